From an optimization exercise on the open Yosys and OpenROAD flow, aimed at small area; shortcuts taken in it are not production practice.
At most, simulation tests tie the RTL to the original design; equivalence was not proved.
Order is by start time. A run may have started before the one above it ended, and the first run may already hold edits.
Some runs may be left out. An edit can pass the tests and still lose a function that they never use.
Function not checked in runs 2, 3, 10 to 15 and 25: the RTL went through the layout flow alone.
No activity file was given, so power comes from the tool's default toggle rates.

==> flow/design.v <==
`timescale 1ns / 1ps
module check_receive_window#(
		parameter OFFSET = 10,
		parameter WAIT_TABLE = 0,
		parameter CHECK_FLAG = 1,
		parameter CHECK_TIME = 0,
		parameter WAIT_DATA = 1,
		parameter DROP_DATA = 2,
		parameter CHECK_ID_LENGTH = 3
		)
	(
	input clk,
	input rst_n,
	input [63:0] in_tt_data,
	input [7:0] in_tt_ctrl,
	input in_tt_wr,
	input in_buffer_rdy,
	input in_table_wr,
	input [15:0] in_port_number,
	input [15:0] in_buffer_number,
	input [63:0] in_window_start,
	input [63:0] in_window_end,
	input [63:0] in_global_time,
	input [15:0] in_flow_id,
	input in_tt_flag,
	input [15:0] in_tt_length,
	output reg out_tt_flag_clear,
	output reg [63:0] out_buffer_data,
	output reg [7:0] out_buffer_ctrl,
	output reg out_buffer_wr,
	output reg out_tt_rdy,
	output reg [3:0] out_switch_port,
	output reg [3:0] out_switch_buffer,
	output reg out_table_rdy
    );
	reg state1;
	reg [1:0] state2;
	reg [15:0] temp_port_number;
	reg [3:0] temp_buffer_number;
	reg [63:0] temp_window_start;
	reg [63:0] temp_window_end;
	reg [15:0] temp_flow_id;
	reg [15:0] temp_tt_length;
	reg check_header_done;
	 reg [63:0] temp_data [1:0];
	 reg [1:0] in_count;
	 reg [1:0] out_count;
	 reg empty;
	always @(posedge clk or negedge rst_n)begin 
	if(!rst_n)begin
		out_table_rdy <= 0;
		empty <= 1;
		state1 <= WAIT_TABLE;
		temp_port_number <= 0;
		temp_buffer_number <= 0;
		temp_window_start <= 0;
		temp_window_end <= 0;
		temp_flow_id <= 0;
		temp_tt_length <= 0;
		out_tt_flag_clear <= 0;
		end
	else begin
	case(state1)
	WAIT_TABLE:begin
		out_tt_flag_clear <= 0;
		if(in_table_wr == 1)begin
		empty <= 0;
		temp_port_number <= in_port_number;
		temp_buffer_number <= in_buffer_number;
		temp_window_start <= in_window_start;
		temp_window_end <= in_window_end;
		temp_tt_length <= in_tt_length;
		temp_flow_id <= in_flow_id;
		state1 <= CHECK_FLAG;
		out_table_rdy <= 0;
		end
		else begin
		out_table_rdy <= 1;
		end
	end
	CHECK_FLAG:begin
		if(in_global_time >= temp_window_end + OFFSET)begin
			if(in_tt_flag == 0)begin
				state1 <= WAIT_TABLE;
			end
			else begin
				if(check_header_done == 1)begin
					out_tt_flag_clear <= 1;
					state1 <= WAIT_TABLE;
				end
			end
		end
	end
	endcase
	end
	end
	always @(posedge clk or negedge rst_n)begin 
	if(!rst_n)begin
		state2 <= CHECK_TIME;
		in_count <= 0;
		out_count <= 0;
		check_header_done <= 0;
		end
	else
	case(state2)
	CHECK_TIME:begin
	if(empty == 1) ;
	else begin
			if(in_count == 2 )begin
				if(temp_data[0] >= temp_window_start && temp_data[0] <= temp_window_end)begin
				check_header_done <= 1;
				state2 <= CHECK_ID_LENGTH;
				in_count <= 0;
				end
				else begin
				state2 <= DROP_DATA;
				in_count <= 0;
				end
			end
			else if(in_count == 1)begin
				if(in_tt_wr == 1)begin
				temp_data[in_count] <= in_tt_data;
				in_count <= 2;
				out_count <= 0;
				check_header_done <= 0;
				end
			end
			else begin
				if(in_tt_wr == 1)begin
				check_header_done <= 0;
				out_count <= 0;
				temp_data[in_count] <= in_tt_data;
				in_count <= 1;
				end
			end
	end
end
	CHECK_ID_LENGTH: begin
		if(temp_data[1][63:48] == temp_flow_id && temp_data[1][47:32] == temp_tt_length)begin
		out_count <= 0;
		state2 <= WAIT_DATA;
		check_header_done <= 1;
		end
		else begin
		in_count <= 0;
		state2 <= DROP_DATA;
		end
end
	DROP_DATA:begin
		if(in_tt_ctrl == 1) state2 <= CHECK_TIME;
	end
	WAIT_DATA:begin
		if(out_count == 2) out_count <= 3;
		if(out_count == 1) out_count <= 2;
		else if(out_count == 0) out_count <= 1;
		else begin
		if(in_tt_ctrl == 1) begin
				state2 <= CHECK_TIME;
			end
			else ;
		end
	end
	endcase
	end
	always @(*) begin
	case(state2)
	CHECK_TIME:
	begin
		if(in_count == 0) out_tt_rdy = 1;
		else out_tt_rdy = 0;
		out_buffer_data = 0;
		out_buffer_ctrl = 0;
		out_buffer_wr = 0;
		out_switch_port = 0;
		out_switch_buffer = 0;
	end
	CHECK_ID_LENGTH:begin
		out_tt_rdy = 0;
		out_buffer_data = 0;
		out_buffer_ctrl = 0;
		out_buffer_wr = 0;
		out_switch_port = 0;
		out_switch_buffer = 0;
	end
	WAIT_DATA: begin
	if(out_count == 0) begin
		out_tt_rdy = 0;
		out_buffer_data = 0;
		out_buffer_ctrl = 0;
		out_buffer_wr = 0;
	case(temp_port_number)
		1: out_switch_port = 4'b0001;
		2: out_switch_port = 4'b0010;
		3: out_switch_port = 4'b0100;
		4: out_switch_port = 4'b1000;
		default: out_switch_port = 4'b0000;
		endcase
		out_switch_buffer = temp_buffer_number;
	end
	else if(out_count <= 2)begin
	out_tt_rdy = 0;
	out_buffer_data = temp_data[out_count-1];
	out_buffer_ctrl = 0;
	out_buffer_wr = 1;
	case(temp_port_number)
		1: out_switch_port = 4'b0001;
		2: out_switch_port = 4'b0010;
		3: out_switch_port = 4'b0100;
		4: out_switch_port = 4'b1000;
		default: out_switch_port = 4'b0000;
		endcase
		out_switch_buffer = temp_buffer_number;
	end
	else begin
		out_tt_rdy = in_buffer_rdy;
		out_buffer_data = in_tt_data;
		out_buffer_ctrl = in_tt_ctrl;
		out_buffer_wr = in_tt_wr;
		case(temp_port_number)
		1: out_switch_port = 4'b0001;
		2: out_switch_port = 4'b0010;
		3: out_switch_port = 4'b0100;
		4: out_switch_port = 4'b1000;
		default: out_switch_port = 4'b0000;
		endcase
		out_switch_buffer = temp_buffer_number;
		end
	end
	DROP_DATA:begin
		out_tt_rdy = 1;
		out_buffer_data = 0;
		out_buffer_ctrl = 0;
		out_buffer_wr = 0;
		out_switch_port = 0;
		out_switch_buffer = 0;
	end
	default: begin
		out_tt_rdy = 0;
		out_buffer_data = 0;
		out_buffer_ctrl = 0;
		out_buffer_wr = 0;
		out_switch_port = 0;
		out_switch_buffer = 0;
	end
	endcase
	end
endmodule
==> flow/run.sh <==
#!/bin/bash
# synth_recipe.tcl (not shown) runs the flow's synth.tcl, then flattens the netlist and writes it again
# the make line also repeats each setting of config.mk as NAME=value (left out here)
make -C /OpenROAD-flow-scripts/flow DESIGN_CONFIG=/design/flow/config.mk WORK_HOME=/design/flow/orfs CLKGATE_MAP_FILE= SYNTH_SCRIPT=/design/flow/synth_recipe.tcl finish
==> flow/config.mk <==
export PLATFORM = sky130hd
export DESIGN_NAME = check_receive_window
export DESIGN_NICKNAME = check_receive_window
export VERILOG_FILES = /design/flow/design.v
export SDC_FILE = /design/flow/constraint.sdc
export NUM_CORES = 4
export LEC_CHECK = 0
export CAP_MARGIN = 20
export CORE_MARGIN = 2
export CORE_UTILIZATION = 40
export SLEW_MARGIN = 20
==> flow/constraint.sdc <==
create_clock -name core_clock -period 5.0 [get_ports {clk}]
set_input_delay 1.0000 -clock core_clock [delete_from_list [all_inputs] [get_ports {clk}]]
set_output_delay 1.0000 -clock core_clock [all_outputs]
set_load 0.01 [all_outputs]
==> results of run 1 <==
Yosys cell counts (9+ instances only):
master	number	area share, %
xnor2_1	60	2.8
nand4_1	52	1.7
and3_1	9	0.30
clkbuf_1	60	1.2
ha_1	204	14
nor3_1	22	0.59
dfrtp_1	190	26
nor2b_1	9	0.30
o21ai_0	163	4.4
inv_1	146	2.9
nand2_1	196	3.9
nor4_1	19	0.64
xor2_1	33	1.6
a21o_1	19	0.77
a21oi_1	133	3.6
edfxtp_1	128	21
a221oi_1	10	0.47
a211oi_1	11	0.44
mux2_2	54	3.3
mux2i_1	64	3.4
nand3_1	34	0.91
nor2_1	168	3.4
repair_timing:
item,4_1_cts,5_1_grt
hold endpoints to repair,0,0
setup buffers,0,0
endpoints found under the setup margin,0,2
gates resized for setup,0,7
stage by stage:
step | hold WS (ns) | instance area, sq um | total power [mW]
6_report | 0.365 | 24800 | 11.9
3_5_place_dp | 0.492 | 23400 | 8.98
3_3_place_gp | 0.484 | 23400 | 8.79
5_1_grt | 0.371 | 24800 | 12.8
2_1_floorplan | 0.473 | 18600 | 7.34
4_1_cts | 0.354 | 24700 | 12.0
cells in the final DEF, fill, tap and decap left out, drive strengths merged, types with 60 or more instances in the layout:
cell           count
nor2             168
xnor2             60
a21oi            133
edfxtp           128
ha               204
inv              148
mux2i             64
clkdlybuf4s50    404
o21ai            163
dfrtp            190
nand2            197
layout make-up:
cell class | count | area, sq um
fillers | 4166 | 21500
well taps | 607 | 759
repair buffers | 421 | 4230
clock inverters | 17 | 244
flip-flops and latches | 319 | 8630
clock buffers | 53 | 1070
diodes | 8 | 20.0
inverters | 146 | 548
multi-input cells | 1330 | 9280
cells by family (layout without fill, tap and decap cells):
group                      Yosys count  after routing  synth area share [%]
AOI/OAI and AO/OA                  366            366                  10.9
xor gates and xnor gates            93             93                  4.37
adders and majority gates          204            204                  13.7
buffers and inverters              212            637                  4.31
DFF                                319            319                  46.3
muxes                              118            118                  6.70
other                                0              8                     0
and+or+nand+nor                    549            549                  13.7
final timing paths:
kind,from,end,cells past startpoint
setup / recovery,temp_window_end[6],out_tt_flag_clear,17
hold / removal,rst_n,temp_window_end[59],1
setup reg to reg,temp_window_end[6],out_tt_flag_clear,17
hold reg to reg,temp_buffer_number[1],temp_buffer_number[1],1
max in group asynchronous,rst_n,temp_port_number[6],2
min in group core_clock,temp_buffer_number[1],temp_buffer_number[1],1
metal layers:
layer | share of wire (%) | vias to the layer above
li1 | - | 7395
met1 | 43 | 7331
met2 | 47 | 399
met3 | 6.5 | 110
met4 | 3.1 | 16
met5 | 0.17 | -
sequential cells by signal, indices dropped and copies added, names as in the netlist, 4 cells and up:
name	count
temp_window_end	64
temp_port_number	16
temp_window_start	64
temp_flow_id	16
temp_tt_length	16
temp_buffer_number	4
temp_data	128
power breakdown:
group | total (mW) | internal (mW) | switching (mW)
clock network | 2.92 | 1.77 | 1.15
registers | 4.17 | 3.61 | 0.561
logic | 4.79 | 2.09 | 2.70
==> results.yml, run 1 <==
global_routing:
  overflow: 0
  grtUsageMet2_pct: 40.0
  antenna_found_initial: 18
  grt_pass1_vias: 15311
  top_usage_layer: "met2"
  grt_use_total_pct: 24.6
  grt_pass1_wl_mm: 88.8
  gr-usage-met1_pct: 31.8
  grt_max_degree: 158
  grt_use_met3_pct: 5.89
clock_network:
  clock-sinks: 319
  path_clk_slew_ns: 0.06
  cts_buffer_depth: 3
  root_buffer: "clkbuf_16"
  cts_buffers: 38
  cts_tree: "built"
  clock_latency_ns: 0.56
  hold_buffers: 0
  htreeDepth: 2
run:
  maxCapViolations: 0
setup_path:
  endpoint_kind: "flop"
  crit_chain: "nand4_2, nor4_4, nand3_2, nor3_4, nand2_1, nor4_2, nand3_1, xnor2_1, ha_1, a2111oi_1, o21ai_0, a31o_2, a221oi_1, o21ai_0, a211oi_1, o21ai_0, a22o_1"
  critPathMaxStageDelay_ns: 0.46
  worst-path-buf-inv: 0
  required_ns: 5.43
  critPathKind: "reg -> reg"
  worst_setup_path_start_kind: "flop"
  crit_top_cell: "o21ai_0"
  cp_max_fo: 6
  critPathSlowestCell: "a2111oi_1"
  rrSetupSlack_ns: 0.44
  arrival_ns: 5.00
  path_delay_family: "compound AO/OA/AOI/OAI gates"
floorplan:
  start_util_pct: 40.3
  pin_count: 418
  row_count: 79
  die_area_sq_mm: 0.0483
  die_w_microns: 220
  coreArea_sq_mm: 0.0463
  fp.dieH_microns: 220
logic_synthesis:
  syn-cell-area_sq_mm: 0.0186
  yosys_warnings: 2
  ys_types: 55
  synthCells: 1861
  synth_seq_cells: 319
  synth_ff_type: "dfrtp_1"
  async_reset_ff_share_pct: 59.9
  seq_area_frac_synth_pct: 46.3
  synth-edff-count: 128
  syn_nets: 2399
  avgSynthCellArea_sq_um: 10.0
placement:
  place.gp.congestion: 0.851
  dp_slack_ns: 0.281
  dp.cells: 2823
  port_buffers: 405
  hpwl_mm: 45.9
route:
  wire_per_inst_microns: 20.7
  route.final.wire_length_mm: 60.2
  drc: 0
  via_per_inst: 5.26
  vias: 15251
  ant_nets: 0
  dr.pass1.iters: 5
  drtIter0Drc: 873
sta:
  skew_ns: 0.0191
  worst_slack_ns: 0.438
  rsz0062_at_grt: "no"
  max-slew-margin-rel_pct: 34.2
  setup_violations: 0
  tns_ns: 0
  slew_viol_final: 0
  min_period_ns: 4.56
  post-route-period-util_pct: 91.2
  fmax_mhz: 219
  hold_violations: 0
  tightest_slew_ns: 0.987
power_and_ir_drop:
  ir_worst_vdd_mv: 0.271
  leakagePower_nw: 10.0
  powerDensity_mw_per_mm2: 479
run_status:
  outcome: "finished clean"
final_layout:
  final_nets: 2794
  fin_util_pct: 53.6
  final_cells: 2901
  syn_to_final_growth_pct: 33.0
  drive_gt1_share_pct: 6.78
hold_path:
  hp-class: "in -> async"
==> inputs of run 2 (changes only) <==
==> flow/design.v (replaced) <==
`timescale 1ns / 1ps
module check_receive_window (
	input clk,
	input rst_n,
	input [63:0] in_tt_data,
	input [7:0] in_tt_ctrl,
	input in_tt_wr,
	input in_buffer_rdy,
	input in_table_wr,
	input [15:0] in_port_number,
	input [15:0] in_buffer_number,
	input [63:0] in_window_start,
	input [63:0] in_window_end,
	input [63:0] in_global_time,
	input [15:0] in_flow_id,
	input in_tt_flag,
	input [15:0] in_tt_length,
	output reg out_tt_flag_clear,
	output [63:0] out_buffer_data,
	output [7:0] out_buffer_ctrl,
	output out_buffer_wr,
	output out_tt_rdy,
	output [3:0] out_switch_port,
	output [3:0] out_switch_buffer,
	output reg out_table_rdy
);
	localparam CHECK_TIME = 2'd0, WAIT_DATA = 2'd1, DROP_DATA = 2'd2, CHECK_ID = 2'd3;
	reg entry_active;           
	reg armed;                  
	reg [3:0] port_onehot;
	reg [3:0] buffer_number;
	reg [63:0] window_start;
	reg [63:0] window_end;
	reg [15:0] flow_id;
	reg [15:0] tt_length;
	reg [1:0] state2;
	reg [1:0] count;            
	reg header_ok;
	reg [63:0] word_a;          
	reg [63:0] word_b;          
	wire [63:0] end_plus;
	wire [64:0] inc_carry;
	assign end_plus[0] = window_end[0];
	assign end_plus[1] = ~window_end[1];
	assign end_plus[2] = window_end[2] ^ window_end[1];
	assign end_plus[3] = ~(window_end[3] ^ (window_end[2] & window_end[1]));
	assign inc_carry[4] = window_end[3] | (window_end[2] & window_end[1]);
	genvar gi;
	generate
		for (gi = 4; gi < 64; gi = gi + 1) begin : inc
			assign end_plus[gi] = window_end[gi] ^ inc_carry[gi];
			assign inc_carry[gi + 1] = window_end[gi] & inc_carry[gi];
		end
	endgenerate
	wire expired, start_ok, end_ok;
	ge64 ge_exp (.a(in_global_time), .b(end_plus), .y(expired));
	ge64 ge_start (.a(word_a), .b(window_start), .y(start_ok));
	ge64 ge_end (.a(window_end), .b(word_a), .y(end_ok));
	wire time_ok = start_ok && end_ok;
	wire id_ok = word_b[63:32] == {flow_id, tt_length};
	wire ctrl_end = in_tt_ctrl == 8'h01;
	wire in_check = state2 == CHECK_TIME;
	wire in_wait = state2 == WAIT_DATA;
	wire take0 = in_check && armed && count == 2'd0 && in_tt_wr;
	wire take1 = in_check && count == 2'd1 && in_tt_wr;
	wire fwd_hdr = in_wait && (count == 2'd1 || count == 2'd2);
	wire pass = in_wait && count == 2'd3;
	always @(posedge clk or negedge rst_n) begin
		if (!rst_n) begin
			entry_active <= 1'b0;
			armed <= 1'b0;
			out_table_rdy <= 1'b0;
			out_tt_flag_clear <= 1'b0;
		end else begin
			out_table_rdy <= !entry_active && !in_table_wr;
			out_tt_flag_clear <= entry_active && expired && in_tt_flag && header_ok;
			if (!entry_active) begin
				if (in_table_wr) begin
					entry_active <= 1'b1;
					armed <= 1'b1;
				end
			end else if (expired && (!in_tt_flag || header_ok)) begin
				entry_active <= 1'b0;
			end
		end
	end
	always @(posedge clk) begin
		if (!entry_active && in_table_wr) begin
			port_onehot <= {in_port_number == 16'd4, in_port_number == 16'd3,
			                in_port_number == 16'd2, in_port_number == 16'd1};
			buffer_number <= in_buffer_number[3:0];
			window_start <= in_window_start;
			window_end <= in_window_end;
			flow_id <= in_flow_id;
			tt_length <= in_tt_length;
		end
	end
	always @(posedge clk or negedge rst_n) begin
		if (!rst_n) begin
			state2 <= CHECK_TIME;
			count <= 2'd0;
			header_ok <= 1'b0;
		end else begin
			case (state2)
			CHECK_TIME: begin
				if (count == 2'd2) begin
					count <= 2'd0;
					if (time_ok) begin
						header_ok <= 1'b1;
						state2 <= CHECK_ID;
					end else begin
						state2 <= DROP_DATA;
					end
				end else if (take0 || take1) begin
					count <= count + 2'd1;
					header_ok <= 1'b0;
				end
			end
			CHECK_ID: state2 <= id_ok ? WAIT_DATA : DROP_DATA;
			DROP_DATA: if (ctrl_end) state2 <= CHECK_TIME;
			WAIT_DATA: begin
				if (count >= 2'd2 && ctrl_end) begin
					state2 <= CHECK_TIME;
					count <= 2'd0;
				end else if (count != 2'd3) begin
					count <= count + 2'd1;
				end
			end
			endcase
		end
	end
	always @(posedge clk) begin
		if (take0 || take1) word_b <= in_tt_data;
		if (take1 || (in_wait && count == 2'd1)) word_a <= word_b;
	end
	assign out_tt_rdy = (in_check && count == 2'd0) || state2 == DROP_DATA || (pass && in_buffer_rdy);
	assign out_buffer_wr = fwd_hdr || (pass && in_tt_wr);
	assign out_buffer_data = fwd_hdr ? word_a : in_tt_data;
	assign out_buffer_ctrl = fwd_hdr ? 8'd0 : in_tt_ctrl;
	assign out_switch_port = port_onehot;
	assign out_switch_buffer = buffer_number;
endmodule
module ge64 (
	input [63:0] a,
	input [63:0] b,
	output y
);
	wire [63:0] g0 = a & ~b;
	wire [63:0] t0 = a | ~b;
	wire [31:0] g1, t1;
	wire [15:0] g2, t2;
	wire [7:0] g3, t3;
	wire [3:0] g4, t4;
	wire [1:0] g5, t5;
	genvar i;
	generate
		for (i = 0; i < 32; i = i + 1) begin : l1
			assign g1[i] = g0[2*i+1] | (t0[2*i+1] & g0[2*i]);
			assign t1[i] = t0[2*i+1] & t0[2*i];
		end
		for (i = 0; i < 16; i = i + 1) begin : l2
			assign g2[i] = g1[2*i+1] | (t1[2*i+1] & g1[2*i]);
			assign t2[i] = t1[2*i+1] & t1[2*i];
		end
		for (i = 0; i < 8; i = i + 1) begin : l3
			assign g3[i] = g2[2*i+1] | (t2[2*i+1] & g2[2*i]);
			assign t3[i] = t2[2*i+1] & t2[2*i];
		end
		for (i = 0; i < 4; i = i + 1) begin : l4
			assign g4[i] = g3[2*i+1] | (t3[2*i+1] & g3[2*i]);
			assign t4[i] = t3[2*i+1] & t3[2*i];
		end
		for (i = 0; i < 2; i = i + 1) begin : l5
			assign g5[i] = g4[2*i+1] | (t4[2*i+1] & g4[2*i]);
			assign t5[i] = t4[2*i+1] & t4[2*i];
		end
	endgenerate
	assign y = g5[1] | (t5[1] & (g5[0] | t5[0]));
endmodule
==> run 2 against run 1 <==
The layout now fails its checks (negative setup slack). Power is 21% lower. Synthesized cell count is 37% lower. Fmax is 60% lower. Global-route usage is 0.17 points lower. Clock skew is 0.0049 ns lower. Worst setup slack worse by 6.9 ns. Combinational power is 37% lower. Routed wire length is 21% lower. Non-clock buffer count is 46 higher. Critical path type unchanged.
==> results.yml, run 2 <==
final_layout:
  syn_to_final_growth_pct: 47.7
  drive_gt1_share_pct: 13.2
  final_cell_mix: "clkdlybuf4s50_1, edfxtp_1, inv_1"
  fin_util_pct: 60.0
  final_cells: 2165
  finish.instance_area_sq_mm: 0.0220
  fillers: 2976
  final_nets: 2066
  layout_commonest_cell: "clkdlybuf4s50_1"
sta:
  worst_slack_ns: -6.44
  post-route-period-util_pct: 229
  hold_violations: 0
  setup_violations: 2
  holdWs_ns: 0.418
  max-slew-margin-rel_pct: 30.0
  rsz0062_at_grt: "yes"
  slew_viol_final: 0
  tightest_slew_ns: 1.05
  min_period_ns: 11.44
  skew_ns: 0.0141
  tns_ns: -12.88
  fmax_mhz: 87.4
logic_synthesis:
  yosys_warnings: 1
  yosys.area.top_type: "edfxtp_1"
  syn-cell-area_sq_mm: 0.0149
  synth_seq_cells: 305
  synth_most_common_cell: "edfxtp_1"
  synthCells: 1167
  syn_nets: 1572
  async_reset_ff_share_pct: 2.95
  avgSynthCellArea_sq_um: 12.7
  synthTopCellsByArea: "edfxtp_1, ha_1, inv_1"
  synth_ff_type: "edfxtp_1"
  ys_types: 62
  synth_commonest_cells: "edfxtp_1, inv_1, ha_1, nand2_1, o21ai_0"
  synth-edff-count: 296
  seq_area_frac_synth_pct: 61.3
  synth_top_area_share_pct: 59.8
power_and_ir_drop:
  combinationalPowerShare_pct: 32.3
  leakagePower_nw: 7.98
  pwr-share-clk_pct: 27.1
  intPower_mw: 6.43
  powerDensity_mw_per_mm2: 430
  seqPwrFrac_pct: 40.7
  switchingPower_mw: 3.01
  ir_worst_vdd_mv: 0.335
  switching_share_pct: 31.9
clock_network:
  htreeDepth: 2
  clock_latency_ns: 0.53
  root_buffer: "clkbuf_16"
  cts_buffer_depth: 3
  hold_buffers: 0
  path_clk_slew_ns: 0.06
  clock-sinks: 305
  cts_buffers: 37
  cts_tree: "built"
placement:
  hpwl_mm: 37.3
  port_buffers: 405
  dp.cells: 2088
  place_area_sq_mm: 0.0207
  place.gp.congestion: 0.900
route:
  via_per_inst: 5.24
  drc: 0
  wire_per_inst_microns: 22.0
  drtIter0Drc: 717
  dr.pass1.iters: 5
  ant_nets: 0
  route.final.wire_length_mm: 47.7
  vias: 11349
setup_path:
  worst_setup_path_start_kind: "flop"
  crit_top_cell: "ha_4"
  endpoint_kind: "flop"
  critPathMaxStageDelay_ns: 0.40
  arrival_ns: 11.91
  critPathKind: "reg -> reg"
  required_ns: 5.47
  critPathSlowestCell: "edfxtp_1"
  cp_max_fo: 2
global_routing:
  grt_pass1_vias: 11588
  grt_max_degree: 65
  grt_pass1_wl_mm: 69.4
  antenna_found_initial: 14
  grt_use_total_pct: 24.4
  overflow: 0
floorplan:
  die_w_microns: 197
  pin_count: 418
  coreArea_sq_mm: 0.0366
  fp.dieH_microns: 197
  die_area_sq_mm: 0.0387
  row_count: 70
  start_util_pct: 40.6
run_status:
  outcome: "complete, but fails checks"
  failed_checks: "negative setup slack"
run:
  maxCapViolations: 0
hold_path:
  hp-class: "reg -> reg"
[run 2: changes by cell type after synthesis, sizes merged, moves of 52 or more]
| cell | before | now |
|---|---|---|
| a21oi | 133 | 28 |
| dfrtp | 190 | 9 |
| edfxtp | 128 | 296 |
| ha | 204 | 71 |
| mux2i | 64 | 0 |
| nand2 | 197 | 68 |
| nand2b | 6 | 58 |
| nor2 | 168 | 33 |
| o21ai | 163 | 69 |
[run 2: per-layer routing]
layer / global-route usage (%) / part of all wire, % / vias up
met5: 0 / 0.12 / -
met4: 7.44 / 2.1 / 8
met3: 7.03 / 8.6 / 57
li1: - / - / 5393
met1: 31.2 / 41 / 5460
met2: 40.2 / 48 / 431
[run 2: layout make-up]
type / instances / area (sq um) / share of cell area (%)
well taps: 468 / 586 / 2.67
clock buffers: 47 / 1010 / 4.58
flip-flops and latches: 305 / 9110 / 41.5
clock inverters: 18 / 146 / 0.667
inverters: 147 / 557 / 2.54
multi-input cells: 703 / 5990 / 27.3
diodes: 10 / 25.0 / 0.114
repair buffers: 467 / 4530 / 20.6
[run 2: stage by stage]
step | worst slack [ns] | power [mW]
finish | -6.44 | 9.43
global route | -6.76 | 9.95
CTS | -6.49 | 9.53
detailed placement | -6.58 | 6.93
global placement | -6.46 | 6.89
floorplan | -6.14 | 5.42
[run 2: what timing repair did]
item / 4_1_cts / 5_1_grt
gates resized for setup: 9 / 1
buffers inserted: 1 / 1
endpoints found under the setup margin: 2 / 2
pin swaps: 8 / 1
[run 2: final timing paths]
kind	depth (start not counted)	end	from	slack (ns)
worst max-delay path	70	entry_active	window_end[1]	-6.44
worst min-delay path	0	word_a[13]	word_b[13]	0.42
worst max register to register	70	entry_active	window_end[1]	-6.44
worst min register to register	0	word_a[13]	word_b[13]	0.42
max in group asynchronous	1	state2[1]	rst_n	3.88
min in group asynchronous	1	entry_active	rst_n	0.80
[run 2: power groups by stage]
stage,Sequential (mW),Clock (mW),Combinational [mW]
after floorplan,3.85,0,1.56
after global placement,3.87,0,3.02
after detailed placement,3.89,0,3.04
after CTS,3.84,2.62,3.08
after global routing,3.90,2.73,3.33
final,3.84,2.55,3.04
[run 2: kinds of logic (layout without fill, tap and decap cells)]
| logic type | after synthesis | after routing | share of synthesized area, % |
|---|---|---|---|
| flops | 305 | 305 | 61.3 |
| simple gates | 288 | 288 | 10.5 |
| compound gates | 246 | 246 | 11.6 |
| buf+inv | 159 | 679 | 4.02 |
| fa+ha+maj | 116 | 116 | 9.05 |
| xor+xnor | 33 | 33 | 1.94 |
| mux | 20 | 20 | 1.52 |
| other cells | 0 | 10 | 0 |
[run 2: critical path, delay by kind of cell (launching register included)]
kind / cells / cell delay (ns)
and+or+nand+nor: 2 / 0.20
buffers and inverters: 3 / 0.23
DFF: 1 / 0.40
adders and majority gates: 62 / 9.70
AOI/OAI and AO/OA: 3 / 0.74
==> inputs of run 3 (changes only) <==
==> flow/flow/run.sh (new file) <==
#!/bin/bash
# Standard ORFS layout with smaller port buffers and a leaner clock tree.
set -euo pipefail
export BUFFER_PORTS_ARGS="-buffer_cell sky130_fd_sc_hd__buf_1"
export CTS_ARGS="-sink_clustering_enable -repair_clock_nets -dont_use_dummy_load"
bash standard.sh > flow_make.log 2>&1
==> flow/standard.sh (new file) <==
#!/bin/bash
# synth_recipe.tcl (not shown) runs the flow's synth.tcl, then flattens the netlist and writes it again
# the make line also repeats each setting of config.mk as NAME=value (left out here)
make -C /OpenROAD-flow-scripts/flow DESIGN_CONFIG=/design/flow/config.mk WORK_HOME=/design/flow/orfs CLKGATE_MAP_FILE= SYNTH_SCRIPT=/design/flow/synth_recipe.tcl "${@:-finish}"
removed: flow/run.sh
==> run 3 against run 2 <==
Still fails the layout checks on negative setup slack. Power fell by 8.5%. Clock power fell by 13%. Critical path depth rose by 2. Largest power group unchanged. Highest routed layer unchanged.
==> results.yml, run 3 <==
sta:
  max-slew-margin-rel_pct: 24.7
  post-route-period-util_pct: 230
  hold_violations: 0
  min_period_ns: 11.49
  skew_ns: 0.0218
  worst_slack_ns: -6.49
  setup_violations: 2
  rsz0062_at_grt: "yes"
  tightest_slew_ns: 1.13
  fmax_mhz: 87.1
  slew_viol_final: 0
logic_synthesis:
  yosys_warnings: 1
  synthCells: 1167
  ys_types: 62
  synth_most_common_cell: "edfxtp_1"
  synthAdderAreaFrac_pct: 9.05
  seq_area_frac_synth_pct: 61.3
  async_reset_ff_share_pct: 2.95
  syn_nets: 1572
  synth_top_area_share_pct: 59.8
  synthXorXnorAreaFrac_pct: 1.94
  yosys.area.top_type: "edfxtp_1"
  yosys.area_share.simple_pct: 10.5
  synthTopCellsByArea: "edfxtp_1, ha_1, inv_1"
  synth_ff_type: "edfxtp_1"
  syn-cell-area_sq_mm: 0.0149
  synth_top_family_by_area: "compound AO/OA/AOI/OAI gates"
  synth_compound_area_share_pct: 11.6
  avgSynthCellArea_sq_um: 12.7
  synthMuxAreaShare_pct: 1.52
  synth-edff-count: 296
  synth_seq_cells: 305
  synth_commonest_cells: "edfxtp_1, inv_1, ha_1, nand2_1, o21ai_0"
clock_network:
  cts_buffer_depth: 3
  cts_tree: "built"
  path_clk_slew_ns: 0.06
  clock-sinks: 305
  clock_latency_ns: 0.54
  root_buffer: "clkbuf_16"
  hold_buffers: 0
  htreeDepth: 2
  cts_buffers: 36
setup_path:
  timing.rr.start: "window_end[1]"
  endpoint_kind: "flop"
  critPathSlowestCell: "edfxtp_1"
  critPathKind: "reg -> reg"
  arrival_ns: 11.91
  cp_max_fo: 2
  worst_setup_path_start_kind: "flop"
  rr_worst_depth: 72
  critPathMaxStageDelay_ns: 0.39
  crit_top_cell: "ha_4"
  crit_start: "window_end[1]"
  required_ns: 5.42
floorplan:
  die_w_microns: 197
  coreArea_sq_mm: 0.0366
  fp.dieH_microns: 197
  die_area_sq_mm: 0.0387
  row_count: 70
  pin_count: 418
  start_util_pct: 40.6
final_layout:
  final_cells: 2128
  layout_commonest_cell: "buf_1"
  drive_gt1_share_pct: 12.5
  final_nets: 2064
  final_cell_mix: "buf_1, edfxtp_1, inv_1"
  syn_to_final_growth_pct: 28.8
route:
  via_per_inst: 5.32
  ant_nets: 0
  dr.pass1.iters: 5
  drtIter0Drc: 672
  route.final.wire_length_mm: 45.6
  drc: 0
  wire_per_inst_microns: 21.4
  vias: 11324
global_routing:
  grt_use_total_pct: 22.9
  grt_pass1_wl_mm: 65.7
  antenna_found_initial: 7
  grt_pass1_vias: 11310
  grt_max_degree: 92
  overflow: 0
power_and_ir_drop:
  intPower_mw: 5.72
  seqPwrFrac_pct: 44.5
  combinationalPowerShare_pct: 29.9
  switching_share_pct: 33.7
  ir_worst_vdd_mv: 0.281
  switchingPower_mw: 2.91
  pwr-share-clk_pct: 25.6
  powerDensity_mw_per_mm2: 451
  power_mw: 8.63
  leakagePower_nw: 6.75
hold_path:
  hp-class: "reg -> reg"
  whs_path_depth: 0
  hp-start: "word_b[14]"
run:
  maxCapViolations: 0
placement:
  place.gp.congestion: 0.845
  hpwl_mm: 35.8
  dp.cells: 2087
  port_buffers: 405
run_status:
  outcome: "complete, but fails checks"
  failed_checks: "negative setup slack"
run 3: cell families after synthesis:
| logic type | after synthesis |
|---|---|
| XOR/XNOR | 33 |
| AND/OR/NAND/NOR | 288 |
| buffers and inverters | 159 |
| AO/OA/AOI/OAI | 246 |
| multiplexers | 20 |
| flip-flops | 305 |
| adder cells (fa/ha/maj) | 116 |
run 3: final cells by class:
| type | instances | area (sq um) |
|---|---|---|
| Inverter | 147 | 557 |
| Tap cell | 468 | 586 |
| Multi-Input combinational cell | 703 | 5980 |
| Clock buffer | 36 | 901 |
| Antenna cell | 3 | 7.51 |
| Sequential cell | 305 | 9110 |
| Timing Repair Buffer | 466 | 1990 |
| Fill cell | 3259 | 17500 |
run 3: what timing repair did:
action | CTS | global route
pin swaps | 9 | 3
setup endpoints to repair | 2 | 2
setup buffers | 0 | 2
gates resized for setup | 7 | 3
gates cloned | 0 | 0
run 3: final timing paths:
check | end | slack [ns]
setup / recovery | entry_active | -6.49
hold / removal | word_a[14] | 0.41
setup reg to reg | entry_active | -6.49
hold reg to reg | word_a[14] | 0.41
max in group asynchronous | count[1] | 4.16
min in group asynchronous | out_table_rdy | 0.44
run 3: per-stage QoR:
stage | worst slack [ns] | TNS (ns) | area, sq um | hold slack [ns] | utilization (%)
global route | -6.79 | -13.58 | 19100 | 0.424 | 52.3
global placement | -6.54 | -13.07 | 18200 | 0.400 | 49.6
detailed placement | -6.65 | -13.31 | 18200 | 0.405 | 49.6
floorplan | -6.14 | -12.27 | 15600 | 0.400 | -
finish | -6.49 | -12.96 | 19100 | 0.408 | 52.3
CTS | -6.52 | -13.03 | 19100 | 0.410 | 52.2
run 3: critical path: cells and delay by family (launching register included):
family                     cells  cell delay (ns)
AOI/OAI and AO/OA              4             0.86
and+or+nand+nor                4             0.43
buffers and inverters          3             0.24
DFF                            1             0.39
adders and majority gates     61             9.39
run 3: routing by layer:
| metal | vias up | share of wire, % | track usage, % |
|---|---|---|---|
| met2 | 448 | 47 | 37.8 |
| li1 | 5352 | - | - |
| met1 | 5442 | 41 | 29.3 |
| met4 | 6 | 2.8 | 7.91 |
| met3 | 76 | 8.7 | 6.13 |
| met5 | - | 0.092 | 0 |
run 3: power groups by stage:
stage / Combinational (mW) / Sequential, mW / Clock, mW
2_1_floorplan: 1.56 / 3.85 / 0
3_3_place_gp: 2.55 / 3.87 / 0
3_5_place_dp: 2.58 / 3.88 / 0
4_1_cts: 2.61 / 3.84 / 2.27
5_1_grt: 2.84 / 3.89 / 2.35
6_report: 2.58 / 3.84 / 2.21
==> inputs of run 4 (changes only) <==
--- a/flow/design.v
+++ b/flow/design.v
@@ -39,16 +39,28 @@
 	reg [63:0] word_a;          
 	reg [63:0] word_b;          
+	wire carry4 = window_end[3] | (window_end[2] & window_end[1]);
 	wire [63:0] end_plus;
-	wire [64:0] inc_carry;
+	wire [63:4] run;            
+	wire [15:0] blk;            
+	wire [15:0] blk_pre;        
 	assign end_plus[0] = window_end[0];
 	assign end_plus[1] = ~window_end[1];
 	assign end_plus[2] = window_end[2] ^ window_end[1];
 	assign end_plus[3] = ~(window_end[3] ^ (window_end[2] & window_end[1]));
-	assign inc_carry[4] = window_end[3] | (window_end[2] & window_end[1]);
+	assign blk_pre[1] = 1'b1;
 	genvar gi;
 	generate
+		for (gi = 1; gi < 16; gi = gi + 1) begin : blocks
+			assign blk[gi] = &window_end[4*gi+3:4*gi];
+			if (gi > 1) begin : pre
+				assign blk_pre[gi] = blk_pre[gi-1] & blk[gi-1];
+			end
+			assign run[4*gi] = blk_pre[gi];
+			assign run[4*gi+1] = blk_pre[gi] & window_end[4*gi];
+			assign run[4*gi+2] = blk_pre[gi] & (&window_end[4*gi+1:4*gi]);
+			assign run[4*gi+3] = blk_pre[gi] & (&window_end[4*gi+2:4*gi]);
+		end
 		for (gi = 4; gi < 64; gi = gi + 1) begin : inc
-			assign end_plus[gi] = window_end[gi] ^ inc_carry[gi];
-			assign inc_carry[gi + 1] = window_end[gi] & inc_carry[gi];
+			assign end_plus[gi] = window_end[gi] ^ (carry4 & run[gi]);
 		end
 	endgenerate
==> run 4 against run 3 <==
Now clean on timing, DRC and antenna. Sequential share of layout area is 0.77 points higher. Clock power hardly changed. Count of clock-buffer cells in the layout stayed put. First-iteration DRC count is 53% higher. Sequential power is 1% higher. Worst hold slack worse by 0.0013 ns. Combinational power is 2% higher. Critical path type unchanged.
==> results.yml, run 4 <==
logic_synthesis:
  async_reset_ff_share_pct: 2.95
  seq_area_frac_synth_pct: 57.7
  synth_commonest_cells: "edfxtp_1, nand2_1, inv_1, o21ai_0, nor2_1"
  ys_types: 84
  yosys.area.top_type: "edfxtp_1"
  synthCells: 1389
  synthTopCellsByArea: "edfxtp_1, o21ai_0, maj3_1"
  synth_ff_type: "edfxtp_1"
  synth_seq_cells: 305
  syn_nets: 1736
  synth-edff-count: 296
  synth_most_common_cell: "edfxtp_1"
  synth_top_area_share_pct: 56.3
  yosys_warnings: 1
  syn-cell-area_sq_mm: 0.0158
  avgSynthCellArea_sq_um: 11.4
clock_network:
  clock_latency_ns: 0.55
  clock-sinks: 305
  hold_buffers: 0
  cts_tree: "built"
  cts_setup_buffers: 0
  cts_buffer_depth: 3
  cts_resized: 0
  htreeDepth: 2
  cts_buffers: 36
  root_buffer: "clkbuf_16"
  path_clk_slew_ns: 0.06
global_routing:
  grt_pass1_vias: 12298
  grt_max_degree: 104
  overflow: 0
  grt_use_total_pct: 23.5
  antenna_found_initial: 7
  grt_pass1_wl_mm: 72.5
floorplan:
  pin_count: 418
  die_w_microns: 203
  start_util_pct: 40.6
  fp.dieH_microns: 203
  die_area_sq_mm: 0.0411
  row_count: 72
  coreArea_sq_mm: 0.0388
placement:
  place.gp.congestion: 0.900
  port_buffers: 405
  hpwl_mm: 38.0
  dp_slack_ns: 0.485
  dp.cells: 2281
  place_area_sq_mm: 0.0179
sta:
  post-route-period-util_pct: 91.7
  tightest_slew_ns: 1.02
  max-slew-margin-rel_pct: 31.7
  setup_violations: 0
  slew_viol_final: 0
  rsz0062_at_grt: "no"
  worst_slack_ns: 0.416
  hold_violations: 0
  skew_ns: 0.0501
  fmax_mhz: 218
  tns_ns: 0
  min_period_ns: 4.58
setup_path:
  critPathKind: "reg -> reg"
  arrival_ns: 4.97
  endpoint_kind: "flop"
  worst_setup_path_start_kind: "flop"
  cp_max_fo: 14
  rr_worst_depth: 16
  required_ns: 5.38
final_layout:
  final_cell_mix: "buf_1, edfxtp_1, nand2_1"
  syn_to_final_growth_pct: 19.3
  final_cells: 2323
  layout_commonest_cell: "buf_1"
  final_nets: 2148
  finish.instance_area_sq_mm: 0.0188
  drive_gt1_share_pct: 4.56
power_and_ir_drop:
  intPower_mw: 5.65
  switchingPower_mw: 3.08
  powerDensity_mw_per_mm2: 463
  seqPwrFrac_pct: 44.5
  pwr-share-clk_pct: 25.4
  switching_share_pct: 35.3
  ir_worst_vdd_mv: 0.294
  leakagePower_nw: 6.35
  combinationalPowerShare_pct: 30.2
hold_path:
  whs_path_depth: 0
  hp-class: "reg -> reg"
route:
  wire_per_inst_microns: 21.3
  drc: 0
  route.final.wire_length_mm: 49.5
  dr.pass1.iters: 5
  drtIter0Drc: 1031
  vias: 12883
  via_per_inst: 5.55
  ant_nets: 0
run:
  maxCapViolations: 0
run_status:
  outcome: "finished clean"
==> run 4: changes by cell type after synthesis, moves of 29 or more <==
cell and delta:
nand2b_1 -29, o21ai_0 +42, nor2_1 +34, a21oi_1 +32, nor2b_1 -31, ha_1 -58, nand2_1 +55
==> run 4: cell families (layout without fill, tap and decap cells) <==
logic type	after synthesis	count (layout)	synth area share [%]
compound gates	373	373	15.8
mux	9	9	0.603
flops	305	305	57.7
simple gates	407	407	13.8
other cells	0	6	0
fa+ha+maj	63	63	4.20
buf+inv	164	574	4.08
xor+xnor	68	68	3.77
==> run 4: power groups by stage <==
stage | clock network [mW] | registers [mW] | logic [mW]
final | 2.21 | 3.88 | 2.63
after global routing | 2.35 | 3.94 | 2.92
after CTS | 2.27 | 3.88 | 2.66
after detailed placement | 0 | 3.92 | 2.64
after global placement | 0 | 3.91 | 2.61
after floorplan | 0 | 3.80 | 1.73
==> run 4: final cells by class <==
cell class / instances / area (sq um)
Antenna cell: 6 / 15.0
Clock buffer: 36 / 901
Fill cell: 3589 / 20000
Inverter: 119 / 447
Multi-Input combinational cell: 920 / 6060
Sequential cell: 305 / 9110
Tap cell: 518 / 648
Timing Repair Buffer: 419 / 1650
==> run 4: worst paths after layout <==
check                                   start  slack (ns)            end
worst max-delay path            window_end[1]        0.42   entry_active
worst min-delay path               word_b[16]        0.41     word_a[16]
worst max register to register  window_end[1]        0.42   entry_active
worst min register to register     word_b[16]        0.41     word_a[16]
max in group asynchronous               rst_n        4.02  out_table_rdy
min in group asynchronous               rst_n        0.49          armed
==> run 4: worst max-delay path, stage by stage (launching register included) <==
cell and delay, ns:
edfxtp_1 0.41, ha_1 0.16, inv_1 0.04, ha_1 0.27, nand4b_2 0.30, or4_4 0.71, buf_4 0.22, nor4_2 0.57
nand3_1 0.29, xor2_1 0.22, o221a_2 0.25, and4_1 0.24, nand2_1 0.11, a211oi_1 0.20, buf_4 0.17, o2111a_1 0.21
nor3_2 0.05
==> run 4: through the flow <==
step	hold WS, ns	utilization (%)	power (mW)
2_1_floorplan	0.400	-	5.53
3_3_place_gp	0.401	46.1	6.51
3_5_place_dp	0.405	46.1	6.56
4_1_cts	0.412	48.5	8.80
5_1_grt	0.424	48.5	9.21
6_report	0.407	48.5	8.72
==> run 4: per-layer routing <==
layer  part of all wire [%]  vias to the layer above  routed length, microns  GRT usage [%]
li1                       -                     6131                       -              -
met1                     43                     6139                   21000           31.6
met2                     47                      523                   23000           37.9
met3                    8.1                       84                    4010           4.99
met4                    2.7                        6                    1340           7.69
met5                  0.077                        -                      38              0
==> inputs of run 5 (changes only) <==
==> flow/flow/run.sh (replaced) <==
#!/bin/bash
# Standard ORFS layout with smaller port buffers and a leaner clock tree.
set -euo pipefail
export BUFFER_PORTS_ARGS="-buffer_cell sky130_fd_sc_hd__buf_1"
export CTS_ARGS="-sink_clustering_enable -repair_clock_nets -dont_use_dummy_load -buf_list sky130_fd_sc_hd__clkbuf_16 -sink_clustering_size 24 -sink_clustering_max_diameter 60"
bash standard.sh > flow_make.log 2>&1
==> run 5 against run 4 <==
Synthesized cell count unchanged. Worst setup slack worse by 0.030 ns. Combinational power about the same. Routed wire length down 0.66%. Still clean. Clock power down 11%. Highest routed layer unchanged.
==> results.yml, run 5 <==
route:
  route.final.wire_length_mm: 49.1
  via_per_inst: 5.52
  drc: 0
  drtIter0Drc: 995
  ant_nets: 0
  dr.pass1.iters: 6
  vias: 12795
  wire_per_inst_microns: 21.2
sta:
  tightest_slew_ns: 1.00
  skew_ns: 0.0515
  setup_violations: 0
  post-route-period-util_pct: 92.3
  hold_violations: 0
  rsz0062_at_grt: "no"
  tns_ns: 0
  worst_slack_ns: 0.387
  min_period_ns: 4.61
  fmax_mhz: 217
  slew_viol_final: 0
  max-slew-margin-rel_pct: 33.3
final_layout:
  syn_to_final_growth_pct: 18.5
  layout_commonest_cell: "buf_1"
  final_cells: 2318
  drive_gt1_share_pct: 4.29
  fillers: 3612
  final_cell_mix: "buf_1, edfxtp_1, nand2_1"
  final_nets: 2143
  finish.instance_area_sq_mm: 0.0187
global_routing:
  grt_pass1_vias: 12203
  gr-usage-met1_pct: 31.5
  top_usage_layer: "met2"
  overflow: 0
  grtUsageMet2_pct: 38.1
  antenna_found_initial: 7
  grt_pass1_wl_mm: 72.1
  grt_use_met3_pct: 4.96
  grt_max_degree: 104
  grt_use_total_pct: 23.2
setup_path:
  rr_worst_depth: 16
  worst_setup_path_start_kind: "flop"
  rrSetupSlack_ns: 0.39
  cp_max_fo: 14
  arrival_ns: 5.04
  timing.rr.start: "window_end[1]"
  crit_start: "window_end[1]"
  required_ns: 5.43
  endpoint_kind: "flop"
  rr_endpoint: "entry_active"
  critPathKind: "reg -> reg"
  endpoint: "entry_active"
placement:
  dp.cells: 2281
  place_area_sq_mm: 0.0179
  hpwl_mm: 38.0
  dp_slack_ns: 0.485
  place.gp.congestion: 0.900
  port_buffers: 405
clock_network:
  hold_buffers: 0
  htreeDepth: 1
  clock_latency_ns: 0.58
  cts_resized: 0
  cts_buffer_depth: 3
  clock-sinks: 305
  cts_tree: "built"
  root_buffer: "clkbuf_16"
  cts_buffers: 31
  cts_setup_buffers: 0
  path_clk_slew_ns: 0.07
run_status:
  outcome: "finished clean"
hold_path:
  hp-class: "reg -> reg"
  whs_path_depth: 0
power_and_ir_drop:
  powerDensity_mw_per_mm2: 453
  intPower_mw: 5.46
  switching_share_pct: 35.7
  power_mw: 8.48
  switchingPower_mw: 3.02
  combinationalPowerShare_pct: 31.0
  leakagePower_nw: 6.29
  seqPwrFrac_pct: 45.7
  pwr-share-clk_pct: 23.3
  ir_worst_vdd_mv: 0.290
logic_synthesis:
  synth_ff_type: "edfxtp_1"
  syn-cell-area_sq_mm: 0.0158
  yosys.area.top_type: "edfxtp_1"
  synth_top_area_share_pct: 56.3
  yosys_warnings: 1
  synth_commonest_cells: "edfxtp_1, nand2_1, inv_1, o21ai_0, nor2_1"
  synthTopCellsByArea: "edfxtp_1, o21ai_0, maj3_1"
  seq_area_frac_synth_pct: 57.7
  ys_types: 84
  avgSynthCellArea_sq_um: 11.4
  synth-edff-count: 296
  synthCells: 1389
  synth_seq_cells: 305
  syn_nets: 1736
  synth_most_common_cell: "edfxtp_1"
  async_reset_ff_share_pct: 2.95
floorplan:
  pin_count: 418
  row_count: 72
  coreArea_sq_mm: 0.0388
  die_w_microns: 203
  fp.dieH_microns: 203
  start_util_pct: 40.6
  die_area_sq_mm: 0.0411
run:
  maxCapViolations: 0
==> run 5: per-stage QoR <==
stage,hold WS (ns),util (%)
floorplan,0.400,-
global placement,0.401,46.1
detailed placement,0.405,46.1
CTS,0.410,48.1
global route,0.419,48.2
finish,0.407,48.2
==> run 5: final cells by class <==
| type | instances | area [sq um] | area share, % |
|---|---|---|---|
| Antenna cell | 6 | 15.0 | 0.0803 |
| Clock buffer | 31 | 776 | 4.15 |
| Inverter | 119 | 447 | 2.39 |
| Multi-Input combinational cell | 920 | 6060 | 32.4 |
| Sequential cell | 305 | 9110 | 48.7 |
| Tap cell | 518 | 648 | 3.46 |
| Timing Repair Buffer | 419 | 1650 | 8.82 |
==> run 5: kinds of logic after synthesis <==
kind of cell,share of synthesized area (%)
AND/OR/NAND/NOR,13.8
AO/OA/AOI/OAI,15.8
flip-flops,57.7
buffers and inverters,4.08
XOR/XNOR,3.77
adder cells (fa/ha/maj),4.20
multiplexers,0.603
==> run 5: worst max-delay path: stages (launching register included) <==
cell	delay, ns
edfxtp_1	0.40
ha_1	0.16
inv_1	0.04
ha_1	0.27
nand4b_2	0.30
or4_4	0.71
buf_4	0.22
nor4_2	0.58
nand3_1	0.29
xor2_1	0.23
o221a_2	0.25
and4_1	0.24
nand2_1	0.12
a211oi_1	0.20
buf_4	0.17
o2111a_1	0.21
nor3_2	0.05
==> run 5: worst min-delay path by stage <==
stage                     startpoint         end  slack, ns
after global routing      word_b[21]  word_a[21]       0.42
after CTS                 word_b[16]  word_a[16]       0.41
after global placement     word_b[4]   word_a[4]       0.40
after floorplan            word_b[0]   word_a[0]       0.40
after detailed placement  word_b[28]  word_a[28]       0.40
final                     word_b[16]  word_a[16]       0.41
==> run 5: layer usage <==
metal  part of all wire [%]  vias to the layer above
met5                  0.077                        -
met4                    2.4                        6
met3                    7.8                       64
met2                     47                      516
met1                     43                     6091
li1                       -                     6118
==> run 5: power groups by stage <==
stage | sequential, mW | combinational (mW) | clock [mW]
detailed placement | 3.92 | 2.64 | 0
global route | 3.94 | 2.92 | 2.12
global placement | 3.91 | 2.61 | 0
finish | 3.88 | 2.63 | 1.97
CTS | 3.87 | 2.66 | 2.03
floorplan | 3.80 | 1.73 | 0
==> inputs of run 6 (changes only) <==
==> flow/flow/run.sh (replaced) <==
#!/bin/bash
# ORFS layout with an area-oriented ABC mapping, smaller port buffers and a
# leaner clock tree. Everything else is the standard flow (standard.sh).
set -euo pipefail
here=$(pwd)
# copy of the ORFS scripts with only the ABC script replaced
rm -rf "$here/orfs_scripts"
cp -r "$FLOW_HOME/scripts" "$here/orfs_scripts"
cp "$here/flow/abc.script" "$here/orfs_scripts/abc_speed.script"
export SCRIPTS_DIR="$here/orfs_scripts"
export BUFFER_PORTS_ARGS="-buffer_cell sky130_fd_sc_hd__buf_1"
export CTS_ARGS="-sink_clustering_enable -repair_clock_nets -dont_use_dummy_load"
bash standard.sh > flow_make.log 2>&1
==> flow/flow/abc.script (new file) <==
strash
&get -n
&fraig -x
&put
scorr
dc2
strash
&get -n
&dch -f
&nf
&put
topo
stime -c
buffer -c
upsize -c
dnsize -c
==> run 6 against run 5 <==
The layout now fails its checks (negative setup slack). Combinational power shrank 17%. Synthesized cell count shrank 15%. Area after synthesis shrank 8.6%. Cell count shrank 7.6%. Worst setup slack lost 2.2 ns. Critical endpoint is now out_tt_flag_clear.
==> results.yml, run 6 <==
setup_path:
  critPathSlowestCell: "edfxtp_1"
  critPathMaxStageDelay_ns: 0.40
  endpoint_kind: "flop"
  cp_max_fo: 2
  timing.rr.start: "window_end[1]"
  worst_setup_path_start_kind: "flop"
  required_ns: 5.40
  crit_top_cell: "o21ai_1"
  critPathKind: "reg -> reg"
  crit_start: "window_end[1]"
  arrival_ns: 7.23
logic_synthesis:
  synthCells: 1180
  syn-cell-area_sq_mm: 0.0144
  synthTopCellsByArea: "edfxtp_1, nand2_1, inv_1"
  avgSynthCellArea_sq_um: 12.2
  seq_area_frac_synth_pct: 63.2
  synth_commonest_cells: "edfxtp_1, nand2_1, inv_1, o21ai_0, o22ai_1"
  async_reset_ff_share_pct: 2.95
  yosys.area.top_type: "edfxtp_1"
  synth_top_area_share_pct: 61.6
  synth-edff-count: 296
  synth_seq_cells: 305
  syn_nets: 1527
  yosys_warnings: 1
  synth_most_common_cell: "edfxtp_1"
  synth_ff_type: "edfxtp_1"
  ys_types: 66
floorplan:
  pin_count: 418
  fp.dieH_microns: 194
  die_w_microns: 194
  start_util_pct: 40.5
  coreArea_sq_mm: 0.0356
  row_count: 69
  die_area_sq_mm: 0.0376
clock_network:
  cts_buffers: 36
  cts_buffer_depth: 3
  htreeDepth: 2
  clock-sinks: 305
  hold_buffers: 0
  root_buffer: "clkbuf_16"
  path_clk_slew_ns: 0.05
  clock_latency_ns: 0.51
  cts_tree: "built"
final_layout:
  drive_gt1_share_pct: 10.3
  layout_commonest_cell: "buf_1"
  final_cell_mix: "buf_1, edfxtp_1, nand2_1"
  fillers: 3251
  fin_util_pct: 50.8
  final_nets: 2026
  syn_to_final_growth_pct: 25.4
  finish.instance_area_sq_mm: 0.0181
global_routing:
  grt_max_degree: 86
  grt_pass1_wl_mm: 62.1
  overflow: 0
  grt_use_total_pct: 21.4
  grt_pass1_vias: 11033
  antenna_found_initial: 3
power_and_ir_drop:
  ir_worst_vdd_mv: 0.332
  power_mw: 8.14
  powerDensity_mw_per_mm2: 450
  leakagePower_nw: 6.49
route:
  dr.pass1.iters: 6
  ant_nets: 0
  route.final.wire_length_mm: 41.8
  drtIter0Drc: 790
  drc: 0
  vias: 11285
  via_per_inst: 5.27
  wire_per_inst_microns: 19.5
sta:
  setup_violations: 2
  min_period_ns: 6.83
  skew_ns: 0.0214
  fmax_mhz: 146
  tns_ns: -3.59
  tightest_slew_ns: 0.964
  rsz0062_at_grt: "yes"
  worst_slack_ns: -1.83
  slew_viol_final: 0
  holdWs_ns: 0.395
  hold_violations: 0
  post-route-period-util_pct: 137
  max-slew-margin-rel_pct: 35.7
placement:
  hpwl_mm: 32.2
  port_buffers: 405
  place.gp.congestion: 0.858
  place_area_sq_mm: 0.0171
hold_path:
  hp-class: "reg -> reg"
  hp-start: "word_b[17]"
run:
  maxCapViolations: 0
run_status:
  outcome: "complete, but fails checks"
  failed_checks: "negative setup slack"
run 6: power by group:
| group | switching [mW] | internal, mW |
|---|---|---|
| clock | 0.939 | 1.26 |
| combinational | 1.41 | 0.775 |
| sequential | 0.297 | 3.46 |
| total | 2.65 | 5.50 |
run 6: final cells by class:
| cell class | count | area [sq um] | area share, % |
|---|---|---|---|
| Multi-Input combinational cell | 718 | 4860 | 26.9 |
| Clock buffer | 36 | 901 | 4.98 |
| Inverter | 141 | 532 | 2.94 |
| Sequential cell | 305 | 9110 | 50.4 |
| Antenna cell | 3 | 7.51 | 0.0415 |
| Tap cell | 461 | 577 | 3.19 |
| Timing Repair Buffer | 477 | 2090 | 11.5 |
run 6: cell families (layout without fill, tap and decap cells):
family | count (synthesis) | after routing | synth area share, %
AND/OR/NAND/NOR | 309 | 309 | 11.7
adder cells (fa/ha/maj) | 19 | 19 | 1.54
other | 0 | 3 | 0
buffers and inverters | 157 | 654 | 4.11
AO/OA/AOI/OAI | 327 | 327 | 15.4
multiplexers | 10 | 10 | 0.781
flip-flops | 305 | 305 | 63.2
XOR/XNOR | 53 | 53 | 3.27
run 6: metrics by stage:
| stage | cells | setup slack, ns |
|---|---|---|
| global placement | 2099 | -2.31 |
| detailed placement | 2099 | -2.24 |
| finish | 2141 | -1.83 |
| global route | 2140 | -2.33 |
| CTS | 2138 | -1.80 |
| floorplan | 1180 | -0.979 |
run 6: critical path: cells and delay by family, from the launching register on:
kind | cells | cell delay, ns
AO/OA/AOI/OAI | 29 | 5.05
adder cells (fa/ha/maj) | 3 | 0.58
buffers and inverters | 5 | 0.48
flip-flops | 1 | 0.40
AND/OR/NAND/NOR | 1 | 0.19
run 6: timing repair:
| item | 4_1_cts | 5_1_grt |
|---|---|---|
| hold endpoints to repair | 0 | 0 |
| pin swaps | 33 | 14 |
| gates cloned | 0 | 0 |
| resized for setup | 11 | 11 |
| buffers inserted | 3 | 0 |
| endpoints found under the setup margin | 3 | 4 |
run 6: final timing paths:
kind / to / slack (ns) / cells past startpoint
max: out_tt_flag_clear / -1.83 / 38
max reg2reg: out_tt_flag_clear / -1.83 / 38
max in group asynchronous: armed / 4.04 / 1
min in group asynchronous: out_table_rdy / 0.51 / 1
min: word_a[17] / 0.39 / 0
min reg2reg: word_a[17] / 0.39 / 0
run 6: metal layers:
layer	track usage [%]	wire, microns	vias to the layer above	part of all wire (%)
li1	-	-	5439	-
met1	29.2	18300	5355	44
met2	35.5	20000	428	48
met3	3.62	2560	63	6.1
met4	5.95	955	0	2.3
met5	0	0	-	0
==> inputs of run 7 (changes only) <==
==> flow/flow/abc.script (replaced) <==
strash
dch
map -D 3000
strash
dch
map -D 3000
topo
stime -c
buffer -c
upsize -c
dnsize -c
==> run 7 against run 6 <==
Fmax grew 52%. Die area is 3.8% higher. Now clean on timing, DRC and antenna. Utilization fell by 1.9 points. Largest cell class unchanged. Combinational power decreased by 5%. Synthesized cell count grew 25%. Clock skew grew 0.016 ns. Design area shrank 0.37%.
==> results.yml, run 7 <==
hold_path:
  hp-class: "reg -> reg"
floorplan:
  start_util_pct: 40.7
  fp.dieH_microns: 198
  die_w_microns: 198
  coreArea_sq_mm: 0.0368
  die_area_sq_mm: 0.0390
  row_count: 70
  pin_count: 418
clock_network:
  path_clk_slew_ns: 0.06
  cts_resized: 0
  cts_tree: "built"
  cts_buffer_depth: 3
  clock_latency_ns: 0.54
  cts_setup_buffers: 0
  cts_buffers: 35
  root_buffer: "clkbuf_16"
  hold_buffers: 0
  htreeDepth: 2
  clock-sinks: 305
final_layout:
  seq_area_sq_mm: 0.00911
  syn_to_final_growth_pct: 20.2
  drive_gt1_share_pct: 5.26
  final_nets: 2251
  layout_commonest_cell: "buf_1"
  final_cells: 2371
  final_cell_mix: "buf_1, edfxtp_1, inv_1"
  multi_input_area_sq_mm: 0.00489
  fillers: 3439
logic_synthesis:
  async_reset_ff_share_pct: 2.95
  synth-edff-count: 296
  yosys.area.top_type: "edfxtp_1"
  ys_types: 65
  synthTopCellsByArea: "edfxtp_1, inv_1, nand2_1"
  syn-cell-area_sq_mm: 0.0150
  synth_ff_type: "edfxtp_1"
  syn_nets: 1817
  avgSynthCellArea_sq_um: 10.2
  synth_seq_cells: 305
  yosys_warnings: 1
  synth_top_area_share_pct: 59.3
  seq_area_frac_synth_pct: 60.8
  synth_commonest_cells: "edfxtp_1, inv_1, nand2_1, nor2_1, o21ai_0"
  synthCells: 1470
  synth_most_common_cell: "edfxtp_1"
setup_path:
  critPathKind: "reg -> reg"
  arrival_ns: 4.90
  worst_setup_path_start_kind: "flop"
  cp_max_fo: 5
  required_ns: 5.42
  endpoint_kind: "flop"
route:
  wire_per_inst_microns: 19.4
  vias: 12572
  drtIter0Drc: 878
  ant_nets: 0
  drc: 0
  dr.pass1.iters: 7
  route.final.wire_length_mm: 46.1
  via_per_inst: 5.30
sta:
  tightest_slew_ns: 1.04
  setup_violations: 0
  hold_violations: 0
  tns_ns: 0
  holdWs_ns: 0.413
  min_period_ns: 4.49
  fmax_mhz: 223
  skew_ns: 0.0369
  max-slew-margin-rel_pct: 28.7
  post-route-period-util_pct: 89.7
  slew_viol_final: 0
  rsz0062_at_grt: "no"
placement:
  hpwl_mm: 36.0
  port_buffers: 405
  dp.cells: 2335
  place.gp.congestion: 0.874
power_and_ir_drop:
  ir_worst_vdd_mv: 0.260
  powerDensity_mw_per_mm2: 441
  leakagePower_nw: 6.86
  power_mw: 7.94
global_routing:
  grt_use_total_pct: 23.2
  grt_pass1_wl_mm: 68.0
  grt_pass1_vias: 11980
  antenna_found_initial: 5
  grt_max_degree: 106
  overflow: 0
run_status:
  outcome: "finished clean"
run:
  maxCapViolations: 0
[run 7: cell count changes in the layout (fill, tap and decap cells not counted), sizes merged, moves of 12 or more]
| cell | change |
|---|---|
| nand3 | +12 |
| nand2 | +95 |
| o21ai | +21 |
| o2bb2ai | -13 |
| xnor2 | -34 |
| nor3 | +35 |
| a222oi | -16 |
| inv | +112 |
| a21oi | +14 |
| nor2b | -12 |
| buf | -65 |
| nor2 | +102 |
[run 7: logic make-up after synthesis]
kind of cell | synth area share [%]
flip-flops | 60.8
adder cells (fa/ha/maj) | 1.09
AND/OR/NAND/NOR | 15.7
AO/OA/AOI/OAI | 14.4
buffers and inverters | 6.77
XOR/XNOR | 1.23
[run 7: layout make-up]
cell class	instances	area share (%)
Multi-Input combinational cell	895	27.2
Timing Repair Buffer	412	8.80
Sequential cell	305	50.6
Tap cell	468	3.25
Antenna cell	1	0.0139
Clock buffer	35	4.86
Inverter	255	5.31
[run 7: per-layer routing]
| metal | vias up | track usage, % | part of all wire, % |
|---|---|---|---|
| li1 | 6044 | - | - |
| met1 | 5942 | 31.3 | 43 |
| met2 | 510 | 38.5 | 47 |
| met3 | 68 | 4.15 | 7.5 |
| met4 | 8 | 6.54 | 2.0 |
| met5 | - | 0 | 0.13 |
[run 7: where the power goes]
| part | total [mW] | leakage (nW) | switching (mW) | internal (mW) |
|---|---|---|---|---|
| clock network | 2.16 | 0.431 | 0.933 | 1.23 |
| logic | 2.07 | 3.58 | 1.43 | 0.638 |
| registers | 3.71 | 2.85 | 0.268 | 3.44 |
| total | 7.94 | 6.86 | 2.63 | 5.31 |
[run 7: worst paths after layout]
kind                       slack, ns           endpoint  cells after the start     startpoint
hold reg to reg                 0.41         word_a[13]                      0     word_b[13]
min in group asynchronous       0.45              armed                      1          rst_n
setup / recovery                0.51  out_tt_flag_clear                     23  window_end[1]
setup reg to reg                0.51  out_tt_flag_clear                     23  window_end[1]
max in group asynchronous       4.15          state2[1]                      1          rst_n
hold / removal                  0.41         word_a[13]                      0     word_b[13]
[run 7: through the flow]
step	util (%)	setup slack [ns]	area (sq um)
floorplan	-	0.888	15000
global placement	46.6	0.633	17100
detailed placement	46.6	0.559	17100
CTS	49.0	0.516	18000
global route	49.0	0.0179	18000
finish	49.0	0.514	18000
[run 7: critical path: stages (launching register included)]
cell and delay (ns):
edfxtp_1 0.42, ha_1 0.17, inv_1 0.04, ha_1 0.29, nor2_2 0.18, inv_2 0.05
nor2_2 0.11, inv_2 0.07, nor4_4 0.24, nand4_2 0.23, nor3_2 0.29, nand3_1 0.20
nor4_2 0.27, xor2_1 0.13, or2_2 0.30, nand2_1 0.09, a221oi_2 0.05, o21ai_1 0.13
a21oi_1 0.07, o41ai_1 0.58, a31oi_1 0.16, buf_4 0.19, nand2_1 0.05, nor2_1 0.04
==> inputs of run 8 (changes only) <==
--- a/flow/flow/run.sh
+++ b/flow/flow/run.sh
@@ -10,4 +10,4 @@
 export SCRIPTS_DIR="$here/orfs_scripts"
 export BUFFER_PORTS_ARGS="-buffer_cell sky130_fd_sc_hd__buf_1"
-export CTS_ARGS="-sink_clustering_enable -repair_clock_nets -dont_use_dummy_load"
+export CTS_ARGS="-sink_clustering_enable -repair_clock_nets -dont_use_dummy_load -buf_list sky130_fd_sc_hd__clkbuf_16 -sink_clustering_size 30 -sink_clustering_max_diameter 100"
 bash standard.sh > flow_make.log 2>&1
==> run 8 against run 7 <==
Still clean. Non-clock buffer count did not move. Global-route usage is 0.67 points lower. Area after synthesis unchanged. Critical path type unchanged. Largest cell class unchanged. Largest power group unchanged. Highest routed layer unchanged.
==> results.yml, run 8 <==
setup_path:
  path_delay_family: "simple AND/OR/NAND/NOR gates"
  cp.depth: 23
  critPathMaxStageDelay_ns: 0.57
  cp_max_fo: 5
  critPathSlowestCell: "o41ai_1"
  arrival_ns: 4.92
  worst-path-buf-inv: 4
  critPathKind: "reg -> reg"
  endpoint_kind: "flop"
  rr_worst_depth: 23
  crit_chain: "ha_1, inv_1, ha_1, nor2_2, inv_2, nor2_2, inv_2, nor4_4, nand4_2, nor3_2, nand3_1, nor4_2, xor2_1, or2_2, nand2_1, a221oi_2, o21ai_1, a21oi_1, o41ai_1, a31oi_1, buf_4, nand2_1, nor2_1"
  required_ns: 5.42
  worst_setup_path_start_kind: "flop"
hold_path:
  whs_path_depth: 0
  hp-class: "reg -> reg"
floorplan:
  start_util_pct: 40.7
  fp.dieH_microns: 198
  pin_count: 418
  die_w_microns: 198
  row_count: 70
  die_area_sq_mm: 0.0390
  coreArea_sq_mm: 0.0368
sta:
  setup_violations: 0
  tns_ns: 0
  holdWs_ns: 0.417
  rsz0062_at_grt: "no"
  tightest_slew_ns: 1.00
  slew_viol_final: 0
  min_period_ns: 4.51
  hold_violations: 0
  max-slew-margin-rel_pct: 31.5
  skew_ns: 0.0629
  post-route-period-util_pct: 90.1
  fmax_mhz: 222
route:
  via_per_inst: 5.29
  dr.pass1.iters: 5
  drc: 0
  ant_nets: 0
  drtIter0Drc: 911
  route.final.wire_length_mm: 45.3
  vias: 12437
  wire_per_inst_microns: 19.3
final_layout:
  fillers: 3502
  layout_commonest_cell: "buf_1"
  drive_gt1_share_pct: 4.30
  syn_to_final_growth_pct: 17.0
  finish.instance_area_sq_mm: 0.0175
  final_cell_mix: "buf_1, edfxtp_1, inv_1"
  final_nets: 2231
logic_synthesis:
  synth_ff_type: "edfxtp_1"
  synth_most_common_cell: "edfxtp_1"
  ys_types: 65
  synth_commonest_cells: "edfxtp_1, inv_1, nand2_1, nor2_1, o21ai_0"
  avgSynthCellArea_sq_um: 10.2
  synth_seq_cells: 305
  seq_area_frac_synth_pct: 60.8
  async_reset_ff_share_pct: 2.95
  synthCells: 1470
  syn_nets: 1817
  synth-edff-count: 296
  yosys_warnings: 1
  synthTopCellsByArea: "edfxtp_1, inv_1, nand2_1"
  synth_top_area_share_pct: 59.3
  syn-cell-area_sq_mm: 0.0150
  yosys.area.top_type: "edfxtp_1"
power_and_ir_drop:
  switchingPower_mw: 2.47
  leakagePower_nw: 6.62
  switching_share_pct: 34.9
  powerDensity_mw_per_mm2: 404
  intPower_mw: 4.61
  combinationalPowerShare_pct: 29.1
  pwr-share-clk_pct: 18.6
  seqPwrFrac_pct: 52.2
  ir_worst_vdd_mv: 0.299
clock_network:
  clock_latency_ns: 0.53
  clock-sinks: 305
  htreeDepth: 1
  root_buffer: "clkbuf_16"
  cts_buffer_depth: 3
  cts_tree: "built"
  cts_setup_buffers: 0
  cts_buffers: 15
  path_clk_slew_ns: 0.11
global_routing:
  grt_max_degree: 106
  antenna_found_initial: 7
  grt_pass1_wl_mm: 66.7
  overflow: 0
  grt_use_total_pct: 22.6
  grt_pass1_vias: 11749
placement:
  port_buffers: 405
  place_area_sq_mm: 0.0171
  place.gp.congestion: 0.874
  hpwl_mm: 36.0
run_status:
  outcome: "finished clean"
run:
  maxCapViolations: 0
==> run 8: repair_timing <==
action / in CTS / in global routing
endpoints found under the setup margin: 0 / 1
hold buffers: 0 / 0
gates resized for setup: 0 / 1
==> run 8: path summary, 6_finish.rpt <==
path,to,slack (ns),start
worst min-delay path,word_a[16],0.42,word_b[16]
worst max register to register,out_tt_flag_clear,0.49,window_end[1]
worst max-delay path,out_tt_flag_clear,0.49,window_end[1]
worst min register to register,word_a[16],0.42,word_b[16]
min in group asynchronous,armed,0.43,rst_n
max in group asynchronous,state2[1],4.17,rst_n
==> run 8: worst register-to-register path: cells and delay by family (launching register included) <==
family | cells | cell delay [ns]
AOI/OAI and AO/OA | 5 | 0.98
xor gates and xnor gates | 1 | 0.13
adders and majority gates | 2 | 0.46
buffers and inverters | 4 | 0.35
DFF | 1 | 0.43
and+or+nand+nor | 11 | 2.05
==> run 8: cell families after synthesis <==
| logic type | Yosys count | synth area share [%] |
|---|---|---|
| flops | 305 | 60.8 |
| xor+xnor | 21 | 1.23 |
| fa+ha+maj | 13 | 1.09 |
| simple gates | 524 | 15.7 |
| buf+inv | 270 | 6.77 |
| compound gates | 337 | 14.4 |
==> run 8: area by class of cell <==
cell class / instances / area [sq um] / share of cell area, %
inverters: 255 / 957 / 5.46
repair buffers: 412 / 1590 / 9.05
flip-flops and latches: 305 / 9110 / 52.0
well taps: 468 / 586 / 3.34
multi-input cells: 895 / 4890 / 27.9
diodes: 3 / 7.51 / 0.0429
clock buffers: 15 / 375 / 2.14
==> run 8: through the flow <==
step	std cells	power [mW]	utilization, %	setup WS (ns)
after global placement	2335	5.78	46.6	0.633
after detailed placement	2335	5.82	46.6	0.559
after floorplan	1470	5.03	-	0.888
final	2353	7.09	47.6	0.493
after CTS	2350	7.14	47.6	0.469
after global routing	2352	7.51	47.6	0.0572
==> run 8: power by group through the flow <==
stage | Sequential [mW] | Combinational, mW | Clock (mW)
6_report | 3.70 | 2.06 | 1.32
5_1_grt | 3.75 | 2.31 | 1.45
2_1_floorplan | 3.70 | 1.33 | 0
3_3_place_gp | 3.75 | 2.03 | 0
3_5_place_dp | 3.76 | 2.06 | 0
4_1_cts | 3.70 | 2.07 | 1.36
==> run 8: layer usage <==
metal / part of all wire (%) / GRT usage (%) / wire length, microns / vias up
li1: - / - / - / 6006
met1: 44 / 31.3 / 19900 / 5906
met2: 47 / 37.8 / 21400 / 470
met3: 6.7 / 3.07 / 3060 / 47
met4: 1.9 / 4.76 / 872 / 8
met5: 0.14 / 0 / 64 / -
==> inputs of run 9 (changes only) <==
--- a/flow/flow/run.sh
+++ b/flow/flow/run.sh
@@ -10,4 +10,4 @@
 export SCRIPTS_DIR="$here/orfs_scripts"
 export BUFFER_PORTS_ARGS="-buffer_cell sky130_fd_sc_hd__buf_1"
-export CTS_ARGS="-sink_clustering_enable -repair_clock_nets -dont_use_dummy_load -buf_list sky130_fd_sc_hd__clkbuf_16 -sink_clustering_size 30 -sink_clustering_max_diameter 100"
+export CTS_ARGS="-sink_clustering_enable -repair_clock_nets -dont_use_dummy_load -buf_list sky130_fd_sc_hd__clkbuf_8 -sink_clustering_size 16 -sink_clustering_max_diameter 80"
 bash standard.sh > flow_make.log 2>&1
==> run 9 against run 8 <==
Routed wire length increased by 1.1%. Critical path depth unchanged. Non-clock buffer count unchanged. Synthesized cell count unchanged. Combinational power about the same. First-iteration DRC count decreased by 2.1%. Worst hold slack got worse by 0.047 ns. Via count increased by 1.2%. Critical path type unchanged. Largest power group unchanged.
==> results.yml, run 9 <==
run_status:
  outcome: "finished clean"
setup_path:
  arrival_ns: 4.99
  cp.depth: 23
  timing.rr.start: "window_end[1]"
  crit_chain: "ha_1, inv_1, ha_1, nor2_2, inv_2, nor2_2, inv_2, nor4_4, nand4_2, nor3_2, nand3_1, nor4_2, xor2_1, or2_2, nand2_1, a221oi_2, o21ai_1, a21oi_1, o41ai_1, a31oi_1, buf_4, nand2_1, nor2_1"
  path_delay_family: "simple AND/OR/NAND/NOR gates"
  cp_max_fo: 5
  rrSetupSlack_ns: 0.51
  critPathMaxStageDelay_ns: 0.61
  worst_setup_path_start_kind: "flop"
  required_ns: 5.50
  rr_endpoint: "out_tt_flag_clear"
  rr_worst_depth: 23
  critPathKind: "reg -> reg"
  crit_start: "window_end[1]"
  worst-path-buf-inv: 4
  endpoint: "out_tt_flag_clear"
  endpoint_kind: "flop"
  critPathSlowestCell: "o41ai_1"
global_routing:
  grt_max_degree: 106
  overflow: 0
  grt_pass1_wl_mm: 67.3
  grt_pass1_vias: 11927
  grt_use_total_pct: 22.7
  antenna_found_initial: 5
power_and_ir_drop:
  ir_worst_vdd_mv: 0.275
  powerDensity_mw_per_mm2: 402
  leakagePower_nw: 6.61
final_layout:
  final_nets: 2241
  drive_gt1_share_pct: 4.76
  layout_commonest_cell: "buf_1"
  final_cell_mix: "buf_1, edfxtp_1, inv_1"
  seq_area_sq_mm: 0.00911
  final_cells: 2362
  fillers: 3512
  multi_input_area_sq_mm: 0.00489
  syn_to_final_growth_pct: 16.7
logic_synthesis:
  synth_ff_type: "edfxtp_1"
  synth_commonest_cells: "edfxtp_1, inv_1, nand2_1, nor2_1, o21ai_0"
  seq_area_frac_synth_pct: 60.8
  syn_nets: 1817
  syn-cell-area_sq_mm: 0.0150
  avgSynthCellArea_sq_um: 10.2
  yosys_warnings: 1
  synthCells: 1470
  synth_seq_cells: 305
  synthTopCellsByArea: "edfxtp_1, inv_1, nand2_1"
  synth-edff-count: 296
  yosys.area.top_type: "edfxtp_1"
  synth_most_common_cell: "edfxtp_1"
  async_reset_ff_share_pct: 2.95
  synth_top_area_share_pct: 59.3
  ys_types: 65
sta:
  min_period_ns: 4.49
  setup_violations: 0
  post-route-period-util_pct: 89.9
  skew_ns: 0.0491
  hold_violations: 0
  tightest_slew_ns: 1.03
  rsz0062_at_grt: "no"
  slew_viol_final: 0
  fmax_mhz: 223
  max-slew-margin-rel_pct: 29.5
  tns_ns: 0
floorplan:
  fp.dieH_microns: 198
  start_util_pct: 40.7
  die_w_microns: 198
  die_area_sq_mm: 0.0390
  coreArea_sq_mm: 0.0368
  pin_count: 418
  row_count: 70
clock_network:
  cts_resized: 0
  hold_buffers: 0
  htreeDepth: 1
  clock_latency_ns: 0.60
  cts_buffer_depth: 3
  cts_buffers: 25
  cts_setup_buffers: 0
  path_clk_slew_ns: 0.11
  root_buffer: "clkbuf_8"
  clock-sinks: 305
  cts_tree: "built"
route:
  vias: 12584
  ant_nets: 0
  drtIter0Drc: 892
  drc: 0
  dr.pass1.iters: 5
  route.final.wire_length_mm: 45.8
  wire_per_inst_microns: 19.4
  via_per_inst: 5.33
hold_path:
  hp-class: "in -> async"
placement:
  place.gp.congestion: 0.874
  dp.cells: 2335
  port_buffers: 405
  hpwl_mm: 36.0
run:
  maxCapViolations: 0
## run 9: cell counts after synthesis
Identical to the previous run, type by type.
## run 9: layer usage
layer | routed length (microns) | vias to the layer above | track usage, %
li1 | - | 6012 | -
met4 | 977 | 6 | 5.15
met3 | 3000 | 57 | 3.06
met5 | 46 | - | 0
met2 | 21600 | 496 | 38.0
met1 | 20300 | 6013 | 31.6
## run 9: where the power goes
group | leakage, nW | internal (mW) | switching, mW
Sequential | 2.85 | 3.43 | 0.269
Clock | 0.180 | 0.446 | 0.802
Combinational | 3.58 | 0.638 | 1.43
Total | 6.61 | 4.52 | 2.50
## run 9: final cells by class
type / count / share of cell area (%)
Sequential cell: 305 / 52.1
Multi-Input combinational cell: 895 / 28.0
Timing Repair Buffer: 412 / 9.07
Inverter: 255 / 5.48
Tap cell: 468 / 3.35
Clock buffer: 25 / 1.97
Antenna cell: 2 / 0.0286
## run 9: cell families after synthesis
group                    Yosys count  synth area share (%)
adder cells (fa/ha/maj)           13                  1.09
buffers and inverters            270                  6.77
AND/OR/NAND/NOR                  524                  15.7
AO/OA/AOI/OAI                    337                  14.4
XOR/XNOR                          21                  1.23
flip-flops                       305                  60.8
## run 9: through the flow
stage          hold WS [ns]  util [%]  cell area, sq um  setup slack (ns)  power, mW
2_1_floorplan         0.400         -             15000             0.888       5.03
5_1_grt               0.373      47.5             17500            0.0204       7.44
3_5_place_dp          0.405      46.6             17100             0.559       5.82
6_report              0.370      47.5             17500             0.506       7.02
4_1_cts               0.330      47.5             17500             0.522       7.08
3_3_place_gp          0.401      46.6             17100             0.633       5.78
## run 9: worst min-delay path by stage
stage                         to  slack (ns)
2_1_floorplan          word_a[0]        0.40
6_report       out_tt_flag_clear        0.37
3_3_place_gp           word_a[6]        0.40
3_5_place_dp          word_a[12]        0.40
5_1_grt        out_tt_flag_clear        0.37
4_1_cts        out_tt_flag_clear        0.33
==> inputs of run 10 (changes only) <==
--- a/flow/design.v
+++ b/flow/design.v
@@ -41,28 +41,100 @@
 	wire carry4 = window_end[3] | (window_end[2] & window_end[1]);
 	wire [63:0] end_plus;
-	wire [63:4] run;            
-	wire [15:0] blk;            
-	wire [15:0] blk_pre;        
 	assign end_plus[0] = window_end[0];
 	assign end_plus[1] = ~window_end[1];
 	assign end_plus[2] = window_end[2] ^ window_end[1];
 	assign end_plus[3] = ~(window_end[3] ^ (window_end[2] & window_end[1]));
-	assign blk_pre[1] = 1'b1;
-	genvar gi;
-	generate
-		for (gi = 1; gi < 16; gi = gi + 1) begin : blocks
-			assign blk[gi] = &window_end[4*gi+3:4*gi];
-			if (gi > 1) begin : pre
-				assign blk_pre[gi] = blk_pre[gi-1] & blk[gi-1];
-			end
-			assign run[4*gi] = blk_pre[gi];
-			assign run[4*gi+1] = blk_pre[gi] & window_end[4*gi];
-			assign run[4*gi+2] = blk_pre[gi] & (&window_end[4*gi+1:4*gi]);
-			assign run[4*gi+3] = blk_pre[gi] & (&window_end[4*gi+2:4*gi]);
-		end
-		for (gi = 4; gi < 64; gi = gi + 1) begin : inc
-			assign end_plus[gi] = window_end[gi] ^ (carry4 & run[gi]);
-		end
-	endgenerate
+	wire [30:0] bp;
+	assign bp[0] = carry4;
+	assign bp[1] = bp[0] & (&window_end[5:4]);
+	assign end_plus[4] = window_end[4] ^ bp[0];
+	assign end_plus[5] = window_end[5] ^ (bp[0] & (&window_end[4:4]));
+	assign bp[2] = bp[1] & (&window_end[7:6]);
+	assign end_plus[6] = window_end[6] ^ bp[1];
+	assign end_plus[7] = window_end[7] ^ (bp[1] & (&window_end[6:6]));
+	assign bp[3] = bp[2] & (&window_end[9:8]);
+	assign end_plus[8] = window_end[8] ^ bp[2];
+	assign end_plus[9] = window_end[9] ^ (bp[2] & (&window_end[8:8]));
+	assign bp[4] = bp[3] & (&window_end[11:10]);
+	assign end_plus[10] = window_end[10] ^ bp[3];
+	assign end_plus[11] = window_end[11] ^ (bp[3] & (&window_end[10:10]));
+	assign bp[5] = bp[4] & (&window_end[13:12]);
+	assign end_plus[12] = window_end[12] ^ bp[4];
+	assign end_plus[13] = window_end[13] ^ (bp[4] & (&window_end[12:12]));
+	assign bp[6] = bp[5] & (&window_end[15:14]);
+	assign end_plus[14] = window_end[14] ^ bp[5];
+	assign end_plus[15] = window_end[15] ^ (bp[5] & (&window_end[14:14]));
+	assign bp[7] = bp[6] & (&window_end[17:16]);
+	assign end_plus[16] = window_end[16] ^ bp[6];
+	assign end_plus[17] = window_end[17] ^ (bp[6] & (&window_end[16:16]));
+	assign bp[8] = bp[7] & (&window_end[19:18]);
+	assign end_plus[18] = window_end[18] ^ bp[7];
+	assign end_plus[19] = window_end[19] ^ (bp[7] & (&window_end[18:18]));
+	assign bp[9] = bp[8] & (&window_end[21:20]);
+	assign end_plus[20] = window_end[20] ^ bp[8];
+	assign end_plus[21] = window_end[21] ^ (bp[8] & (&window_end[20:20]));
+	assign bp[10] = bp[9] & (&window_end[23:22]);
+	assign end_plus[22] = window_end[22] ^ bp[9];
+	assign end_plus[23] = window_end[23] ^ (bp[9] & (&window_end[22:22]));
+	assign bp[11] = bp[10] & (&window_end[25:24]);
+	assign end_plus[24] = window_end[24] ^ bp[10];
+	assign end_plus[25] = window_end[25] ^ (bp[10] & (&window_end[24:24]));
+	assign bp[12] = bp[11] & (&window_end[27:26]);
+	assign end_plus[26] = window_end[26] ^ bp[11];
+	assign end_plus[27] = window_end[27] ^ (bp[11] & (&window_end[26:26]));
+	assign bp[13] = bp[12] & (&window_end[29:28]);
+	assign end_plus[28] = window_end[28] ^ bp[12];
+	assign end_plus[29] = window_end[29] ^ (bp[12] & (&window_end[28:28]));
+	assign bp[14] = bp[13] & (&window_end[31:30]);
+	assign end_plus[30] = window_end[30] ^ bp[13];
+	assign end_plus[31] = window_end[31] ^ (bp[13] & (&window_end[30:30]));
+	assign bp[15] = bp[14] & (&window_end[33:32]);
+	assign end_plus[32] = window_end[32] ^ bp[14];
+	assign end_plus[33] = window_end[33] ^ (bp[14] & (&window_end[32:32]));
+	assign bp[16] = bp[15] & (&window_end[35:34]);
+	assign end_plus[34] = window_end[34] ^ bp[15];
+	assign end_plus[35] = window_end[35] ^ (bp[15] & (&window_end[34:34]));
+	assign bp[17] = bp[16] & (&window_end[37:36]);
+	assign end_plus[36] = window_end[36] ^ bp[16];
+	assign end_plus[37] = window_end[37] ^ (bp[16] & (&window_end[36:36]));
+	assign bp[18] = bp[17] & (&window_end[39:38]);
+	assign end_plus[38] = window_end[38] ^ bp[17];
+	assign end_plus[39] = window_end[39] ^ (bp[17] & (&window_end[38:38]));
+	assign bp[19] = bp[18] & (&window_end[41:40]);
+	assign end_plus[40] = window_end[40] ^ bp[18];
+	assign end_plus[41] = window_end[41] ^ (bp[18] & (&window_end[40:40]));
+	assign bp[20] = bp[19] & (&window_end[43:42]);
+	assign end_plus[42] = window_end[42] ^ bp[19];
+	assign end_plus[43] = window_end[43] ^ (bp[19] & (&window_end[42:42]));
+	assign bp[21] = bp[20] & (&window_end[45:44]);
+	assign end_plus[44] = window_end[44] ^ bp[20];
+	assign end_plus[45] = window_end[45] ^ (bp[20] & (&window_end[44:44]));
+	assign bp[22] = bp[21] & (&window_end[47:46]);
+	assign end_plus[46] = window_end[46] ^ bp[21];
+	assign end_plus[47] = window_end[47] ^ (bp[21] & (&window_end[46:46]));
+	assign bp[23] = bp[22] & (&window_end[49:48]);
+	assign end_plus[48] = window_end[48] ^ bp[22];
+	assign end_plus[49] = window_end[49] ^ (bp[22] & (&window_end[48:48]));
+	assign bp[24] = bp[23] & (&window_end[51:50]);
+	assign end_plus[50] = window_end[50] ^ bp[23];
+	assign end_plus[51] = window_end[51] ^ (bp[23] & (&window_end[50:50]));
+	assign bp[25] = bp[24] & (&window_end[53:52]);
+	assign end_plus[52] = window_end[52] ^ bp[24];
+	assign end_plus[53] = window_end[53] ^ (bp[24] & (&window_end[52:52]));
+	assign bp[26] = bp[25] & (&window_end[55:54]);
+	assign end_plus[54] = window_end[54] ^ bp[25];
+	assign end_plus[55] = window_end[55] ^ (bp[25] & (&window_end[54:54]));
+	assign bp[27] = bp[26] & (&window_end[57:56]);
+	assign end_plus[56] = window_end[56] ^ bp[26];
+	assign end_plus[57] = window_end[57] ^ (bp[26] & (&window_end[56:56]));
+	assign bp[28] = bp[27] & (&window_end[59:58]);
+	assign end_plus[58] = window_end[58] ^ bp[27];
+	assign end_plus[59] = window_end[59] ^ (bp[27] & (&window_end[58:58]));
+	assign bp[29] = bp[28] & (&window_end[61:60]);
+	assign end_plus[60] = window_end[60] ^ bp[28];
+	assign end_plus[61] = window_end[61] ^ (bp[28] & (&window_end[60:60]));
+	assign bp[30] = bp[29] & (&window_end[63:62]);
+	assign end_plus[62] = window_end[62] ^ bp[29];
+	assign end_plus[63] = window_end[63] ^ (bp[29] & (&window_end[62:62]));
 	wire expired, start_ok, end_ok;
 	ge64 ge_exp (.a(in_global_time), .b(end_plus), .y(expired));
==> run 10 against run 9 <==
The layout now fails its checks (negative setup slack). Combinational power rose by 21%. Sequential power grew 1%. Flip-flop and latch count is the same. Non-clock buffer count is 50 higher. Cell count shrank 4.9%. Worst hold slack got worse by 0.0076 ns. Worst setup slack got worse by 1.7 ns. Global-route usage is 1.1 points lower. Routed wire length is 9.0% lower. Synthesized cell count down 11%. Critical endpoint unchanged.
==> results.yml, run 10 <==
final_layout:
  syn_to_final_growth_pct: 20.4
  final_nets: 2153
  final_cells: 2246
  layout_commonest_cell: "buf_1"
  final_cell_mix: "buf_1, edfxtp_1, inv_1"
  drive_gt1_share_pct: 7.27
setup_path:
  critPathKind: "reg -> reg"
  endpoint_kind: "flop"
  worst_setup_path_start_kind: "flop"
  cp_max_fo: 3
  arrival_ns: 6.64
  crit_top_cell: "and3_4"
  required_ns: 5.49
  critPathSlowestCell: "edfxtp_1"
  critPathMaxStageDelay_ns: 0.39
floorplan:
  start_util_pct: 40.3
  pin_count: 418
  fp.dieH_microns: 195
  coreArea_sq_mm: 0.0363
  die_w_microns: 195
  die_area_sq_mm: 0.0381
  row_count: 70
clock_network:
  cts_tree: "built"
  root_buffer: "clkbuf_8"
  cts_buffer_depth: 3
  clock-sinks: 305
  cts_buffers: 25
  hold_buffers: 0
  htreeDepth: 1
  clock_latency_ns: 0.57
  path_clk_slew_ns: 0.10
placement:
  port_buffers: 405
  dp.cells: 2209
  place.gp.congestion: 0.884
  hpwl_mm: 32.9
sta:
  worst_slack_ns: -1.15
  skew_ns: 0.0468
  post-route-period-util_pct: 123
  fmax_mhz: 163
  max-slew-margin-rel_pct: 31.5
  setup_violations: 2
  rsz0062_at_grt: "yes"
  hold_violations: 0
  slew_viol_final: 0
  tns_ns: -2.29
  tightest_slew_ns: 1.02
  min_period_ns: 6.15
power_and_ir_drop:
  power_mw: 7.47
  switching_share_pct: 37.0
  switchingPower_mw: 2.77
  intPower_mw: 4.71
  powerDensity_mw_per_mm2: 425
  pwr-share-clk_pct: 16.3
  seqPwrFrac_pct: 50.2
  combinationalPowerShare_pct: 33.6
  ir_worst_vdd_mv: 0.252
  leakagePower_nw: 6.62
logic_synthesis:
  synth_seq_cells: 305
  synthCells: 1302
  syn_nets: 1678
  synthTopCellsByArea: "edfxtp_1, inv_1, nand2_1"
  synth-edff-count: 296
  synth_ff_type: "edfxtp_1"
  yosys_warnings: 1
  avgSynthCellArea_sq_um: 11.2
  ys_types: 56
  synth_top_area_share_pct: 60.8
  seq_area_frac_synth_pct: 62.3
  syn-cell-area_sq_mm: 0.0146
  synth_commonest_cells: "edfxtp_1, inv_1, nand2_1, o21ai_0, nor2_1"
  yosys.area.top_type: "edfxtp_1"
  synth_most_common_cell: "edfxtp_1"
  async_reset_ff_share_pct: 2.95
route:
  ant_nets: 0
  wire_per_inst_microns: 18.6
  dr.pass1.iters: 5
  via_per_inst: 5.15
  vias: 11565
  drc: 0
  drtIter0Drc: 708
  route.final.wire_length_mm: 41.7
run_status:
  outcome: "complete, but fails checks"
  failed_checks: "negative setup slack"
hold_path:
  hp-class: "in -> async"
global_routing:
  grt_use_total_pct: 21.6
  overflow: 0
  grt_max_degree: 81
  grt_pass1_vias: 11326
  grt_pass1_wl_mm: 63.4
  antenna_found_initial: 6
run:
  maxCapViolations: 0
[run 10: changes by cell type in the layout (fill, tap and decap cells not counted), sizes merged, moves of 10 or more]
| cell | before | now |
|---|---|---|
| ha | 13 | 42 |
| nand3 | 38 | 25 |
| buf | 412 | 462 |
| a22oi | 33 | 43 |
| inv | 253 | 196 |
| a21oi | 50 | 38 |
| nor2 | 155 | 112 |
| nand2 | 245 | 166 |
| xnor2 | 9 | 37 |
[run 10: kinds of logic after synthesis]
logic type               synth area share, %
AND/OR/NAND/NOR                         12.2
AO/OA/AOI/OAI                           14.0
flip-flops                              62.3
buffers and inverters                   5.42
adder cells (fa/ha/maj)                 3.59
XOR/XNOR                                2.40
[run 10: worst paths after layout]
path | start | endpoint | slack [ns] | depth (start not counted)
min | rst_n | out_table_rdy | 0.36 | 1
max reg2reg | window_end[1] | out_tt_flag_clear | -1.15 | 40
min in group core_clock | word_b[31] | word_a[31] | 0.39 | 0
min reg2reg | word_b[31] | word_a[31] | 0.39 | 0
max | window_end[1] | out_tt_flag_clear | -1.15 | 40
max in group asynchronous | rst_n | state2[0] | 4.26 | 1
[run 10: per-stage QoR]
stage,setup WS (ns),area [sq um],hold WS [ns],util [%]
after floorplan,-0.639,14700,0.400,-
after global placement,-1.29,17100,0.401,47.1
after detailed placement,-1.41,17100,0.405,47.1
after CTS,-1.19,17600,0.331,48.4
after global routing,-1.62,17600,0.362,48.5
final,-1.15,17600,0.363,48.5
[run 10: layout make-up]
class	instances	area, sq um
diodes	3	7.51
clock buffers	25	344
flip-flops and latches	305	9110
fillers	3458	18700
inverters	197	742
multi-input cells	786	4850
well taps	468	586
repair buffers	462	1950
[run 10: per-layer routing]
metal	routed length, microns	vias to the layer above	global-route usage, %
met4	834	6	4.92
met5	38	-	0
met2	20500	378	37.6
met1	17900	5468	28.5
li1	-	5657	-
met3	2500	56	3.49
[run 10: what timing repair did]
item | CTS | global route
setup buffers | 9 | 0
gates cloned | 0 | 0
endpoints found under the setup margin | 2 | 2
pin swaps | 2 | 0
hold endpoints to repair | 0 | 0
gates resized for setup | 13 | 4
[run 10: worst max-delay path: cells and delay by family (launching register included)]
family / cells / cell delay [ns]
buf+inv: 3 / 0.26
xor+xnor: 1 / 0.12
fa+ha+maj: 3 / 0.57
flops: 1 / 0.39
simple gates: 29 / 3.79
compound gates: 4 / 0.90
[run 10: power by group through the flow]
stage	clock network [mW]	registers, mW	logic (mW)
global route	1.36	3.81	2.83
floorplan	0	3.77	1.54
CTS	1.28	3.75	2.55
finish	1.22	3.75	2.51
detailed placement	0	3.81	2.53
global placement	0	3.79	2.48
==> inputs of run 11 (changes only) <==
==> flow/design.v (replaced) <==
`timescale 1ns / 1ps
module check_receive_window (
	input clk,
	input rst_n,
	input [63:0] in_tt_data,
	input [7:0] in_tt_ctrl,
	input in_tt_wr,
	input in_buffer_rdy,
	input in_table_wr,
	input [15:0] in_port_number,
	input [15:0] in_buffer_number,
	input [63:0] in_window_start,
	input [63:0] in_window_end,
	input [63:0] in_global_time,
	input [15:0] in_flow_id,
	input in_tt_flag,
	input [15:0] in_tt_length,
	output reg out_tt_flag_clear,
	output [63:0] out_buffer_data,
	output [7:0] out_buffer_ctrl,
	output out_buffer_wr,
	output out_tt_rdy,
	output [3:0] out_switch_port,
	output [3:0] out_switch_buffer,
	output reg out_table_rdy
);
	localparam CHECK_TIME = 2'd0, WAIT_DATA = 2'd1, DROP_DATA = 2'd2, CHECK_ID = 2'd3;
	reg entry_active;           
	reg armed;                  
	reg [3:0] port_onehot;
	reg [3:0] buffer_number;
	reg [63:0] window_start;
	reg [63:0] window_end;
	reg [15:0] flow_id;
	reg [15:0] tt_length;
	reg [1:0] state2;
	reg [1:0] count;            
	reg header_ok;
	reg [63:0] word_a;          
	reg [63:0] word_b;          
	wire carry4 = window_end[3] | (window_end[2] & window_end[1]);
	wire [63:0] end_plus;
	assign end_plus[0] = window_end[0];
	assign end_plus[1] = ~window_end[1];
	assign end_plus[2] = window_end[2] ^ window_end[1];
	assign end_plus[3] = ~(window_end[3] ^ (window_end[2] & window_end[1]));
	wire [10:0] bp;
	assign bp[0] = carry4;
	assign bp[1] = bp[0] & (&window_end[9:4]);
	assign end_plus[4] = window_end[4] ^ bp[0];
	assign end_plus[5] = window_end[5] ^ (bp[0] & (&window_end[4:4]));
	assign end_plus[6] = window_end[6] ^ (bp[0] & (&window_end[5:4]));
	assign end_plus[7] = window_end[7] ^ (bp[0] & (&window_end[6:4]));
	assign end_plus[8] = window_end[8] ^ (bp[0] & (&window_end[7:4]));
	assign end_plus[9] = window_end[9] ^ (bp[0] & (&window_end[8:4]));
	assign bp[2] = bp[1] & (&window_end[15:10]);
	assign end_plus[10] = window_end[10] ^ bp[1];
	assign end_plus[11] = window_end[11] ^ (bp[1] & (&window_end[10:10]));
	assign end_plus[12] = window_end[12] ^ (bp[1] & (&window_end[11:10]));
	assign end_plus[13] = window_end[13] ^ (bp[1] & (&window_end[12:10]));
	assign end_plus[14] = window_end[14] ^ (bp[1] & (&window_end[13:10]));
	assign end_plus[15] = window_end[15] ^ (bp[1] & (&window_end[14:10]));
	assign bp[3] = bp[2] & (&window_end[21:16]);
	assign end_plus[16] = window_end[16] ^ bp[2];
	assign end_plus[17] = window_end[17] ^ (bp[2] & (&window_end[16:16]));
	assign end_plus[18] = window_end[18] ^ (bp[2] & (&window_end[17:16]));
	assign end_plus[19] = window_end[19] ^ (bp[2] & (&window_end[18:16]));
	assign end_plus[20] = window_end[20] ^ (bp[2] & (&window_end[19:16]));
	assign end_plus[21] = window_end[21] ^ (bp[2] & (&window_end[20:16]));
	assign bp[4] = bp[3] & (&window_end[27:22]);
	assign end_plus[22] = window_end[22] ^ bp[3];
	assign end_plus[23] = window_end[23] ^ (bp[3] & (&window_end[22:22]));
	assign end_plus[24] = window_end[24] ^ (bp[3] & (&window_end[23:22]));
	assign end_plus[25] = window_end[25] ^ (bp[3] & (&window_end[24:22]));
	assign end_plus[26] = window_end[26] ^ (bp[3] & (&window_end[25:22]));
	assign end_plus[27] = window_end[27] ^ (bp[3] & (&window_end[26:22]));
	assign bp[5] = bp[4] & (&window_end[33:28]);
	assign end_plus[28] = window_end[28] ^ bp[4];
	assign end_plus[29] = window_end[29] ^ (bp[4] & (&window_end[28:28]));
	assign end_plus[30] = window_end[30] ^ (bp[4] & (&window_end[29:28]));
	assign end_plus[31] = window_end[31] ^ (bp[4] & (&window_end[30:28]));
	assign end_plus[32] = window_end[32] ^ (bp[4] & (&window_end[31:28]));
	assign end_plus[33] = window_end[33] ^ (bp[4] & (&window_end[32:28]));
	assign bp[6] = bp[5] & (&window_end[39:34]);
	assign end_plus[34] = window_end[34] ^ bp[5];
	assign end_plus[35] = window_end[35] ^ (bp[5] & (&window_end[34:34]));
	assign end_plus[36] = window_end[36] ^ (bp[5] & (&window_end[35:34]));
	assign end_plus[37] = window_end[37] ^ (bp[5] & (&window_end[36:34]));
	assign end_plus[38] = window_end[38] ^ (bp[5] & (&window_end[37:34]));
	assign end_plus[39] = window_end[39] ^ (bp[5] & (&window_end[38:34]));
	assign bp[7] = bp[6] & (&window_end[45:40]);
	assign end_plus[40] = window_end[40] ^ bp[6];
	assign end_plus[41] = window_end[41] ^ (bp[6] & (&window_end[40:40]));
	assign end_plus[42] = window_end[42] ^ (bp[6] & (&window_end[41:40]));
	assign end_plus[43] = window_end[43] ^ (bp[6] & (&window_end[42:40]));
	assign end_plus[44] = window_end[44] ^ (bp[6] & (&window_end[43:40]));
	assign end_plus[45] = window_end[45] ^ (bp[6] & (&window_end[44:40]));
	assign bp[8] = bp[7] & (&window_end[51:46]);
	assign end_plus[46] = window_end[46] ^ bp[7];
	assign end_plus[47] = window_end[47] ^ (bp[7] & (&window_end[46:46]));
	assign end_plus[48] = window_end[48] ^ (bp[7] & (&window_end[47:46]));
	assign end_plus[49] = window_end[49] ^ (bp[7] & (&window_end[48:46]));
	assign end_plus[50] = window_end[50] ^ (bp[7] & (&window_end[49:46]));
	assign end_plus[51] = window_end[51] ^ (bp[7] & (&window_end[50:46]));
	assign bp[9] = bp[8] & (&window_end[57:52]);
	assign end_plus[52] = window_end[52] ^ bp[8];
	assign end_plus[53] = window_end[53] ^ (bp[8] & (&window_end[52:52]));
	assign end_plus[54] = window_end[54] ^ (bp[8] & (&window_end[53:52]));
	assign end_plus[55] = window_end[55] ^ (bp[8] & (&window_end[54:52]));
	assign end_plus[56] = window_end[56] ^ (bp[8] & (&window_end[55:52]));
	assign end_plus[57] = window_end[57] ^ (bp[8] & (&window_end[56:52]));
	assign bp[10] = bp[9] & (&window_end[63:58]);
	assign end_plus[58] = window_end[58] ^ bp[9];
	assign end_plus[59] = window_end[59] ^ (bp[9] & (&window_end[58:58]));
	assign end_plus[60] = window_end[60] ^ (bp[9] & (&window_end[59:58]));
	assign end_plus[61] = window_end[61] ^ (bp[9] & (&window_end[60:58]));
	assign end_plus[62] = window_end[62] ^ (bp[9] & (&window_end[61:58]));
	assign end_plus[63] = window_end[63] ^ (bp[9] & (&window_end[62:58]));
	wire expired, start_ok, end_ok;
	ge64 ge_exp (.a(in_global_time), .b(end_plus), .y(expired));
	ge64 ge_start (.a(word_a), .b(window_start), .y(start_ok));
	ge64 ge_end (.a(window_end), .b(word_a), .y(end_ok));
	wire time_ok = start_ok && end_ok;
	wire id_ok = word_b[63:32] == {flow_id, tt_length};
	wire ctrl_end = in_tt_ctrl == 8'h01;
	wire in_check = state2 == CHECK_TIME;
	wire in_wait = state2 == WAIT_DATA;
	wire take0 = in_check && armed && count == 2'd0 && in_tt_wr;
	wire take1 = in_check && count == 2'd1 && in_tt_wr;
	wire fwd_hdr = in_wait && (count == 2'd1 || count == 2'd2);
	wire pass = in_wait && count == 2'd3;
	always @(posedge clk or negedge rst_n) begin
		if (!rst_n) begin
			entry_active <= 1'b0;
			armed <= 1'b0;
			out_table_rdy <= 1'b0;
			out_tt_flag_clear <= 1'b0;
		end else begin
			out_table_rdy <= !entry_active && !in_table_wr;
			out_tt_flag_clear <= entry_active && expired && in_tt_flag && header_ok;
			if (!entry_active) begin
				if (in_table_wr) begin
					entry_active <= 1'b1;
					armed <= 1'b1;
				end
			end else if (expired && (!in_tt_flag || header_ok)) begin
				entry_active <= 1'b0;
			end
		end
	end
	always @(posedge clk) begin
		if (!entry_active && in_table_wr) begin
			port_onehot <= {in_port_number == 16'd4, in_port_number == 16'd3,
			                in_port_number == 16'd2, in_port_number == 16'd1};
			buffer_number <= in_buffer_number[3:0];
			window_start <= in_window_start;
			window_end <= in_window_end;
			flow_id <= in_flow_id;
			tt_length <= in_tt_length;
		end
	end
	always @(posedge clk or negedge rst_n) begin
		if (!rst_n) begin
			state2 <= CHECK_TIME;
			count <= 2'd0;
			header_ok <= 1'b0;
		end else begin
			case (state2)
			CHECK_TIME: begin
				if (count == 2'd2) begin
					count <= 2'd0;
					if (time_ok) begin
						header_ok <= 1'b1;
						state2 <= CHECK_ID;
					end else begin
						state2 <= DROP_DATA;
					end
				end else if (take0 || take1) begin
					count <= count + 2'd1;
					header_ok <= 1'b0;
				end
			end
			CHECK_ID: state2 <= id_ok ? WAIT_DATA : DROP_DATA;
			DROP_DATA: if (ctrl_end) state2 <= CHECK_TIME;
			WAIT_DATA: begin
				if (count >= 2'd2 && ctrl_end) begin
					state2 <= CHECK_TIME;
					count <= 2'd0;
				end else if (count != 2'd3) begin
					count <= count + 2'd1;
				end
			end
			endcase
		end
	end
	always @(posedge clk) begin
		if (take0 || take1) word_b <= in_tt_data;
		if (take1 || (in_wait && count == 2'd1)) word_a <= word_b;
	end
	assign out_tt_rdy = (in_check && count == 2'd0) || state2 == DROP_DATA || (pass && in_buffer_rdy);
	assign out_buffer_wr = fwd_hdr || (pass && in_tt_wr);
	assign out_buffer_data = fwd_hdr ? word_a : in_tt_data;
	assign out_buffer_ctrl = fwd_hdr ? 8'd0 : in_tt_ctrl;
	assign out_switch_port = port_onehot;
	assign out_switch_buffer = buffer_number;
endmodule
module ge64 (
	input [63:0] a,
	input [63:0] b,
	output y
);
	wire [63:0] g0 = a & ~b;
	wire [63:0] t0 = a | ~b;
	wire [31:0] g1, t1;
	wire [15:0] g2, t2;
	wire [7:0] g3, t3;
	wire [3:0] g4, t4;
	wire [1:0] g5, t5;
	genvar i;
	generate
		for (i = 0; i < 32; i = i + 1) begin : l1
			assign g1[i] = g0[2*i+1] | (t0[2*i+1] & g0[2*i]);
			assign t1[i] = t0[2*i+1] & t0[2*i];
		end
		for (i = 0; i < 16; i = i + 1) begin : l2
			assign g2[i] = g1[2*i+1] | (t1[2*i+1] & g1[2*i]);
			assign t2[i] = t1[2*i+1] & t1[2*i];
		end
		for (i = 0; i < 8; i = i + 1) begin : l3
			assign g3[i] = g2[2*i+1] | (t2[2*i+1] & g2[2*i]);
			assign t3[i] = t2[2*i+1] & t2[2*i];
		end
		for (i = 0; i < 4; i = i + 1) begin : l4
			assign g4[i] = g3[2*i+1] | (t3[2*i+1] & g3[2*i]);
			assign t4[i] = t3[2*i+1] & t3[2*i];
		end
		for (i = 0; i < 2; i = i + 1) begin : l5
			assign g5[i] = g4[2*i+1] | (t4[2*i+1] & g4[2*i]);
			assign t5[i] = t4[2*i+1] & t4[2*i];
		end
	endgenerate
	assign y = g5[1] | (t5[1] & (g5[0] | t5[0]));
endmodule
==> run 11 against run 10 <==
The run now finishes clean. First-iteration DRC count increased by 26%. Routed wire length is 3.1% higher. Clock skew is 0.00064 ns lower. Clock power hardly changed. Global-route usage down 0.12 points. Register-to-register slack better by 1.5 ns. Design area down 0.44%.
==> results.yml, run 11 <==
route:
  drtIter0Drc: 892
  ant_nets: 0
  wire_per_inst_microns: 18.6
  drc: 0
  dr.pass1.iters: 6
  via_per_inst: 5.19
  vias: 12026
  route.final.wire_length_mm: 43.0
logic_synthesis:
  seq_area_frac_synth_pct: 61.3
  synth_commonest_cells: "edfxtp_1, inv_1, nand2_1, nor2_1, o21ai_0"
  syn_nets: 1769
  yosys_warnings: 1
  async_reset_ff_share_pct: 2.95
  synth_top_area_share_pct: 59.8
  synthTopCellsByArea: "edfxtp_1, inv_1, nand2_1"
  synthCells: 1413
  synth_seq_cells: 305
  avgSynthCellArea_sq_um: 10.5
  synth-edff-count: 296
  yosys.area.top_type: "edfxtp_1"
  synth_ff_type: "edfxtp_1"
  ys_types: 61
  synth_most_common_cell: "edfxtp_1"
  syn-cell-area_sq_mm: 0.0149
sta:
  fmax_mhz: 216
  tns_ns: 0
  tightest_slew_ns: 0.870
  post-route-period-util_pct: 92.5
  skew_ns: 0.0461
  max-slew-margin-rel_pct: 40.5
  slew_viol_final: 0
  hold_violations: 0
  min_period_ns: 4.63
  setup_violations: 0
final_layout:
  drive_gt1_share_pct: 5.15
  final_nets: 2202
  layout_commonest_cell: "buf_1"
  multi_input_area_sq_mm: 0.00486
  seq_area_sq_mm: 0.00911
  syn_to_final_growth_pct: 17.8
  final_cell_mix: "buf_1, edfxtp_1, inv_1"
  finish.instance_area_sq_mm: 0.0175
  fillers: 3492
power_and_ir_drop:
  switchingPower_mw: 2.71
  pwr-share-clk_pct: 16.6
  ir_worst_vdd_mv: 0.264
  powerDensity_mw_per_mm2: 425
  seqPwrFrac_pct: 52.0
  intPower_mw: 4.73
  leakagePower_nw: 6.68
  switching_share_pct: 36.5
  combinationalPowerShare_pct: 31.4
floorplan:
  die_w_microns: 197
  start_util_pct: 40.6
  pin_count: 418
  coreArea_sq_mm: 0.0366
  die_area_sq_mm: 0.0387
  fp.dieH_microns: 197
  row_count: 70
global_routing:
  overflow: 0
  grt_pass1_vias: 11603
  grt_use_total_pct: 21.5
  grt_pass1_wl_mm: 63.3
  antenna_found_initial: 6
  grt_max_degree: 105
setup_path:
  arrival_ns: 5.16
  critPathKind: "reg -> reg"
  worst_setup_path_start_kind: "flop"
  required_ns: 5.54
  rr_worst_depth: 30
  cp_max_fo: 6
  critPathSlowestCell: "edfxtp_1"
  endpoint_kind: "flop"
  crit_top_cell: "nor2_4"
  critPathMaxStageDelay_ns: 0.44
placement:
  place_area_sq_mm: 0.0170
  port_buffers: 405
  hpwl_mm: 33.7
  place.gp.congestion: 0.852
clock_network:
  hold_buffers: 0
  cts_tree: "built"
  clock-sinks: 305
  clock_latency_ns: 0.60
  root_buffer: "clkbuf_8"
  path_clk_slew_ns: 0.11
  cts_buffer_depth: 3
  htreeDepth: 1
  cts_buffers: 25
hold_path:
  hp-class: "in -> async"
run:
  maxCapViolations: 0
run_status:
  outcome: "finished clean"
## run 11: cell types whose count changed in the layout (fill, tap and decap cells not counted), sizes merged, moves of 5 or more
cell and delta:
o21ai +10, ha -20, and3 -8, inv +53, a211oi -7, xor2 +5
buf -42, nand2 +33, nor3 -11, a21oi +27, a221oi -6, o22ai -6
xnor2 -17, nor2 +31
## run 11: final timing paths
kind	start	to	slack, ns
hold / removal	rst_n	armed	0.36
hold reg to reg	word_b[29]	word_a[29]	0.40
setup / recovery	window_end[1]	out_tt_flag_clear	0.37
max in group asynchronous	rst_n	count[0]	4.25
setup reg to reg	window_end[1]	out_tt_flag_clear	0.37
min in group core_clock	word_b[29]	word_a[29]	0.40
## run 11: critical path, delay by kind of cell (launching register included)
family	cells	cell delay (ns)
AND/OR/NAND/NOR	18	2.08
AO/OA/AOI/OAI	5	1.11
buffers and inverters	5	0.59
flip-flops	1	0.44
adder cells (fa/ha/maj)	2	0.36
## run 11: through the flow
stage	hold slack [ns]	worst slack, ns	instances	utilization, %	total power, mW
final	0.365	0.374	2317	47.8	7.44
after global routing	0.350	-0.00731	2316	47.8	7.91
after CTS	0.331	0.261	2307	47.5	7.50
after detailed placement	0.405	0.250	2282	46.6	6.25
after global placement	0.401	0.299	2282	46.6	6.20
after floorplan	0.400	0.307	1413	-	5.35
## run 11: final cells by class
type                       instances  share of cell area [%]
tap                              468                    3.34
clock buffer                      25                    1.96
sequential                       305                    52.0
antenna                            5                  0.0714
inverter                         249                    5.34
multi-input combinational        845                    27.7
timing repair buffer             420                    9.51
## run 11: layer usage
metal  track usage, %  wire, microns  vias up
li1                 -              -     5869
met1             28.4          18200     5644
met2             36.9          20900      453
met3             3.68           2870       58
met4             5.71           1050        2
met5                0             15        -
## run 11: power groups by stage
stage / clock network (mW) / registers (mW) / logic [mW]
final: 1.23 / 3.87 / 2.34
after global placement: 0 / 3.91 / 2.29
after CTS: 1.29 / 3.87 / 2.34
after detailed placement: 0 / 3.93 / 2.33
after global routing: 1.36 / 3.93 / 2.61
after floorplan: 0 / 3.86 / 1.48
## run 11: kinds of logic after synthesis
kind of cell	share of synthesized area (%)
AND/OR/NAND/NOR	13.3
buffers and inverters	6.64
XOR/XNOR	1.65
flip-flops	61.3
AO/OA/AOI/OAI	15.2
adder cells (fa/ha/maj)	1.92
## run 11: repair_timing
item,in CTS,in global routing
endpoints found under the setup margin,0,2
setup buffers,0,4
hold endpoints to repair,0,0
resized for setup,0,12
==> inputs of run 12 (changes only) <==
--- a/flow/design.v
+++ b/flow/design.v
@@ -41,80 +41,27 @@
 	wire carry4 = window_end[3] | (window_end[2] & window_end[1]);
 	wire [63:0] end_plus;
+	wire [64:4] inc_c;
 	assign end_plus[0] = window_end[0];
 	assign end_plus[1] = ~window_end[1];
 	assign end_plus[2] = window_end[2] ^ window_end[1];
 	assign end_plus[3] = ~(window_end[3] ^ (window_end[2] & window_end[1]));
-	wire [10:0] bp;
-	assign bp[0] = carry4;
-	assign bp[1] = bp[0] & (&window_end[9:4]);
-	assign end_plus[4] = window_end[4] ^ bp[0];
-	assign end_plus[5] = window_end[5] ^ (bp[0] & (&window_end[4:4]));
-	assign end_plus[6] = window_end[6] ^ (bp[0] & (&window_end[5:4]));
-	assign end_plus[7] = window_end[7] ^ (bp[0] & (&window_end[6:4]));
-	assign end_plus[8] = window_end[8] ^ (bp[0] & (&window_end[7:4]));
-	assign end_plus[9] = window_end[9] ^ (bp[0] & (&window_end[8:4]));
-	assign bp[2] = bp[1] & (&window_end[15:10]);
-	assign end_plus[10] = window_end[10] ^ bp[1];
-	assign end_plus[11] = window_end[11] ^ (bp[1] & (&window_end[10:10]));
-	assign end_plus[12] = window_end[12] ^ (bp[1] & (&window_end[11:10]));
-	assign end_plus[13] = window_end[13] ^ (bp[1] & (&window_end[12:10]));
-	assign end_plus[14] = window_end[14] ^ (bp[1] & (&window_end[13:10]));
-	assign end_plus[15] = window_end[15] ^ (bp[1] & (&window_end[14:10]));
-	assign bp[3] = bp[2] & (&window_end[21:16]);
-	assign end_plus[16] = window_end[16] ^ bp[2];
-	assign end_plus[17] = window_end[17] ^ (bp[2] & (&window_end[16:16]));
-	assign end_plus[18] = window_end[18] ^ (bp[2] & (&window_end[17:16]));
-	assign end_plus[19] = window_end[19] ^ (bp[2] & (&window_end[18:16]));
-	assign end_plus[20] = window_end[20] ^ (bp[2] & (&window_end[19:16]));
-	assign end_plus[21] = window_end[21] ^ (bp[2] & (&window_end[20:16]));
-	assign bp[4] = bp[3] & (&window_end[27:22]);
-	assign end_plus[22] = window_end[22] ^ bp[3];
-	assign end_plus[23] = window_end[23] ^ (bp[3] & (&window_end[22:22]));
-	assign end_plus[24] = window_end[24] ^ (bp[3] & (&window_end[23:22]));
-	assign end_plus[25] = window_end[25] ^ (bp[3] & (&window_end[24:22]));
-	assign end_plus[26] = window_end[26] ^ (bp[3] & (&window_end[25:22]));
-	assign end_plus[27] = window_end[27] ^ (bp[3] & (&window_end[26:22]));
-	assign bp[5] = bp[4] & (&window_end[33:28]);
-	assign end_plus[28] = window_end[28] ^ bp[4];
-	assign end_plus[29] = window_end[29] ^ (bp[4] & (&window_end[28:28]));
-	assign end_plus[30] = window_end[30] ^ (bp[4] & (&window_end[29:28]));
-	assign end_plus[31] = window_end[31] ^ (bp[4] & (&window_end[30:28]));
-	assign end_plus[32] = window_end[32] ^ (bp[4] & (&window_end[31:28]));
-	assign end_plus[33] = window_end[33] ^ (bp[4] & (&window_end[32:28]));
-	assign bp[6] = bp[5] & (&window_end[39:34]);
-	assign end_plus[34] = window_end[34] ^ bp[5];
-	assign end_plus[35] = window_end[35] ^ (bp[5] & (&window_end[34:34]));
-	assign end_plus[36] = window_end[36] ^ (bp[5] & (&window_end[35:34]));
-	assign end_plus[37] = window_end[37] ^ (bp[5] & (&window_end[36:34]));
-	assign end_plus[38] = window_end[38] ^ (bp[5] & (&window_end[37:34]));
-	assign end_plus[39] = window_end[39] ^ (bp[5] & (&window_end[38:34]));
-	assign bp[7] = bp[6] & (&window_end[45:40]);
-	assign end_plus[40] = window_end[40] ^ bp[6];
-	assign end_plus[41] = window_end[41] ^ (bp[6] & (&window_end[40:40]));
-	assign end_plus[42] = window_end[42] ^ (bp[6] & (&window_end[41:40]));
-	assign end_plus[43] = window_end[43] ^ (bp[6] & (&window_end[42:40]));
-	assign end_plus[44] = window_end[44] ^ (bp[6] & (&window_end[43:40]));
-	assign end_plus[45] = window_end[45] ^ (bp[6] & (&window_end[44:40]));
-	assign bp[8] = bp[7] & (&window_end[51:46]);
-	assign end_plus[46] = window_end[46] ^ bp[7];
-	assign end_plus[47] = window_end[47] ^ (bp[7] & (&window_end[46:46]));
-	assign end_plus[48] = window_end[48] ^ (bp[7] & (&window_end[47:46]));
-	assign end_plus[49] = window_end[49] ^ (bp[7] & (&window_end[48:46]));
-	assign end_plus[50] = window_end[50] ^ (bp[7] & (&window_end[49:46]));
-	assign end_plus[51] = window_end[51] ^ (bp[7] & (&window_end[50:46]));
-	assign bp[9] = bp[8] & (&window_end[57:52]);
-	assign end_plus[52] = window_end[52] ^ bp[8];
-	assign end_plus[53] = window_end[53] ^ (bp[8] & (&window_end[52:52]));
-	assign end_plus[54] = window_end[54] ^ (bp[8] & (&window_end[53:52]));
-	assign end_plus[55] = window_end[55] ^ (bp[8] & (&window_end[54:52]));
-	assign end_plus[56] = window_end[56] ^ (bp[8] & (&window_end[55:52]));
-	assign end_plus[57] = window_end[57] ^ (bp[8] & (&window_end[56:52]));
-	assign bp[10] = bp[9] & (&window_end[63:58]);
-	assign end_plus[58] = window_end[58] ^ bp[9];
-	assign end_plus[59] = window_end[59] ^ (bp[9] & (&window_end[58:58]));
-	assign end_plus[60] = window_end[60] ^ (bp[9] & (&window_end[59:58]));
-	assign end_plus[61] = window_end[61] ^ (bp[9] & (&window_end[60:58]));
-	assign end_plus[62] = window_end[62] ^ (bp[9] & (&window_end[61:58]));
-	assign end_plus[63] = window_end[63] ^ (bp[9] & (&window_end[62:58]));
+	genvar gi;
+	generate
+		for (gi = 4; gi < 64; gi = gi + 1) begin : inc
+			assign end_plus[gi] = window_end[gi] ^ inc_c[gi];
+			if ((gi - 4) % 8 == 7 || gi == 63) begin : last
+				assign inc_c[gi + 1] = 1'b0;
+			end else begin : mid
+				assign inc_c[gi + 1] = window_end[gi] & inc_c[gi];
+			end
+		end
+		for (gi = 4; gi < 64; gi = gi + 8) begin : blk
+			if (gi == 4) begin : first
+				assign inc_c[gi] = carry4;
+			end else begin : rest
+				assign inc_c[gi] = carry4 & (&window_end[gi - 1:4]);
+			end
+		end
+	endgenerate
 	wire expired, start_ok, end_ok;
 	ge64 ge_exp (.a(in_global_time), .b(end_plus), .y(expired));
==> run 12 against run 11 <==
Still clean. Cell count fell by 8.9%. First-iteration DRC count down 24%. Utilization is 0.19 points lower. Critical path type is now reg -> out. Largest power group unchanged. Critical endpoint is now out_buffer_data[59].
==> results.yml, run 12 <==
run_status:
  outcome: "finished clean"
floorplan:
  die_w_microns: 190
  start_util_pct: 40.4
  fp.dieH_microns: 190
  pin_count: 418
  die_area_sq_mm: 0.0361
  row_count: 68
  coreArea_sq_mm: 0.0343
clock_network:
  cts_tree: "built"
  path_clk_slew_ns: 0.08
  cts_setup_buffers: 0
  clock-sinks: 305
  cts_resized: 0
  root_buffer: "clkbuf_8"
  htreeDepth: 1
  cts_buffer_depth: 3
  hold_buffers: 0
  cts_buffers: 25
  clock_latency_ns: 0.56
route:
  drtIter0Drc: 677
  drc: 0
  ant_nets: 0
  wire_per_inst_microns: 19.2
  via_per_inst: 5.27
  route.final.wire_length_mm: 40.5
  vias: 11129
  dr.pass1.iters: 5
setup_path:
  endpoint_kind: "output pin"
  arrival_ns: 3.05
  worst_setup_path_start_kind: "flop"
  critPathKind: "reg -> out"
  cp_max_fo: 84
  rrSetupSlack_ns: 1.13
  required_ns: 4.00
sta:
  hold_violations: 0
  slew_viol_final: 0
  worst_slack_ns: 0.948
  tightest_slew_ns: 1.01
  min_period_ns: 4.05
  setup_violations: 0
  skew_ns: 0.0419
  tns_ns: 0
  fmax_mhz: 247
  rsz0062_at_grt: "no"
  post-route-period-util_pct: 81.0
  max-slew-margin-rel_pct: 32.7
placement:
  hpwl_mm: 31.3
  place.gp.congestion: 0.883
  port_buffers: 405
  dp_slack_ns: 1.12
logic_synthesis:
  seq_area_frac_synth_pct: 65.8
  yosys_warnings: 1
  avgSynthCellArea_sq_um: 11.2
  synth_ff_type: "edfxtp_1"
  synthTopCellsByArea: "edfxtp_1, inv_1, nand2_1"
  ys_types: 50
  syn-cell-area_sq_mm: 0.0139
  synth_top_area_share_pct: 64.2
  synth_most_common_cell: "edfxtp_1"
  yosys.area.top_type: "edfxtp_1"
  async_reset_ff_share_pct: 2.95
  synthCells: 1233
  synth_commonest_cells: "edfxtp_1, inv_1, nand2_1, o21ai_0, nor2_1"
  synth-edff-count: 296
  syn_nets: 1586
  synth_seq_cells: 305
global_routing:
  grt_pass1_vias: 10906
  overflow: 0
  antenna_found_initial: 1
  grt_pass1_wl_mm: 60.0
  grt_max_degree: 85
  grt_use_total_pct: 21.8
final_layout:
  final_nets: 2011
  seq_area_sq_mm: 0.00911
  fin_util_pct: 47.7
  layout_commonest_cell: "buf_1"
  final_cell_mix: "buf_1, edfxtp_1, inv_1"
  syn_to_final_growth_pct: 17.9
  multi_input_area_sq_mm: 0.00392
  fillers: 3265
  drive_gt1_share_pct: 3.26
  antenna_cells: 0
hold_path:
  hp-class: "in -> async"
power_and_ir_drop:
  switchingPower_mw: 2.52
  intPower_mw: 4.57
  combinationalPowerShare_pct: 30.0
  seqPwrFrac_pct: 52.8
  powerDensity_mw_per_mm2: 434
  ir_worst_vdd_mv: 0.232
  pwr-share-clk_pct: 17.3
  switching_share_pct: 35.5
  leakagePower_nw: 6.11
run:
  maxCapViolations: 0
-- run 12: changes by cell type in the layout (fill, tap and decap cells not counted), moves of 11 or more --
cell     previous run  this run
nor2_1            131        99
a21oi_1            65        46
inv_1             245       214
nand2_1           191       162
xnor2_1            20         9
o22ai_1            42        53
-- run 12: power by group through the flow --
stage | Sequential, mW | Clock (mW) | Combinational [mW]
5_1_grt | 3.80 | 1.36 | 2.40
3_5_place_dp | 3.80 | 0 | 2.15
4_1_cts | 3.74 | 1.28 | 2.16
6_report | 3.74 | 1.22 | 2.12
2_1_floorplan | 3.75 | 0 | 1.35
3_3_place_gp | 3.78 | 0 | 2.10
-- run 12: metrics by stage --
| stage | instances | total power, mW | hold slack, ns | instance area [sq um] |
|---|---|---|---|---|
| floorplan | 1233 | 5.10 | 0.400 | 13900 |
| global placement | 2086 | 5.88 | 0.401 | 16000 |
| detailed placement | 2086 | 5.95 | 0.405 | 16000 |
| CTS | 2111 | 7.18 | 0.346 | 16300 |
| global route | 2111 | 7.55 | 0.408 | 16300 |
| finish | 2111 | 7.09 | 0.390 | 16300 |
-- run 12: kinds of logic after synthesis --
| kind of cell | Yosys count | synth area share [%] |
|---|---|---|
| AO/OA/AOI/OAI | 337 | 15.7 |
| AND/OR/NAND/NOR | 332 | 9.95 |
| flip-flops | 305 | 65.8 |
| buffers and inverters | 230 | 6.23 |
| adder cells (fa/ha/maj) | 19 | 1.72 |
| XOR/XNOR | 10 | 0.632 |
-- run 12: area by class of cell --
cell class	instances	share of cell area, %
clock buffer	25	2.11
tap	455	3.48
multi-input combinational	698	24.0
timing repair buffer	412	9.70
sequential	305	55.8
inverter	216	4.96
-- run 12: final timing paths --
check,startpoint,end,depth (start not counted)
min in group core_clock,word_b[8],word_a[8],0
worst min register to register,word_b[8],word_a[8],0
max in group asynchronous,rst_n,state2[1],1
worst max register to register,window_end[1],out_tt_flag_clear,23
worst max-delay path,count[0],out_buffer_data[59],7
worst min-delay path,rst_n,state2[0],1
-- run 12: metal layers --
layer  part of all wire, %  GRT usage, %
met2                    48          38.0
met5                 0.032             0
met4                   2.1          4.86
met3                   8.4          3.87
met1                    42          28.4
-- run 12: worst max-delay path, stage by stage (launching register included) --
cell and delay (ns):
dfrtp_1 0.43, inv_1 0.12, ha_1 0.34, nand2_4 0.61, buf_4 0.53, nand2_1 0.09, o21ai_0 0.18, buf_1 0.20
==> inputs of run 13 (changes only) <==
--- a/flow/design.v
+++ b/flow/design.v
@@ -50,5 +50,5 @@
 		for (gi = 4; gi < 64; gi = gi + 1) begin : inc
 			assign end_plus[gi] = window_end[gi] ^ inc_c[gi];
-			if ((gi - 4) % 8 == 7 || gi == 63) begin : last
+			if ((gi - 4) % 12 == 11 || gi == 63) begin : last
 				assign inc_c[gi + 1] = 1'b0;
 			end else begin : mid
@@ -56,5 +56,5 @@
 			end
 		end
-		for (gi = 4; gi < 64; gi = gi + 8) begin : blk
+		for (gi = 4; gi < 64; gi = gi + 12) begin : blk
 			if (gi == 4) begin : first
 				assign inc_c[gi] = carry4;
==> run 13 against run 12 <==
Still clean. Sequential power is essentially flat. Area after synthesis barely moved. Combinational power shrank 3%. Sequential share of layout area about the same. Count of clock-buffer cells in the layout unchanged. Register-to-register slack got worse by 0.51 ns. Power shrank 1.1%. Utilization barely moved. Routed wire length fell by 1.9%. Synthesized cell count is 1.8% lower.
==> results.yml, run 13 <==
final_layout:
  final_cell_mix: "buf_1, edfxtp_1, inv_1"
  final_nets: 1993
  layout_commonest_cell: "buf_1"
  final_cells: 2090
  drive_gt1_share_pct: 4.77
  fin_util_pct: 47.7
  fillers: 3252
  syn_to_final_growth_pct: 18.0
run:
  maxCapViolations: 0
setup_path:
  endpoint_kind: "flop"
  cp_max_fo: 5
  arrival_ns: 4.84
  worst_setup_path_start_kind: "flop"
  critPathKind: "reg -> reg"
  required_ns: 5.47
global_routing:
  antenna_found_initial: 4
  overflow: 0
  grt_use_total_pct: 21.3
  grt_max_degree: 112
  grt_pass1_wl_mm: 58.3
  grt_pass1_vias: 10580
clock_network:
  path_clk_slew_ns: 0.10
  cts_setup_buffers: 0
  cts_buffers: 25
  hold_buffers: 0
  clock-sinks: 305
  cts_tree: "built"
  cts_buffer_depth: 3
  root_buffer: "clkbuf_8"
  htreeDepth: 1
  clock_latency_ns: 0.58
  cts_resized: 0
logic_synthesis:
  avgSynthCellArea_sq_um: 11.4
  yosys_warnings: 1
  synth-edff-count: 296
  synth_commonest_cells: "edfxtp_1, inv_1, nand2_1, nor2_1, o21ai_0"
  yosys.area.top_type: "edfxtp_1"
  synth_seq_cells: 305
  synth_most_common_cell: "edfxtp_1"
  syn-cell-area_sq_mm: 0.0138
  syn_nets: 1568
  seq_area_frac_synth_pct: 65.8
  async_reset_ff_share_pct: 2.95
  synth_top_area_share_pct: 64.2
  ys_types: 57
  synthCells: 1211
  synth_ff_type: "edfxtp_1"
  synthTopCellsByArea: "edfxtp_1, inv_1, nand2_1"
sta:
  hold_violations: 0
  slew_viol_final: 0
  tightest_slew_ns: 0.953
  skew_ns: 0.0449
  tns_ns: 0
  setup_violations: 0
  fmax_mhz: 228
  min_period_ns: 4.38
  worst_slack_ns: 0.622
  post-route-period-util_pct: 87.6
  rsz0062_at_grt: "no"
  max-slew-margin-rel_pct: 34.9
floorplan:
  die_w_microns: 190
  die_area_sq_mm: 0.0361
  coreArea_sq_mm: 0.0343
  fp.dieH_microns: 190
  start_util_pct: 40.4
  pin_count: 418
  row_count: 68
hold_path:
  hp-class: "in -> async"
power_and_ir_drop:
  power_mw: 7.01
  combinationalPowerShare_pct: 29.4
  switchingPower_mw: 2.46
  powerDensity_mw_per_mm2: 429
  switching_share_pct: 35.2
  ir_worst_vdd_mv: 0.247
  leakagePower_nw: 6.06
  seqPwrFrac_pct: 52.9
  intPower_mw: 4.55
  pwr-share-clk_pct: 17.7
placement:
  dp.cells: 2064
  port_buffers: 405
  hpwl_mm: 30.6
  place.gp.congestion: 0.875
  dp_slack_ns: 0.590
route:
  dr.pass1.iters: 5
  wire_per_inst_microns: 19.0
  ant_nets: 0
  drtIter0Drc: 739
  route.final.wire_length_mm: 39.7
  via_per_inst: 5.23
  drc: 0
  vias: 10926
run_status:
  outcome: "finished clean"
## run 13: cell count changes after synthesis, sizes merged, moves of 5 or more
cell	previous run	this run
xnor2	9	4
nor3	20	15
o21ai	112	100
xor2	1	10
inv	215	196
o221ai	9	21
o22ai	53	43
a221oi	18	8
nor2	100	94
## run 13: logic make-up (layout without fill, tap and decap cells)
kind of cell,Yosys count,count (layout),share of synthesized area (%)
xor+xnor,14,14,0.885
flops,305,305,65.8
simple gates,331,331,9.92
fa+ha+maj,23,23,2.08
other cells,0,1,0
compound gates,325,325,15.5
buf+inv,213,636,5.78
## run 13: per-stage QoR
step           hold WS [ns]  instance area, sq um
2_1_floorplan         0.400                 13900
3_3_place_gp          0.400                 16000
3_5_place_dp          0.405                 16000
4_1_cts               0.327                 16300
5_1_grt               0.352                 16300
6_report              0.357                 16300
## run 13: critical path, cell delays in order, from the launching register on
cell	delay (ns)
edfxtp_1	0.47
ha_1	0.23
inv_1	0.05
ha_1	0.12
inv_1	0.04
ha_1	0.16
ha_1	0.18
ha_1	0.18
ha_1	0.17
ha_1	0.18
ha_1	0.19
ha_1	0.18
ha_1	0.24
ha_1	0.21
ha_1	0.18
ha_1	0.18
xnor2_1	0.18
nor2_1	0.08
a21oi_1	0.16
o211ai_1	0.11
nor2_1	0.12
o2111ai_1	0.20
a21oi_1	0.19
o21ai_1	0.09
a21oi_1	0.12
nor2_1	0.05
## run 13: metal layers
layer	track usage, %	vias up	share of wire (%)
li1	-	5241	-
met4	7.16	6	3.4
met3	4.32	73	8.4
met1	27.0	5139	41
met5	0	-	0.10
met2	36.4	467	47
## run 13: cell type report
type                       count  area [sq um]  area share [%]
clock buffer                  25           344            2.11
antenna                        1          2.50          0.0153
inverter                     199           748            4.58
multi-input combinational    693          3970            24.3
tap                          455           569            3.48
timing repair buffer         412          1600            9.77
sequential                   305          9110            55.8
## run 13: final timing paths
| check | endpoint | start | slack [ns] | cells after the start |
|---|---|---|---|---|
| worst max register to register | entry_active | window_end[1] | 0.62 | 25 |
| worst max-delay path | entry_active | window_end[1] | 0.62 | 25 |
| worst min register to register | word_a[11] | word_b[11] | 0.42 | 0 |
| worst min-delay path | state2[0] | rst_n | 0.36 | 1 |
| max in group asynchronous | count[0] | rst_n | 4.24 | 1 |
| min in group core_clock | word_a[11] | word_b[11] | 0.42 | 0 |
## run 13: power by group through the flow
stage	clock network, mW	registers (mW)	logic [mW]
after floorplan	0	3.74	1.31
after global placement	0	3.75	2.04
after global routing	1.37	3.76	2.32
after CTS	1.29	3.71	2.09
after detailed placement	0	3.77	2.08
final	1.24	3.71	2.06
==> inputs of run 14 (changes only) <==
--- a/flow/design.v
+++ b/flow/design.v
@@ -66,6 +66,6 @@
 	wire expired, start_ok, end_ok;
 	ge64 ge_exp (.a(in_global_time), .b(end_plus), .y(expired));
-	ge64 ge_start (.a(word_a), .b(window_start), .y(start_ok));
-	ge64 ge_end (.a(window_end), .b(word_a), .y(end_ok));
+	gerip64 ge_start (.a(word_a), .b(window_start), .y(start_ok));
+	gerip64 ge_end (.a(window_end), .b(word_a), .y(end_ok));
 	wire time_ok = start_ok && end_ok;
 	wire id_ok = word_b[63:32] == {flow_id, tt_length};
@@ -189,2 +189,17 @@
 	assign y = g5[1] | (t5[1] & (g5[0] | t5[0]));
 endmodule
+module gerip64 (
+	input [63:0] a,
+	input [63:0] b,
+	output y
+);
+	wire [64:0] c;
+	assign c[0] = 1'b1;
+	genvar i;
+	generate
+		for (i = 0; i < 64; i = i + 1) begin : r
+			assign c[i + 1] = (a[i] & ~b[i]) | ((a[i] | ~b[i]) & c[i]);
+		end
+	endgenerate
+	assign y = c[64];
+endmodule
==> run 14 against run 13 <==
The layout now fails its checks (negative setup slack). Worst hold slack better by 0.0076 ns. Combinational power is 4% lower. Non-clock buffer count is 15 higher. Flip-flop and latch count stayed put. Utilization is 0.89 points higher. Clock power is 4% lower. Register-to-register slack worse by 1.3 ns. First-iteration DRC count is 8.8% lower. Routed wire length is 5.0% lower.
==> results.yml, run 14 <==
run_status:
  outcome: "complete, but fails checks"
  failed_checks: "negative setup slack"
sta:
  max-slew-margin-rel_pct: 42.2
  slew_viol_final: 0
  post-route-period-util_pct: 113
  hold_violations: 0
  tightest_slew_ns: 0.867
  holdWs_ns: 0.365
  rsz0062_at_grt: "yes"
  fmax_mhz: 177
  skew_ns: 0.0455
  min_period_ns: 5.66
  setup_violations: 2
  worst_slack_ns: -0.665
  tns_ns: -1.25
final_layout:
  final_cell_mix: "buf_1, edfxtp_1, inv_1"
  drive_gt1_share_pct: 6.86
  syn_to_final_growth_pct: 19.8
  fillers: 3146
  final_nets: 1947
  layout_commonest_cell: "buf_1"
floorplan:
  pin_count: 418
  fp.dieH_microns: 188
  coreArea_sq_mm: 0.0334
  row_count: 67
  die_area_sq_mm: 0.0354
  die_w_microns: 188
  start_util_pct: 40.5
route:
  via_per_inst: 5.12
  dr.pass1.iters: 5
  drc: 0
  ant_nets: 0
  wire_per_inst_microns: 18.5
  drtIter0Drc: 674
  route.final.wire_length_mm: 37.8
  vias: 10472
logic_synthesis:
  yosys_warnings: 1
  synthCells: 1152
  syn-cell-area_sq_mm: 0.0136
  avgSynthCellArea_sq_um: 11.8
  ys_types: 47
  syn_nets: 1509
  synth_seq_cells: 305
  async_reset_ff_share_pct: 2.95
  synth_ff_type: "edfxtp_1"
  seq_area_frac_synth_pct: 67.2
  yosys.area.top_type: "edfxtp_1"
  synth_top_area_share_pct: 65.5
  synth-edff-count: 296
  synthTopCellsByArea: "edfxtp_1, inv_1, nand2_1"
  synth_most_common_cell: "edfxtp_1"
  synth_commonest_cells: "edfxtp_1, inv_1, nand2_1, o21ai_0, o22ai_1"
setup_path:
  rrSetupSlack_ns: -0.66
  critPathSlowestCell: "edfxtp_1"
  rr_worst_depth: 42
  critPathKind: "reg -> reg"
  crit_start: "window_end[2]"
  crit_top_cell: "a21oi_1"
  timing.rr.start: "window_end[2]"
  cp_max_fo: 3
  critPathMaxStageDelay_ns: 0.43
  endpoint_kind: "flop"
  required_ns: 5.46
  endpoint: "state2[0]"
  rr_endpoint: "state2[0]"
  arrival_ns: 6.13
  worst_setup_path_start_kind: "flop"
clock_network:
  root_buffer: "clkbuf_8"
  htreeDepth: 1
  path_clk_slew_ns: 0.10
  clock_latency_ns: 0.57
  clock-sinks: 305
  cts_buffer_depth: 3
  cts_buffers: 23
  cts_tree: "built"
power_and_ir_drop:
  ir_worst_vdd_mv: 0.217
  leakagePower_nw: 5.98
  powerDensity_mw_per_mm2: 421
global_routing:
  grt_use_total_pct: 20.6
  antenna_found_initial: 8
  grt_pass1_vias: 10363
  grt_pass1_wl_mm: 56.1
  grt_max_degree: 97
  overflow: 0
run:
  maxCapViolations: 0
placement:
  place.gp.congestion: 0.901
  dp_slack_ns: -0.773
  hpwl_mm: 28.8
  port_buffers: 405
hold_path:
  hp-class: "in -> async"
==> run 14: cell count changes in the layout (fill, tap and decap cells not counted), sizes merged, moves of 9 or more <==
| cell | delta |
|---|---|
| o22ai | +36 |
| xor2 | -9 |
| buf | +15 |
| inv | -10 |
| o221ai | -9 |
| a21oi | +12 |
| nand2 | -18 |
| o211ai | -9 |
| nor2 | -34 |
| o21ai | +10 |
| nand3 | -12 |
==> run 14: report_power, final <==
part	leakage (nW)	internal (mW)	switching [mW]	total (mW)
combinational	2.97	0.647	1.32	1.97
clock	0.165	0.413	0.774	1.19
sequential	2.84	3.43	0.242	3.67
total	5.98	4.49	2.34	6.83
==> run 14: worst max-delay path: cells and delay by family, from the launching register on <==
kind / cells / cell delay (ns)
flops: 1 / 0.43
compound gates: 41 / 5.04
simple gates: 1 / 0.08
==> run 14: layout make-up <==
type                       instances  area [sq um]  share of cell area [%]
multi-input combinational        638          3800                    23.4
inverter                         195           736                    4.53
timing repair buffer             427          1700                    10.5
clock buffer                      23           317                    1.95
antenna                            9          22.5                   0.139
sequential                       305          9110                    56.1
tap                              448           561                    3.45
==> run 14: metal layers <==
layer | track usage [%] | share of wire, % | up-vias
met2 | 34.8 | 48 | 366
met4 | 6.97 | 3.0 | 2
met5 | 0 | 0.034 | -
met1 | 26.6 | 42 | 4973
li1 | - | - | 5070
met3 | 3.89 | 6.6 | 61
==> run 14: through the flow <==
step	cell area [sq um]	utilization [%]	cells	total power, mW
after floorplan	13600	-	1152	4.92
after global placement	15800	47.2	2013	5.64
after detailed placement	15800	47.2	2013	5.67
after CTS	16100	48.2	2036	6.88
after global routing	16200	48.5	2039	7.24
final	16200	48.6	2045	6.83
==> run 14: worst min-delay path by stage <==
stage	start	endpoint	slack (ns)	cells past startpoint
6_report	rst_n	state2[1]	0.36	1
5_1_grt	rst_n	header_ok	0.38	1
4_1_cts	rst_n	state2[0]	0.35	1
3_5_place_dp	word_b[17]	word_a[17]	0.40	0
3_3_place_gp	word_b[28]	word_a[28]	0.40	0
2_1_floorplan	word_b[0]	word_a[0]	0.40	0
==> run 14: repair_timing <==
action	CTS	global route
hold buffers	0	0
pin swaps	0	4
endpoints found under the setup margin	3	4
gates resized for setup	4	21
setup buffers	0	0
==> run 14: cell families after synthesis <==
kind of cell             synth area share, %
buffers and inverters                   5.80
adder cells (fa/ha/maj)                 2.12
AO/OA/AOI/OAI                           16.6
AND/OR/NAND/NOR                         7.81
flip-flops                              67.2
XOR/XNOR                               0.452
==> inputs of run 15 (changes only) <==
--- a/flow/design.v
+++ b/flow/design.v
@@ -41,5 +41,5 @@
 	wire carry4 = window_end[3] | (window_end[2] & window_end[1]);
 	wire [63:0] end_plus;
-	wire [64:4] inc_c;
+	wire [63:4] inc_c;
 	assign end_plus[0] = window_end[0];
 	assign end_plus[1] = ~window_end[1];
@@ -50,15 +50,10 @@
 		for (gi = 4; gi < 64; gi = gi + 1) begin : inc
 			assign end_plus[gi] = window_end[gi] ^ inc_c[gi];
-			if ((gi - 4) % 12 == 11 || gi == 63) begin : last
-				assign inc_c[gi + 1] = 1'b0;
-			end else begin : mid
-				assign inc_c[gi + 1] = window_end[gi] & inc_c[gi];
-			end
-		end
-		for (gi = 4; gi < 64; gi = gi + 12) begin : blk
 			if (gi == 4) begin : first
 				assign inc_c[gi] = carry4;
-			end else begin : rest
+			end else if ((gi - 4) % 8 == 0) begin : blk
 				assign inc_c[gi] = carry4 & (&window_end[gi - 1:4]);
+			end else begin : mid
+				assign inc_c[gi] = window_end[gi - 1] & inc_c[gi - 1];
 			end
 		end
==> run 15 against run 14 <==
Still fails the layout checks on negative setup slack. Utilization grew 1.6 points. First-iteration DRC count shrank 3.9%. Combinational power grew 16%. Via count grew 6.7%. Routed wire length grew 7.4%. Synthesized cell count grew 10%. Power grew 5.4%. Clock power grew 5%. Die area grew 5.5%. Non-clock buffer count grew 22. Flip-flop and latch count is the same. Critical endpoint unchanged. Largest power group unchanged. Highest routed layer is now met4.
==> results.yml, run 15 <==
route:
  route.final.wire_length_mm: 40.6
  vias: 11171
  wire_per_inst_microns: 18.4
  ant_nets: 0
  dr.pass1.iters: 5
  drtIter0Drc: 648
  via_per_inst: 5.07
  drc: 0
final_layout:
  syn_to_final_growth_pct: 24.0
  final_cell_mix: "buf_1, edfxtp_1, inv_1"
  final_cells: 2202
  drive_gt1_share_pct: 10.8
  finish.instance_area_sq_mm: 0.0178
  final_nets: 2130
  fin_util_pct: 50.2
  layout_commonest_cell: "buf_1"
logic_synthesis:
  ys_types: 43
  synth_commonest_cells: "edfxtp_1, inv_1, nand2_1, o21ai_0, o22ai_1"
  yosys_warnings: 1
  synth-edff-count: 296
  seq_area_frac_synth_pct: 63.6
  synth_most_common_cell: "edfxtp_1"
  synth_seq_cells: 305
  syn_nets: 1668
  synthTopCellsByArea: "edfxtp_1, ha_1, inv_1"
  async_reset_ff_share_pct: 2.95
  synth_ff_type: "edfxtp_1"
  synth_top_area_share_pct: 62.0
  yosys.area.top_type: "edfxtp_1"
  avgSynthCellArea_sq_um: 11.3
  synthCells: 1270
  syn-cell-area_sq_mm: 0.0143
global_routing:
  antenna_found_initial: 11
  overflow: 0
  grt_max_degree: 170
  grtUsageMet2_pct: 34.1
  grt_use_met3_pct: 2.91
  gr-usage-met1_pct: 27.5
  grt_use_total_pct: 20.6
  grt_pass1_wl_mm: 59.9
  top_usage_layer: "met2"
  grt_pass1_vias: 11073
setup_path:
  rr_endpoint: "state2[0]"
  rr_worst_depth: 43
  rrSetupSlack_ns: -0.76
  endpoint_kind: "flop"
  worst_setup_path_start_kind: "flop"
  crit_start: "word_a[2]"
  critPathSlowestCell: "edfxtp_1"
  crit_top_cell: "a21oi_1"
  endpoint: "state2[0]"
  critPathMaxStageDelay_ns: 0.42
  required_ns: 5.50
  timing.rr.start: "word_a[2]"
  arrival_ns: 6.26
  cp_max_fo: 3
  critPathKind: "reg -> reg"
sta:
  rsz0062_at_grt: "yes"
  max-slew-margin-rel_pct: 32.2
  tns_ns: -1.52
  setup_violations: 2
  min_period_ns: 5.76
  tightest_slew_ns: 1.02
  fmax_mhz: 174
  post-route-period-util_pct: 115
  slew_viol_final: 0
  worst_slack_ns: -0.763
  hold_violations: 0
  skew_ns: 0.0370
clock_network:
  hold_buffers: 0
  cts_buffers: 25
  clock_latency_ns: 0.57
  cts_buffer_depth: 3
  root_buffer: "clkbuf_8"
  cts_tree: "built"
  htreeDepth: 1
  path_clk_slew_ns: 0.09
  clock-sinks: 305
power_and_ir_drop:
  switchingPower_mw: 2.58
  power_mw: 7.20
  combinationalPowerShare_pct: 31.7
  seqPwrFrac_pct: 50.9
  intPower_mw: 4.62
  leakagePower_nw: 6.76
  powerDensity_mw_per_mm2: 405
  pwr-share-clk_pct: 17.4
  switching_share_pct: 35.8
  ir_worst_vdd_mv: 0.760
run_status:
  failed_checks: "negative setup slack"
  outcome: "complete, but fails checks"
floorplan:
  coreArea_sq_mm: 0.0354
  die_w_microns: 193
  die_area_sq_mm: 0.0373
  row_count: 69
  pin_count: 418
  fp.dieH_microns: 193
  start_util_pct: 40.5
placement:
  place.gp.congestion: 0.895
  dp.cells: 2164
  place_area_sq_mm: 0.0167
  hpwl_mm: 30.1
  port_buffers: 405
hold_path:
  hp-class: "in -> async"
run:
  maxCapViolations: 0
## run 15: cell count changes after synthesis, sizes merged, moves of 7 or more
cell	before	now
nand2	149	196
ha	23	64
o22ai	79	92
inv	187	215
a22oi	46	30
nand4	7	14
xor2	1	10
clkinv	8	0
## run 15: final cells by class
type | instances | area [sq um]
clock buffer | 25 | 344
fill | 3310 | 17600
multi-input combinational | 736 | 5020
timing repair buffer | 449 | 1870
tap | 461 | 577
antenna | 11 | 27.5
inverter | 215 | 808
sequential | 305 | 9110
## run 15: cells by family (layout without fill, tap and decap cells)
family,count (synthesis),in the layout,share of synthesized area (%)
buffers and inverters,229,689,6.00
xor gates and xnor gates,22,22,1.35
other,0,11,0
and+or+nand+nor,313,313,9.06
adders and majority gates,64,64,5.59
DFF,305,305,63.6
AOI/OAI and AO/OA,337,337,14.4
## run 15: metal layers
metal	wire length [microns]	share of wire, %
met1	17500	43
met2	19700	49
met3	2100	5.2
met4	1230	3.0
met5	0	0
## run 15: metrics by stage
stage	worst slack (ns)	hold WS, ns
final	-0.763	0.375
after global routing	-1.38	0.377
after CTS	-0.837	0.336
after floorplan	0.291	0.400
after detailed placement	-0.907	0.405
after global placement	-0.845	0.401
## run 15: power by group through the flow
stage / Combinational, mW / Sequential (mW) / Clock [mW]
after CTS: 2.24 / 3.65 / 1.30
after global placement: 2.14 / 3.70 / 0
after detailed placement: 2.18 / 3.71 / 0
after floorplan: 1.34 / 3.67 / 0
after global routing: 2.55 / 3.72 / 1.38
final: 2.28 / 3.67 / 1.25
## run 15: how the worst min path moves through the flow
| stage | from | end | slack (ns) | cells past startpoint |
|---|---|---|---|---|
| after CTS | rst_n | out_table_rdy | 0.34 | 1 |
| after global placement | word_b[19] | word_a[19] | 0.40 | 0 |
| after global routing | rst_n | out_table_rdy | 0.38 | 1 |
| after detailed placement | word_b[0] | word_a[0] | 0.40 | 0 |
| final | rst_n | out_table_rdy | 0.38 | 1 |
| after floorplan | word_b[0] | word_a[0] | 0.40 | 0 |
## run 15: worst max-delay path: cells and delay by family (launching register included)
family                 cells  cell delay [ns]
buffers and inverters      1             0.17
DFF                        1             0.42
AOI/OAI and AO/OA         42             5.09
## run 15: timing repair
| action | 4_1_cts | 5_1_grt |
|---|---|---|
| endpoints found under the setup margin | 4 | 4 |
| pin swaps | 19 | 43 |
| hold endpoints to repair | 0 | 0 |
| resized for setup | 44 | 97 |
| buffers inserted | 1 | 5 |
==> inputs of run 16 (changes only) <==
--- a/flow/design.v
+++ b/flow/design.v
@@ -61,6 +61,6 @@
 	wire expired, start_ok, end_ok;
 	ge64 ge_exp (.a(in_global_time), .b(end_plus), .y(expired));
-	gerip64 ge_start (.a(word_a), .b(window_start), .y(start_ok));
-	gerip64 ge_end (.a(window_end), .b(word_a), .y(end_ok));
+	ge64 ge_start (.a(word_a), .b(window_start), .y(start_ok));
+	ge64 ge_end (.a(window_end), .b(word_a), .y(end_ok));
 	wire time_ok = start_ok && end_ok;
 	wire id_ok = word_b[63:32] == {flow_id, tt_length};
@@ -184,17 +184,2 @@
 	assign y = g5[1] | (t5[1] & (g5[0] | t5[0]));
 endmodule
-module gerip64 (
-	input [63:0] a,
-	input [63:0] b,
-	output y
-);
-	wire [64:0] c;
-	assign c[0] = 1'b1;
-	genvar i;
-	generate
-		for (i = 0; i < 64; i = i + 1) begin : r
-			assign c[i + 1] = (a[i] & ~b[i]) | ((a[i] | ~b[i]) & c[i]);
-		end
-	endgenerate
-	assign y = c[64];
-endmodule
==> run 16 against run 15 <==
The run now finishes clean. Critical path depth is 13 lower. Cell count shrank 0.73%. Flip-flop and latch count unchanged. Synthesized cell count up 1.1%. Routed wire length grew 5.2%. Worst hold slack worse by 0.015 ns. Utilization fell by 2.0 points. Die area is 1.4% higher. Largest power group unchanged. Fmax increased by 28%. Register-to-register slack improved by 1.2 ns. Combinational power down 4%. Sequential share of layout area grew 1.7 points.
==> results.yml, run 16 <==
floorplan:
  fp.dieH_microns: 195
  pin_count: 418
  coreArea_sq_mm: 0.0357
  die_area_sq_mm: 0.0379
  row_count: 69
  die_w_microns: 195
  start_util_pct: 40.8
final_layout:
  multi_input_area_sq_mm: 0.00474
  final_nets: 2119
  seq_area_sq_mm: 0.00911
  syn_to_final_growth_pct: 18.3
  layout_commonest_cell: "buf_1"
  fillers: 3374
  final_cell_mix: "buf_1, edfxtp_1, inv_1"
  drive_gt1_share_pct: 4.48
clock_network:
  cts_buffers: 24
  path_clk_slew_ns: 0.11
  cts_buffer_depth: 3
  cts_tree: "built"
  htreeDepth: 1
  clock-sinks: 305
  clock_latency_ns: 0.59
  root_buffer: "clkbuf_8"
setup_path:
  required_ns: 5.49
  worst_setup_path_start_kind: "flop"
  critPathSlowestCell: "edfxtp_1"
  arrival_ns: 5.00
  critPathMaxStageDelay_ns: 0.40
  cp_max_fo: 3
  critPathKind: "reg -> reg"
  endpoint_kind: "flop"
  crit_top_cell: "ha_1"
power_and_ir_drop:
  powerDensity_mw_per_mm2: 411
  power_mw: 7.07
  ir_worst_vdd_mv: 0.242
  leakagePower_nw: 6.54
placement:
  port_buffers: 405
  place.gp.congestion: 0.899
  hpwl_mm: 32.7
sta:
  slew_viol_final: 0
  rsz0062_at_grt: "no"
  fmax_mhz: 221
  skew_ns: 0.0357
  setup_violations: 0
  hold_violations: 0
  holdWs_ns: 0.360
  max-slew-margin-rel_pct: 27.4
  tightest_slew_ns: 1.09
  post-route-period-util_pct: 90.3
  tns_ns: 0
  min_period_ns: 4.52
logic_synthesis:
  synthXorXnorAreaFrac_pct: 1.33
  yosys_warnings: 1
  seq_area_frac_synth_pct: 62.7
  synthCells: 1284
  avgSynthCellArea_sq_um: 11.3
  synth_most_common_cell: "edfxtp_1"
  yosys.area_share.simple_pct: 10.4
  synthMuxAreaShare_pct: 0
  synth_top_area_share_pct: 61.2
  synth-edff-count: 296
  synth_commonest_cells: "edfxtp_1, inv_1, nand2_1, o21ai_0, nor2_1"
  synthTopCellsByArea: "edfxtp_1, ha_1, inv_1"
  async_reset_ff_share_pct: 2.95
  yosys.area.top_type: "edfxtp_1"
  synth_compound_area_share_pct: 14.7
  ys_types: 54
  synth_top_family_by_area: "compound AO/OA/AOI/OAI gates"
  syn_nets: 1682
  synth_seq_cells: 305
  synth_ff_type: "edfxtp_1"
  syn-cell-area_sq_mm: 0.0145
  synthAdderAreaFrac_pct: 5.58
global_routing:
  antenna_found_initial: 5
  grt_pass1_wl_mm: 62.9
  overflow: 0
  grt_max_degree: 97
  grt_use_total_pct: 21.7
  grt_pass1_vias: 11291
route:
  drtIter0Drc: 740
  drc: 0
  route.final.wire_length_mm: 42.7
  dr.pass1.iters: 5
  wire_per_inst_microns: 19.5
  vias: 11516
  ant_nets: 0
  via_per_inst: 5.27
run_status:
  outcome: "finished clean"
hold_path:
  hp-class: "in -> async"
run:
  maxCapViolations: 0
run 16: changes by cell type after synthesis, sizes merged, moves of 9 or more:
| cell | delta |
|---|---|
| a22oi | +16 |
| a221oi | +9 |
| nor2 | +42 |
| nor3 | +9 |
| a21oi | -10 |
| o22ai | -40 |
| nand2 | -16 |
| inv | -26 |
run 16: worst paths after layout:
kind | depth (start not counted) | from | slack, ns | end
min in group core_clock | 0 | word_b[19] | 0.42 | word_a[19]
max in group asynchronous | 1 | rst_n | 4.27 | header_ok
hold / removal | 1 | rst_n | 0.36 | armed
setup / recovery | 30 | window_end[2] | 0.48 | entry_active
setup reg to reg | 30 | window_end[2] | 0.48 | entry_active
hold reg to reg | 0 | word_b[19] | 0.42 | word_a[19]
run 16: power by group:
part / switching, mW / leakage, nW / internal (mW)
clock: 0.798 / 0.173 / 0.430
combinational: 1.49 / 3.52 / 0.692
sequential: 0.262 / 2.84 / 3.40
total: 2.55 / 6.54 / 4.52
run 16: cell families (layout without fill, tap and decap cells):
family | count (synthesis) | after routing
AND/OR/NAND/NOR | 359 | 359
other | 0 | 6
buffers and inverters | 204 | 639
adder cells (fa/ha/maj) | 65 | 65
flip-flops | 305 | 305
XOR/XNOR | 22 | 22
AO/OA/AOI/OAI | 329 | 329
run 16: final cells by class:
class / instances / share of cell area [%]
well taps: 461 / 3.36
repair buffers: 425 / 9.86
clock buffers: 24 / 1.92
multi-input cells: 775 / 27.6
diodes: 6 / 0.0874
inverters: 190 / 4.16
flip-flops and latches: 305 / 53.0
run 16: stage by stage:
step	std cells	instance area (sq um)	worst slack (ns)	utilization [%]
after floorplan	1284	14500	0.290	-
after global placement	2151	16700	0.213	47.0
after detailed placement	2151	16700	0.101	47.0
after CTS	2175	17100	0.0608	47.9
after global routing	2185	17200	0.0253	48.2
final	2186	17200	0.483	48.2
run 16: timing repair:
action / CTS / global route
hold buffers: 0 / 0
resized for setup: 0 / 12
setup endpoints to repair: 0 / 2
setup buffers: 0 / 5
run 16: routing by layer:
metal	routed length [microns]	up-vias	track usage [%]
li1	-	5565	-
met1	18200	5480	28.1
met2	20700	413	37.2
met3	2570	58	3.40
met4	1220	0	7.21
met5	0	-	0
run 16: critical path: cells and delay by family, from the launching register on:
family / cells / cell delay, ns
flops: 1 / 0.40
xor+xnor: 1 / 0.14
simple gates: 9 / 1.18
fa+ha+maj: 9 / 1.33
buf+inv: 7 / 0.77
compound gates: 4 / 0.60
==> inputs of run 17 (changes only) <==
--- a/flow/design.v
+++ b/flow/design.v
@@ -25,5 +25,13 @@
 	output reg out_table_rdy
 );
-	localparam CHECK_TIME = 2'd0, WAIT_DATA = 2'd1, DROP_DATA = 2'd2, CHECK_ID = 2'd3;
+	localparam [3:0] CT0 = 4'b0000;    
+	localparam [3:0] CT1 = 4'b0001;    
+	localparam [3:0] CT2 = 4'b0011;    
+	localparam [3:0] CID = 4'b0111;    
+	localparam [3:0] DROP = 4'b0100;   
+	localparam [3:0] WD0 = 4'b0110;    
+	localparam [3:0] WD1 = 4'b1110;    
+	localparam [3:0] WD2 = 4'b1010;    
+	localparam [3:0] WD3 = 4'b0010;    
 	reg entry_active;           
 	reg armed;                  
@@ -34,6 +42,5 @@
 	reg [15:0] flow_id;
 	reg [15:0] tt_length;
-	reg [1:0] state2;
-	reg [1:0] count;            
+	reg [3:0] pstate;
 	reg header_ok;
 	reg [63:0] word_a;          
@@ -66,10 +73,8 @@
 	wire id_ok = word_b[63:32] == {flow_id, tt_length};
 	wire ctrl_end = in_tt_ctrl == 8'h01;
-	wire in_check = state2 == CHECK_TIME;
-	wire in_wait = state2 == WAIT_DATA;
-	wire take0 = in_check && armed && count == 2'd0 && in_tt_wr;
-	wire take1 = in_check && count == 2'd1 && in_tt_wr;
-	wire fwd_hdr = in_wait && (count == 2'd1 || count == 2'd2);
-	wire pass = in_wait && count == 2'd3;
+	wire take0 = pstate == CT0 && armed && in_tt_wr;
+	wire take1 = pstate == CT1 && in_tt_wr;
+	wire fwd_hdr = pstate[3];
+	wire pass = pstate == WD3;
 	always @(posedge clk or negedge rst_n) begin
 		if (!rst_n) begin
@@ -104,33 +109,29 @@
 	always @(posedge clk or negedge rst_n) begin
 		if (!rst_n) begin
-			state2 <= CHECK_TIME;
-			count <= 2'd0;
+			pstate <= CT0;
 			header_ok <= 1'b0;
 		end else begin
-			case (state2)
-			CHECK_TIME: begin
-				if (count == 2'd2) begin
-					count <= 2'd0;
-					if (time_ok) begin
-						header_ok <= 1'b1;
-						state2 <= CHECK_ID;
-					end else begin
-						state2 <= DROP_DATA;
-					end
-				end else if (take0 || take1) begin
-					count <= count + 2'd1;
-					header_ok <= 1'b0;
-				end
+			case (pstate)
+			CT0: if (take0) begin
+				pstate <= CT1;
+				header_ok <= 1'b0;
 			end
-			CHECK_ID: state2 <= id_ok ? WAIT_DATA : DROP_DATA;
-			DROP_DATA: if (ctrl_end) state2 <= CHECK_TIME;
-			WAIT_DATA: begin
-				if (count >= 2'd2 && ctrl_end) begin
-					state2 <= CHECK_TIME;
-					count <= 2'd0;
-				end else if (count != 2'd3) begin
-					count <= count + 2'd1;
-				end
+			CT1: if (in_tt_wr) begin
+				pstate <= CT2;
+				header_ok <= 1'b0;
 			end
+			CT2: if (time_ok) begin
+				pstate <= CID;
+				header_ok <= 1'b1;
+			end else begin
+				pstate <= DROP;
+			end
+			CID: pstate <= id_ok ? WD0 : DROP;
+			DROP: if (ctrl_end) pstate <= CT0;
+			WD0: pstate <= WD1;
+			WD1: pstate <= WD2;
+			WD2: pstate <= ctrl_end ? CT0 : WD3;
+			WD3: if (ctrl_end) pstate <= CT0;
+			default: pstate <= CT0;
 			endcase
 		end
@@ -138,7 +139,7 @@
 	always @(posedge clk) begin
 		if (take0 || take1) word_b <= in_tt_data;
-		if (take1 || (in_wait && count == 2'd1)) word_a <= word_b;
+		if (take1 || pstate == WD1) word_a <= word_b;
 	end
-	assign out_tt_rdy = (in_check && count == 2'd0) || state2 == DROP_DATA || (pass && in_buffer_rdy);
+	assign out_tt_rdy = pstate == CT0 || pstate == DROP || (pass && in_buffer_rdy);
 	assign out_buffer_wr = fwd_hdr || (pass && in_tt_wr);
 	assign out_buffer_data = fwd_hdr ? word_a : in_tt_data;
==> run 17 against run 16 <==
Global-route usage hardly changed. First-iteration DRC count is 5.3% lower. Clock skew is 0.0086 ns lower. Area after synthesis is 0.67% lower. Die area is 0.66% lower. Via count is 0.23% lower. Sequential power is 6.6% higher. Critical endpoint unchanged. Largest cell class unchanged.
==> results.yml, run 17 <==
setup_path:
  crit_top_cell: "ha_1"
  cp_max_fo: 4
  timing.rr.start: "window_end[5]"
  critPathSlowestCell: "or4_4"
  endpoint_kind: "flop"
  endpoint: "entry_active"
  crit_chain: "nand4_1, or4_4, nor4_2, buf_4, inv_1, nor3_4, ha_1, ha_1, ha_1, ha_1, ha_1, ha_1, ha_1, xnor2_1, o21a_1, nand2_1, a2111oi_4, nand2_1, nor4_2, buf_4, o21ai_1, a21oi_1, nor2_1"
  arrival_ns: 5.09
  worst_setup_path_start_kind: "flop"
  crit_start: "window_end[5]"
  critPathMaxStageDelay_ns: 0.57
  rrSetupSlack_ns: 0.39
  rr_worst_depth: 23
  critPathKind: "reg -> reg"
  required_ns: 5.48
  rr_endpoint: "entry_active"
floorplan:
  pin_count: 418
  start_util_pct: 40.6
  fp.dieH_microns: 194
  row_count: 69
  die_area_sq_mm: 0.0376
  die_w_microns: 194
  coreArea_sq_mm: 0.0356
sta:
  max-slew-margin-rel_pct: 30.0
  setup_violations: 0
  hold_violations: 0
  post-route-period-util_pct: 92.2
  skew_ns: 0.0271
  tightest_slew_ns: 1.05
  fmax_mhz: 217
  min_period_ns: 4.61
  slew_viol_final: 0
  worst_slack_ns: 0.391
  holdWs_ns: 0.347
route:
  drc: 0
  dr.pass1.iters: 6
  wire_per_inst_microns: 19.5
  route.final.wire_length_mm: 42.3
  vias: 11489
  ant_nets: 0
  via_per_inst: 5.28
  drtIter0Drc: 701
logic_synthesis:
  avgSynthCellArea_sq_um: 11.3
  seq_area_frac_synth_pct: 63.1
  syn-cell-area_sq_mm: 0.0144
  ys_types: 56
  synth_top_area_share_pct: 61.6
  yosys.area.top_type: "edfxtp_1"
  synth_seq_cells: 305
  yosys_warnings: 1
  synthCells: 1275
  synth-edff-count: 296
  syn_nets: 1663
  synth_ff_type: "edfxtp_1"
  synth_most_common_cell: "edfxtp_1"
  synth_commonest_cells: "edfxtp_1, inv_1, nor2_1, nand2_1, a21oi_1"
  synthTopCellsByArea: "edfxtp_1, inv_1, ha_1"
  async_reset_ff_share_pct: 2.95
placement:
  dp_slack_ns: -0.0611
  hpwl_mm: 32.5
  port_buffers: 405
  place.gp.congestion: 0.876
final_layout:
  layout_commonest_cell: "buf_1"
  drive_gt1_share_pct: 4.34
  syn_to_final_growth_pct: 18.5
  seq_area_sq_mm: 0.00912
  fillers: 3381
  multi_input_area_sq_mm: 0.00463
  final_cell_mix: "buf_1, edfxtp_1, inv_1"
  final_nets: 2097
power_and_ir_drop:
  switchingPower_mw: 2.53
  ir_worst_vdd_mv: 0.364
  combinationalPowerShare_pct: 28.7
  powerDensity_mw_per_mm2: 423
  leakagePower_nw: 6.43
  seqPwrFrac_pct: 53.9
  switching_share_pct: 34.9
  intPower_mw: 4.71
  pwr-share-clk_pct: 17.3
clock_network:
  cts_buffers: 25
  clock_latency_ns: 0.59
  hold_buffers: 0
  root_buffer: "clkbuf_8"
  clock-sinks: 305
  cts_tree: "built"
  cts_buffer_depth: 3
  htreeDepth: 1
  path_clk_slew_ns: 0.10
global_routing:
  antenna_found_initial: 10
  grt_pass1_wl_mm: 62.2
  grt_use_total_pct: 21.7
  grt_max_degree: 76
  overflow: 0
  grt_pass1_vias: 11086
run_status:
  outcome: "finished clean"
hold_path:
  hp-class: "in -> async"
run:
  maxCapViolations: 0
run 17: routing by layer:
layer	share of wire [%]	global-route usage, %
met5	0.13	0
met4	4.0	8.84
met3	7.0	4.19
met2	47	35.5
met1	42	28.4
run 17: area by class of cell:
cell class / instances / area share [%]
Antenna cell: 6 / 0.0878
Clock buffer: 25 / 2.01
Inverter: 193 / 4.23
Multi-Input combinational cell: 762 / 27.1
Sequential cell: 305 / 53.3
Tap cell: 461 / 3.37
Timing Repair Buffer: 422 / 9.92
run 17: worst min-delay path by stage:
stage / start / slack, ns / depth (start not counted) / end
final: rst_n / 0.35 / 1 / pstate[2]
after global routing: rst_n / 0.35 / 1 / pstate[2]
after CTS: rst_n / 0.31 / 1 / pstate[2]
after detailed placement: word_b[9] / 0.40 / 0 / word_a[9]
after global placement: word_b[24] / 0.40 / 0 / word_a[24]
after floorplan: word_b[0] / 0.40 / 0 / word_a[0]
run 17: cell families (layout without fill, tap and decap cells):
kind of cell / count (synthesis) / count (layout) / synth area share [%]
and+or+nand+nor: 359 / 359 / 10.6
AOI/OAI and AO/OA: 315 / 315 / 14.1
DFF: 305 / 305 / 63.1
buffers and inverters: 208 / 640 / 5.41
adders and majority gates: 54 / 54 / 4.68
xor gates and xnor gates: 34 / 34 / 2.06
other: 0 / 6 / 0
run 17: through the flow:
step                      setup TNS [ns]  cells  cell area, sq um  power (mW)  utilization (%)
after global routing            -0.00165   2174             17100        7.66             48.1
final                                  0   2174             17100        7.24             48.1
after global placement                 0   2134             16600        5.97             46.7
after floorplan                        0   1275             14400        5.20                -
after detailed placement         -0.0611   2134             16600        6.03             46.7
after CTS                              0   2159             17000        7.30             47.7
run 17: critical path, delay by kind of cell, from the launching register on:
kind            cells  cell delay [ns]
compound gates      4             0.60
simple gates        8             1.76
fa+ha+maj           7             1.14
flops               1             0.43
xor+xnor            1             0.15
buf+inv             3             0.39
run 17: timing repair:
| action | in CTS | in global routing |
|---|---|---|
| setup endpoints to repair | 2 | 2 |
| pin swaps | 0 | 7 |
| hold endpoints to repair | 0 | 0 |
| buffers inserted | 0 | 8 |
| gates resized for setup | 3 | 7 |
| cloned | 0 | 0 |
run 17: power groups by stage:
| stage | logic [mW] | registers [mW] | clock network, mW |
|---|---|---|---|
| detailed placement | 2.08 | 3.96 | 0 |
| floorplan | 1.31 | 3.89 | 0 |
| CTS | 2.08 | 3.90 | 1.31 |
| finish | 2.08 | 3.90 | 1.26 |
| global route | 2.32 | 3.97 | 1.37 |
| global placement | 2.04 | 3.94 | 0 |
==> inputs of run 18 (changes only) <==
--- a/flow/config.mk
+++ b/flow/config.mk
@@ -6,6 +6,6 @@
 export NUM_CORES = 4
 export LEC_CHECK = 0
-export CAP_MARGIN = 20
+export CAP_MARGIN = 0
 export CORE_MARGIN = 2
 export CORE_UTILIZATION = 40
-export SLEW_MARGIN = 20
+export SLEW_MARGIN = 0
==> run 18 against run 17 <==
Still clean on timing, DRC and antenna. Utilization shrank 0.056 points. Power is essentially flat. Worst setup slack gained 0.0053 ns. Sequential power is essentially flat. First-iteration DRC count grew 2.3%. Worst hold slack lost 0.0024 ns. Critical endpoint unchanged. Largest power group unchanged.
==> results.yml, run 18 <==
sta:
  fmax_mhz: 217
  skew_ns: 0.0288
  setup_violations: 0
  min_period_ns: 4.60
  max-slew-margin-rel_pct: 27.8
  hold_violations: 0
  post-route-period-util_pct: 92.1
  tightest_slew_ns: 1.08
  slew_viol_final: 0
placement:
  hpwl_mm: 32.5
  port_buffers: 405
  place.gp.congestion: 0.876
setup_path:
  timing.rr.start: "window_end[5]"
  rrSetupSlack_ns: 0.40
  rr_endpoint: "entry_active"
  arrival_ns: 5.08
  worst_setup_path_start_kind: "flop"
  rr_worst_depth: 23
  endpoint_kind: "flop"
  critPathKind: "reg -> reg"
  required_ns: 5.48
  cp_max_fo: 4
  crit_start: "window_end[5]"
route:
  route.final.wire_length_mm: 42.3
  wire_per_inst_microns: 19.5
  drc: 0
  ant_nets: 0
  dr.pass1.iters: 5
  vias: 11450
  via_per_inst: 5.27
  drtIter0Drc: 717
logic_synthesis:
  synth_most_common_cell: "edfxtp_1"
  ys_types: 56
  synth_top_family_by_area: "compound AO/OA/AOI/OAI gates"
  syn-cell-area_sq_mm: 0.0144
  synth_commonest_cells: "edfxtp_1, inv_1, nor2_1, nand2_1, a21oi_1"
  async_reset_ff_share_pct: 2.95
  synthAdderAreaFrac_pct: 4.68
  yosys.area_share.simple_pct: 10.6
  synth-edff-count: 296
  synth_ff_type: "edfxtp_1"
  synthMuxAreaShare_pct: 0
  yosys_warnings: 1
  yosys.area.top_type: "edfxtp_1"
  synth_compound_area_share_pct: 14.1
  seq_area_frac_synth_pct: 63.1
  synthCells: 1275
  syn_nets: 1663
  synth_seq_cells: 305
  avgSynthCellArea_sq_um: 11.3
  synthTopCellsByArea: "edfxtp_1, inv_1, ha_1"
  synth_top_area_share_pct: 61.6
  synthXorXnorAreaFrac_pct: 2.06
final_layout:
  layout_commonest_cell: "buf_1"
  drive_gt1_share_pct: 4.28
  fillers: 3383
  fin_util_pct: 48.0
  final_nets: 2096
  final_cell_mix: "buf_1, edfxtp_1, inv_1"
  syn_to_final_growth_pct: 18.4
power_and_ir_drop:
  power_mw: 7.23
  leakagePower_nw: 6.42
  switchingPower_mw: 2.53
  combinationalPowerShare_pct: 28.6
  powerDensity_mw_per_mm2: 423
  pwr-share-clk_pct: 17.4
  switching_share_pct: 35.0
  seqPwrFrac_pct: 54.0
  intPower_mw: 4.70
  ir_worst_vdd_mv: 0.365
clock_network:
  cts_buffer_depth: 3
  hold_buffers: 0
  cts_buffers: 25
  htreeDepth: 1
  cts_tree: "built"
  clock_latency_ns: 0.59
  path_clk_slew_ns: 0.10
  root_buffer: "clkbuf_8"
  clock-sinks: 305
run:
  maxCapViolations: 0
floorplan:
  start_util_pct: 40.6
  coreArea_sq_mm: 0.0356
  die_w_microns: 194
  pin_count: 418
  die_area_sq_mm: 0.0376
  fp.dieH_microns: 194
  row_count: 69
global_routing:
  antenna_found_initial: 10
  grt_max_degree: 76
  grt_use_total_pct: 21.7
  grt_pass1_wl_mm: 62.2
  overflow: 0
  grt_pass1_vias: 11086
hold_path:
  hp-class: "in -> async"
run_status:
  outcome: "finished clean"
-- run 18: through the flow --
stage               setup slack (ns)  hold WS [ns]  cells  TNS [ns]  instance area (sq um)
finish                         0.396         0.345   2173         0                  17100
detailed placement           -0.0611         0.405   2134   -0.0611                  16600
global placement               0.236         0.401   2134         0                  16600
floorplan                      0.587         0.400   1275         0                  14400
CTS                           0.0276         0.311   2159         0                  17000
global route                -0.00165         0.351   2173  -0.00165                  17100
-- run 18: layout make-up --
| class | instances | area, sq um | area share [%] |
|---|---|---|---|
| diodes | 6 | 15.0 | 0.0879 |
| clock buffers | 25 | 344 | 2.01 |
| inverters | 193 | 724 | 4.24 |
| multi-input cells | 762 | 4630 | 27.1 |
| flip-flops and latches | 305 | 9120 | 53.4 |
| well taps | 461 | 577 | 3.38 |
| repair buffers | 421 | 1680 | 9.82 |
-- run 18: per-layer routing --
layer / vias up / GRT usage [%] / part of all wire, %
met3: 82 / 4.19 / 6.7
met2: 445 / 35.5 / 48
met1: 5431 / 28.4 / 42
met5: - / 0 / 0.13
li1: 5484 / - / -
met4: 8 / 8.84 / 3.9
-- run 18: timing repair --
item,in CTS,in global routing
resized for setup,3,7
cloned,0,0
setup endpoints to repair,2,2
pin swaps,0,7
buffers inserted,0,8
-- run 18: logic make-up (layout without fill, tap and decap cells) --
family / after synthesis / in the layout
flops: 305 / 305
xor+xnor: 34 / 34
buf+inv: 208 / 639
compound gates: 315 / 315
simple gates: 359 / 359
fa+ha+maj: 54 / 54
other cells: 0 / 6
-- run 18: worst max-delay path by stage --
| stage | slack [ns] | to |
|---|---|---|
| final | 0.40 | entry_active |
| after global routing | -0.002 | entry_active |
| after CTS | 0.03 | entry_active |
| after detailed placement | -0.06 | entry_active |
| after global placement | 0.24 | entry_active |
| after floorplan | 0.59 | word_b[0] |
-- run 18: power by group through the flow --
stage                     combinational, mW  clock [mW]  sequential (mW)
after floorplan                        1.31           0             3.89
after global placement                 2.04           0             3.94
after detailed placement               2.08           0             3.96
after CTS                              2.08        1.31             3.90
after global routing                   2.31        1.37             3.97
final                                  2.07        1.26             3.91
-- run 18: worst max-delay path: stages, from the launching register on --
cell and delay (ns):
edfxtp_1 0.43, nand4_1 0.16, or4_4 0.57, nor4_2 0.22, buf_4 0.16, inv_1 0.08
nor3_4 0.20, nor3b_2 0.22, ha_1 0.19, ha_1 0.17, ha_1 0.16, xnor2_1 0.14
nor2_1 0.09, a221oi_2 0.20, nand2_1 0.13, nor3_2 0.11, nand2_1 0.15, a2111oi_4 0.25
nand2_1 0.15, nor4_2 0.29, buf_4 0.15, o21ai_1 0.07, a21oi_1 0.13, nor2_1 0.05
==> inputs of run 19 (changes only) <==
--- a/flow/config.mk
+++ b/flow/config.mk
@@ -8,4 +8,4 @@
 export CAP_MARGIN = 0
 export CORE_MARGIN = 2
-export CORE_UTILIZATION = 40
+export CORE_UTILIZATION = 75
 export SLEW_MARGIN = 0
==> run 19 against run 18 <==
Worst hold slack lost 0.0029 ns. Still clean. Critical path type unchanged. Sequential share of layout area grew 1.3 points. Count of clock-buffer cells in the layout shrank 2.
==> results.yml, run 19 <==
clock_network:
  cts_buffer_depth: 3
  clock_latency_ns: 0.58
  clock-sinks: 305
  htreeDepth: 1
  path_clk_slew_ns: 0.10
  cts_buffers: 23
  cts_tree: "built"
  root_buffer: "clkbuf_8"
sta:
  hold_violations: 0
  slew_viol_final: 0
  setup_violations: 0
  post-route-period-util_pct: 95.7
  tightest_slew_ns: 0.985
  holdWs_ns: 0.342
  min_period_ns: 4.78
  skew_ns: 0.0635
  max-slew-margin-rel_pct: 34.2
  fmax_mhz: 209
floorplan:
  pin_count: 418
  die_w_microns: 143
  coreArea_sq_mm: 0.0188
  fp.dieH_microns: 143
  start_util_pct: 76.9
  row_count: 50
  die_area_sq_mm: 0.0204
route:
  drc: 0
  dr.pass1.iters: 6
  via_per_inst: 6.41
  wire_per_inst_microns: 21.9
  vias: 12404
  ant_nets: 0
  drtIter0Drc: 1506
  route.final.wire_length_mm: 42.4
global_routing:
  grt_use_total_pct: 40.5
  grt_max_degree: 92
  gr-usage-met1_pct: 48.9
  grtUsageMet2_pct: 70.5
  top_usage_layer: "met2"
  grt_use_met3_pct: 8.08
  grt_pass1_vias: 12226
  grt_pass1_wl_mm: 62.2
  antenna_found_initial: 5
  overflow: 0
final_layout:
  fin_util_pct: 88.9
  final_nets: 2085
  final_cells: 1936
  syn_to_final_growth_pct: 15.6
  drive_gt1_share_pct: 3.60
  layout_commonest_cell: "buf_1"
  final_cell_mix: "buf_1, edfxtp_1, inv_1"
logic_synthesis:
  yosys.area.top_type: "edfxtp_1"
  synth-edff-count: 296
  yosys.area_share.simple_pct: 10.6
  synth_top_family_by_area: "compound AO/OA/AOI/OAI gates"
  synth_seq_cells: 305
  yosys_warnings: 1
  syn_nets: 1663
  synthAdderAreaFrac_pct: 4.68
  seq_area_frac_synth_pct: 63.1
  syn-cell-area_sq_mm: 0.0144
  synthMuxAreaShare_pct: 0
  synth_most_common_cell: "edfxtp_1"
  synth_compound_area_share_pct: 14.1
  synth_ff_type: "edfxtp_1"
  async_reset_ff_share_pct: 2.95
  synthXorXnorAreaFrac_pct: 2.06
  synthTopCellsByArea: "edfxtp_1, inv_1, ha_1"
  synth_commonest_cells: "edfxtp_1, inv_1, nor2_1, nand2_1, a21oi_1"
  ys_types: 56
  synthCells: 1275
  synth_top_area_share_pct: 61.6
  avgSynthCellArea_sq_um: 11.3
setup_path:
  cp_max_fo: 4
  arrival_ns: 5.26
  required_ns: 5.47
  rrSetupSlack_ns: 0.22
  critPathKind: "reg -> reg"
  endpoint_kind: "flop"
  worst_setup_path_start_kind: "flop"
power_and_ir_drop:
  leakagePower_nw: 6.36
  powerDensity_mw_per_mm2: 431
  ir_worst_vdd_mv: 0.347
placement:
  port_buffers: 405
  place.gp.congestion: 0.942
  dp.cells: 1904
  hpwl_mm: 32.2
hold_path:
  hp-class: "in -> async"
run:
  maxCapViolations: 0
run_status:
  outcome: "finished clean"
[run 19: power by group]
| group | switching [mW] | internal, mW |
|---|---|---|
| clock | 0.767 | 0.414 |
| combinational | 1.40 | 0.661 |
| sequential | 0.379 | 3.58 |
| total | 2.54 | 4.65 |
[run 19: stage by stage]
step / cell area (sq um) / setup TNS, ns / total power, mW / worst slack, ns
after global placement: 16300 / 0 / 5.83 / 0.355
after CTS: 16600 / 0 / 7.10 / 0.0520
after floorplan: 14400 / 0 / 5.20 / 0.587
final: 16700 / 0 / 7.20 / 0.217
after detailed placement: 16300 / -0.0870 / 5.97 / -0.0870
after global routing: 16700 / -0.0232 / 7.48 / -0.0232
[run 19: kinds of logic (layout without fill, tap and decap cells)]
| logic type | after synthesis | after routing |
|---|---|---|
| AO/OA/AOI/OAI | 315 | 315 |
| XOR/XNOR | 34 | 34 |
| adder cells (fa/ha/maj) | 54 | 54 |
| buffers and inverters | 208 | 628 |
| flip-flops | 305 | 305 |
| other | 0 | 7 |
| AND/OR/NAND/NOR | 359 | 359 |
[run 19: critical path, stage by stage, from the launching register on]
cell and delay (ns):
edfxtp_1 0.38, ha_1 0.15, inv_1 0.05, ha_2 0.22, nor3_2 0.20, nand4_1 0.23
nor4_4 0.42, inv_2 0.10, nor2_2 0.15, ha_1 0.19, ha_1 0.16, ha_1 0.15
ha_1 0.22, ha_1 0.18, ha_1 0.14, ha_1 0.16, xnor2_1 0.16, nor2_1 0.11
a21oi_2 0.15, nand2_1 0.12, a2111oi_4 0.34, nand2_1 0.14, nor4_4 0.25, o21ai_1 0.13
a21oi_1 0.14, nor2_1 0.05
[run 19: final cells by class]
cell class	count	area [sq um]
clock buffer	23	317
timing repair buffer	412	1600
tap	234	293
antenna	7	17.5
sequential	305	9120
multi-input combinational	762	4620
inverter	193	724
fill	888	2080
[run 19: worst paths after layout]
path / start / to / depth (start not counted)
min reg2reg: word_b[13] / word_a[13] / 0
max: window_end[1] / entry_active / 25
min in group core_clock: word_b[13] / word_a[13] / 0
min: rst_n / pstate[1] / 1
max reg2reg: window_end[1] / entry_active / 25
max in group asynchronous: rst_n / pstate[3] / 1
[run 19: repair_timing]
action                                  in CTS  in global routing
setup buffers                                0                  2
endpoints found under the setup margin       2                  2
gates resized for setup                      2                  8
pin swaps                                    1                  4
hold buffers                                 0                  0
hold endpoints to repair                     0                  0
[run 19: per-layer routing]
metal | part of all wire, % | routed length [microns]
met5 | 0.057 | 24
met2 | 50 | 21100
met1 | 32 | 13800
met4 | 5.7 | 2410
met3 | 12 | 5040
==> inputs of run 20 (changes only) <==
--- a/flow/config.mk
+++ b/flow/config.mk
@@ -8,4 +8,4 @@
 export CAP_MARGIN = 0
 export CORE_MARGIN = 2
-export CORE_UTILIZATION = 75
+export CORE_UTILIZATION = 60
 export SLEW_MARGIN = 0
==> run 20 against run 19 <==
Via count shrank 6.7%. Routed wire length down 7.3%. First-iteration DRC count shrank 29%. Clock skew down 0.0072 ns. Largest power group unchanged. Sequential share of layout area is 0.56 points lower. Non-clock buffer count grew 7. Power decreased by 1.2%. Highest routed layer unchanged. Critical path type unchanged. Design area is 1.0% higher.
==> results.yml, run 20 <==
route:
  ant_nets: 0
  dr.pass1.iters: 5
  drtIter0Drc: 1065
  drc: 0
  route.final.wire_length_mm: 39.3
  via_per_inst: 5.71
  wire_per_inst_microns: 19.4
  vias: 11577
clock_network:
  root_buffer: "clkbuf_8"
  htreeDepth: 1
  clock-sinks: 305
  clock_latency_ns: 0.57
  cts_tree: "built"
  cts_buffer_depth: 3
  cts_buffers: 23
  path_clk_slew_ns: 0.10
  hold_buffers: 0
setup_path:
  arrival_ns: 5.14
  cp_max_fo: 4
  crit_start: "window_end[4]"
  worst_setup_path_start_kind: "flop"
  rrSetupSlack_ns: 0.33
  worst-path-buf-inv: 1
  crit_chain: "nand4_1, or4_4, nor4_4, inv_2, nor3_4, nor3b_2, ha_1, ha_1, ha_1, xnor2_1, nor2_1, a221oi_2, nand2_1, nor3_2, nand2_2, a2111oi_4, nand2_2, nor4_4, o21ai_1, a21oi_1, nor2_1"
  rr_worst_depth: 21
  timing.rr.start: "window_end[4]"
  critPathMaxStageDelay_ns: 0.62
  rr_endpoint: "entry_active"
  required_ns: 5.47
  critPathSlowestCell: "or4_4"
  crit_top_cell: "ha_1"
  endpoint_kind: "flop"
  critPathKind: "reg -> reg"
  path_delay_family: "simple AND/OR/NAND/NOR gates"
logic_synthesis:
  synth_ff_type: "edfxtp_1"
  seq_area_frac_synth_pct: 63.1
  yosys_warnings: 1
  syn-cell-area_sq_mm: 0.0144
  synth_seq_cells: 305
  syn_nets: 1663
  synth_top_area_share_pct: 61.6
  yosys.area.top_type: "edfxtp_1"
  ys_types: 56
  synth_most_common_cell: "edfxtp_1"
  synthTopCellsByArea: "edfxtp_1, inv_1, ha_1"
  synth-edff-count: 296
  synth_commonest_cells: "edfxtp_1, inv_1, nor2_1, nand2_1, a21oi_1"
  synthCells: 1275
  avgSynthCellArea_sq_um: 11.3
  async_reset_ff_share_pct: 2.95
sta:
  skew_ns: 0.0563
  min_period_ns: 4.67
  hold_violations: 0
  setup_violations: 0
  fmax_mhz: 214
  slew_viol_final: 0
  post-route-period-util_pct: 93.5
  tightest_slew_ns: 1.00
  max-slew-margin-rel_pct: 33.2
global_routing:
  overflow: 0
  top_usage_layer: "met2"
  grt_use_met3_pct: 5.29
  grt_max_degree: 131
  grt_pass1_vias: 11088
  grt_use_total_pct: 29.9
  grtUsageMet2_pct: 50.9
  antenna_found_initial: 7
  gr-usage-met1_pct: 38.6
  grt_pass1_wl_mm: 58.3
final_layout:
  syn_to_final_growth_pct: 16.8
  final_cell_mix: "buf_1, edfxtp_1, inv_1"
  finish.instance_area_sq_mm: 0.0169
  layout_commonest_cell: "buf_1"
  final_nets: 2092
  drive_gt1_share_pct: 4.17
  fin_util_pct: 71.6
floorplan:
  pin_count: 418
  die_area_sq_mm: 0.0253
  row_count: 56
  start_util_pct: 61.3
  fp.dieH_microns: 159
  coreArea_sq_mm: 0.0235
  die_w_microns: 159
run_status:
  outcome: "finished clean"
placement:
  place.gp.congestion: 0.856
  place_area_sq_mm: 0.0164
  port_buffers: 405
  hpwl_mm: 29.8
run:
  maxCapViolations: 0
power_and_ir_drop:
  powerDensity_mw_per_mm2: 422
  ir_worst_vdd_mv: 0.297
  leakagePower_nw: 6.40
  power_mw: 7.11
hold_path:
  hp-class: "in -> async"
## run 20: cell count changes in the layout (fill, tap and decap cells not counted), sizes merged
cell  delta
buf      +7
## run 20: where the power goes
part / total [mW] / internal [mW] / leakage, nW / switching (mW)
clock: 1.17 / 0.413 / 0.165 / 0.758
combinational: 2.00 / 0.666 / 3.38 / 1.34
sequential: 3.94 / 3.58 / 2.86 / 0.359
total: 7.11 / 4.66 / 6.40 / 2.45
## run 20: how the worst max path moves through the flow
stage              endpoint  slack (ns)  cells past startpoint
4_1_cts        entry_active        0.04                     24
6_report       entry_active        0.33                     21
3_3_place_gp   entry_active        0.29                     24
5_1_grt        entry_active       -0.04                     21
2_1_floorplan     word_b[0]        0.59                      4
3_5_place_dp   entry_active       -0.06                     24
## run 20: repair_timing
action                     4_1_cts  5_1_grt
resized for setup                2       12
pin swaps                        0        7
buffers inserted                 0       10
setup endpoints to repair        1        2
## run 20: final cells by class
class                      count  area [sq um]
clock buffer                  23           317
fill                        1776          6680
antenna                        7          17.5
timing repair buffer         419          1650
sequential                   305          9120
multi-input combinational    762          4640
inverter                     193           724
tap                          319           399
## run 20: metal layers
layer  share of wire (%)  up-vias
li1                    -     5472
met1                  39     5386
met3                 8.9       90
met2                  48      627
met5               0.041        -
met4                 3.9        2
## run 20: kinds of logic after synthesis
kind of cell	count (synthesis)	share of synthesized area (%)
adder cells (fa/ha/maj)	54	4.68
AO/OA/AOI/OAI	315	14.1
buffers and inverters	208	5.41
AND/OR/NAND/NOR	359	10.6
flip-flops	305	63.1
XOR/XNOR	34	2.06
## run 20: per-stage QoR
stage          setup TNS, ns  hold slack (ns)  instances  setup slack, ns
2_1_floorplan              0            0.400       1275            0.587
3_3_place_gp               0            0.400       1988            0.289
3_5_place_dp         -0.0556            0.405       1988          -0.0556
4_1_cts                    0            0.343       2011           0.0448
5_1_grt              -0.0436            0.373       2026          -0.0436
6_report                   0            0.354       2028            0.325
==> inputs of run 21 (changes only) <==
--- a/flow/flow/run.sh
+++ b/flow/flow/run.sh
@@ -10,4 +10,4 @@
 export SCRIPTS_DIR="$here/orfs_scripts"
 export BUFFER_PORTS_ARGS="-buffer_cell sky130_fd_sc_hd__buf_1"
-export CTS_ARGS="-sink_clustering_enable -repair_clock_nets -dont_use_dummy_load -buf_list sky130_fd_sc_hd__clkbuf_8 -sink_clustering_size 16 -sink_clustering_max_diameter 80"
+export CTS_ARGS="-sink_clustering_enable -repair_clock_nets -dont_use_dummy_load -buf_list sky130_fd_sc_hd__clkbuf_8 -sink_clustering_size 20 -sink_clustering_max_diameter 60"
 bash standard.sh > flow_make.log 2>&1
==> run 21 against run 20 <==
Worst setup slack got worse by 0.0062 ns. Die area did not move. Design area rose by 0.31%. Flip-flop and latch count unchanged. Sequential share of layout area fell by 0.17 points. Cell count grew 0.20%. Area after synthesis is the same. Global-route usage rose by 0.13 points. Worst hold slack better by 0.0028 ns. First-iteration DRC count is 10% higher. Largest cell class unchanged.
==> results.yml, run 21 <==
global_routing:
  overflow: 0
  grt_use_total_pct: 30.0
  grt_pass1_wl_mm: 58.6
  grt_max_degree: 131
  grt_pass1_vias: 11127
  antenna_found_initial: 7
power_and_ir_drop:
  leakagePower_nw: 6.44
  switching_share_pct: 34.5
  intPower_mw: 4.70
  ir_worst_vdd_mv: 0.299
  seqPwrFrac_pct: 54.9
  powerDensity_mw_per_mm2: 424
  pwr-share-clk_pct: 16.9
  power_mw: 7.17
  switchingPower_mw: 2.47
  combinationalPowerShare_pct: 28.2
logic_synthesis:
  ys_types: 56
  avgSynthCellArea_sq_um: 11.3
  seq_area_frac_synth_pct: 63.1
  synthCells: 1275
  synth_seq_cells: 305
  syn_nets: 1663
  synth-edff-count: 296
  synth_commonest_cells: "edfxtp_1, inv_1, nor2_1, nand2_1, a21oi_1"
  synth_most_common_cell: "edfxtp_1"
  synth_ff_type: "edfxtp_1"
  yosys_warnings: 1
  synth_top_area_share_pct: 61.6
  syn-cell-area_sq_mm: 0.0144
  yosys.area.top_type: "edfxtp_1"
  async_reset_ff_share_pct: 2.95
  synthTopCellsByArea: "edfxtp_1, inv_1, ha_1"
route:
  drtIter0Drc: 1172
  drc: 0
  via_per_inst: 5.76
  wire_per_inst_microns: 19.5
  dr.pass1.iters: 6
  ant_nets: 0
  route.final.wire_length_mm: 39.6
  vias: 11707
floorplan:
  start_util_pct: 61.3
  fp.dieH_microns: 159
  die_w_microns: 159
  row_count: 56
  die_area_sq_mm: 0.0253
  coreArea_sq_mm: 0.0235
  pin_count: 418
setup_path:
  worst_setup_path_start_kind: "flop"
  critPathSlowestCell: "or4_4"
  rrSetupSlack_ns: 0.32
  cp_max_fo: 4
  critPathKind: "reg -> reg"
  crit_chain: "nand4_1, or4_4, nor4_4, inv_1, nor3_4, nor3b_2, ha_1, ha_1, ha_1, xnor2_1, nor2_1, a221oi_2, nand2_1, nor3_2, nand2_2, a2111oi_4, nand2_2, nor4_4, o21ai_1, a21oi_1, nor2_1"
  rr_endpoint: "entry_active"
  required_ns: 5.47
  critPathMaxStageDelay_ns: 0.57
  endpoint_kind: "flop"
  rr_worst_depth: 21
  timing.rr.start: "window_end[4]"
  arrival_ns: 5.15
  crit_top_cell: "ha_1"
sta:
  setup_violations: 0
  skew_ns: 0.0520
  post-route-period-util_pct: 93.6
  hold_violations: 0
  max-slew-margin-rel_pct: 33.2
  tightest_slew_ns: 1.00
  fmax_mhz: 214
  slew_viol_final: 0
  min_period_ns: 4.68
clock_network:
  cts_buffer_depth: 3
  clock-sinks: 305
  path_clk_slew_ns: 0.11
  root_buffer: "clkbuf_8"
  clock_latency_ns: 0.59
  cts_buffers: 25
  cts_tree: "built"
  htreeDepth: 1
final_layout:
  fin_util_pct: 71.8
  layout_commonest_cell: "buf_1"
  multi_input_area_sq_mm: 0.00464
  final_cell_mix: "buf_1, edfxtp_1, inv_1"
  drive_gt1_share_pct: 4.45
  final_nets: 2098
  seq_area_sq_mm: 0.00912
  syn_to_final_growth_pct: 17.2
  fillers: 1773
run_status:
  outcome: "finished clean"
placement:
  hpwl_mm: 29.8
  place.gp.congestion: 0.856
  port_buffers: 405
run:
  maxCapViolations: 0
hold_path:
  hp-class: "in -> async"
-- run 21: cell counts after synthesis --
Identical to the previous run, type by type.
-- run 21: area by class of cell --
class | instances | area share, %
antenna | 5 | 0.0740
clock buffer | 25 | 2.03
inverter | 193 | 4.28
multi-input combinational | 762 | 27.4
sequential | 305 | 53.9
tap | 319 | 2.36
timing repair buffer | 423 | 9.93
-- run 21: stage by stage --
step	instances	hold slack, ns	area, sq um	TNS, ns	setup slack, ns
4_1_cts	2013	0.346	16700	0	0.0640
3_5_place_dp	1988	0.405	16400	-0.0556	-0.0556
6_report	2032	0.356	16900	0	0.319
2_1_floorplan	1275	0.400	14400	0	0.587
5_1_grt	2031	0.390	16900	-0.00632	-0.00632
3_3_place_gp	1988	0.400	16400	0	0.289
-- run 21: kinds of logic after synthesis --
logic type                 count (synthesis)  share of synthesized area, %
DFF                                      305                          63.1
buffers and inverters                    208                          5.41
AOI/OAI and AO/OA                        315                          14.1
adders and majority gates                 54                          4.68
and+or+nand+nor                          359                          10.6
xor gates and xnor gates                  34                          2.06
-- run 21: power groups by stage --
stage / Clock [mW] / Sequential [mW] / Combinational [mW]
2_1_floorplan: 0 / 3.89 / 1.31
3_3_place_gp: 0 / 3.96 / 1.91
3_5_place_dp: 0 / 3.99 / 1.97
4_1_cts: 1.23 / 3.93 / 1.99
5_1_grt: 1.31 / 3.99 / 2.23
6_report: 1.21 / 3.94 / 2.02
-- run 21: layer usage --
layer | global-route usage, % | share of wire [%] | up-vias
li1 | - | - | 5487
met1 | 38.5 | 39 | 5445
met2 | 51.1 | 48 | 658
met3 | 5.29 | 9.0 | 113
met4 | 12.2 | 4.5 | 4
met5 | 0 | 0.066 | -
-- run 21: worst max-delay path, delay by kind of cell, from the launching register on --
family,cells,cell delay [ns]
AND/OR/NAND/NOR,12,2.52
AO/OA/AOI/OAI,4,0.85
adder cells (fa/ha/maj),3,0.46
flip-flops,1,0.43
XOR/XNOR,1,0.17
buffers and inverters,1,0.14
-- run 21: worst max-delay path by stage --
stage	startpoint	endpoint	slack [ns]	cells after the start
2_1_floorplan	in_tt_wr	word_b[0]	0.59	4
3_3_place_gp	window_end[1]	entry_active	0.29	24
3_5_place_dp	window_end[1]	entry_active	-0.06	24
4_1_cts	window_end[1]	entry_active	0.06	24
5_1_grt	window_end[1]	entry_active	-0.006	24
6_report	window_end[4]	entry_active	0.32	21
-- run 21: what timing repair did --
action | 4_1_cts | 5_1_grt
hold endpoints to repair | 0 | 0
gates cloned | 0 | 0
resized for setup | 2 | 11
pin swaps | 0 | 9
endpoints found under the setup margin | 1 | 2
buffers inserted | 0 | 14
hold buffers | 0 | 0
==> inputs of run 22 (changes only) <==
--- a/flow/flow/run.sh
+++ b/flow/flow/run.sh
@@ -10,4 +10,4 @@
 export SCRIPTS_DIR="$here/orfs_scripts"
 export BUFFER_PORTS_ARGS="-buffer_cell sky130_fd_sc_hd__buf_1"
-export CTS_ARGS="-sink_clustering_enable -repair_clock_nets -dont_use_dummy_load -buf_list sky130_fd_sc_hd__clkbuf_8 -sink_clustering_size 20 -sink_clustering_max_diameter 60"
+export CTS_ARGS="-sink_clustering_enable -repair_clock_nets -dont_use_dummy_load -buf_list sky130_fd_sc_hd__clkbuf_8 -sink_clustering_size 16 -sink_clustering_max_diameter 80"
 bash standard.sh > flow_make.log 2>&1
==> flow/flow/abc.script (replaced) <==
strash
dch
map -D 3000
strash
dch
map -D 3000
strash
dch
map -D 3000
strash
dch
map -D 3000
strash
dch
map -D 3000
strash
dch
map -D 3000
strash
dch
map -D 3000
strash
dch
map -D 3000
strash
dch
map -D 3000
strash
dch
map -D 3000
strash
dch
map -D 3000
strash
dch
map -D 3000
strash
dch
map -D 3000
strash
dch
map -D 3000
strash
dch
map -D 3000
strash
dch
map -D 3000
strash
dch
map -D 3000
strash
dch
map -D 3000
strash
dch
map -D 3000
strash
dch
map -D 3000
strash
dch
map -D 3000
strash
dch
map -D 3000
strash
dch
map -D 3000
strash
dch
map -D 3000
strash
dch
map -D 3000
strash
dch
map -D 3000
strash
dch
map -D 3000
strash
dch
map -D 3000
strash
dch
map -D 3000
strash
dch
map -D 3000
strash
dch
map -D 3000
strash
dch
map -D 3000
topo
stime -c
buffer -c
upsize -c
dnsize -c
==> run 22 against run 21 <==
Flip-flop and latch count stayed put. Critical path depth is 6 higher. Utilization down 0.17 points. Still clean on timing, DRC and antenna. Largest cell class unchanged. Worst setup slack worse by 0.20 ns. Synthesized cell count decreased by 3.3%. Clock skew increased by 0.0060 ns. Critical path type unchanged. First-iteration DRC count grew 0.94%.
==> results.yml, run 22 <==
run_status:
  outcome: "finished clean"
placement:
  hpwl_mm: 29.5
  place.gp.congestion: 0.951
  place_area_sq_mm: 0.0162
  port_buffers: 405
final_layout:
  drive_gt1_share_pct: 6.63
  finish.instance_area_sq_mm: 0.0168
  final_nets: 2049
  final_cell_mix: "buf_1, edfxtp_1, inv_1"
  fin_util_pct: 71.7
  layout_commonest_cell: "buf_1"
  syn_to_final_growth_pct: 17.9
logic_synthesis:
  synthCells: 1233
  yosys_warnings: 1
  syn-cell-area_sq_mm: 0.0142
  synth_seq_cells: 305
  syn_nets: 1621
  seq_area_frac_synth_pct: 64.0
  synth_most_common_cell: "edfxtp_1"
  yosys.area.top_type: "edfxtp_1"
  synth_commonest_cells: "edfxtp_1, inv_1, nor2_1, a21oi_1, nand2_1"
  synth_ff_type: "edfxtp_1"
  synth_top_area_share_pct: 62.5
  synthTopCellsByArea: "edfxtp_1, ha_1, inv_1"
  avgSynthCellArea_sq_um: 11.5
  synth-edff-count: 296
  async_reset_ff_share_pct: 2.95
  ys_types: 51
hold_path:
  hp-class: "in -> async"
setup_path:
  timing.rr.start: "window_end[1]"
  required_ns: 5.45
  crit_top_cell: "ha_4"
  crit_start: "window_end[1]"
  critPathMaxStageDelay_ns: 0.43
  endpoint_kind: "flop"
  worst_setup_path_start_kind: "flop"
  critPathKind: "reg -> reg"
  arrival_ns: 5.33
  critPathSlowestCell: "edfxtp_1"
  cp_max_fo: 2
power_and_ir_drop:
  switching_share_pct: 34.0
  intPower_mw: 4.57
  switchingPower_mw: 2.36
  powerDensity_mw_per_mm2: 413
  seqPwrFrac_pct: 56.2
  ir_worst_vdd_mv: 0.352
  leakagePower_nw: 6.28
  pwr-share-clk_pct: 16.8
  combinationalPowerShare_pct: 27.0
sta:
  holdWs_ns: 0.371
  setup_violations: 0
  tightest_slew_ns: 0.829
  hold_violations: 0
  max-slew-margin-rel_pct: 44.5
  rsz0062_at_grt: "yes"
  slew_viol_final: 0
  fmax_mhz: 205
  min_period_ns: 4.88
  post-route-period-util_pct: 97.7
  skew_ns: 0.0580
global_routing:
  antenna_found_initial: 3
  grt_use_total_pct: 30.0
  grt_pass1_wl_mm: 56.2
  grt_pass1_vias: 10781
  overflow: 0
  grt_max_degree: 113
route:
  drtIter0Drc: 1183
  ant_nets: 0
  via_per_inst: 5.76
  route.final.wire_length_mm: 38.8
  dr.pass1.iters: 5
  wire_per_inst_microns: 19.6
  drc: 0
  vias: 11418
clock_network:
  clock_latency_ns: 0.55
  hold_buffers: 0
  cts_tree: "built"
  cts_buffers: 23
  htreeDepth: 1
  path_clk_slew_ns: 0.10
  root_buffer: "clkbuf_8"
  cts_buffer_depth: 3
  clock-sinks: 305
floorplan:
  pin_count: 418
  die_w_microns: 158
  row_count: 56
  fp.dieH_microns: 158
  start_util_pct: 60.8
  die_area_sq_mm: 0.0250
  coreArea_sq_mm: 0.0234
run:
  maxCapViolations: 0
==> run 22: changes by cell type after synthesis, moves of 7 or more <==
cell / previous run / this run
a22oi_1: 38 / 49
inv_1: 192 / 169
inv_2: 1 / 31
nand2_1: 128 / 100
nand3_1: 28 / 16
o21ai_0: 44 / 29
o21ai_1: 4 / 11
o22ai_1: 50 / 61
xnor2_1: 30 / 17
==> run 22: timing repair <==
action / in CTS / in global routing
pin swaps: 0 / 16
setup endpoints to repair: 2 / 2
buffers inserted: 0 / 2
gates cloned: 0 / 0
resized for setup: 3 / 36
==> run 22: kinds of logic (layout without fill, tap and decap cells) <==
group	Yosys count	in the layout	share of synthesized area, %
xor gates and xnor gates	20	20	1.23
buffers and inverters	218	644	5.78
DFF	305	305	64.0
AOI/OAI and AO/OA	333	333	15.2
and+or+nand+nor	303	303	9.03
adders and majority gates	54	54	4.75
other	0	4	0
==> run 22: final timing paths <==
check	slack [ns]	depth (start not counted)	endpoint
min in group core_clock	0.42	0	word_a[14]
worst max-delay path	0.12	27	entry_active
worst min-delay path	0.37	1	out_tt_flag_clear
worst max register to register	0.12	27	entry_active
worst min register to register	0.42	0	word_a[14]
max in group asynchronous	4.24	1	pstate[3]
==> run 22: worst max-delay path: cells and delay by family, from the launching register on <==
| family | cells | cell delay (ns) |
|---|---|---|
| AO/OA/AOI/OAI | 10 | 1.88 |
| adder cells (fa/ha/maj) | 9 | 1.50 |
| buffers and inverters | 4 | 0.43 |
| flip-flops | 1 | 0.43 |
| AND/OR/NAND/NOR | 4 | 0.54 |
==> run 22: layer usage <==
layer	vias up	share of wire (%)	track usage (%)
li1	5386	-	-
met3	82	9.4	4.49
met1	5279	39	40.4
met5	-	0.026	0
met2	669	48	50.1
met4	2	3.6	10.3
==> run 22: power by group through the flow <==
stage / clock network (mW) / logic [mW] / registers (mW)
finish: 1.16 / 1.87 / 3.89
global route: 1.27 / 2.06 / 3.95
CTS: 1.19 / 1.83 / 3.88
detailed placement: 0 / 1.82 / 3.94
global placement: 0 / 1.78 / 3.91
floorplan: 0 / 1.19 / 3.84
==> run 22: area by class of cell <==
| class | count | area (sq um) |
|---|---|---|
| sequential | 305 | 9120 |
| fill | 1748 | 6630 |
| multi-input combinational | 710 | 4520 |
| timing repair buffer | 418 | 1640 |
| inverter | 203 | 766 |
| tap | 319 | 399 |
| clock buffer | 23 | 317 |
| antenna | 4 | 10.0 |
==> run 22: through the flow <==
| step | TNS [ns] | cells | setup slack (ns) | power (mW) |
|---|---|---|---|---|
| floorplan | 0 | 1233 | 0.528 | 5.03 |
| global placement | -0.0610 | 1953 | -0.0610 | 5.69 |
| detailed placement | -0.222 | 1953 | -0.181 | 5.75 |
| CTS | 0 | 1976 | 0.0163 | 6.90 |
| global route | -0.0904 | 1980 | -0.0904 | 7.28 |
| finish | 0 | 1982 | 0.116 | 6.93 |
==> inputs of run 23 (changes only) <==
--- a/flow/config.mk
+++ b/flow/config.mk
@@ -8,4 +8,4 @@
 export CAP_MARGIN = 0
 export CORE_MARGIN = 2
-export CORE_UTILIZATION = 60
+export CORE_UTILIZATION = 75
 export SLEW_MARGIN = 0
==> run 23 against run 22 <==
Now fails the layout checks on negative setup slack. Largest cell class unchanged. Clock skew shrank 0.0034 ns. Sequential power hardly changed. Flip-flop and latch count did not move. Area after synthesis unchanged. Global-route usage increased by 12 points. Via count rose by 12%. Worst setup slack worse by 0.18 ns.
==> results.yml, run 23 <==
floorplan:
  die_w_microns: 142
  coreArea_sq_mm: 0.0186
  die_area_sq_mm: 0.0201
  pin_count: 418
  fp.dieH_microns: 142
  row_count: 50
  start_util_pct: 76.3
setup_path:
  worst_setup_path_start_kind: "flop"
  cp_max_fo: 2
  critPathKind: "reg -> reg"
  required_ns: 5.44
  endpoint_kind: "flop"
  arrival_ns: 5.51
  rr_worst_depth: 26
logic_synthesis:
  async_reset_ff_share_pct: 2.95
  synth_top_area_share_pct: 62.5
  synth_commonest_cells: "edfxtp_1, inv_1, nor2_1, a21oi_1, nand2_1"
  avgSynthCellArea_sq_um: 11.5
  yosys.area.top_type: "edfxtp_1"
  ys_types: 51
  syn-cell-area_sq_mm: 0.0142
  synth_most_common_cell: "edfxtp_1"
  synth_seq_cells: 305
  yosys_warnings: 1
  synth_ff_type: "edfxtp_1"
  syn_nets: 1621
  synthTopCellsByArea: "edfxtp_1, ha_1, inv_1"
  seq_area_frac_synth_pct: 64.0
  synth-edff-count: 296
  synthCells: 1233
final_layout:
  finish.instance_area_sq_mm: 0.0167
  final_nets: 2050
  drive_gt1_share_pct: 6.99
  syn_to_final_growth_pct: 17.4
  layout_commonest_cell: "buf_1"
  fin_util_pct: 89.6
  final_cells: 1902
  final_cell_mix: "buf_1, edfxtp_1, inv_1"
placement:
  place_area_sq_mm: 0.0161
  port_buffers: 405
  place.gp.congestion: 0.975
  dp_slack_ns: -0.194
  hpwl_mm: 31.7
  dp.cells: 1868
global_routing:
  overflow: 0
  grt_use_total_pct: 41.6
  grt_pass1_wl_mm: 63.2
  grt_max_degree: 103
  grt_pass1_vias: 12046
  antenna_found_initial: 4
clock_network:
  cts_buffer_depth: 3
  clock_latency_ns: 0.55
  cts_tree: "built"
  root_buffer: "clkbuf_8"
  htreeDepth: 1
  hold_buffers: 0
  path_clk_slew_ns: 0.11
  cts_buffers: 23
  clock-sinks: 305
route:
  wire_per_inst_microns: 23.8
  met1_length_mm: 13.9
  dr_wl_met2_mm: 21.6
  routed.top_layer: "met4"
  dr.pass1.iters: 12
  ant_nets: 0
  via_per_inst: 6.74
  vias: 12825
  drtIter0Drc: 1718
  wl_met3_mm: 6.27
  drc: 0
  route.final.wire_length_mm: 45.3
sta:
  worst_slack_ns: -0.0644
  hold_violations: 0
  post-route-period-util_pct: 101
  min_period_ns: 5.06
  fmax_mhz: 197
  slew_viol_final: 0
  skew_ns: 0.0546
  tightest_slew_ns: 1.11
  max-slew-margin-rel_pct: 25.7
  setup_violations: 1
run_status:
  failed_checks: "negative setup slack"
  outcome: "complete, but fails checks"
run:
  maxCapViolations: 0
power_and_ir_drop:
  power_mw: 7.09
  powerDensity_mw_per_mm2: 424
  ir_worst_vdd_mv: 0.284
  leakagePower_nw: 6.28
hold_path:
  hp-class: "in -> async"
run 23: area by class of cell:
type                    count  area, sq um
repair buffers            419         1640
inverters                 203          766
diodes                      8         20.0
well taps                 234          293
fillers                   788         1930
clock buffers              23          317
flip-flops and latches    305         9120
multi-input cells         710         4560
run 23: through the flow:
stage          setup TNS [ns]  hold slack [ns]
3_3_place_gp                0            0.401
4_1_cts                     0            0.386
2_1_floorplan               0            0.400
3_5_place_dp           -0.253            0.405
5_1_grt                -0.746            0.419
6_report              -0.0644            0.384
run 23: worst max-delay path, stage by stage (launching register included):
cell and delay, ns:
edfxtp_1 0.42, ha_2 0.21, inv_2 0.07, ha_4 0.14, inv_2 0.04, ha_4 0.16, ha_4 0.16, ha_4 0.15
ha_4 0.15, ha_4 0.16, ha_4 0.16, ha_4 0.25, a22oi_2 0.17, o21ai_1 0.24, a2111oi_2 0.42, buf_4 0.18
o211ai_1 0.11, a32oi_2 0.26, o221ai_2 0.15, a221oi_2 0.24, nor2_1 0.08, o22ai_2 0.24, a41oi_2 0.23, nor3_2 0.28
o21ai_2 0.11, a21oi_2 0.11, nor2_1 0.05
run 23: power breakdown:
group          switching (mW)  internal, mW
clock                   0.774         0.414
combinational            1.38         0.622
sequential              0.353          3.54
run 23: path summary, 6_finish.rpt:
check | slack, ns | endpoint | start
min | 0.38 | pstate[1] | rst_n
min reg2reg | 0.41 | word_a[26] | word_b[26]
min in group core_clock | 0.41 | word_a[26] | word_b[26]
max | -0.06 | entry_active | window_end[2]
max in group asynchronous | 4.23 | pstate[3] | rst_n
max reg2reg | -0.06 | entry_active | window_end[2]
run 23: routing by layer:
layer	global-route usage, %	up-vias
li1	-	5380
met1	51.1	5774
met2	70.4	1346
met3	7.86	325
met4	22.8	0
met5	0	-
run 23: kinds of logic after synthesis:
kind of cell               Yosys count  share of synthesized area, %
xor gates and xnor gates            20                          1.23
and+or+nand+nor                    303                          9.03
DFF                                305                          64.0
adders and majority gates           54                          4.75
AOI/OAI and AO/OA                  333                          15.2
buffers and inverters              218                          5.78
run 23: what timing repair did:
item	in CTS	in global routing
pin swaps	0	19
gates resized for setup	2	43
setup endpoints to repair	2	2
cloned	0	0
buffers inserted	0	3
==> inputs of run 24 (changes only) <==
--- a/flow/design.v
+++ b/flow/design.v
@@ -59,5 +59,5 @@
 			if (gi == 4) begin : first
 				assign inc_c[gi] = carry4;
-			end else if ((gi - 4) % 8 == 0) begin : blk
+			end else if ((gi - 4) % 4 == 0) begin : blk
 				assign inc_c[gi] = carry4 & (&window_end[gi - 1:4]);
 			end else begin : mid
--- a/flow/config.mk
+++ b/flow/config.mk
@@ -8,4 +8,4 @@
 export CAP_MARGIN = 0
 export CORE_MARGIN = 2
-export CORE_UTILIZATION = 75
+export CORE_UTILIZATION = 60
 export SLEW_MARGIN = 0
==> run 24 against run 23 <==
The run now finishes clean. Sequential power about the same. Critical path depth unchanged. Clock power about the same. Non-clock buffer count decreased by 1. Fmax increased by 7.9%. Count of clock-buffer cells in the layout unchanged. Power decreased by 1.6%. Clock skew decreased by 0.010 ns. Synthesized cell count decreased by 0.41%. Critical endpoint unchanged. Largest cell class unchanged.
==> results.yml, run 24 <==
clock_network:
  cts_buffer_depth: 3
  root_buffer: "clkbuf_8"
  path_clk_slew_ns: 0.10
  clock_latency_ns: 0.56
  hold_buffers: 0
  cts_tree: "built"
  htreeDepth: 1
  clock-sinks: 305
  cts_buffers: 23
logic_synthesis:
  synth_most_common_cell: "edfxtp_1"
  synth_top_area_share_pct: 62.7
  ys_types: 43
  async_reset_ff_share_pct: 2.95
  synth_commonest_cells: "edfxtp_1, inv_1, nor2_1, a21oi_1, nand2_1"
  yosys_warnings: 1
  synth_ff_type: "edfxtp_1"
  synth_seq_cells: 305
  syn_nets: 1609
  seq_area_frac_synth_pct: 64.3
  syn-cell-area_sq_mm: 0.0142
  synth-edff-count: 296
  synthTopCellsByArea: "edfxtp_1, inv_1, ha_1"
  avgSynthCellArea_sq_um: 11.5
  synthCells: 1228
  yosys.area.top_type: "edfxtp_1"
sta:
  holdWs_ns: 0.387
  tightest_slew_ns: 1.02
  fmax_mhz: 213
  post-route-period-util_pct: 93.9
  max-slew-margin-rel_pct: 31.6
  skew_ns: 0.0446
  min_period_ns: 4.70
  setup_violations: 0
  hold_violations: 0
  slew_viol_final: 0
placement:
  dp.cells: 1946
  place.gp.congestion: 0.921
  hpwl_mm: 29.3
  port_buffers: 405
route:
  met1_length_mm: 15.0
  vias: 11251
  drtIter0Drc: 1108
  dr_wl_met2_mm: 18.4
  route.final.wire_length_mm: 37.9
  wl_met3_mm: 3.38
  wire_per_inst_microns: 19.2
  dr.pass1.iters: 5
  drc: 0
  ant_nets: 0
  routed.top_layer: "met5"
  via_per_inst: 5.68
setup_path:
  timing.rr.start: "window_end[1]"
  endpoint: "entry_active"
  critPathSlowestCell: "edfxtp_1"
  rr_endpoint: "entry_active"
  critPathMaxStageDelay_ns: 0.39
  required_ns: 5.45
  rr_worst_depth: 26
  crit_start: "window_end[1]"
  arrival_ns: 5.15
  cp_max_fo: 4
  crit_top_cell: "ha_1"
  endpoint_kind: "flop"
  rrSetupSlack_ns: 0.30
  worst_setup_path_start_kind: "flop"
  critPathKind: "reg -> reg"
final_layout:
  fillers: 1808
  drive_gt1_share_pct: 4.23
  syn_to_final_growth_pct: 17.4
  final_cells: 1981
  layout_commonest_cell: "buf_1"
  final_cell_mix: "buf_1, edfxtp_1, inv_1"
  multi_input_area_sq_mm: 0.00445
  fin_util_pct: 71.3
  final_nets: 2037
  seq_area_sq_mm: 0.00912
floorplan:
  die_w_microns: 158
  coreArea_sq_mm: 0.0233
  row_count: 56
  die_area_sq_mm: 0.0249
  pin_count: 418
  start_util_pct: 60.8
  fp.dieH_microns: 158
run:
  maxCapViolations: 0
global_routing:
  grt_pass1_wl_mm: 54.3
  grt_pass1_vias: 10440
  grt_max_degree: 90
  overflow: 0
  grt_use_total_pct: 29.3
  antenna_found_initial: 8
power_and_ir_drop:
  powerDensity_mw_per_mm2: 419
  leakagePower_nw: 6.31
  power_mw: 6.98
  ir_worst_vdd_mv: 0.302
run_status:
  outcome: "finished clean"
hold_path:
  hp-class: "in -> async"
run 24: through the flow:
step	setup WS [ns]	cell area (sq um)	setup TNS, ns
floorplan	0.583	14200	0
global placement	0.106	16200	0
detailed placement	-0.109	16200	-0.109
CTS	0.00550	16500	0
global route	-0.0818	16600	-0.0818
finish	0.305	16600	0
run 24: layout make-up:
cell class              count  share of cell area (%)
flip-flops and latches    305                    54.8
multi-input cells         726                    26.7
repair buffers            418                    9.95
inverters                 182                    4.10
well taps                 319                    2.40
clock buffers              23                    1.90
diodes                      8                   0.120
run 24: power breakdown:
part | internal [mW] | switching, mW | leakage, nW
sequential | 3.57 | 0.333 | 2.85
combinational | 0.627 | 1.29 | 3.29
clock | 0.414 | 0.742 | 0.165
total | 4.61 | 2.37 | 6.31
run 24: cells by family (layout without fill, tap and decap cells):
| logic type | Yosys count | in the layout | share of synthesized area [%] |
|---|---|---|---|
| xor gates and xnor gates | 41 | 41 | 2.53 |
| adders and majority gates | 47 | 47 | 4.15 |
| AOI/OAI and AO/OA | 319 | 319 | 14.2 |
| DFF | 305 | 305 | 64.3 |
| buffers and inverters | 197 | 623 | 5.21 |
| and+or+nand+nor | 319 | 319 | 9.67 |
| other | 0 | 8 | 0 |
run 24: worst min path at each step:
| stage | depth (start not counted) | to |
|---|---|---|
| final | 1 | pstate[2] |
| after global routing | 1 | pstate[2] |
| after CTS | 1 | pstate[2] |
| after detailed placement | 0 | word_a[6] |
| after global placement | 0 | word_a[26] |
| after floorplan | 0 | word_a[0] |
run 24: critical path: cells and delay by family, from the launching register on:
| kind | cells | cell delay, ns |
|---|---|---|
| simple gates | 14 | 2.26 |
| buf+inv | 2 | 0.14 |
| fa+ha+maj | 5 | 0.86 |
| flops | 1 | 0.39 |
| compound gates | 4 | 0.83 |
| xor+xnor | 1 | 0.12 |
run 24: layer usage:
layer  global-route usage, %  vias to the layer above
met4                    10.5                        4
met1                    39.6                     5232
li1                        -                     5345
met5                       0                        -
met2                    48.2                      588
met3                    4.85                       82
run 24: timing repair:
action,in CTS,in global routing
setup buffers,1,3
endpoints found under the hold margin,0,0
endpoints found under the setup margin,2,2
pin swaps,0,9
resized for setup,2,17
==> inputs of run 25 (changes only) <==
--- a/flow/design.v
+++ b/flow/design.v
@@ -34,6 +34,6 @@
 	localparam [3:0] WD2 = 4'b1010;    
 	localparam [3:0] WD3 = 4'b0010;    
+	localparam [3:0] IDLE = 4'b0101;   
 	reg entry_active;           
-	reg armed;                  
 	reg [3:0] port_onehot;
 	reg [3:0] buffer_number;
@@ -73,5 +73,5 @@
 	wire id_ok = word_b[63:32] == {flow_id, tt_length};
 	wire ctrl_end = in_tt_ctrl == 8'h01;
-	wire take0 = pstate == CT0 && armed && in_tt_wr;
+	wire take0 = pstate == CT0 && in_tt_wr;
 	wire take1 = pstate == CT1 && in_tt_wr;
 	wire fwd_hdr = pstate[3];
@@ -80,5 +80,4 @@
 		if (!rst_n) begin
 			entry_active <= 1'b0;
-			armed <= 1'b0;
 			out_table_rdy <= 1'b0;
 			out_tt_flag_clear <= 1'b0;
@@ -87,8 +86,5 @@
 			out_tt_flag_clear <= entry_active && expired && in_tt_flag && header_ok;
 			if (!entry_active) begin
-				if (in_table_wr) begin
-					entry_active <= 1'b1;
-					armed <= 1'b1;
-				end
+				if (in_table_wr) entry_active <= 1'b1;
 			end else if (expired && (!in_tt_flag || header_ok)) begin
 				entry_active <= 1'b0;
@@ -109,8 +105,9 @@
 	always @(posedge clk or negedge rst_n) begin
 		if (!rst_n) begin
-			pstate <= CT0;
+			pstate <= IDLE;
 			header_ok <= 1'b0;
 		end else begin
 			case (pstate)
+			IDLE: if (in_table_wr) pstate <= CT0;
 			CT0: if (take0) begin
 				pstate <= CT1;
@@ -141,5 +138,5 @@
 		if (take1 || pstate == WD1) word_a <= word_b;
 	end
-	assign out_tt_rdy = pstate == CT0 || pstate == DROP || (pass && in_buffer_rdy);
+	assign out_tt_rdy = pstate == CT0 || pstate == DROP || pstate == IDLE || (pass && in_buffer_rdy);
 	assign out_buffer_wr = fwd_hdr || (pass && in_tt_wr);
 	assign out_buffer_data = fwd_hdr ? word_a : in_tt_data;
==> run 25 against run 24 <==
Largest cell class unchanged. Synthesized cell count fell by 1.3%. Worst setup slack gained 0.014 ns. Design area about the same. Clock skew is 0.017 ns lower. Critical endpoint is now out_tt_flag_clear. Sequential power is 5.4% lower. Highest routed layer unchanged. Cell count shrank 0.91%. First-iteration DRC count is 7.9% lower. Worst hold slack improved by 0.015 ns. Register-to-register slack is essentially flat. Critical path depth grew 1.
==> results.yml, run 25 <==
route:
  vias: 11135
  wl_met3_mm: 3.18
  via_per_inst: 5.67
  dr_wl_met2_mm: 19.0
  wire_per_inst_microns: 19.6
  drc: 0
  route.final.wire_length_mm: 38.4
  ant_nets: 0
  routed.top_layer: "met5"
  drtIter0Drc: 1020
  dr.pass1.iters: 5
  met1_length_mm: 14.9
logic_synthesis:
  async_reset_ff_share_pct: 2.63
  seq_area_frac_synth_pct: 64.1
  synthCells: 1212
  syn_nets: 1593
  synthTopCellsByArea: "edfxtp_1, inv_1, ha_1"
  synth_ff_type: "edfxtp_1"
  synth-edff-count: 296
  synth_top_area_share_pct: 62.7
  yosys_warnings: 1
  yosys.area.top_type: "edfxtp_1"
  avgSynthCellArea_sq_um: 11.7
  ys_types: 56
  syn-cell-area_sq_mm: 0.0142
  synth_seq_cells: 304
  synth_commonest_cells: "edfxtp_1, inv_1, nor2_1, a21oi_1, nand2_1"
  synth_most_common_cell: "edfxtp_1"
final_layout:
  final_cells: 1963
  final_cell_mix: "buf_1, edfxtp_1, inv_1"
  final_nets: 2024
  layout_commonest_cell: "buf_1"
  syn_to_final_growth_pct: 17.4
  drive_gt1_share_pct: 6.22
floorplan:
  row_count: 56
  coreArea_sq_mm: 0.0233
  start_util_pct: 60.8
  pin_count: 418
  fp.dieH_microns: 158
  die_w_microns: 158
  die_area_sq_mm: 0.0249
sta:
  tightest_slew_ns: 1.02
  post-route-period-util_pct: 93.6
  skew_ns: 0.0279
  min_period_ns: 4.68
  rsz0062_at_grt: "no"
  hold_violations: 0
  tns_ns: 0
  fmax_mhz: 214
  max-slew-margin-rel_pct: 31.8
  worst_slack_ns: 0.319
  holdWs_ns: 0.402
  setup_violations: 0
  slew_viol_final: 0
placement:
  dp_slack_ns: -0.222
  place.gp.congestion: 0.947
  hpwl_mm: 29.3
  dp.cells: 1935
  port_buffers: 405
run_status:
  outcome: "finished clean"
power_and_ir_drop:
  leakagePower_nw: 6.19
  pwr-share-clk_pct: 17.7
  power_mw: 6.53
  combinationalPowerShare_pct: 25.8
  switchingPower_mw: 2.17
  intPower_mw: 4.36
  ir_worst_vdd_mv: 0.262
  seqPwrFrac_pct: 56.5
  switching_share_pct: 33.2
  powerDensity_mw_per_mm2: 392
setup_path:
  arrival_ns: 5.16
  required_ns: 5.48
  endpoint_kind: "flop"
  critPathKind: "reg -> reg"
  cp_max_fo: 3
  worst_setup_path_start_kind: "flop"
clock_network:
  path_clk_slew_ns: 0.10
  cts_buffers: 22
  htreeDepth: 1
  cts_buffer_depth: 3
  cts_tree: "built"
  clock-sinks: 304
  root_buffer: "clkbuf_8"
  clock_latency_ns: 0.56
hold_path:
  hp-class: "in -> async"
global_routing:
  grt_pass1_vias: 10675
  overflow: 0
  grt_pass1_wl_mm: 55.8
  grt_use_total_pct: 29.9
  antenna_found_initial: 4
  grt_max_degree: 90
run:
  maxCapViolations: 0
-- run 25: repair_timing --
item	in CTS	in global routing
gates resized for setup	4	22
pin swaps	1	5
hold buffers	0	0
endpoints found under the setup margin	2	2
buffers inserted	1	2
-- run 25: worst max-delay path: stages, from the launching register on --
cell,delay (ns)
edfxtp_1,0.41
ha_1,0.22
inv_1,0.06
ha_2,0.20
inv_1,0.05
ha_1,0.17
ha_1,0.18
ha_1,0.27
inv_1,0.08
a221oi_1,0.08
a211oi_1,0.21
o22ai_1,0.12
a221oi_1,0.26
a21oi_1,0.07
o21ai_1,0.09
a21oi_1,0.09
a221oi_2,0.19
o2111ai_1,0.17
o2111ai_1,0.16
a31oi_2,0.21
nor4_2,0.37
nand4_1,0.14
a21oi_1,0.16
buf_4,0.16
o2111ai_1,0.11
a21boi_1,0.22
nand2_1,0.08
nor2_1,0.08
-- run 25: worst paths after layout --
| path | from | end | cells past startpoint | slack, ns |
|---|---|---|---|---|
| setup / recovery | window_end[1] | out_tt_flag_clear | 27 | 0.32 |
| hold / removal | rst_n | pstate[3] | 1 | 0.40 |
| setup reg to reg | window_end[1] | out_tt_flag_clear | 27 | 0.32 |
| hold reg to reg | word_b[31] | word_a[31] | 0 | 0.42 |
| max in group asynchronous | rst_n | pstate[3] | 1 | 4.18 |
| min in group core_clock | word_b[31] | word_a[31] | 0 | 0.42 |
-- run 25: final cells by class --
cell class | count | area (sq um)
Timing Repair Buffer | 422 | 1670
Antenna cell | 3 | 7.51
Tap cell | 319 | 399
Fill cell | 1783 | 6690
Multi-Input combinational cell | 712 | 4480
Sequential cell | 304 | 9090
Inverter | 181 | 679
Clock buffer | 22 | 303
-- run 25: metal layers --
metal	vias to the layer above	track usage (%)
met2	531	51.7
met5	-	0
met1	5229	38.0
li1	5292	-
met4	2	11.2
met3	81	5.26
-- run 25: power groups by stage --
stage               logic [mW]  clock network [mW]  registers [mW]
floorplan                 1.10                   0            3.66
finish                    1.69                1.15            3.69
detailed placement        1.65                   0            3.74
global placement          1.62                   0            3.72
CTS                       1.66                1.17            3.68
global route              1.87                1.26            3.74
-- run 25: metrics by stage --
stage                     util, %  area, sq um
final                        71.3        16600
after global routing         71.3        16600
after CTS                    70.8        16500
after detailed placement     69.4        16200
after global placement       69.4        16200
after floorplan                 -        14200
-- run 25: cell families after synthesis --
group	count (synthesis)	share of synthesized area, %
buffers and inverters	196	5.24
adders and majority gates	48	4.22
xor gates and xnor gates	39	2.41
and+or+nand+nor	299	8.86
DFF	304	64.1
AOI/OAI and AO/OA	326	15.2
==> inputs of run 26 (changes only) <==
--- a/flow/design.v
+++ b/flow/design.v
@@ -34,6 +34,6 @@
 	localparam [3:0] WD2 = 4'b1010;    
 	localparam [3:0] WD3 = 4'b0010;    
-	localparam [3:0] IDLE = 4'b0101;   
 	reg entry_active;           
+	reg armed;                  
 	reg [3:0] port_onehot;
 	reg [3:0] buffer_number;
@@ -73,5 +73,5 @@
 	wire id_ok = word_b[63:32] == {flow_id, tt_length};
 	wire ctrl_end = in_tt_ctrl == 8'h01;
-	wire take0 = pstate == CT0 && in_tt_wr;
+	wire take0 = pstate == CT0 && armed && in_tt_wr;
 	wire take1 = pstate == CT1 && in_tt_wr;
 	wire fwd_hdr = pstate[3];
@@ -80,4 +80,5 @@
 		if (!rst_n) begin
 			entry_active <= 1'b0;
+			armed <= 1'b0;
 			out_table_rdy <= 1'b0;
 			out_tt_flag_clear <= 1'b0;
@@ -86,5 +87,8 @@
 			out_tt_flag_clear <= entry_active && expired && in_tt_flag && header_ok;
 			if (!entry_active) begin
-				if (in_table_wr) entry_active <= 1'b1;
+				if (in_table_wr) begin
+					entry_active <= 1'b1;
+					armed <= 1'b1;
+				end
 			end else if (expired && (!in_tt_flag || header_ok)) begin
 				entry_active <= 1'b0;
@@ -105,9 +109,8 @@
 	always @(posedge clk or negedge rst_n) begin
 		if (!rst_n) begin
-			pstate <= IDLE;
+			pstate <= CT0;
 			header_ok <= 1'b0;
 		end else begin
 			case (pstate)
-			IDLE: if (in_table_wr) pstate <= CT0;
 			CT0: if (take0) begin
 				pstate <= CT1;
@@ -138,5 +141,5 @@
 		if (take1 || pstate == WD1) word_a <= word_b;
 	end
-	assign out_tt_rdy = pstate == CT0 || pstate == DROP || pstate == IDLE || (pass && in_buffer_rdy);
+	assign out_tt_rdy = pstate == CT0 || pstate == DROP || (pass && in_buffer_rdy);
 	assign out_buffer_wr = fwd_hdr || (pass && in_tt_wr);
 	assign out_buffer_data = fwd_hdr ? word_a : in_tt_data;
--- a/flow/flow/run.sh
+++ b/flow/flow/run.sh
@@ -11,3 +11,4 @@
 export BUFFER_PORTS_ARGS="-buffer_cell sky130_fd_sc_hd__buf_1"
 export CTS_ARGS="-sink_clustering_enable -repair_clock_nets -dont_use_dummy_load -buf_list sky130_fd_sc_hd__clkbuf_8 -sink_clustering_size 16 -sink_clustering_max_diameter 80"
+export RECOVER_POWER=100
 bash standard.sh > flow_make.log 2>&1
==> run 26 against run 25 <==
The layout now fails its checks (max-capacitance violations, max-slew violations). Clock power hardly changed. Design area down 0.43%. Sequential share of layout area increased by 0.36 points. Power is 6.7% higher. Sequential power rose by 6.2%. Register-to-register slack barely moved. Synthesized cell count rose by 1.3%. First-iteration DRC count fell by 0.59%. Count of clock-buffer cells in the layout rose by 1. Worst setup slack got worse by 0.0031 ns. Die area about the same. Fmax about the same. Critical path type unchanged.
==> results.yml, run 26 <==
final_layout:
  multi_input_area_sq_mm: 0.00442
  fillers: 1827
  layout_commonest_cell: "buf_1"
  syn_to_final_growth_pct: 16.8
  drive_gt1_share_pct: 3.87
  seq_area_sq_mm: 0.00911
  final_cell_mix: "buf_1, edfxtp_1, inv_1"
  final_nets: 2037
route:
  dr.pass1.iters: 7
  via_per_inst: 5.70
  drc: 0
  ant_nets: 0
  drtIter0Drc: 1014
  wire_per_inst_microns: 19.2
  vias: 11288
  route.final.wire_length_mm: 38.0
logic_synthesis:
  avgSynthCellArea_sq_um: 11.5
  synth_seq_cells: 305
  synth-edff-count: 296
  synth_commonest_cells: "edfxtp_1, inv_1, nor2_1, a21oi_1, nand2_1"
  seq_area_frac_synth_pct: 64.3
  synth_top_area_share_pct: 62.7
  yosys_warnings: 1
  ys_types: 43
  async_reset_ff_share_pct: 2.95
  synth_most_common_cell: "edfxtp_1"
  synthTopCellsByArea: "edfxtp_1, inv_1, ha_1"
  synthCells: 1228
  synth_ff_type: "edfxtp_1"
  syn-cell-area_sq_mm: 0.0142
  syn_nets: 1609
  yosys.area.top_type: "edfxtp_1"
clock_network:
  path_clk_slew_ns: 0.10
  root_buffer: "clkbuf_8"
  htreeDepth: 1
  cts_buffer_depth: 3
  cts_buffers: 23
  clock-sinks: 305
  clock_latency_ns: 0.56
  cts_tree: "built"
placement:
  port_buffers: 405
  hpwl_mm: 29.3
  dp_slack_ns: -0.109
  place.gp.congestion: 0.921
setup_path:
  worst_setup_path_start_kind: "flop"
  rr_worst_depth: 26
  timing.rr.start: "window_end[1]"
  critPathSlowestCell: "edfxtp_1"
  crit_start: "window_end[1]"
  critPathKind: "reg -> reg"
  arrival_ns: 5.14
  cp_max_fo: 4
  critPathMaxStageDelay_ns: 0.39
  crit_top_cell: "ha_1"
  endpoint_kind: "flop"
  required_ns: 5.45
global_routing:
  overflow: 0
  grt_use_total_pct: 29.3
  grt_max_degree: 90
  grt_pass1_vias: 10440
  antenna_found_initial: 8
  grt_pass1_wl_mm: 54.3
sta:
  setup_violations: 0
  tightest_slew_ns: 2.83
  fmax_mhz: 213
  worst_slack_ns: 0.316
  min_period_ns: 4.68
  slew_viol_final: 227
  holdWs_ns: 0.383
  hold_violations: 0
  max-slew-margin-rel_pct: -89.7
  post-route-period-util_pct: 93.7
  skew_ns: 0.0445
power_and_ir_drop:
  powerDensity_mw_per_mm2: 420
  leakagePower_nw: 6.28
  ir_worst_vdd_mv: 0.301
floorplan:
  start_util_pct: 60.8
  row_count: 56
  fp.dieH_microns: 158
  die_area_sq_mm: 0.0249
  die_w_microns: 158
  pin_count: 418
  coreArea_sq_mm: 0.0233
run_status:
  outcome: "complete, but fails checks"
  failed_checks: "max-capacitance violations, max-slew violations"
run:
  maxCapViolations: 4
hold_path:
  hp-class: "in -> async"
## run 26: cell type report
type	count	share of cell area [%]
flip-flops and latches	305	55.0
multi-input cells	726	26.7
repair buffers	418	9.73
inverters	182	4.12
well taps	319	2.41
clock buffers	23	1.91
diodes	8	0.121
## run 26: path summary, 6_finish.rpt
kind	slack [ns]	end
setup / recovery	0.32	entry_active
hold / removal	0.38	pstate[2]
setup reg to reg	0.32	entry_active
hold reg to reg	0.41	word_a[24]
max in group asynchronous	4.23	pstate[3]
min in group core_clock	0.41	word_a[24]
## run 26: per-layer routing
| layer | part of all wire, % | GRT usage, % | vias to the layer above | wire, microns |
|---|---|---|---|---|
| li1 | - | - | 5339 | - |
| met1 | 40 | 39.6 | 5291 | 15200 |
| met2 | 48 | 48.2 | 566 | 18300 |
| met3 | 8.4 | 4.85 | 88 | 3200 |
| met4 | 3.3 | 10.5 | 4 | 1270 |
| met5 | 0.074 | 0 | - | 28 |
## run 26: timing repair
item	in CTS	in global routing
hold endpoints to repair	0	0
endpoints found under the setup margin	2	2
buffers inserted	1	3
resized for setup	2	17
hold buffers	0	0
pin swaps	0	9
## run 26: logic make-up (layout without fill, tap and decap cells)
logic type,count (synthesis),in the layout,synth area share [%]
AO/OA/AOI/OAI,319,319,14.2
AND/OR/NAND/NOR,319,319,9.67
flip-flops,305,305,64.3
buffers and inverters,197,623,5.21
adder cells (fa/ha/maj),47,47,4.15
XOR/XNOR,41,41,2.53
other,0,8,0
## run 26: power by group
| group | switching, mW | total (mW) | internal [mW] |
|---|---|---|---|
| clock | 0.743 | 1.16 | 0.414 |
| sequential | 0.332 | 3.92 | 3.59 |
| combinational | 1.29 | 1.89 | 0.604 |
## run 26: critical path, delay by kind of cell, from the launching register on
kind | cells | cell delay (ns)
and+or+nand+nor | 14 | 2.25
DFF | 1 | 0.39
adders and majority gates | 5 | 0.85
xor gates and xnor gates | 1 | 0.12
buffers and inverters | 2 | 0.14
AOI/OAI and AO/OA | 4 | 0.82
## run 26: through the flow
stage	total power [mW]	cell area, sq um	TNS [ns]	std cells	utilization [%]
floorplan	5.11	14200	0	1228	-
global placement	5.79	16200	0	1946	69.3
detailed placement	5.85	16200	-0.109	1946	69.3
CTS	6.97	16500	0	1970	70.8
global route	7.32	16600	-0.0802	1978	71.0
finish	6.97	16600	0	1981	71.0
==> inputs of run 27 (changes only) <==
--- a/flow/flow/run.sh
+++ b/flow/flow/run.sh
@@ -11,4 +11,3 @@
 export BUFFER_PORTS_ARGS="-buffer_cell sky130_fd_sc_hd__buf_1"
 export CTS_ARGS="-sink_clustering_enable -repair_clock_nets -dont_use_dummy_load -buf_list sky130_fd_sc_hd__clkbuf_8 -sink_clustering_size 16 -sink_clustering_max_diameter 80"
-export RECOVER_POWER=100
 bash standard.sh > flow_make.log 2>&1
--- a/flow/config.mk
+++ b/flow/config.mk
@@ -9,3 +9,4 @@
 export CORE_MARGIN = 2
 export CORE_UTILIZATION = 60
+export GPL_TIMING_DRIVEN = 0
 export SLEW_MARGIN = 0
==> run 27 against run 26 <==
The run now finishes clean. Synthesized cell count stayed put. Count of clock-buffer cells in the layout stayed put. Combinational power is 9% higher. Global-route usage is 0.94 points higher. Clock skew is 0.022 ns higher. Utilization is 0.87 points higher. Power is 1.7% higher. First-iteration DRC count is 8.3% higher.
==> results.yml, run 27 <==
run_status:
  outcome: "finished clean"
global_routing:
  grt_pass1_vias: 10639
  grt_max_degree: 34
  overflow: 0
  antenna_found_initial: 6
  grt_pass1_wl_mm: 55.9
  grt_use_total_pct: 30.2
clock_network:
  cts_buffer_depth: 3
  cts_buffers: 23
  path_clk_slew_ns: 0.10
  clock_latency_ns: 0.59
  htreeDepth: 1
  root_buffer: "clkbuf_8"
  hold_buffers: 0
  clock-sinks: 305
  cts_tree: "built"
logic_synthesis:
  synth-edff-count: 296
  syn_nets: 1609
  synth_seq_cells: 305
  async_reset_ff_share_pct: 2.95
  synthCells: 1228
  synth_ff_type: "edfxtp_1"
  yosys_warnings: 1
  seq_area_frac_synth_pct: 64.3
  synthTopCellsByArea: "edfxtp_1, inv_1, ha_1"
  ys_types: 43
  synth_most_common_cell: "edfxtp_1"
  synth_top_area_share_pct: 62.7
  syn-cell-area_sq_mm: 0.0142
  avgSynthCellArea_sq_um: 11.5
  yosys.area.top_type: "edfxtp_1"
  synth_commonest_cells: "edfxtp_1, inv_1, nor2_1, a21oi_1, nand2_1"
route:
  dr.pass1.iters: 6
  via_per_inst: 5.68
  wire_per_inst_microns: 19.4
  drc: 0
  vias: 11324
  ant_nets: 0
  route.final.wire_length_mm: 38.7
  drtIter0Drc: 1098
power_and_ir_drop:
  ir_worst_vdd_mv: 0.280
  powerDensity_mw_per_mm2: 423
  leakagePower_nw: 6.36
  switching_share_pct: 34.2
  power_mw: 7.09
  pwr-share-clk_pct: 16.4
  switchingPower_mw: 2.43
  seqPwrFrac_pct: 54.5
  intPower_mw: 4.66
  combinationalPowerShare_pct: 29.1
setup_path:
  required_ns: 5.49
  endpoint_kind: "flop"
  arrival_ns: 5.10
  cp_max_fo: 4
  worst_setup_path_start_kind: "flop"
  critPathKind: "reg -> reg"
sta:
  tightest_slew_ns: 1.00
  max-slew-margin-rel_pct: 33.2
  min_period_ns: 4.61
  slew_viol_final: 0
  skew_ns: 0.0667
  fmax_mhz: 217
  hold_violations: 0
  post-route-period-util_pct: 92.2
  setup_violations: 0
final_layout:
  layout_commonest_cell: "buf_1"
  final_nets: 2052
  syn_to_final_growth_pct: 18.3
  final_cell_mix: "buf_1, edfxtp_1, inv_1"
  fin_util_pct: 71.9
  drive_gt1_share_pct: 4.13
floorplan:
  row_count: 56
  die_w_microns: 158
  die_area_sq_mm: 0.0249
  pin_count: 418
  start_util_pct: 60.8
  fp.dieH_microns: 158
  coreArea_sq_mm: 0.0233
placement:
  port_buffers: 405
  place.gp.congestion: 0.896
  hpwl_mm: 30.1
run:
  maxCapViolations: 0
hold_path:
  hp-class: "in -> async"
## run 27: critical path, cell delays in order (launching register included)
cell and delay [ns]:
edfxtp_1 0.40, ha_1 0.16, inv_1 0.04, ha_1 0.23, nor3_4 0.15, and3_4 0.22, nand2_2 0.10, nor3_4 0.22
nor3b_4 0.28, nand2_2 0.12, nor4_4 0.28, inv_2 0.10, nor2_1 0.11, ha_1 0.16, ha_1 0.14, ha_1 0.15
xnor2_1 0.14, nor2_1 0.09, a21oi_2 0.14, nand3_1 0.10, a211oi_2 0.31, nand3_1 0.14, nor3_2 0.15, a221oi_2 0.11
o2111ai_2 0.24, nand2_1 0.10, a21oi_1 0.13, nor2_1 0.05
## run 27: final timing paths
check | cells past startpoint | slack (ns) | endpoint | start
setup reg to reg | 27 | 0.39 | entry_active | window_end[1]
max in group asynchronous | 1 | 4.19 | pstate[1] | rst_n
setup / recovery | 27 | 0.39 | entry_active | window_end[1]
hold reg to reg | 0 | 0.43 | word_a[28] | word_b[28]
min in group core_clock | 0 | 0.43 | word_a[28] | word_b[28]
hold / removal | 1 | 0.37 | pstate[3] | rst_n
## run 27: per-layer routing
layer	GRT usage, %	share of wire (%)
met5	0	0.065
met4	13.4	4.5
met3	5.58	8.3
met2	50.0	47
met1	39.2	40
## run 27: repair_timing
action	4_1_cts	5_1_grt
buffers inserted	0	4
pin swaps	0	7
gates resized for setup	4	16
gates cloned	0	0
setup endpoints to repair	2	2
## run 27: area by class of cell
class                   count  area (sq um)
flip-flops and latches    305          9110
fillers                  1742          6560
multi-input cells         726          4460
repair buffers            418          1730
inverters                 182           683
well taps                 319           399
clock buffers              23           317
plain buffers              15          56.3
diodes                      5          12.5
## run 27: cells by family (layout without fill, tap and decap cells)
| kind of cell | after synthesis | after routing | share of synthesized area, % |
|---|---|---|---|
| AOI/OAI and AO/OA | 319 | 319 | 14.2 |
| xor gates and xnor gates | 41 | 41 | 2.53 |
| adders and majority gates | 47 | 47 | 4.15 |
| and+or+nand+nor | 319 | 319 | 9.67 |
| other | 0 | 5 | 0 |
| DFF | 305 | 305 | 64.3 |
| buffers and inverters | 197 | 638 | 5.21 |
## run 27: power groups by stage
stage | Clock, mW | Sequential (mW) | Combinational, mW
final | 1.16 | 3.87 | 2.06
after floorplan | 0 | 3.88 | 1.23
after detailed placement | 0 | 3.91 | 2.02
after CTS | 1.18 | 3.86 | 2.04
after global routing | 1.26 | 3.92 | 2.27
after global placement | 0 | 4.00 | 1.84
## run 27: metrics by stage
step | std cells | hold WS, ns | cell area, sq um | setup WS, ns | setup TNS, ns
after CTS | 1984 | 0.376 | 16600 | 0.0557 | 0
after global placement | 1952 | 0.400 | 16100 | -1.65 | -221.59
after floorplan | 1228 | 0.400 | 14200 | 0.583 | 0
final | 1993 | 0.372 | 16800 | 0.389 | 0
after detailed placement | 1961 | 0.405 | 16300 | -0.269 | -0.450
after global routing | 1991 | 0.398 | 16800 | -0.0276 | -0.0276
==> inputs of run 28 (changes only) <==
--- a/flow/config.mk
+++ b/flow/config.mk
@@ -9,4 +9,5 @@
 export CORE_MARGIN = 2
 export CORE_UTILIZATION = 60
+export GPL_ROUTABILITY_DRIVEN = 0
 export GPL_TIMING_DRIVEN = 0
 export SLEW_MARGIN = 0
==> run 28 against run 27 <==
Die area is the same. Highest routed layer is now met4. First-iteration DRC count fell by 14%. Power is essentially flat. Synthesized cell count did not move. Worst setup slack lost 0.031 ns. Design area grew 0.22%. Flip-flop and latch count is the same. Via count increased by 0.17%. Combinational power hardly changed. Still clean on timing, DRC and antenna.
==> results.yml, run 28 <==
run_status:
  outcome: "finished clean"
setup_path:
  arrival_ns: 5.09
  critPathMaxStageDelay_ns: 0.38
  critPathSlowestCell: "edfxtp_1"
  cp_max_fo: 4
  required_ns: 5.45
  worst_setup_path_start_kind: "flop"
  crit_top_cell: "ha_1"
  endpoint_kind: "flop"
  critPathKind: "reg -> reg"
logic_synthesis:
  syn-cell-area_sq_mm: 0.0142
  avgSynthCellArea_sq_um: 11.5
  synthCells: 1228
  synth_ff_type: "edfxtp_1"
  ys_types: 43
  yosys_warnings: 1
  syn_nets: 1609
  synth_commonest_cells: "edfxtp_1, inv_1, nor2_1, a21oi_1, nand2_1"
  yosys.area.top_type: "edfxtp_1"
  async_reset_ff_share_pct: 2.95
  synth_seq_cells: 305
  synthTopCellsByArea: "edfxtp_1, inv_1, ha_1"
  synth-edff-count: 296
  synth_top_area_share_pct: 62.7
  seq_area_frac_synth_pct: 64.3
  synth_most_common_cell: "edfxtp_1"
route:
  vias: 11343
  drtIter0Drc: 940
  dr.pass1.iters: 5
  wire_per_inst_microns: 19.3
  drc: 0
  via_per_inst: 5.67
  ant_nets: 0
  route.final.wire_length_mm: 38.6
final_layout:
  drive_gt1_share_pct: 4.30
  syn_to_final_growth_pct: 18.5
  fin_util_pct: 72.0
  multi_input_area_sq_mm: 0.00445
  seq_area_sq_mm: 0.00911
  layout_commonest_cell: "buf_1"
  final_cell_mix: "buf_1, edfxtp_1, inv_1"
  fillers: 1759
  final_nets: 2056
clock_network:
  cts_buffer_depth: 3
  root_buffer: "clkbuf_8"
  cts_buffers: 23
  hold_buffers: 0
  htreeDepth: 1
  path_clk_slew_ns: 0.11
  clock_latency_ns: 0.56
  cts_tree: "built"
  clock-sinks: 305
floorplan:
  row_count: 56
  die_area_sq_mm: 0.0249
  fp.dieH_microns: 158
  start_util_pct: 60.8
  pin_count: 418
  die_w_microns: 158
  coreArea_sq_mm: 0.0233
sta:
  setup_violations: 0
  tightest_slew_ns: 1.04
  max-slew-margin-rel_pct: 30.9
  min_period_ns: 4.64
  slew_viol_final: 0
  skew_ns: 0.0651
  tns_ns: 0
  fmax_mhz: 215
  post-route-period-util_pct: 92.8
  hold_violations: 0
power_and_ir_drop:
  combinationalPowerShare_pct: 29.1
  switchingPower_mw: 2.42
  powerDensity_mw_per_mm2: 421
  pwr-share-clk_pct: 16.3
  leakagePower_nw: 6.38
  intPower_mw: 4.67
  switching_share_pct: 34.1
  ir_worst_vdd_mv: 0.276
  seqPwrFrac_pct: 54.6
global_routing:
  overflow: 0
  grt_use_total_pct: 30.3
  grt_pass1_wl_mm: 56.6
  grt_max_degree: 36
  antenna_found_initial: 4
  grt_pass1_vias: 10685
placement:
  hpwl_mm: 30.1
  port_buffers: 405
run:
  maxCapViolations: 0
hold_path:
  hp-class: "in -> async"
## run 28: cells by family (layout without fill, tap and decap cells)
group,count (synthesis),after routing,synth area share (%)
AO/OA/AOI/OAI,319,319,14.2
flip-flops,305,305,64.3
AND/OR/NAND/NOR,319,319,9.67
XOR/XNOR,41,41,2.53
buffers and inverters,197,642,5.21
adder cells (fa/ha/maj),47,47,4.15
other,0,7,0
## run 28: final timing paths
kind,start,endpoint,slack [ns],depth (start not counted)
worst max-delay path,window_end[2],entry_active,0.36,26
worst min-delay path,rst_n,pstate[2],0.38,1
worst max register to register,window_end[2],entry_active,0.36,26
worst min register to register,word_b[57],word_a[57],0.41,0
max in group asynchronous,rst_n,entry_active,4.25,1
min in group core_clock,word_b[57],word_a[57],0.41,0
## run 28: routing by layer
| metal | vias up | share of wire [%] | GRT usage (%) |
|---|---|---|---|
| met2 | 549 | 48 | 51.3 |
| met1 | 5335 | 40 | 40.0 |
| met5 | - | 0 | 0 |
| met4 | 0 | 3.0 | 10.3 |
| met3 | 67 | 8.8 | 4.79 |
| li1 | 5392 | - | - |
## run 28: layout make-up
class / count / area share, %
diodes: 7 / 0.104
plain buffers: 15 / 0.335
clock buffers: 23 / 1.88
inverters: 182 / 4.06
multi-input cells: 726 / 26.5
flip-flops and latches: 305 / 54.2
well taps: 319 / 2.37
repair buffers: 422 / 10.5
## run 28: power groups by stage
stage / clock network (mW) / logic [mW] / registers, mW
finish: 1.16 / 2.06 / 3.87
floorplan: 0 / 1.23 / 3.88
CTS: 1.17 / 2.04 / 3.86
global placement: 0 / 1.84 / 4.00
global route: 1.25 / 2.27 / 3.92
detailed placement: 0 / 2.02 / 3.92
## run 28: worst max-delay path: cells and delay by family, from the launching register on
family                     cells  cell delay [ns]
adders and majority gates      5             0.78
and+or+nand+nor               14             2.21
AOI/OAI and AO/OA              4             0.85
DFF                            1             0.38
xor gates and xnor gates       1             0.16
buffers and inverters          2             0.15
## run 28: through the flow
step	area [sq um]	setup WS, ns	cells	power, mW	hold WS (ns)
after detailed placement	16300	-0.251	1961	5.94	0.405
after CTS	16700	0.0196	1985	7.07	0.369
final	16800	0.359	1999	7.08	0.381
after floorplan	14200	0.583	1228	5.11	0.400
after global routing	16800	-0.0664	1994	7.45	0.406
after global placement	16100	-1.67	1952	5.85	0.400
## run 28: timing repair
item / CTS / global route
gates resized for setup: 4 / 15
setup endpoints to repair: 2 / 2
buffers inserted: 1 / 7
pin swaps: 0 / 6
cloned: 0 / 0
==> inputs of run 29 (changes only) <==
--- a/flow/flow/run.sh
+++ b/flow/flow/run.sh
@@ -10,4 +10,4 @@
 export SCRIPTS_DIR="$here/orfs_scripts"
 export BUFFER_PORTS_ARGS="-buffer_cell sky130_fd_sc_hd__buf_1"
-export CTS_ARGS="-sink_clustering_enable -repair_clock_nets -dont_use_dummy_load -buf_list sky130_fd_sc_hd__clkbuf_8 -sink_clustering_size 16 -sink_clustering_max_diameter 80"
+export CTS_ARGS="-sink_clustering_enable -repair_clock_nets -dont_use_dummy_load -buf_list sky130_fd_sc_hd__clkbuf_8 -root_buf sky130_fd_sc_hd__clkbuf_4 -tree_buf sky130_fd_sc_hd__clkbuf_4 -sink_clustering_size 16 -sink_clustering_max_diameter 80"
 bash standard.sh > flow_make.log 2>&1
--- a/flow/config.mk
+++ b/flow/config.mk
@@ -9,5 +9,3 @@
 export CORE_MARGIN = 2
 export CORE_UTILIZATION = 60
-export GPL_ROUTABILITY_DRIVEN = 0
-export GPL_TIMING_DRIVEN = 0
 export SLEW_MARGIN = 0
==> run 29 against run 28 <==
Utilization is 0.75 points lower. Via count is 0.14% lower. Sequential share of layout area is 0.59 points higher. Critical path type unchanged.
==> results.yml, run 29 <==
run_status:
  outcome: "finished clean"
logic_synthesis:
  yosys_warnings: 1
  avgSynthCellArea_sq_um: 11.5
  seq_area_frac_synth_pct: 64.3
  synth_most_common_cell: "edfxtp_1"
  synth_commonest_cells: "edfxtp_1, inv_1, nor2_1, a21oi_1, nand2_1"
  synth_seq_cells: 305
  synthCells: 1228
  syn_nets: 1609
  synthTopCellsByArea: "edfxtp_1, inv_1, ha_1"
  synth-edff-count: 296
  yosys.area.top_type: "edfxtp_1"
  syn-cell-area_sq_mm: 0.0142
  ys_types: 43
  synth_ff_type: "edfxtp_1"
  async_reset_ff_share_pct: 2.95
  synth_top_area_share_pct: 62.7
final_layout:
  layout_commonest_cell: "buf_1"
  syn_to_final_growth_pct: 17.3
  fin_util_pct: 71.3
  seq_area_sq_mm: 0.00912
  fillers: 1810
  final_nets: 2037
  multi_input_area_sq_mm: 0.00445
  final_cell_mix: "buf_1, edfxtp_1, inv_1"
  drive_gt1_share_pct: 4.23
  finish.instance_area_sq_mm: 0.0166
placement:
  port_buffers: 405
  hpwl_mm: 29.3
  place_area_sq_mm: 0.0162
  place.gp.congestion: 0.921
route:
  vias: 11327
  wire_per_inst_microns: 19.2
  dr.pass1.iters: 6
  drtIter0Drc: 1005
  ant_nets: 0
  drc: 0
  route.final.wire_length_mm: 38.0
  via_per_inst: 5.71
hold_path:
  hp-class: "in -> async"
sta:
  tightest_slew_ns: 1.03
  setup_violations: 0
  post-route-period-util_pct: 94.1
  hold_violations: 0
  fmax_mhz: 212
  max-slew-margin-rel_pct: 31.4
  min_period_ns: 4.71
  skew_ns: 0.0515
  slew_viol_final: 0
clock_network:
  htreeDepth: 1
  root_buffer: "clkbuf_4"
  cts_buffer_depth: 3
  path_clk_slew_ns: 0.10
  clock_latency_ns: 0.70
  cts_buffers: 23
  clock-sinks: 305
  cts_tree: "built"
power_and_ir_drop:
  ir_worst_vdd_mv: 0.301
  powerDensity_mw_per_mm2: 417
  leakagePower_nw: 6.30
global_routing:
  overflow: 0
  grt_pass1_vias: 10436
  grt_max_degree: 90
  grt_use_total_pct: 29.3
  antenna_found_initial: 9
  grt_pass1_wl_mm: 54.3
run:
  maxCapViolations: 0
floorplan:
  die_area_sq_mm: 0.0249
  pin_count: 418
  die_w_microns: 158
  start_util_pct: 60.8
  row_count: 56
  fp.dieH_microns: 158
  coreArea_sq_mm: 0.0233
setup_path:
  crit_top_cell: "ha_1"
  critPathKind: "reg -> reg"
  arrival_ns: 5.30
  cp_max_fo: 4
  critPathSlowestCell: "edfxtp_1"
  required_ns: 5.59
  critPathMaxStageDelay_ns: 0.39
  endpoint_kind: "flop"
  worst_setup_path_start_kind: "flop"
## run 29: cell families after synthesis
group | synth area share [%]
and+or+nand+nor | 9.67
adders and majority gates | 4.15
AOI/OAI and AO/OA | 14.2
DFF | 64.3
buffers and inverters | 5.21
xor gates and xnor gates | 2.53
## run 29: timing repair
| action | in CTS | in global routing |
|---|---|---|
| pin swaps | 0 | 9 |
| gates resized for setup | 2 | 17 |
| setup endpoints to repair | 1 | 2 |
| buffers inserted | 1 | 3 |
| gates cloned | 0 | 0 |
| hold buffers | 0 | 0 |
## run 29: worst paths after layout
path                                from            to  slack [ns]  cells past startpoint
setup / recovery           window_end[1]  entry_active        0.29                     26
hold / removal                     rst_n     pstate[2]        0.24                      1
setup reg to reg           window_end[1]  entry_active        0.29                     26
hold reg to reg               word_b[24]    word_a[24]        0.41                      0
max in group asynchronous          rst_n     pstate[3]        4.34                      1
min in group core_clock       word_b[24]    word_a[24]        0.41                      0
## run 29: worst max-delay path: cells and delay by family, from the launching register on
| family | cells | cell delay (ns) |
|---|---|---|
| compound gates | 4 | 0.85 |
| buf+inv | 2 | 0.15 |
| simple gates | 14 | 2.26 |
| fa+ha+maj | 5 | 0.85 |
| flops | 1 | 0.39 |
| xor+xnor | 1 | 0.12 |
## run 29: layout make-up
class / count / area share [%]
diodes: 11 / 0.166
clock buffers: 23 / 1.79
inverters: 182 / 4.11
multi-input cells: 726 / 26.8
flip-flops and latches: 305 / 54.8
well taps: 319 / 2.40
repair buffers: 418 / 9.95
## run 29: stage by stage
step	TNS (ns)	worst slack, ns	hold slack (ns)	std cells	total power [mW]
after floorplan	0	0.583	0.400	1228	5.11
after global placement	0	0.106	0.400	1946	5.79
after detailed placement	-0.109	-0.109	0.405	1946	5.85
after CTS	0	0.0125	0.223	1970	6.94
after global routing	-0.0776	-0.0776	0.247	1979	7.30
final	0	0.294	0.244	1984	6.94
## run 29: where the power goes
part	internal (mW)	total, mW	switching [mW]
registers	3.57	3.90	0.334
logic	0.627	1.92	1.29
clock network	0.382	1.12	0.740
total	4.58	6.94	2.37
## run 29: layer usage
layer / routed length [microns] / vias to the layer above / global-route usage [%]
li1: - / 5351 / -
met3: 3430 / 82 / 4.87
met5: 24 / - / 0
met2: 18300 / 597 / 48.2
met4: 1200 / 4 / 10.5
met1: 15100 / 5293 / 39.6

[static timing again, ports no longer ideal]
No port has a modelled driver above. Below, the same layouts with a new extraction and two added sets of constraints. Step 1 (the two cells are an assumption about what drives the block):
set clk [get_ports {clk}]
set_driving_cell -lib_cell sky130_fd_sc_hd__clkbuf_16 $clk
set_driving_cell -lib_cell sky130_fd_sc_hd__buf_2 [delete_from_list [all_inputs] $clk]
Step 2 moves the port delays by t, midway between the first and last clock arrival at a register: inputs arrive t later, outputs are due t later. That takes back most of the time a late clock gives input paths. Three values: no drivers, after step 1, after step 2; two values: the first two.
run	t (ns)	setup slack, ns	worst setup path at the end	clock arrival spread, ns	worst slew at a driven data input, ns
run 1	0.609	0.438 / 0.438 / 0.438	register to register	0.023 / 0.023	0.14
run 2	0.579	-6.443 / -6.443 / -6.443	register to register	0.017 / 0.017	0.10
run 3	0.574	-6.485 / -6.485 / -6.485	register to register	0.034 / 0.034	0.10
run 4	0.575	0.416 / 0.416 / 0.416	register to register	0.058 / 0.058	0.09
run 5	0.617	0.387 / 0.387 / 0.387	register to register	0.057 / 0.057	0.10
run 6	0.550	-1.831 / -1.831 / -2.013	input to register	0.026 / 0.025	0.09
run 7	0.573	0.514 / 0.514 / 0.514	register to register	0.043 / 0.044	0.11
run 8	0.552	0.493 / 0.493 / 0.493	register to register	0.066 / 0.066	0.12
run 9	0.619	0.506 / 0.506 / 0.506	register to register	0.051 / 0.052	0.10
run 10	0.594	-1.148 / -1.148 / -1.148	register to register	0.062 / 0.062	0.09
run 11	0.622	0.374 / 0.374 / 0.374	register to register	0.048 / 0.048	0.11
run 12	0.598	0.948 / 0.901 / 1.135	register to register	0.058 / 0.058	0.11
run 13	0.606	0.622 / 0.622 / 0.622	register to register	0.050 / 0.050	0.11
run 14	0.596	-0.665 / -0.665 / -0.665	register to register	0.046 / 0.046	0.10
run 15	0.597	-0.763 / -0.763 / -0.763	register to register	0.041 / 0.041	0.09
run 16	0.617	0.483 / 0.483 / 0.483	register to register	0.037 / 0.037	0.08
run 17	0.627	0.391 / 0.391 / 0.391	register to register	0.037 / 0.037	0.10
run 18	0.626	0.396 / 0.396 / 0.396	register to register	0.039 / 0.038	0.10
run 19	0.589	0.217 / 0.217 / 0.217	register to register	0.064 / 0.065	0.11
run 20	0.583	0.325 / 0.325 / 0.325	register to register	0.061 / 0.062	0.09
run 21	0.602	0.319 / 0.319 / 0.319	register to register	0.057 / 0.058	0.10
run 22	0.569	0.116 / 0.116 / 0.116	register to register	0.067 / 0.067	0.09
run 23	0.568	-0.064 / -0.064 / -0.064	register to register	0.063 / 0.062	0.10
run 24	0.581	0.305 / 0.305 / 0.305	register to register	0.050 / 0.049	0.10
run 25	0.589	0.319 / 0.319 / 0.319	register to register	0.029 / 0.029	0.09
run 26	0.586	0.316 / 0.316 / -0.174	input to register	0.050 / 0.050	0.09
run 27	0.601	0.389 / 0.389 / 0.389	register to register	0.068 / 0.068	0.09
run 28	0.570	0.359 / 0.359 / 0.359	register to register	0.068 / 0.067	0.10
run 29	0.722	0.294 / 0.294 / 0.294	register to register	0.057 / 0.057	0.09
The setup slack of run 26, which loses most, moves by 0.000 ns with the drivers and by -0.490 ns with both steps.
